Context: an optimization exercise on an open-source flow, tuned for small area. The choices shown serve that exercise and are no tape-out recipe. At most, simulation tests tie the RTL to the original design; equivalence was not proved. Runs are listed by start time; runs that overlapped did not see each other's results, and the first one shown may already differ from the original design. Some runs may be left out. An edit can pass the tests and still lose a function that they never use. No functional check of the RTL was part of runs 1, 2 and 6 to 8. The clock cells of runs 9 to 13 come from the design's own scripts or RTL, not from TritonCTS. The clock port is modelled as an ideal driver, which makes a skipped or thinned clock tree look cheaper than it is; a real chip needs a root buffer or a tree. No activity file was given, so power comes from the tool's default toggle rates.

==> flow/design.v <==
`timescale 1ns / 1ps
module debounce
    (
        input logic clk,
        input logic rst,
        input logic button,
        output logic pulse
    );
    localparam logic [9:0] START = 10'd751;   
    logic [9:0] s;
    logic p;
    logic det;
    logic [9:0] nxt;
    assign det = ~s[9] & s[8] & s[7] & s[5] & s[4] & s[3] & s[1] & s[0];
    assign nxt = {s[8], s[7], s[6] | det, s[5:0], ~(s[9] ^ s[6])};
    always_ff @(posedge clk) begin
        if (rst || !button)
            s <= START;
        else
            s <= nxt;
        p <= det & ~rst;
    end
    assign pulse = p;
endmodule
`timescale 1ns / 1ps
module single_pulse_detector 
    #(
        parameter detect_type = 2'b0
    )
    (
        input logic clk,
        input logic rst,
        input logic input_signal,
        output logic output_pulse
    );
    logic ff0;
    logic ff1;
    always_ff@(posedge clk, posedge rst) begin
        if (rst) begin
            ff0 <= 1'b0;
            ff1 <= 1'b0;
        end
        else begin
            ff0 <= input_signal;
            ff1 <= ff0;
        end
    end
    always_comb begin
        if (detect_type == 2'b00)
            output_pulse = ~ff1 & ff0;
        else if (detect_type == 2'b01)
            output_pulse = ~ff0 & ff1;
        else if (detect_type == 2'b10)
            output_pulse = ff0 ^ ff1;
        else
            output_pulse = 1'b0;
    end
endmodule
`timescale 1ns/1ps
module lock_fsm
(
    input logic clk,
    input logic rst,
    input logic [3:0] nwse,
    output logic [3:0] led,
    output logic [2:0] rgb
);
    localparam logic [3:0] LOCK   = 4'd0;
    localparam logic [3:0] S1     = 4'd1;
    localparam logic [3:0] S2     = 4'd2;
    localparam logic [3:0] S3     = 4'd3;
    localparam logic [3:0] UNLOCK = 4'd4;
    localparam logic [3:0] W1     = 4'd5;
    localparam logic [3:0] W2     = 4'd6;
    localparam logic [3:0] W3     = 4'd7;
    localparam logic [3:0] ALARM  = 4'd8;
    localparam logic [3:0] A1     = 4'd9;
    localparam logic [3:0] R1     = 4'd10;
    localparam logic [3:0] R2     = 4'd11;
    localparam logic [3:0] R3     = 4'd12;
    localparam logic [3:0] RESET  = 4'd13;
    logic [3:0] st, nst;
    logic any, is_e, is_s, is_w, is_n;
    assign any  = |nwse;
    assign is_e = nwse == 4'h1;
    assign is_s = nwse == 4'h2;
    assign is_w = nwse == 4'h4;
    assign is_n = nwse == 4'h8;
    always_comb begin
        nst = st;
        case (st)
            LOCK:   if (nwse[1]) nst = S1;
                    else if (is_w || is_n) nst = W1;
                    else if (nwse[0]) nst = R1;
            R1:     if (nwse[0]) nst = RESET;
                    else if (any) nst = W2;
            R2:     if (nwse[0]) nst = RESET;
                    else if (any) nst = W3;
            R3:     if (nwse[0]) nst = RESET;
                    else if (any) nst = ALARM;
                    else nst = R2;
            RESET:  nst = LOCK;
            S1:     if (nwse[2]) nst = S2;
                    else if (is_s || is_n) nst = W2;
                    else if (nwse[0]) nst = R2;
            S2:     if (nwse[0]) nst = S3;
                    else if (any) nst = W3;
            S3:     if (nwse[2]) nst = UNLOCK;
                    else if (is_s || is_e || is_n) nst = ALARM;
                    else if (nwse[0]) nst = RESET;
            UNLOCK: if (any) nst = LOCK;
            W1:     if (nwse[0]) nst = R2;
                    else if (any) nst = W2;
            W2:     if (nwse[0]) nst = R3;
                    else if (any) nst = W3;
            W3:     if (any) nst = ALARM;
            ALARM:  if (is_w) nst = A1;
            A1:     if (is_e) nst = RESET;
                    else if (is_s || is_w || is_n) nst = ALARM;
            default: nst = LOCK;
        endcase
    end
    always_ff @(posedge clk, posedge rst) begin
        if (rst)
            st <= LOCK;
        else
            st <= nst;
    end
    logic [12:0] y1;
    logic [13:0] y2;
    logic f;
    logic en1, en2;
    logic [13:0] c1;
    logic [14:0] c2;
    assign en1 = (st == UNLOCK) || (st == ALARM);
    assign en2 = (st == A1);
    assign c1[0] = en1;
    assign c2[0] = en2;
    genvar i;
    generate
        for (i = 0; i < 13; i++) begin : g_c1
            assign c1[i+1] = c1[i] & y1[i];
        end
        for (i = 0; i < 14; i++) begin : g_c2
            assign c2[i+1] = c2[i] & y2[i];
        end
    endgenerate
    always_ff @(posedge clk) begin
        if (!(en1 || en2)) begin
            y1 <= '1;
            y2 <= '1;
            f <= 1'b0;
        end
        else begin
            y1 <= y1 ^ c1[12:0];
            y2 <= y2 ^ c2[13:0];
            f <= f ^ (c1[13] | c2[14]);
        end
    end
    always_comb begin
        rgb = 3'h0;
        led = 4'h0;
        case (st)
            LOCK:            rgb = 3'h1;
            S1, W1, R1:      led = 4'h1;
            S2, W2, R2:      led = 4'h3;
            S3, W3, R3:      led = 4'h7;
            UNLOCK:          led = {4{f}};
            ALARM, A1:       rgb = {f, 2'b00};
            default: ;
        endcase
    end
endmodule
`timescale 1ns / 1ps
module top_fsm
(
    input logic clk,
    input logic rst,
    input logic [3:0] btn,
    output logic [3:0] led,
    output logic [2:0] rgb
);
    logic [3:0] btn_pulse;
genvar k;
generate
    for (k = 0; k < 4; k++) begin : g_btn
        debounce db_btn_i
        (
            .clk(clk),
            .rst(rst),
            .button(btn[k]),
            .pulse(btn_pulse[k])
        );
    end
endgenerate
lock_fsm lock_fsm_i
(
    .clk(clk),
    .rst(rst),
    .nwse(btn_pulse),
    .led(led),
    .rgb(rgb)
);
endmodule
==> flow/constraint.sdc <==
create_clock -name core_clock -period 8.0 [get_ports {clk}]
set_input_delay 1.6000 -clock core_clock [delete_from_list [all_inputs] [get_ports {clk}]]
set_output_delay 1.6000 -clock core_clock [all_outputs]
set_load 0.01 [all_outputs]
==> flow/config.mk <==
export PLATFORM = sky130hd
export DESIGN_NAME = top_fsm
export DESIGN_NICKNAME = top_fsm
export VERILOG_FILES = /design/flow/design.v
export SDC_FILE = /design/flow/constraint.sdc
export NUM_CORES = 4
export LEC_CHECK = 0
export ABC_AREA = 1
export CAP_MARGIN = 20
export CORE_MARGIN = 2
export CORE_UTILIZATION = 40
export SLEW_MARGIN = 20
==> flow/run.sh <==
#!/bin/bash
# synth_recipe.tcl (not shown) runs the flow's synth.tcl, then flattens the netlist and writes it again
# the make line also repeats each setting of config.mk as NAME=value (left out here)
make -C /OpenROAD-flow-scripts/flow DESIGN_CONFIG=/design/flow/config.mk WORK_HOME=/design/flow/orfs CLKGATE_MAP_FILE= SYNTH_SCRIPT=/design/flow/synth_recipe.tcl finish
==> summary.txt, run 1 <==
* Final layout net count at 459
* Max frequency at 255 MHz
* DRT antenna net count at 0
* WL met2 at 2.41 mm
* Layout cell share with drive strength beyond 1 at 11.4%
* Met3 wire len at 229 µm
* Std-Cell Rows at 32
* Cell area power density at 306 nW/µm²
* # DRC at 0
* Number of detailed-route iterations in the first pass at 4
* Final Wtd Congestion at 0.960
* Synthesized area per cell at 7.99 µm²
* Max clock buf depth at 2
* Worst setup path class: register to register
* Largest net degree at the start of global routing at 29
* Flops & latches, synth at 76
* Status: no timing/DRC/antenna violations
* First-pass GRT wire length at 9.89 mm
* Area share of the largest cell type after synthesis at 44.1%
* Ant diodes at 0
* CP Capture Type: register
* Most frequent cells in the layout: nand2_1 (104), dfxtp_1 (72), inv_1 (70), nor2_1 (39), ha_1 (27)
* RSZ-0062 raised after global routing: no
* Vias in the first global route at 2247
* Initial DRC Count at 145
* Grt ovf at 0
* Initial antenna violation count at 0
* Buffers on Ports at 11
* Cell area after placement at 3460 µm²
* Finished layout cell area at 3700 µm²
* Peak VDD IR at 0.0950 mV
* Core area at 7810 µm²
* Synth warn at 2
* Setup_tns at 0 ns
* Yosys cell types at 28
* Max Cap Viol at 0
* Post-Synthesis Cells at 409
* DR top layer: met4
* Min Clock Period, post-route at 3.92 ns
* Count of pins over their slew limit at 0
* Top cells by area, synth: dfxtp_1 (44%), nand2_1 (12%), ha_1 (10%), inv_1 (8.0%), nor2_1 (4.5%)
* Most common cell after layout, fill and taps aside: nand2_1
* Sequential area share after synthesis at 47.2%
* Vias at 2402
* TritonCTS Sinks at 76
* Initial Util at 41.8%
* Post-DR vias/cell at 4.51
* Max Clock Skew at 0.0138 ns
* Leak at 1.97 nW
* Leading area contributor after synthesis: dfxtp_1
* Critical Path AT at 4.20 ns
* GRT Total Usage at 14.2%
* Worst Path Required at 8.28 ns
* Cells on Worst Hold Path at 1
* M1 WL at 2.71 mm
* Min-delay worst type: register to register
* Post-CTS Resized at 0
* Final HPWL DP at 4.00 mm
* Die area at 8910 µm²
* Final Cycle Share at 49.0%
* H-Tree Depth at 3
* Layout area overhead at 13.2%
* CTS tree: yes
* Post-CTS Hold Fix Bufs at 0
* Setup Buffers After CTS at 0
* IO Pins at 13
* Root Driver: clkbuf_8
* Fin. Hold Viols at 0
* Crit-path max FO at 5
* Worst skew pair latency at 0.34 ns
* Routed length per instance at 10.3 µm
* Die height at 94.4 µm
* FF-to-FF path depth at 21
* Cell area after synthesis at 3270 µm²
* Total Wirelength at 5.48 mm
* Clk slew on worst S/H paths at 0.07 ns
* CP Launch Type: register
* Cts bufs inserted at 9
* Syn nets at 442
* Setup Viol. Count Final at 0
* Die Width at 94.4 µm
-- cell type report --
class / count / area, µm²
Fill cell: 802 / 4110
Sequential cell: 76 / 1540
Multi-Input combinational cell: 250 / 1390
Inverter: 78 / 293
Clock buffer: 10 / 128
Tap cell: 102 / 128
Clock inverter: 6 / 111
Timing Repair Buffer: 11 / 110
-- critical path, cell delays in order (launching register included) --
cell	delay, ns
dfrtp_1	0.52
inv_2	0.08
nand2_1	0.07
nor2_1	0.06
ha_1	0.20
ha_1	0.20
ha_1	0.20
ha_1	0.20
ha_1	0.20
ha_1	0.20
ha_1	0.19
ha_1	0.19
ha_1	0.19
ha_1	0.19
ha_1	0.20
ha_1	0.21
ha_1	0.20
ha_1	0.20
nor2_1	0.11
xor2_1	0.15
nand2_1	0.06
inv_1	0.05
-- cell usage after synthesis --
cell,instances
a211oi_2,1
a21oi_1,8
a21oi_4,3
buf_4,3
buf_6,2
conb_1,1
dfrtp_1,4
dfxtp_1,72
ha_1,27
inv_1,70
inv_2,8
nand2_1,104
nand2_2,6
nand2_4,1
nand3_1,22
nand4_1,1
nand4_2,1
nor2_1,39
nor2_2,3
nor2_4,3
nor3_1,6
nor4_1,4
o211ai_1,2
o21ai_0,7
o21ai_1,1
o311ai_0,1
or2_2,8
xor2_1,1
-- power breakdown --
group / switching (mW) / internal (mW) / leakage, nW / total [mW]
sequential: 0.0264 / 0.432 / 0.642 / 0.458
clock: 0.135 / 0.208 / 0.117 / 0.343
combinational: 0.198 / 0.131 / 1.22 / 0.329
-- per-stage QoR --
stage | utilization [%] | worst slack (ns) | power (mW) | cells | hold WS, ns
after floorplan | - | 4.37 | 0.731 | 409 | 0.393
after global placement | 44.3 | 4.14 | 0.792 | 517 | 0.394
after detailed placement | 44.3 | 4.08 | 0.797 | 517 | 0.400
after CTS | 47.4 | 4.04 | 1.14 | 533 | 0.420
after global routing | 47.4 | 3.79 | 1.23 | 533 | 0.431
final | 47.4 | 4.08 | 1.13 | 533 | 0.417
-- registers in the layout (all words and copies together), names as in the netlist --
name,flops
g_btn.db_btn_i.s,40
lock_fsm_i.y1,13
lock_fsm_i.f,1
lock_fsm_i.st,4
lock_fsm_i.y2,14
g_btn.db_btn_i.p,4
-- final timing paths --
kind	from	endpoint	slack [ns]
max	lock_fsm_i.st[2]	lock_fsm_i.f	4.08
min	g_btn[1].db_btn_i.s[2]	g_btn[1].db_btn_i.s[3]	0.42
max reg2reg	lock_fsm_i.st[2]	lock_fsm_i.f	4.08
min reg2reg	g_btn[1].db_btn_i.s[2]	g_btn[1].db_btn_i.s[3]	0.42
max in group asynchronous	rst	lock_fsm_i.st[1]	6.07
min in group asynchronous	rst	lock_fsm_i.st[2]	1.67
-- kinds of logic (layout without fill, tap and decap cells) --
group,count (synthesis),count (layout),share of synthesized area [%]
compound gates,23,23,5.06
other cells,1,1,0.115
simple gates,198,198,26.7
xor+xnor,1,1,0.268
buf+inv,83,105,10.3
flops,76,76,47.2
fa+ha+maj,27,27,10.3
-- layer usage --
layer / GRT usage, % / up-vias
met5: 0 / -
met4: 7.73 / 0
met3: 3.35 / 8
met2: 22.4 / 52
met1: 18.1 / 1058
li1: - / 1284
==> inputs of run 2 (changes only) <==
--- a/flow/config.mk
+++ b/flow/config.mk
@@ -6,5 +6,4 @@
 export NUM_CORES = 4
 export LEC_CHECK = 0
-export ABC_AREA = 1
 export CAP_MARGIN = 20
 export CORE_MARGIN = 2
==> run 2 against run 1 <==
Compared with the run above:
- setup slack worse by 0.63 ns
- hold slack worse by 0.0041 ns
- sequential power up 4%
==> summary.txt, run 2 <==
* Layout cell share with drive strength beyond 1 at 6.73% (-4.6 points)
* Finished layout cell area at 3570 µm² (-3.4%)
* Count of pins over their slew limit at 0 (unchanged)
* Worst skew pair latency at 0.34 ns (about the same)
* Post-DR vias/cell at 4.91 (+8.9%)
* Final Cycle Share at 56.9% (+7.9 points)
* Cts bufs inserted at 9 (unchanged)
* Final HPWL DP at 3.52 mm (-12%)
* RSZ-0062 raised after global routing: no
* Final core utilization at 46.2% (-1.1 points)
* Top cells by area, synth: dfxtp_1 (45%), nand2b_1 (11%), ha_1 (11%), dfrtp_1 (3.1%), nand2_1 (2.2%)
* Crit path top cell by count: ha_1
* Status: no timing/DRC/antenna violations
* Fin. Hold Viols at 0 (unchanged)
* Min-delay worst type: register to register
* GRT Total Usage at 13.3% (-0.91 points)
* CP Capture Type: register
* Buffers on Ports at 11 (unchanged)
* Largest net degree at the start of global routing at 29 (unchanged)
* Worst Path Required at 8.24 ns (-0.04 ns)
* Simple-Gate Fraction of Synth Area at 24.1% (-2.6 points)
* Post-synthesis compound-gate area fraction at 10.5% (+5.4 points)
* Die area at 8700 µm² (-2.3%)
* Overall Power at 1.14 mW (+0.45%)
* Post-CTS Resized at 0 (unchanged)
* Post-synth EDFFs at 0 (unchanged)
* Synthesized area per cell at 9.99 µm² (+25%)
* Std-Cell Rows at 32 (unchanged)
* Post-CTS Hold Fix Bufs at 0 (unchanged)
* Initial Util at 41.3% (-0.59 points)
* Grt ovf at 0 (unchanged)
* Worst-Margin Slew at 0.748 ns
* Most frequent cells in the layout: dfxtp_1 (72), nand2b_1 (58), ha_1 (27), nand2_1 (19), nor2_1 (13)
* Hold WS at 0.413 ns (-0.00414 ns)
* Initial DRC Count at 92 (-37%)
* Largest regs: g_btn.db_btn_i.s x40, lock_fsm_i.y2 x14, lock_fsm_i.y1 x13
* Post-Synthesis Cells at 319 (-22%)
* Syn nets at 352 (-20%)
* Post-Synth XOR/XNOR Area at 1.92% (+1.7 points)
* Pre-CTS setup slack at 3.43 ns (-0.655 ns)
* Critical path, cell by cell: inv_1, nand2_1, nor3_1, ha_1, ha_1, ha_1, ha_1, ha_1, ha_1, ha_1, ha_1, ha_1, ha_1, ha_1, ha_1, ha_1, ha_1, or3_1, and3_1
* Yosys cell types at 48 (+71%)
* Largest reg by FF count: g_btn.db_btn_i.s
* Main combinational cell family by area after synthesis: simple AND/OR/NAND/NOR gates
* Peak VDD IR at 0.126 mV (+33%)
* Flops & latches, synth at 76 (unchanged)
* Clk slew on worst S/H paths at 0.08 ns (about the same)
* Vias in the first global route at 2001 (-11%)
* Post-placement cell count at 413 (-20%)
* Crit-path max FO at 17 (+12)
* Max Clock Skew at 0.00704 ns (-0.00679 ns)
* Sequential area share after synthesis at 48.4% (+1.2 points)
* Worst setup margin at 3.45 ns (-0.629 ns)
* Final layout net count at 355 (-23%)
* Most common cell after layout, fill and taps aside: dfxtp_1
* Mux contribution to synthesized area at 0.667% (+0.67 points)
* Die height at 93.3 µm (-1.2%)
* Worst setup path class: register to register
* DRT antenna net count at 0 (unchanged)
* Routed length per instance at 12.0 µm (+17%)
* TritonCTS Sinks at 76 (unchanged)
* Final Wtd Congestion at 0.845 (-12%)
* Max Cap Viol at 0 (unchanged)
* Max frequency at 220 MHz (-14%)
* Root Driver: clkbuf_8
* Die Width at 93.3 µm (-1.2%)
* Cells on Worst Hold Path at 1 (unchanged)
* CTS tree: yes
* Initial antenna violation count at 0 (unchanged)
* Post-synth top cells: dfxtp_1 (72), nand2b_1 (58), ha_1 (27), nand2_1 (19), nor2_1 (13)
* Total Wirelength at 5.14 mm (-6.1%)
* CP Launch Type: register
* Vias at 2106 (-12%)
* Cell family with most CP delay: adder cells
* Setup_tns at 0 ns (unchanged)
* Setup Viol. Count Final at 0 (unchanged)
* Layout area overhead at 12.0%
* Cell area after synthesis at 3190 µm² (-2.4%)
* # DRC at 0 (unchanged)
* Main synth FF type: dfxtp_1
* Core area at 7730 µm² (-1.0%)
* Critical Path AT at 4.78 ns (+0.58 ns)
* Crit path depth at 19 (-9.5%)
* Relative slew slack at 50.1%
* FF-to-FF path depth at 19 (-9.5%)
* H-Tree Depth at 3 (unchanged)
* Leading area contributor after synthesis: dfxtp_1
* Post-Layout Cell Count at 429 (-20%)
* CP Buf/Inv Count at 1 (-1)
* Max clock buf depth at 2 (unchanged)
* Setup Buffers After CTS at 0 (unchanged)
* Top-count cell post-synth: dfxtp_1
* Slowest cell on crit path: dfrtp_1
* Leak at 1.35 nW (-32%)
* Synth warn at 2 (unchanged)
* Ant diodes at 0 (unchanged)
* Number of flip-flops in the largest register at 40 (unchanged)
* Number of detailed-route iterations in the first pass at 4 (unchanged)
* First-pass GRT wire length at 9.25 mm (-6.5%)
* Area share of the largest cell type after synthesis at 45.2% (+1.1 points)
* Adder-cell share of the synthesized area at 10.6% (+0.26 points)
* FFs w/ async S/R, synth at 5.26% (unchanged)
* Min Clock Period, post-route at 4.55 ns (+0.629 ns)
* Cell area after placement at 3340 µm² (-3.4%)
* Cell area power density at 318 nW/µm² (+4.0%)
* IO Pins at 13 (unchanged)
* Slowest cell delay on critical path at 0.67 ns (+0.15 ns)
[run 2: cell count changes after synthesis, moves of 9 or more]
| cell | change |
|---|---|
| clkbuf_1 | +11 |
| and2_1 | +9 |
| nand2b_1 | +58 |
| inv_1 | -62 |
| nand2_1 | -85 |
| nand3_1 | -22 |
| nor2_1 | -26 |
[run 2: area by class of cell]
type	instances	area, µm²
fillers	732	4160
flip-flops and latches	76	1540
multi-input cells	215	1530
well taps	102	128
clock buffers	9	124
repair buffers	12	118
clock inverters	7	106
inverters	8	30.0
[run 2: kinds of logic (layout without fill, tap and decap cells)]
kind of cell / after synthesis / after routing
other cells: 1 / 1
mux: 2 / 2
compound gates: 47 / 47
buf+inv: 28 / 36
fa+ha+maj: 27 / 27
flops: 76 / 76
xor+xnor: 7 / 7
simple gates: 131 / 131
[run 2: worst reg2reg max path, cell delays in order (launching register included)]
cell and delay [ns]:
dfrtp_1 0.67, inv_1 0.20, nand2_1 0.23, nor3_1 0.09
ha_1 0.23, ha_1 0.19, ha_1 0.20, ha_1 0.20
ha_1 0.20, ha_1 0.21, ha_1 0.20, ha_1 0.19
ha_1 0.20, ha_1 0.20, ha_1 0.19, ha_1 0.19
ha_1 0.20, ha_1 0.20, or3_1 0.30, and3_1 0.16
[run 2: metal layers]
layer | track usage (%) | part of all wire (%) | vias to the layer above
met5 | 0 | 0 | -
met4 | 5.51 | 1.8 | 0
met3 | 3.63 | 4.5 | 7
met2 | 18.6 | 41 | 35
met1 | 19.2 | 52 | 965
li1 | - | - | 1099
[run 2: worst paths after layout]
check | endpoint | slack, ns | start
max reg2reg | lock_fsm_i.f | 3.45 | lock_fsm_i.st[2]
min in group asynchronous | lock_fsm_i.st[3] | 1.76 | rst
max in group asynchronous | lock_fsm_i.st[2] | 6.08 | rst
max | lock_fsm_i.f | 3.45 | lock_fsm_i.st[2]
min | g_btn[2].db_btn_i.s[3] | 0.41 | g_btn[2].db_btn_i.s[2]
min reg2reg | g_btn[2].db_btn_i.s[3] | 0.41 | g_btn[2].db_btn_i.s[2]
[run 2: report_power, final]
part / total, mW / internal, mW / switching (mW)
clock network: 0.330 / 0.182 / 0.148
registers: 0.476 / 0.417 / 0.0587
logic: 0.330 / 0.165 / 0.165
total: 1.14 / 0.764 / 0.372
==> inputs of run 3 (changes only) <==
--- a/flow/design.v
+++ b/flow/design.v
@@ -7,16 +7,16 @@
         output logic pulse
     );
-    localparam logic [9:0] START = 10'd751;   
-    logic [9:0] s;
-    logic p;
-    logic det;
-    logic [9:0] nxt;
-    assign det = ~s[9] & s[8] & s[7] & s[5] & s[4] & s[3] & s[1] & s[0];
-    assign nxt = {s[8], s[7], s[6] | det, s[5:0], ~(s[9] ^ s[6])};
+    localparam logic [9:0] START = 10'd751;           
+    localparam logic [9:0] POL   = 10'b10_1010_1010;
+    logic [9:0] q, l, nl;
+    logic p, det;
+    assign l = q ^ POL;
+    assign det = ~l[9] & l[8] & l[7] & l[5] & l[4] & l[3] & l[1] & l[0];
+    assign nl = {l[8], l[7], l[6] | det, l[5:0], ~(l[9] ^ l[6])};
     always_ff @(posedge clk) begin
         if (rst || !button)
-            s <= START;
+            q <= START ^ POL;
         else
-            s <= nxt;
+            q <= nl ^ POL;
         p <= det & ~rst;
     end
@@ -94,9 +94,9 @@
                     else if (nwse[0]) nst = R1;
             R1:     if (nwse[0]) nst = RESET;
-                    else if (any) nst = W2;
+                    else if (is_s || is_w || is_n) nst = W2;
             R2:     if (nwse[0]) nst = RESET;
-                    else if (any) nst = W3;
+                    else if (is_s || is_w || is_n) nst = W3;
             R3:     if (nwse[0]) nst = RESET;
-                    else if (any) nst = ALARM;
+                    else if (is_s || is_w || is_n) nst = ALARM;
                     else nst = R2;
             RESET:  nst = LOCK;
@@ -105,5 +105,5 @@
                     else if (nwse[0]) nst = R2;
             S2:     if (nwse[0]) nst = S3;
-                    else if (any) nst = W3;
+                    else if (is_s || is_w || is_n) nst = W3;
             S3:     if (nwse[2]) nst = UNLOCK;
                     else if (is_s || is_e || is_n) nst = ALARM;
@@ -127,7 +127,11 @@
             st <= nst;
     end
-    logic [12:0] y1;
-    logic [13:0] y2;
+    logic [12:0] y1, z1;
+    localparam logic [12:0] P1 = 13'b1010101010101;
+    logic [13:0] y2, z2;
+    localparam logic [13:0] P2 = 14'b01010101010101;
     logic f;
+    assign y1 = z1 ^ P1;
+    assign y2 = z2 ^ P2;
     logic en1, en2;
     logic [13:0] c1;
@@ -148,11 +152,11 @@
     always_ff @(posedge clk) begin
         if (!(en1 || en2)) begin
-            y1 <= '1;
-            y2 <= '1;
+            z1 <= ~P1;
+            z2 <= ~P2;
             f <= 1'b0;
         end
         else begin
-            y1 <= y1 ^ c1[12:0];
-            y2 <= y2 ^ c2[13:0];
+            z1 <= y1 ^ c1[12:0] ^ P1;
+            z2 <= y2 ^ c2[13:0] ^ P2;
             f <= f ^ (c1[13] | c2[14]);
         end
==> run 3 against run 2 <==
Compared with the run above:
- still clean
- sequential share of layout area is 0.34 points lower
- final cell count increased by 7.7%
- combinational power grew 27%
- first-iteration DRC count fell by 1.1%
- cell area is 0.81% higher
==> summary.txt, run 3 <==
* Post-synth EDFFs at 0 (unchanged)
* Number of flip-flops in the largest register at 40 (unchanged)
* Sequential area share after synthesis at 47.0% (-1.3 points)
* Crit-path max FO at 23 (+6)
* Cells on Worst Hold Path at 1 (unchanged)
* Psw at 452 µW (+22%)
* Crit path depth at 17 (-2)
* Worst setup path class: register to register
* Initial antenna violation count at 0 (unchanged)
* Critical Path AT at 4.59 ns (-0.19 ns)
* Synthesized area per cell at 9.44 µm² (-5.5%)
* Sequential Power Share at 42.5% (+0.6 points)
* Die area at 8930 µm² (+2.7%)
* Worst skew pair latency at 0.35 ns (about the same)
* TritonCTS Sinks at 76 (unchanged)
* RSZ-0062 raised after global routing: no
* Count of pins over their slew limit at 0 (unchanged)
* Hold path startpoint: g_btn[0].db_btn_i.q[2]
* Ant diodes at 0 (unchanged)
* Critical path, cell by cell: nand2b_1, nor3_1, ha_1, ha_1, ha_1, ha_1, ha_1, ha_1, ha_1, ha_1, ha_1, ha_1, ha_1, ha_1, ha_1, ha_1, or2_2
* Max Cap Viol at 0 (unchanged)
* Routed length per instance at 12.1 µm (+1.0%)
* Clk pwr share at 22.8% (-6.2 points)
* Relative slew slack at 48.4% (-1.7 points)
* Post-CTS Hold Fix Bufs at 0 (unchanged)
* Layout cell share with drive strength beyond 1 at 9.80% (+3.1 points)
* FF-to-FF path depth at 17 (-2)
* Worst setup margin at 3.65 ns (+0.200 ns)
* Yosys cell types at 64 (+33%)
* Final layout net count at 385 (+8.5%)
* Max frequency at 230 MHz (+4.6%)
* Min-delay worst type: register to register
* Final HPWL DP at 3.78 mm (+7.4%)
* R2R Setup Slk at 3.65 ns (+0.20 ns)
* Initial DRC Count at 91 (-1.1%)
* Flops & latches, synth at 76 (unchanged)
* Post-Synthesis Cells at 347 (+8.8%)
* Fin. Hold Viols at 0 (unchanged)
* Min Clock Period, post-route at 4.35 ns (-0.200 ns)
* Root Driver: clkbuf_8
* Post-synth top cells: dfxtp_1 (72), nor2_1 (49), ha_1 (27), nand2_1 (27), inv_1 (20)
* Post-CTS Resized at 0 (unchanged)
* Finished layout cell area at 3600 µm² (+0.81%)
* Sw frac at 37.3% (+4.6 points)
* Most frequent cells in the layout: dfxtp_1 (72), nor2_1 (49), nand2_1 (27), ha_1 (27), inv_1 (20)
* Setup_tns at 0 ns (unchanged)
* Vias in the first global route at 2181 (+9.0%)
* Initial Util at 40.5% (-0.76 points)
* Leak at 1.38 nW (+2.3%)
* CP Buf/Inv Count at 0 (-1)
* Max clock buf depth at 2 (unchanged)
* WHS Endpoint: g_btn[0].db_btn_i.q[3]
* H-Tree Depth at 3 (unchanged)
* Setup Viol. Count Final at 0 (unchanged)
* Die height at 94.5 µm (+1.3%)
* Cts bufs inserted at 9 (unchanged)
* Largest reg by FF count: g_btn.db_btn_i.q
* # DRC at 0 (unchanged)
* GRT Total Usage at 14.0% (+0.65 points)
* Die Width at 94.5 µm (+1.3%)
* Std-Cell Rows at 33 (+3.1%)
* Setup Buffers After CTS at 0 (unchanged)
* Worst-Margin Slew at 0.772 ns (+0.0235 ns)
* Top-count cell post-synth: dfxtp_1
* Pre-CTS setup slack at 3.63 ns (+0.202 ns)
* CP Launch Type: register
* Buffers on Ports at 11 (unchanged)
* Layout area overhead at 9.89%
* DRT antenna net count at 0 (unchanged)
* Final core utilization at 44.5% (-1.7 points)
* Cell area after synthesis at 3280 µm² (+2.8%)
* Crit path top cell by count: ha_1
* Status: no timing/DRC/antenna violations
* Final Wtd Congestion at 0.872 (+3.2%)
* RR Startpoint: lock_fsm_i.st[1]
* Area share of the largest cell type after synthesis at 44.0% (-1.2 points)
* Cell area after placement at 3410 µm² (+2.1%)
* Most common cell after layout, fill and taps aside: dfxtp_1
* Grt ovf at 0 (unchanged)
* CP Capture Type: register
* Peak VDD IR at 0.115 mV (-9.1%)
* Clk slew on worst S/H paths at 0.09 ns (about the same)
* IO Pins at 13 (unchanged)
* Largest regs: g_btn.db_btn_i.q x40, lock_fsm_i.z2 x14, lock_fsm_i.z1 x13
* Cell family with most CP delay: adder cells
* Largest net degree at the start of global routing at 29 (unchanged)
* Main synth FF type: dfxtp_1
* Power share of the combinational group at 34.7% (+5.6 points)
* R2r endpoint: lock_fsm_i.z2[13]
* First-pass GRT wire length at 9.90 mm (+7.1%)
* FFs w/ async S/R, synth at 5.26% (unchanged)
* Slowest cell delay on critical path at 0.79 ns (+0.12 ns)
* Total Wirelength at 5.60 mm (+8.8%)
* CTS tree: yes
* Final Cycle Share at 54.4% (-2.5 points)
* Max Clock Skew at 0.0101 ns (+0.00306 ns)
* Worst Path Required at 8.24 ns (about the same)
* Slowest cell on crit path: dfrtp_1
* Post-DR vias/cell at 5.08 (+3.6%)
* Core area at 8090 µm² (+4.7%)
* Top cells by area, synth: dfxtp_1 (44%), ha_1 (10%), nor2_1 (5.6%), nand2_1 (3.1%), dfrtp_1 (3.1%)
* Leading area contributor after synthesis: dfxtp_1
* Internal Pwr Total at 758 µW (-0.78%)
* Synth warn at 2 (unchanged)
* Vias at 2349 (+12%)
* Cell area power density at 336 nW/µm² (+5.7%)
* Number of detailed-route iterations in the first pass at 4 (unchanged)
* Syn nets at 380 (+8.0%)
-- run 3: per-layer routing --
layer / wire (µm) / GRT usage [%] / vias to the layer above
met2: 2440 / 20.5 / 55
met3: 258 / 3.67 / 9
met1: 2780 / 19.0 / 1073
met4: 111 / 6.64 / 0
met5: 0 / 0 / -
li1: - / - / 1212
-- run 3: logic make-up (layout without fill, tap and decap cells) --
| logic type | count (synthesis) | count (layout) | share of synthesized area, % |
|---|---|---|---|
| adder cells (fa/ha/maj) | 27 | 27 | 10.3 |
| XOR/XNOR | 8 | 8 | 2.14 |
| other | 1 | 1 | 0.114 |
| AND/OR/NAND/NOR | 141 | 141 | 22.6 |
| AO/OA/AOI/OAI | 56 | 56 | 12.0 |
| multiplexers | 1 | 1 | 0.305 |
| buffers and inverters | 37 | 47 | 5.50 |
| flip-flops | 76 | 76 | 47.0 |
-- run 3: layout make-up --
| class | count | area, µm² |
|---|---|---|
| multi-input combinational | 234 | 1560 |
| sequential | 76 | 1540 |
| tap | 105 | 131 |
| inverter | 20 | 75.1 |
| clock buffer | 9 | 124 |
| fill | 820 | 4490 |
| timing repair buffer | 11 | 110 |
| clock inverter | 7 | 63.8 |
-- run 3: worst register-to-register path, cell delays in order, from the launching register on --
cell and delay, ns:
dfrtp_1 0.79, nand2b_1 0.26, nor3_1 0.07, ha_1 0.23, ha_1 0.20, ha_1 0.19
ha_1 0.19, ha_1 0.19, ha_1 0.19, ha_1 0.20, ha_1 0.19, ha_1 0.19
ha_1 0.19, ha_1 0.19, ha_1 0.19, ha_1 0.19, ha_1 0.28, or2_2 0.29
-- run 3: stage by stage --
stage          power [mW]  std cells  hold slack [ns]
3_5_place_dp        0.944        446            0.365
4_1_cts              1.23        462            0.378
2_1_floorplan       0.843        347            0.352
3_3_place_gp        0.941        446            0.363
5_1_grt              1.32        462            0.398
6_report             1.21        462            0.381
-- run 3: power by group through the flow --
| stage | Combinational, mW | Sequential, mW | Clock, mW |
|---|---|---|---|
| 3_3_place_gp | 0.421 | 0.520 | 0 |
| 3_5_place_dp | 0.423 | 0.521 | 0 |
| 5_1_grt | 0.492 | 0.525 | 0.303 |
| 4_1_cts | 0.428 | 0.513 | 0.287 |
| 6_report | 0.420 | 0.514 | 0.276 |
| 2_1_floorplan | 0.376 | 0.467 | 0 |
-- run 3: how the worst max path moves through the flow --
| stage | startpoint | endpoint | slack (ns) |
|---|---|---|---|
| 5_1_grt | lock_fsm_i.st[1] | lock_fsm_i.f | 3.30 |
| 3_3_place_gp | lock_fsm_i.st[1] | lock_fsm_i.z2[13] | 3.70 |
| 6_report | lock_fsm_i.st[1] | lock_fsm_i.z2[13] | 3.65 |
| 4_1_cts | lock_fsm_i.st[1] | lock_fsm_i.z2[13] | 3.63 |
| 3_5_place_dp | lock_fsm_i.st[1] | lock_fsm_i.z2[13] | 3.63 |
| 2_1_floorplan | lock_fsm_i.st[2] | lock_fsm_i.z2[13] | 4.03 |
==> inputs of run 4 (changes only) <==
--- a/flow/config.mk
+++ b/flow/config.mk
@@ -9,3 +9,5 @@
 export CORE_MARGIN = 2
 export CORE_UTILIZATION = 40
+export CTS_CLUSTER_DIAMETER = 500
+export CTS_CLUSTER_SIZE = 100
 export SLEW_MARGIN = 20
==> run 4 against run 3 <==
Compared with the run above:
- flip-flop and latch count stayed put
- first-iteration DRC count unchanged
- clock skew is the same
- largest cell class unchanged
- die area stayed put
- combinational power is essentially flat
- critical endpoint unchanged
- setup slack did not move
- non-clock buffer count unchanged
- sequential share of layout area is the same
- core utilization stayed put
==> summary.txt, run 4 <==
* Leading area contributor after synthesis: dfxtp_1
* Initial Util at 40.5% (unchanged)
* Peak VDD IR at 0.115 mV (unchanged)
* Worst setup path class: register to register
* CP Capture Type: register
* RSZ-0062 raised after global routing: no
* Main synth FF type: dfxtp_1
* WL met2 at 2.44 mm (unchanged)
* Clk slew on worst S/H paths at 0.09 ns (about the same)
* Max frequency at 230 MHz (unchanged)
* Synth warn at 2 (unchanged)
* M1 WL at 2.78 mm (unchanged)
* Initial DRC Count at 91 (unchanged)
* DR top layer: met4
* Worst-Margin Slew at 0.772 ns (unchanged)
* Filler cells at 820 (unchanged)
* Layout cell share with drive strength beyond 1 at 9.80% (unchanged)
* DRT antenna net count at 0 (unchanged)
* Largest reg by FF count: g_btn.db_btn_i.q
* Cell area after synthesis at 3280 µm² (unchanged)
* Setup Viol. Count Final at 0 (unchanged)
* GRT Total Usage at 14.0% (unchanged)
* Most frequent cells in the layout: dfxtp_1 (72), nor2_1 (49), nand2_1 (27), ha_1 (27), inv_1 (20)
* Grt ovf at 0 (unchanged)
* CP Launch Type: register
* Total Wirelength at 5.60 mm (unchanged)
* Count of pins over their slew limit at 0 (unchanged)
* Post-synth top cells: dfxtp_1 (72), nor2_1 (49), ha_1 (27), nand2_1 (27), inv_1 (20)
* Die height at 94.5 µm (unchanged)
* Most common cell after layout, fill and taps aside: dfxtp_1
* Synthesized area per cell at 9.44 µm² (unchanged)
* Routed length per instance at 12.1 µm (unchanged)
* Fin. Hold Viols at 0 (unchanged)
* Setup Buffers After CTS at 0 (unchanged)
* Area share of the largest cell type after synthesis at 44.0% (unchanged)
* Vias in the first global route at 2181 (unchanged)
* Yosys cell types at 64 (unchanged)
* Worst Path Required at 8.24 ns (about the same)
* # DRC at 0 (unchanged)
* Cell area power density at 336 nW/µm² (unchanged)
* Vias at 2349 (unchanged)
* Top cells by area, synth: dfxtp_1 (44%), ha_1 (10%), nor2_1 (5.6%), nand2_1 (3.1%), dfrtp_1 (3.1%)
* IO Pins at 13 (unchanged)
* Syn nets at 380 (unchanged)
* Critical Path AT at 4.59 ns (about the same)
* Final layout net count at 385 (unchanged)
* Sequential area share after synthesis at 47.0% (unchanged)
* Worst skew pair latency at 0.35 ns (about the same)
* Min-delay worst type: register to register
* Post-DR vias/cell at 5.08 (unchanged)
* Finished layout cell area at 3600 µm² (unchanged)
* H-Tree Depth at 3 (unchanged)
* Post-CTS Hold Fix Bufs at 0 (unchanged)
* Setup_tns at 0 ns (unchanged)
* Buffers on Ports at 11 (unchanged)
* Ant diodes at 0 (unchanged)
* Top-count cell post-synth: dfxtp_1
* Cts bufs inserted at 9 (unchanged)
* Post-synth EDFFs at 0 (unchanged)
* Final Wtd Congestion at 0.872 (unchanged)
* Crit-path max FO at 23 (unchanged)
* Final Cycle Share at 54.4% (unchanged)
* Status: no timing/DRC/antenna violations
* Layout area overhead at 9.89% (unchanged)
* Cell area after placement at 3410 µm² (unchanged)
* Die Width at 94.5 µm (unchanged)
* First-pass GRT wire length at 9.90 mm (unchanged)
* Met3 wire len at 258 µm (unchanged)
* Post-CTS Resized at 0 (unchanged)
* Core area at 8090 µm² (unchanged)
* Max Clock Skew at 0.0101 ns (unchanged)
* Std-Cell Rows at 33 (unchanged)
* Relative slew slack at 48.4% (unchanged)
* Leak at 1.38 nW (unchanged)
* Min Clock Period, post-route at 4.35 ns (unchanged)
* Flops & latches, synth at 76 (unchanged)
* Max Cap Viol at 0 (unchanged)
* Number of detailed-route iterations in the first pass at 4 (unchanged)
* Die area at 8930 µm² (unchanged)
* CTS tree: yes
* Final HPWL DP at 3.78 mm (unchanged)
* Largest regs: g_btn.db_btn_i.q x40, lock_fsm_i.z2 x14, lock_fsm_i.z1 x13
* Max clock buf depth at 2 (unchanged)
* Initial antenna violation count at 0 (unchanged)
* Largest net degree at the start of global routing at 29 (unchanged)
* TritonCTS Sinks at 76 (unchanged)
* Root Driver: clkbuf_8
* Post-Synthesis Cells at 347 (unchanged)
* FFs w/ async S/R, synth at 5.26% (unchanged)
* Final core utilization at 44.5% (unchanged)
* Number of flip-flops in the largest register at 40 (unchanged)
[run 4: cell counts after synthesis]
No cell type changed its count.
[run 4: where the power goes]
group | internal [mW] | total [mW] | switching, mW
Combinational | 0.200 | 0.420 | 0.220
Clock | 0.121 | 0.276 | 0.155
Sequential | 0.438 | 0.514 | 0.0762
Total | 0.758 | 1.21 | 0.452
[run 4: critical path: stages, from the launching register on]
cell and delay, ns:
dfrtp_1 0.79, nand2b_1 0.25, nor3_1 0.07, ha_1 0.23
ha_1 0.20, ha_1 0.19, ha_1 0.19, ha_1 0.19
ha_1 0.19, ha_1 0.20, ha_1 0.19, ha_1 0.19
ha_1 0.19, ha_1 0.19, ha_1 0.19, ha_1 0.19
ha_1 0.28, or2_2 0.29
[run 4: metrics by stage]
step                      std cells  setup WS (ns)  hold WS (ns)  total power [mW]
after global placement          446           3.70         0.363             0.941
after floorplan                 347           4.03         0.352             0.843
final                           462           3.65         0.381              1.21
after CTS                       462           3.63         0.378              1.23
after global routing            462           3.30         0.398              1.32
after detailed placement        446           3.63         0.365             0.944
[run 4: cell type report]
class	instances	area (µm²)	share of cell area [%]
clock buffers	9	124	3.44
clock inverters	7	63.8	1.77
inverters	20	75.1	2.08
multi-input cells	234	1560	43.2
flip-flops and latches	76	1540	42.8
well taps	105	131	3.65
repair buffers	11	110	3.06
[run 4: path summary, 6_finish.rpt]
kind	startpoint	end	slack, ns	depth (start not counted)
hold / removal	g_btn[0].db_btn_i.q[2]	g_btn[0].db_btn_i.q[3]	0.38	1
max in group asynchronous	rst	lock_fsm_i.st[3]	5.94	2
min in group asynchronous	rst	lock_fsm_i.st[0]	1.82	2
setup / recovery	lock_fsm_i.st[1]	lock_fsm_i.z2[13]	3.65	17
setup reg to reg	lock_fsm_i.st[1]	lock_fsm_i.z2[13]	3.65	17
hold reg to reg	g_btn[0].db_btn_i.q[2]	g_btn[0].db_btn_i.q[3]	0.38	1
[run 4: metal layers]
metal	up-vias	track usage [%]
met4	0	6.64
met1	1073	19.0
met3	9	3.67
met5	-	0
met2	55	20.5
li1	1212	-
[run 4: logic make-up after synthesis]
group / Yosys count / share of synthesized area [%]
and+or+nand+nor: 141 / 22.6
DFF: 76 / 47.0
AOI/OAI and AO/OA: 56 / 12.0
buffers and inverters: 37 / 5.50
adders and majority gates: 27 / 10.3
xor gates and xnor gates: 8 / 2.14
other: 1 / 0.114
muxes: 1 / 0.305
==> inputs of run 5 (changes only) <==
==> flow/design.v (replaced) <==
`timescale 1ns / 1ps
module debounce
    (
        input logic clk,
        input logic rst,
        input logic button,
        output logic pulse
    );
    localparam logic [9:0] START = 10'd751;           
    localparam logic [9:0] POL   = 10'b10_1010_1010;
    logic [9:0] q, l, nl;
    logic p, det;
    assign l = q ^ POL;
    assign det = ~l[9] & l[8] & l[7] & l[5] & l[4] & l[3] & l[1] & l[0];
    assign nl = {l[8], l[7], l[6] | det, l[5:0], ~(l[9] ^ l[6])};
    always_ff @(posedge clk) begin
        if (rst || !button)
            q <= START ^ POL;
        else
            q <= nl ^ POL;
        p <= det & ~rst;
    end
    assign pulse = p;
endmodule
`timescale 1ns / 1ps
module single_pulse_detector 
    #(
        parameter detect_type = 2'b0
    )
    (
        input logic clk,
        input logic rst,
        input logic input_signal,
        output logic output_pulse
    );
    logic ff0;
    logic ff1;
    always_ff@(posedge clk, posedge rst) begin
        if (rst) begin
            ff0 <= 1'b0;
            ff1 <= 1'b0;
        end
        else begin
            ff0 <= input_signal;
            ff1 <= ff0;
        end
    end
    always_comb begin
        if (detect_type == 2'b00)
            output_pulse = ~ff1 & ff0;
        else if (detect_type == 2'b01)
            output_pulse = ~ff0 & ff1;
        else if (detect_type == 2'b10)
            output_pulse = ff0 ^ ff1;
        else
            output_pulse = 1'b0;
    end
endmodule
`timescale 1ns/1ps
module lock_fsm
(
    input logic clk,
    input logic rst,
    input logic [3:0] nwse,
    output logic [3:0] led,
    output logic [2:0] rgb
);
    logic [3:0] st, nst;
    logic fl, en1, is_unl, is_alm, is_lock, ge1, ge2, ge3;
    assign nst[0] = (~st[1] & ~st[2]) | (nwse[0] & ~st[3]) | (~nwse[1] & ~nwse[2] & ~nwse[3] & st[0]) | (nwse[1] & nwse[2] & st[0] & ~st[2]) | (nwse[1] & nwse[3] & st[0] & ~st[2]) | (st[0] & ~st[1]) | (nwse[0] & ~st[0] & st[1] & st[2]) | (~nwse[1] & nwse[2] & nwse[3] & st[0]) | (nwse[1] & st[2] & ~st[3]) | (nwse[0] & ~nwse[2] & ~st[2]) | (nwse[2] & st[2] & ~st[3]) | (nwse[0] & ~nwse[1] & st[0]) | (nwse[3] & st[2] & ~st[3]);
    assign nst[1] = (~nwse[0] & ~nwse[1] & ~nwse[2] & ~nwse[3] & ~st[0] & ~st[2]) | (~nwse[0] & nwse[1] & nwse[2] & ~st[2]) | (~nwse[0] & nwse[1] & nwse[3] & ~st[0] & ~st[2]) | (~nwse[0] & nwse[2] & nwse[3] & ~st[2]) | (~st[1] & ~st[2] & st[3]) | (nwse[2] & st[0] & ~st[1] & ~st[2]) | (~nwse[0] & ~nwse[1] & ~nwse[2] & ~nwse[3] & st[1]) | (st[0] & st[1] & st[2]) | (nwse[0] & ~st[0] & st[1] & st[3]) | (~nwse[0] & nwse[1] & nwse[3] & st[0] & st[1]) | (nwse[2] & ~st[0] & ~st[2] & st[3]);
    assign nst[2] = (~nwse[0] & ~nwse[1] & ~nwse[2] & nwse[3]) | (nwse[2] & st[0] & ~st[1]) | (~nwse[0] & ~nwse[1] & nwse[2] & ~nwse[3] & ~st[3]) | (~nwse[0] & nwse[1] & ~nwse[2] & ~nwse[3] & ~st[2]) | (~nwse[0] & ~nwse[1] & nwse[2] & ~nwse[3] & st[0]) | (st[2] & ~st[3]) | (~nwse[0] & ~st[0] & st[2]) | (~nwse[0] & ~nwse[1] & st[2]) | (nwse[1] & st[0] & ~st[1] & st[3]) | (~st[1] & ~st[2] & st[3]) | (nwse[3] & st[0] & ~st[1] & st[2]) | (nwse[0] & ~nwse[1] & ~nwse[3] & st[0] & ~st[1] & ~st[3]);
    assign nst[3] = (nwse[0] & ~st[0] & ~st[1] & ~st[2]) | (nwse[0] & st[0] & st[1]) | (~nwse[0] & ~nwse[1] & ~nwse[2] & ~nwse[3] & st[3]) | (nwse[0] & st[0] & st[3]) | (~nwse[0] & ~nwse[1] & nwse[2] & ~nwse[3] & st[0] & st[2] & ~st[3]) | (nwse[1] & nwse[2] & st[0] & st[3]) | (nwse[1] & nwse[3] & st[0] & st[3]) | (nwse[2] & nwse[3] & st[0] & st[3]) | (~nwse[0] & ~nwse[2] & st[1] & st[3]) | (~nwse[0] & nwse[2] & st[1] & st[2]) | (st[0] & ~st[2] & st[3]) | (nwse[3] & st[1] & st[2] & ~st[3]) | (nwse[0] & nwse[1] & ~nwse[2] & st[0] & ~st[2]) | (~nwse[0] & nwse[1] & st[1] & st[2]) | (nwse[0] & ~nwse[2] & nwse[3] & st[0] & ~st[2]);
    assign fl = (st[0] & ~st[1] & st[2]) | (st[1] & st[2] & ~st[3]);
    assign en1 = (~st[3]);
    assign is_unl = (st[1] & ~st[3]);
    assign is_alm = (~st[1] & st[2]);
    assign is_lock = (st[0] & st[1] & st[2] & st[3]);
    assign ge1 = (~st[2] & ~st[3]) | (~st[0]) | (st[1] & ~st[2]);
    assign ge2 = (~st[2] & ~st[3]) | (~st[0] & ~st[1]);
    assign ge3 = (~st[1] & ~st[2] & ~st[3]) | (~st[0] & ~st[1] & ~st[3]);
    always_ff @(posedge clk, posedge rst) begin
        if (rst)
            st <= 4'd15;
        else
            st <= nst;
    end
    logic [12:0] y1;
    logic [13:0] y2;
    logic f;
    logic [13:0] c1;
    logic [14:0] c2;
    assign c1[0] = en1;
    assign c2[0] = ~en1;
    genvar i;
    generate
        for (i = 0; i < 13; i++) begin : g_c1
            assign c1[i+1] = c1[i] & y1[i];
        end
        for (i = 0; i < 14; i++) begin : g_c2
            assign c2[i+1] = c2[i] & y2[i];
        end
    endgenerate
    always_ff @(posedge clk) begin
        if (!fl) begin
            y1 <= '1;
            y2 <= '1;
        end
        else begin
            y1 <= y1 ^ c1[12:0];
            y2 <= y2 ^ c2[13:0];
        end
    end
    always_ff @(posedge clk, posedge rst) begin
        if (rst)
            f <= 1'b0;
        else if (!fl)
            f <= 1'b0;
        else
            f <= f ^ (c1[13] | c2[14]);
    end
    assign led = {is_unl & f, {3{is_unl & f}} | {ge3, ge2, ge1}};
    assign rgb = {is_alm & f, 1'b0, is_lock};
endmodule
`timescale 1ns / 1ps
module top_fsm
(
    input logic clk,
    input logic rst,
    input logic [3:0] btn,
    output logic [3:0] led,
    output logic [2:0] rgb
);
    logic [3:0] btn_pulse;
genvar k;
generate
    for (k = 0; k < 4; k++) begin : g_btn
        debounce db_btn_i
        (
            .clk(clk),
            .rst(rst),
            .button(btn[k]),
            .pulse(btn_pulse[k])
        );
    end
endgenerate
lock_fsm lock_fsm_i
(
    .clk(clk),
    .rst(rst),
    .nwse(btn_pulse),
    .led(led),
    .rgb(rgb)
);
endmodule
--- a/flow/config.mk
+++ b/flow/config.mk
@@ -9,5 +9,3 @@
 export CORE_MARGIN = 2
 export CORE_UTILIZATION = 40
-export CTS_CLUSTER_DIAMETER = 500
-export CTS_CLUSTER_SIZE = 100
 export SLEW_MARGIN = 20
==> run 5 against run 4 <==
Compared with the run above:
- first-iteration DRC count increased by 1.1%
- synthesized cell count shrank 16%
- sequential power decreased by 9.3%
- register-to-register slack gained 0.55 ns
- sequential share of layout area increased by 4.5 points
- clock power rose by 13%
- global-route usage fell by 0.60 points
- critical path type unchanged
- highest routed layer unchanged
==> summary.txt, run 5 <==
* Min-delay worst type: register to register
* Post-Synthesis Cells at 291 (-16%)
* IO Pins at 13 (unchanged)
* Largest reg by FF count: g_btn.db_btn_i.q
* Layout area overhead at 12.1%
* Core area at 7180 µm² (-11%)
* Cell area after synthesis at 2930 µm² (-11%)
* Finished layout cell area at 3280 µm² (-9.0%)
* Top cells by area, synth: dfxtp_1 (49%), ha_1 (12%), or3_1 (6.0%), nor2_1 (4.6%), dfstp_2 (3.6%)
* Top-count cell post-synth: dfxtp_1
* Cell area after placement at 3060 µm² (-10%)
* Vias at 1978 (-16%)
* Worst setup path class: register to register
* Overall Power at 1.05 mW (-13%)
* Critical Path AT at 4.03 ns (-0.56 ns)
* Die Width at 89.5 µm (-5.3%)
* CP Launch Type: register
* Post-DR vias/cell at 4.95 (-2.7%)
* Layout cell share with drive strength beyond 1 at 7.64% (-2.2 points)
* Initial Util at 40.8% (+0.28 points)
* Area of the multi-input gates at 1260 µm² (-19%)
* Area share of the largest cell type after synthesis at 48.6% (+4.6 points)
* Leading area contributor after synthesis: dfxtp_1
* Count of pins over their slew limit at 0 (unchanged)
* TritonCTS Sinks at 76 (unchanged)
* Routed length per instance at 11.6 µm (-4.6%)
* CTS tree: yes
* H-Tree Depth at 3 (unchanged)
* Post-Layout Cell Count at 400 (-13%)
* First-pass GRT wire length at 8.20 mm (-17%)
* Root Driver: clkbuf_8
* Die area at 8010 µm² (-10%)
* Final Wtd Congestion at 0.760 (-13%)
* Status: no timing/DRC/antenna violations
* Fin. Hold Viols at 0 (unchanged)
* Std-Cell Rows at 31 (-6.1%)
* Final HPWL DP at 3.11 mm (-18%)
* Max frequency at 263 MHz (+14%)
* Synth warn at 2 (unchanged)
* GRT Total Usage at 13.4% (-0.60 points)
* Crit-path max FO at 9 (-61%)
* Synthesized area per cell at 10.1 µm² (+6.4%)
* Setup_tns at 0 ns (unchanged)
* Final core utilization at 45.7% (+1.2 points)
* Die height at 89.5 µm (-5.3%)
* Max Cap Viol at 0 (unchanged)
* Setup Buffers After CTS at 0 (unchanged)
* Total Wirelength at 4.62 mm (-17%)
* Filler cells at 687 (-16%)
* Post-placement cell count at 384 (-14%)
* Buffers on Ports at 11 (unchanged)
* Largest net degree at the start of global routing at 33 (+14%)
* Sequential area share after synthesis at 53.0% (+6.0 points)
* Yosys cell types at 43 (-33%)
* Max clock buf depth at 2 (unchanged)
* Grt ovf at 0 (unchanged)
* Post-synth EDFFs at 0 (unchanged)
* Initial antenna violation count at 0 (unchanged)
* Flops & latches, synth at 76 (unchanged)
* Largest regs: g_btn.db_btn_i.q x40, lock_fsm_i.y2 x14, lock_fsm_i.y1 x13
* RSZ-0062 raised after global routing: no
* Peak VDD IR at 0.100 mV (-12%)
* Cts bufs inserted at 9 (unchanged)
* Pre-CTS setup slack at 4.19 ns (+0.555 ns)
* Main synth FF type: dfxtp_1
* Hold WS at 0.380 ns (-0.000617 ns)
* Number of detailed-route iterations in the first pass at 4 (unchanged)
* Worst skew pair latency at 0.34 ns (about the same)
* FFs w/ async S/R, synth at 6.58% (+1.3 points)
* Cell area power density at 321 nW/µm² (-4.6%)
* # DRC at 0 (unchanged)
* Final layout net count at 329 (-15%)
* Post-synth top cells: dfxtp_1 (71), nor2_1 (36), or3_1 (28), ha_1 (27), nand2_1 (23)
* Initial DRC Count at 92 (+1.1%)
* FF/Latch Area at 1550 µm² (+0.65%)
* Most common cell after layout, fill and taps aside: dfxtp_1
* Syn nets at 324 (-15%)
* Post-CTS Hold Fix Bufs at 0 (unchanged)
* Relative slew slack at 49.2% (+0.75 points)
* Min Clock Period, post-route at 3.80 ns (-0.546 ns)
* Clk slew on worst S/H paths at 0.08 ns (about the same)
* CP Capture Type: register
* Vias in the first global route at 1862 (-15%)
* Final Cycle Share at 47.5% (-6.8 points)
* Worst Path Required at 8.23 ns (about the same)
* Post-CTS Resized at 0 (unchanged)
* Worst-Margin Slew at 0.762 ns (-0.0102 ns)
* Leak at 1.28 nW (-6.7%)
* Max Clock Skew at 0.0104 ns (+0.000289 ns)
* Ant diodes at 0 (unchanged)
* DRT antenna net count at 0 (unchanged)
* Setup Viol. Count Final at 0 (unchanged)
* Most frequent cells in the layout: dfxtp_1 (71), nor2_1 (36), or3_1 (28), ha_1 (27), nand2_1 (23)
* Worst setup margin at 4.20 ns (+0.546 ns)
* Number of flip-flops in the largest register at 40 (unchanged)
## run 5: cell types whose count changed after synthesis, moves of 5 or more
| cell | before | now |
|---|---|---|
| buf_2 | 3 | 9 |
| or3_1 | 2 | 28 |
| or2_2 | 9 | 1 |
| nor2_1 | 49 | 36 |
| inv_1 | 20 | 3 |
| or2_1 | 5 | 0 |
## run 5: layout make-up
type / instances / area share, %
Timing Repair Buffer: 11 / 3.36
Inverter: 5 / 0.611
Sequential cell: 76 / 47.3
Clock buffer: 10 / 3.89
Clock inverter: 6 / 2.71
Tap cell: 99 / 3.78
Multi-Input combinational cell: 193 / 38.3
## run 5: kinds of logic after synthesis
group                      after synthesis  synth area share (%)
other                                    1                 0.128
AOI/OAI and AO/OA                       29                  6.07
muxes                                    1                 0.770
DFF                                     76                  53.0
buffers and inverters                   22                  4.02
and+or+nand+nor                        129                  22.6
xor gates and xnor gates                 6                  1.80
adders and majority gates               27                  11.5
## run 5: final timing paths
kind | start | slack [ns] | end | depth (start not counted)
max | lock_fsm_i.st[3] | 4.20 | lock_fsm_i.y1[12] | 15
min | g_btn[1].db_btn_i.q[5] | 0.38 | g_btn[1].db_btn_i.q[6] | 1
max in group asynchronous | rst | 5.78 | lock_fsm_i.st[3] | 2
min in group asynchronous | rst | 1.89 | lock_fsm_i.f | 2
max reg2reg | lock_fsm_i.st[3] | 4.20 | lock_fsm_i.y1[12] | 15
min reg2reg | g_btn[1].db_btn_i.q[5] | 0.38 | g_btn[1].db_btn_i.q[6] | 1
## run 5: layer usage
layer	vias up	routed length [µm]	GRT usage, %
li1	1026	-	-
met1	902	2390	17.5
met2	45	1980	20.2
met3	5	214	4.43
met4	0	40	5.70
met5	-	0	0
## run 5: power breakdown
part / leakage [nW] / internal, mW / total (mW) / switching (mW)
Combinational: 0.546 / 0.131 / 0.272 / 0.141
Sequential: 0.635 / 0.430 / 0.466 / 0.0367
Clock: 0.102 / 0.176 / 0.312 / 0.136
Total: 1.28 / 0.736 / 1.05 / 0.315
## run 5: critical path, cell delays in order (launching register included)
cell and delay, ns:
dfstp_2 0.63, inv_2 0.11, ha_1 0.22, ha_1 0.20
ha_1 0.19, ha_1 0.19, ha_1 0.19, ha_1 0.19
ha_1 0.19, ha_1 0.20, ha_1 0.20, ha_1 0.19
ha_1 0.20, ha_1 0.20, ha_1 0.26, or3_1 0.33
==> inputs of run 6 (changes only) <==
--- a/flow/design.v
+++ b/flow/design.v
@@ -7,16 +7,21 @@
         output logic pulse
     );
-    localparam logic [9:0] START = 10'd751;           
-    localparam logic [9:0] POL   = 10'b10_1010_1010;
-    logic [9:0] q, l, nl;
-    logic p, det;
-    assign l = q ^ POL;
-    assign det = ~l[9] & l[8] & l[7] & l[5] & l[4] & l[3] & l[1] & l[0];
-    assign nl = {l[8], l[7], l[6] | det, l[5:0], ~(l[9] ^ l[6])};
+    logic [9:0] q, nq;
+    logic en, clr, det, p;
+    assign en  = button & ~rst;
+    assign clr = ~en;
+    assign det = (q[0] & q[4] & q[8] & q[9]) & ~(q[1] | q[3] | q[5] | q[7]);
+    assign nq[9] = ~(clr | q[8]);
+    assign nq[8] = ~(clr | q[7]);
+    assign nq[7] = ~(clr | q[6] | det);    
+    assign nq[6] = ~(en & q[5]);
+    assign nq[5] = ~(clr | q[4]);
+    assign nq[4] = ~(clr | q[3]);
+    assign nq[3] = ~(clr | q[2]);
+    assign nq[2] = ~(en & q[1]);
+    assign nq[1] = ~(clr | q[0]);
+    assign nq[0] = ~(en & ~(q[9] ^ q[6]));
     always_ff @(posedge clk) begin
-        if (rst || !button)
-            q <= START ^ POL;
-        else
-            q <= nl ^ POL;
+        q <= nq;
         p <= det & ~rst;
     end
==> run 6 against run 5 <==
Compared with the run above:
- hold slack worse by 0.0026 ns
- clock power up 14%
- register-to-register slack about the same
- critical path type unchanged
- critical endpoint unchanged
- highest routed layer unchanged
==> summary.txt, run 6 <==
* Initial antenna violation count at 0 (unchanged)
* Post-CTS Resized at 0 (unchanged)
* Top cells by area, synth: dfxtp_1 (49%), ha_1 (12%), or2_2 (6.0%), nor2_1 (4.8%), dfstp_2 (3.6%)
* DRT antenna net count at 0 (unchanged)
* Largest regs: g_btn.db_btn_i.q x40, lock_fsm_i.y2 x14, lock_fsm_i.y1 x13
* Min-delay worst type: register to register
* Syn nets at 322 (-0.62%)
* Area share of the largest cell type after synthesis at 48.7% (+0.13 points)
* Sequential area share after synthesis at 53.2% (+0.14 points)
* Largest net degree at the start of global routing at 29 (-12%)
* Most common cell after layout, fill and taps aside: dfxtp_1
* Worst-Margin Slew at 0.826 ns (+0.0638 ns)
* Worst setup path class: register to register
* Cell area power density at 306 nW/µm² (-4.6%)
* Core area at 7180 µm² (unchanged)
* Cts bufs inserted at 9 (unchanged)
* Initial DRC Count at 85 (-7.6%)
* Die area at 7990 µm² (-0.25%)
* Max Clock Skew at 0.0105 ns (+0.000121 ns)
* Final Wtd Congestion at 0.798 (+5.0%)
* Leak at 1.33 nW (+3.5%)
* Setup Viol. Count Final at 0 (unchanged)
* Main synth FF type: dfxtp_1
* Synthesized area per cell at 10.1 µm² (+0.43%)
* Layout cell share with drive strength beyond 1 at 17.2% (+9.6 points)
* Worst Path Required at 8.23 ns (about the same)
* Post-CTS Hold Fix Bufs at 0 (unchanged)
* CP Launch Type: register
* Worst skew pair latency at 0.34 ns (about the same)
* Synth warn at 2 (unchanged)
* Peak VDD IR at 0.121 mV (+20%)
* RSZ-0062 raised after global routing: no
* Top-count cell post-synth: dfxtp_1
* IO Pins at 13 (unchanged)
* Post-Synthesis Cells at 289 (-0.69%)
* Post-DR vias/cell at 4.77 (-3.6%)
* Crit-path max FO at 10 (+1)
* First-pass GRT wire length at 8.07 mm (-1.7%)
* Final Cycle Share at 47.6% (about the same)
* Root Driver: clkbuf_8
* Die Width at 89.4 µm (-0.12%)
* Clk slew on worst S/H paths at 0.07 ns (about the same)
* TritonCTS Sinks at 76 (unchanged)
* Final core utilization at 46.2% (+0.54 points)
* H-Tree Depth at 3 (unchanged)
* Yosys cell types at 45 (+4.7%)
* Max Cap Viol at 0 (unchanged)
* Cell area after placement at 3060 µm² (-0.12%)
* Max frequency at 263 MHz (about the same)
* Routed length per instance at 11.3 µm (-2.4%)
* CP Capture Type: register
* Largest reg by FF count: g_btn.db_btn_i.q
* Fin. Hold Viols at 0 (unchanged)
* Vias at 1911 (-3.4%)
* Number of flip-flops in the largest register at 40 (unchanged)
* Min Clock Period, post-route at 3.81 ns (+0.00365 ns)
* Worst setup margin at 4.19 ns (-0.00365 ns)
* Flops & latches, synth at 76 (unchanged)
* FFs w/ async S/R, synth at 6.58% (unchanged)
* # DRC at 0 (unchanged)
* Post-synth top cells: dfxtp_1 (71), nor2_1 (37), or2_2 (28), ha_1 (27), nand2_1 (25)
* Std-Cell Rows at 31 (unchanged)
* GRT Total Usage at 13.3% (-0.036 points)
* Setup_tns at 0 ns (unchanged)
* Critical Path AT at 4.03 ns (about the same)
* Vias in the first global route at 1850 (-0.64%)
* Buffers on Ports at 11 (unchanged)
* Relative slew slack at 45.0% (-4.2 points)
* Number of detailed-route iterations in the first pass at 4 (unchanged)
* Most frequent cells in the layout: dfxtp_1 (71), nor2_1 (37), or2_2 (28), ha_1 (27), nand2_1 (25)
* CTS tree: yes
* Pre-CTS setup slack at 4.19 ns (+0.00109 ns)
* Leading area contributor after synthesis: dfxtp_1
* Setup Buffers After CTS at 0 (unchanged)
* Count of pins over their slew limit at 0 (unchanged)
* Layout area overhead at 13.7%
* Final HPWL DP at 3.10 mm (-0.27%)
* Finished layout cell area at 3320 µm² (+1.2%)
* Filler cells at 695 (+1.2%)
* Die height at 89.4 µm (-0.12%)
* Initial Util at 40.7% (-0.10 points)
* Grt ovf at 0 (unchanged)
* Final layout net count at 330 (+0.30%)
* Max clock buf depth at 2 (unchanged)
* Cell area after synthesis at 2920 µm² (-0.26%)
* Status: no timing/DRC/antenna violations
* Ant diodes at 0 (unchanged)
* Total Wirelength at 4.52 mm (-2.2%)
* Post-synth EDFFs at 0 (unchanged)
==> run 6: changes by cell type in the layout (fill, tap and decap cells not counted), sizes merged, moves of 3 or more <==
cell and delta:
inv +3, nand3b -3, or3 -28, o21ai -7, or2 +29
==> run 6: cell type report <==
class,count,area [µm²],share of cell area (%)
timing repair buffer,11,110,3.32
sequential,76,1550,46.8
inverter,7,26.3,0.792
clock inverter,5,108,3.24
multi-input combinational,192,1250,37.6
clock buffer,11,151,4.56
tap,99,124,3.73
==> run 6: stage by stage <==
| step | hold WS [ns] | total power, mW | instances |
|---|---|---|---|
| 2_1_floorplan | 0.353 | 0.616 | 289 |
| 3_3_place_gp | 0.369 | 0.664 | 385 |
| 3_5_place_dp | 0.369 | 0.671 | 385 |
| 4_1_cts | 0.377 | 1.03 | 401 |
| 5_1_grt | 0.395 | 1.09 | 401 |
| 6_report | 0.377 | 1.01 | 401 |
==> run 6: layer usage <==
layer	GRT usage [%]	wire length (µm)	vias to the layer above	part of all wire, %
met3	4.80	149	4	3.3
met1	17.1	2300	885	51
met2	19.3	2020	29	45
met4	7.73	59	0	1.3
li1	-	-	993	-
met5	0	0	-	0
==> run 6: report_power, final <==
part	switching, mW	internal [mW]
clock network	0.132	0.225
logic	0.102	0.108
registers	0.0288	0.418
total	0.263	0.751
==> run 6: worst max-delay path, stage by stage, from the launching register on <==
cell and delay (ns):
dfstp_2 0.62, inv_1 0.16, ha_1 0.23, ha_1 0.19, ha_1 0.19, ha_1 0.19
ha_1 0.19, ha_1 0.19, ha_1 0.19, ha_1 0.20, ha_1 0.20, ha_1 0.20
ha_1 0.20, ha_1 0.19, ha_1 0.26, or2_2 0.28
==> run 6: cell families after synthesis <==
kind of cell	share of synthesized area, %
simple gates	21.7
flops	53.2
compound gates	7.16
fa+ha+maj	11.6
buf+inv	4.12
xor+xnor	1.80
other cells	0.129
mux	0.343
==> run 6: path summary, 6_finish.rpt <==
check                                    endpoint  slack (ns)  depth (start not counted)              startpoint
min in group asynchronous            lock_fsm_i.f        1.88                          2                     rst
min reg2reg                g_btn[2].db_btn_i.q[2]        0.38                          1  g_btn[2].db_btn_i.q[1]
max in group asynchronous        lock_fsm_i.st[2]        5.79                          2                     rst
min                        g_btn[2].db_btn_i.q[2]        0.38                          1  g_btn[2].db_btn_i.q[1]
max reg2reg                     lock_fsm_i.y1[12]        4.19                         15        lock_fsm_i.st[3]
max                             lock_fsm_i.y1[12]        4.19                         15        lock_fsm_i.st[3]
==> inputs of run 7 (changes only) <==
==> flow/flow/run.sh (new file) <==
#!/bin/bash
# Standard layout with custom clock tree synthesis and port buffer arguments.
set -e
export CTS_ARGS="-sink_clustering_enable -repair_clock_nets -dont_use_dummy_load -sink_clustering_size 40 -sink_clustering_max_diameter 500 -buf_list {sky130_fd_sc_hd__clkbuf_8 sky130_fd_sc_hd__clkbuf_16}"
export BUFFER_PORTS_ARGS="-buffer_cell sky130_fd_sc_hd__buf_1"
bash standard.sh > standard.log 2>&1
==> flow/standard.sh (new file) <==
#!/bin/bash
# synth_recipe.tcl (not shown) runs the flow's synth.tcl, then flattens the netlist and writes it again
# the make line also repeats each setting of config.mk as NAME=value (left out here)
make -C /OpenROAD-flow-scripts/flow DESIGN_CONFIG=/design/flow/config.mk WORK_HOME=/design/flow/orfs CLKGATE_MAP_FILE= SYNTH_SCRIPT=/design/flow/synth_recipe.tcl "${@:-finish}"
removed: flow/run.sh
==> run 7 against run 6 <==
Compared with the run above:
- still clean
- sequential power hardly changed
- combinational power decreased by 6%
- fmax decreased by 0.64%
- die area stayed put
- register-to-register slack got worse by 0.02 ns
- clock skew increased by 0.0094 ns
- first-iteration DRC count fell by 48%
- synthesized cell count stayed put
- critical endpoint unchanged
==> summary.txt, run 7 <==
* Post-Synth XOR/XNOR Area at 1.80% (unchanged)
* Slowest cell delay on critical path at 0.62 ns (about the same)
* Max frequency at 261 MHz (-0.64%)
* Syn nets at 322 (unchanged)
* Finished layout cell area at 3110 µm² (-6.1%)
* Worst-Margin Slew at 0.768 ns (-0.0575 ns)
* Final Cycle Share at 47.9% (+0.30 points)
* Layout cell share with drive strength beyond 1 at 15.3% (-2.0 points)
* Post-CTS Resized at 0 (unchanged)
* Largest regs: g_btn.db_btn_i.q x40, lock_fsm_i.y2 x14, lock_fsm_i.y1 x13
* Setup Buffers After CTS at 0 (unchanged)
* Grt ovf at 0 (unchanged)
* Synth warn at 2 (unchanged)
* Setup_tns at 0 ns (unchanged)
* Slowest cell on crit path: dfstp_2
* Flops & latches, synth at 76 (unchanged)
* Peak VDD IR at 0.149 mV (+24%)
* Post-Synthesis Cells at 289 (unchanged)
* Root Driver: clkbuf_8
* Die Width at 89.4 µm (unchanged)
* Final layout net count at 330 (unchanged)
* Worst Path Required at 8.22 ns (about the same)
* Synthesized area per cell at 10.1 µm² (unchanged)
* First-pass GRT wire length at 8.09 mm (+0.33%)
* Setup Viol. Count Final at 0 (unchanged)
* Ant diodes at 0 (unchanged)
* Hold WS at 0.379 ns (+0.00190 ns)
* IO Pins at 13 (unchanged)
* Leak at 1.24 nW (-7.0%)
* Mux contribution to synthesized area at 0.343% (unchanged)
* Main combinational cell family by area after synthesis: simple AND/OR/NAND/NOR gates
* GRT Total Usage at 13.4% (+0.088 points)
* Final HPWL DP at 3.12 mm (+0.67%)
* Main synth FF type: dfxtp_1
* TritonCTS Sinks at 76 (unchanged)
* Cell area after placement at 2990 µm² (-2.3%)
* Cell area after synthesis at 2920 µm² (unchanged)
* Clk slew on worst S/H paths at 0.08 ns (about the same)
* Post-synth EDFFs at 0 (unchanged)
* Post-synth top cells: dfxtp_1 (71), nor2_1 (37), or2_2 (28), ha_1 (27), nand2_1 (25)
* Area share of the largest cell type after synthesis at 48.7% (unchanged)
* Critical path, cell by cell: inv_1, ha_1, ha_1, ha_1, ha_1, ha_1, ha_1, ha_1, ha_1, ha_1, ha_1, ha_1, ha_1, ha_1, or2_2
* Initial DRC Count at 44 (-48%)
* Most frequent cells in the layout: dfxtp_1 (71), nor2_1 (37), or2_2 (28), ha_1 (27), nand2_1 (25)
* Top-count cell post-synth: dfxtp_1
* Crit path top cell by count: ha_1
* Count of pins over their slew limit at 0 (unchanged)
* Layout area overhead at 6.69%
* Max clock buf depth at 2 (unchanged)
* Leading area contributor after synthesis: dfxtp_1
* Vias in the first global route at 1830 (-1.1%)
* DRT antenna net count at 0 (unchanged)
* Number of detailed-route iterations in the first pass at 4 (unchanged)
* Yosys cell types at 45 (unchanged)
* Largest reg by FF count: g_btn.db_btn_i.q
* Top cells by area, synth: dfxtp_1 (49%), ha_1 (12%), or2_2 (6.0%), nor2_1 (4.8%), dfstp_2 (3.6%)
* Vias at 1911 (unchanged)
* Sequential area share after synthesis at 53.2% (unchanged)
* Relative slew slack at 48.8% (+3.8 points)
* Max Clock Skew at 0.0199 ns (+0.00940 ns)
* Simple-Gate Fraction of Synth Area at 21.7% (unchanged)
* Initial Util at 40.7% (unchanged)
* Total Wirelength at 4.53 mm (about the same)
* Post-synthesis compound-gate area fraction at 7.16% (unchanged)
* Final Wtd Congestion at 0.815 (+2.1%)
* Initial antenna violation count at 0 (unchanged)
* H-Tree Depth at 3 (unchanged)
* Die height at 89.4 µm (unchanged)
* Min-delay worst type: register to register
* CP Capture Type: register
* Cell area power density at 276 nW/µm² (-9.7%)
* Std-Cell Rows at 31 (unchanged)
* Cts bufs inserted at 9 (unchanged)
* Post-CTS Hold Fix Bufs at 0 (unchanged)
* Min Clock Period, post-route at 3.83 ns (+0.0244 ns)
* CTS tree: yes
* CP Launch Type: register
* RSZ-0062 raised after global routing: no
* Worst skew pair latency at 0.34 ns (about the same)
* Max Cap Viol at 0 (unchanged)
* Pre-CTS setup slack at 4.15 ns (-0.0372 ns)
* Fin. Hold Viols at 0 (unchanged)
* Post-DR vias/cell at 4.85 (+1.8%)
* Core area at 7180 µm² (unchanged)
* Status: no timing/DRC/antenna violations
* Buffers on Ports at 11 (unchanged)
* Number of flip-flops in the largest register at 40 (unchanged)
* Die area at 7990 µm² (unchanged)
* Adder-cell share of the synthesized area at 11.6% (unchanged)
* Most common cell after layout, fill and taps aside: dfxtp_1
* Crit-path max FO at 10 (unchanged)
* Routed length per instance at 11.5 µm (+1.8%)
* Largest net degree at the start of global routing at 29 (unchanged)
* Worst setup margin at 4.17 ns (-0.0244 ns)
* Critical Path AT at 4.05 ns (+0.02 ns)
* # DRC at 0 (unchanged)
* Worst setup path class: register to register
* FFs w/ async S/R, synth at 6.58% (unchanged)
==> run 7: final timing paths <==
check	from	to	slack, ns	cells past startpoint
worst max-delay path	lock_fsm_i.st[3]	lock_fsm_i.y1[12]	4.17	15
worst min-delay path	g_btn[0].db_btn_i.q[5]	g_btn[0].db_btn_i.q[6]	0.38	1
worst max register to register	lock_fsm_i.st[3]	lock_fsm_i.y1[12]	4.17	15
worst min register to register	g_btn[0].db_btn_i.q[5]	g_btn[0].db_btn_i.q[6]	0.38	1
max in group asynchronous	rst	lock_fsm_i.st[3]	6.20	2
min in group asynchronous	rst	lock_fsm_i.f	1.46	2
==> run 7: through the flow <==
| stage | cells | util (%) | total power, mW |
|---|---|---|---|
| final | 394 | 43.4 | 0.859 |
| after global routing | 394 | 43.4 | 0.946 |
| after detailed placement | 385 | 41.7 | 0.659 |
| after global placement | 385 | 41.7 | 0.654 |
| after CTS | 394 | 43.4 | 0.878 |
| after floorplan | 289 | - | 0.616 |
==> run 7: logic make-up (layout without fill, tap and decap cells) <==
logic type / count (synthesis) / in the layout
other: 1 / 1
AO/OA/AOI/OAI: 30 / 30
multiplexers: 1 / 1
flip-flops: 76 / 76
AND/OR/NAND/NOR: 127 / 127
buffers and inverters: 21 / 27
adder cells (fa/ha/maj): 27 / 27
XOR/XNOR: 6 / 6
==> run 7: worst max-delay path: cells and delay by family (launching register included) <==
kind / cells / cell delay (ns)
adder cells (fa/ha/maj): 13 / 2.67
flip-flops: 1 / 0.62
AND/OR/NAND/NOR: 1 / 0.28
buffers and inverters: 1 / 0.16
==> run 7: layout make-up <==
cell class	count	area (µm²)
fill	722	4060
sequential	76	1550
multi-input combinational	192	1250
clock buffer	9	124
tap	99	124
timing repair buffer	11	41.3
inverter	7	26.3
==> run 7: where the power goes <==
| part | internal [mW] | switching, mW |
|---|---|---|
| combinational | 0.0967 | 0.100 |
| clock | 0.100 | 0.114 |
| sequential | 0.418 | 0.0297 |
| total | 0.615 | 0.244 |
==> run 7: per-layer routing <==
metal / up-vias / global-route usage (%) / part of all wire [%]
li1: 979 / - / -
met1: 874 / 17.0 / 49
met2: 49 / 19.7 / 44
met3: 9 / 5.26 / 5.1
met4: 0 / 7.06 / 2.0
met5: - / 0 / 0
==> inputs of run 8 (changes only) <==
==> flow/flow/run.sh (replaced) <==
#!/bin/bash
# Standard layout with custom clock tree synthesis and port buffer arguments.
set -e
export CTS_ARGS="-repair_clock_nets -dont_use_dummy_load -buf_list sky130_fd_sc_hd__clkbuf_16"
export BUFFER_PORTS_ARGS=""
bash standard.sh > standard.log 2>&1
==> run 8 against run 7 <==
Compared with the run above:
- clock-buffer cell count stayed put
- cell area is 5.5% higher
- first-iteration DRC count up 48%
- clock skew is 0.0036 ns lower
- critical endpoint unchanged
- largest power group unchanged
==> summary.txt, run 8 <==
* Finished layout cell area at 3280 µm² (+5.5%)
* CP Launch Type: register
* Cell area power density at 297 nW/µm² (+7.7%)
* Status: no timing/DRC/antenna violations
* Main synth FF type: dfxtp_1
* Most common cell after layout, fill and taps aside: dfxtp_1
* IO Pins at 13 (unchanged)
* Setup_tns at 0 ns (unchanged)
* Post-CTS Hold Fix Bufs at 0 (unchanged)
* Worst-Margin Slew at 0.793 ns (+0.0251 ns)
* Core area at 7180 µm² (unchanged)
* Std-Cell Rows at 31 (unchanged)
* # DRC at 0 (unchanged)
* Post-CTS Resized at 0 (unchanged)
* Post-Synthesis Cells at 289 (unchanged)
* H-Tree Depth at 3 (unchanged)
* GRT Total Usage at 13.2% (-0.18 points)
* Die Width at 89.4 µm (unchanged)
* Setup Viol. Count Final at 0 (unchanged)
* Largest regs: g_btn.db_btn_i.q x40, lock_fsm_i.y2 x14, lock_fsm_i.y1 x13
* Max Clock Skew at 0.0163 ns (-0.00364 ns)
* Initial antenna violation count at 0 (unchanged)
* Count of pins over their slew limit at 0 (unchanged)
* Min Clock Period, post-route at 3.80 ns (-0.0338 ns)
* Leak at 1.31 nW (+6.0%)
* Post-synth top cells: dfxtp_1 (71), nor2_1 (37), or2_2 (28), ha_1 (27), nand2_1 (25)
* Top-count cell post-synth: dfxtp_1
* Buffers on Ports at 11 (unchanged)
* Initial DRC Count at 65 (+48%)
* Synth warn at 2 (unchanged)
* Min-delay worst type: register to register
* Ant diodes at 0 (unchanged)
* Internal Pwr Total at 723 µW (+17%)
* Fin. Hold Viols at 0 (unchanged)
* Cts bufs inserted at 9 (unchanged)
* Leading area contributor after synthesis: dfxtp_1
* R2R Setup Slk at 4.20 ns (+0.03 ns)
* Initial Util at 40.7% (unchanged)
* Flops & latches, synth at 76 (unchanged)
* Largest reg by FF count: g_btn.db_btn_i.q
* Most frequent cells in the layout: dfxtp_1 (71), nor2_1 (37), or2_2 (28), ha_1 (27), nand2_1 (25)
* Cell area after placement at 3060 µm² (+2.3%)
* Relative slew slack at 47.1% (-1.7 points)
* CP Capture Type: register
* Final layout net count at 330 (unchanged)
* Layout cell share with drive strength beyond 1 at 15.3% (unchanged)
* Grt ovf at 0 (unchanged)
* Max clock buf depth at 2 (unchanged)
* Layout area overhead at 12.5%
* Die height at 89.4 µm (unchanged)
* Number of detailed-route iterations in the first pass at 4 (unchanged)
* Sequential Power Share at 45.9% (-6.2 points)
* Top cells by area, synth: dfxtp_1 (49%), ha_1 (12%), or2_2 (6.0%), nor2_1 (4.8%), dfstp_2 (3.6%)
* Number of flip-flops in the largest register at 40 (unchanged)
* Worst skew pair latency at 0.32 ns (-0.02 ns)
* Final HPWL DP at 3.10 mm (-0.67%)
* Crit-path max FO at 10 (unchanged)
* Clk pwr share at 32.7% (+7.7 points)
* TritonCTS Sinks at 76 (unchanged)
* Worst setup path class: register to register
* Setup Buffers After CTS at 0 (unchanged)
* Post-DR vias/cell at 4.82 (-0.63%)
* RSZ-0062 raised after global routing: no
* Sequential area share after synthesis at 53.2% (unchanged)
* Area share of the largest cell type after synthesis at 48.7% (unchanged)
* Overall Power at 976 µW (+14%)
* Final Wtd Congestion at 0.798 (-2.1%)
* FFs w/ async S/R, synth at 6.58% (unchanged)
* Largest net degree at the start of global routing at 29 (unchanged)
* DRT antenna net count at 0 (unchanged)
* First-pass GRT wire length at 8.07 mm (-0.25%)
* Routed length per instance at 11.5 µm (-0.13%)
* Die area at 7990 µm² (unchanged)
* Peak VDD IR at 0.145 mV (-2.8%)
* Synthesized area per cell at 10.1 µm² (unchanged)
* Clk slew on worst S/H paths at 0.05 ns (-0.03 ns)
* Yosys cell types at 45 (unchanged)
* Syn nets at 322 (unchanged)
* Max Cap Viol at 0 (unchanged)
* Psw at 253 µW (+3.7%)
* Final Cycle Share at 47.5% (-0.42 points)
* Max frequency at 263 MHz (+0.89%)
* Vias in the first global route at 1870 (+2.2%)
* Root Driver: clkbuf_16
* CTS tree: yes
* Vias at 1899 (-0.63%)
* Worst Path Required at 8.20 ns (-0.02 ns)
* Cell area after synthesis at 2920 µm² (unchanged)
* Total Wirelength at 4.52 mm (-0.13%)
* Sw frac at 25.9% (-2.5 points)
* Post-synth EDFFs at 0 (unchanged)
* Critical Path AT at 4.00 ns (-0.05 ns)
* Power share of the combinational group at 21.4% (-1.5 points)
[run 8: cell type report]
class	instances	area, µm²
Sequential cell	76	1550
Multi-Input combinational cell	192	1250
Tap cell	99	124
Inverter	7	26.3
Timing Repair Buffer	11	110
Clock buffer	9	225
Fill cell	690	3890
[run 8: final timing paths]
kind,startpoint,to,cells after the start
max in group asynchronous,rst,lock_fsm_i.st[2],2
max reg2reg,lock_fsm_i.st[3],lock_fsm_i.y1[12],15
max,lock_fsm_i.st[3],lock_fsm_i.y1[12],15
min in group asynchronous,rst,lock_fsm_i.f,2
min reg2reg,g_btn[2].db_btn_i.q[1],g_btn[2].db_btn_i.q[2],1
min,g_btn[2].db_btn_i.q[1],g_btn[2].db_btn_i.q[2],1
[run 8: critical path, cell delays in order (launching register included)]
cell and delay [ns]:
dfstp_2 0.62, inv_1 0.16, ha_1 0.23, ha_1 0.19, ha_1 0.19, ha_1 0.19, ha_1 0.19, ha_1 0.19
ha_1 0.19, ha_1 0.20, ha_1 0.20, ha_1 0.20, ha_1 0.20, ha_1 0.19, ha_1 0.26, or2_2 0.28
[run 8: cell families (layout without fill, tap and decap cells)]
group / after synthesis / in the layout / share of synthesized area (%)
compound gates: 30 / 30 / 7.16
xor+xnor: 6 / 6 / 1.80
fa+ha+maj: 27 / 27 / 11.6
buf+inv: 21 / 27 / 4.12
flops: 76 / 76 / 53.2
mux: 1 / 1 / 0.343
other cells: 1 / 1 / 0.129
simple gates: 127 / 127 / 21.7
[run 8: routing by layer]
layer	wire length [µm]	global-route usage [%]	up-vias
li1	-	-	989
met3	200	4.80	9
met5	0	0	-
met1	2190	16.6	861
met2	2020	20.1	40
met4	108	6.51	0
[run 8: power groups by stage]
stage          clock, mW  combinational (mW)  sequential [mW]
6_report           0.319               0.208            0.448
5_1_grt            0.349               0.251            0.454
4_1_cts            0.333               0.217            0.448
3_5_place_dp           0               0.215            0.456
3_3_place_gp           0               0.208            0.456
2_1_floorplan          0               0.179            0.437
[run 8: through the flow]
| step | cells | hold WS [ns] | worst slack, ns | util [%] |
|---|---|---|---|---|
| finish | 394 | 0.371 | 4.20 | 45.8 |
| global route | 394 | 0.390 | 4.01 | 45.8 |
| CTS | 394 | 0.372 | 4.18 | 45.8 |
| detailed placement | 385 | 0.369 | 4.19 | 42.6 |
| global placement | 385 | 0.369 | 4.23 | 42.6 |
| floorplan | 289 | 0.353 | 4.34 | - |
==> inputs of run 9 (changes only) <==
--- a/flow/design.v
+++ b/flow/design.v
@@ -73,19 +73,19 @@
     logic [3:0] st, nst;
     logic fl, en1, is_unl, is_alm, is_lock, ge1, ge2, ge3;
-    assign nst[0] = (~st[1] & ~st[2]) | (nwse[0] & ~st[3]) | (~nwse[1] & ~nwse[2] & ~nwse[3] & st[0]) | (nwse[1] & nwse[2] & st[0] & ~st[2]) | (nwse[1] & nwse[3] & st[0] & ~st[2]) | (st[0] & ~st[1]) | (nwse[0] & ~st[0] & st[1] & st[2]) | (~nwse[1] & nwse[2] & nwse[3] & st[0]) | (nwse[1] & st[2] & ~st[3]) | (nwse[0] & ~nwse[2] & ~st[2]) | (nwse[2] & st[2] & ~st[3]) | (nwse[0] & ~nwse[1] & st[0]) | (nwse[3] & st[2] & ~st[3]);
-    assign nst[1] = (~nwse[0] & ~nwse[1] & ~nwse[2] & ~nwse[3] & ~st[0] & ~st[2]) | (~nwse[0] & nwse[1] & nwse[2] & ~st[2]) | (~nwse[0] & nwse[1] & nwse[3] & ~st[0] & ~st[2]) | (~nwse[0] & nwse[2] & nwse[3] & ~st[2]) | (~st[1] & ~st[2] & st[3]) | (nwse[2] & st[0] & ~st[1] & ~st[2]) | (~nwse[0] & ~nwse[1] & ~nwse[2] & ~nwse[3] & st[1]) | (st[0] & st[1] & st[2]) | (nwse[0] & ~st[0] & st[1] & st[3]) | (~nwse[0] & nwse[1] & nwse[3] & st[0] & st[1]) | (nwse[2] & ~st[0] & ~st[2] & st[3]);
-    assign nst[2] = (~nwse[0] & ~nwse[1] & ~nwse[2] & nwse[3]) | (nwse[2] & st[0] & ~st[1]) | (~nwse[0] & ~nwse[1] & nwse[2] & ~nwse[3] & ~st[3]) | (~nwse[0] & nwse[1] & ~nwse[2] & ~nwse[3] & ~st[2]) | (~nwse[0] & ~nwse[1] & nwse[2] & ~nwse[3] & st[0]) | (st[2] & ~st[3]) | (~nwse[0] & ~st[0] & st[2]) | (~nwse[0] & ~nwse[1] & st[2]) | (nwse[1] & st[0] & ~st[1] & st[3]) | (~st[1] & ~st[2] & st[3]) | (nwse[3] & st[0] & ~st[1] & st[2]) | (nwse[0] & ~nwse[1] & ~nwse[3] & st[0] & ~st[1] & ~st[3]);
-    assign nst[3] = (nwse[0] & ~st[0] & ~st[1] & ~st[2]) | (nwse[0] & st[0] & st[1]) | (~nwse[0] & ~nwse[1] & ~nwse[2] & ~nwse[3] & st[3]) | (nwse[0] & st[0] & st[3]) | (~nwse[0] & ~nwse[1] & nwse[2] & ~nwse[3] & st[0] & st[2] & ~st[3]) | (nwse[1] & nwse[2] & st[0] & st[3]) | (nwse[1] & nwse[3] & st[0] & st[3]) | (nwse[2] & nwse[3] & st[0] & st[3]) | (~nwse[0] & ~nwse[2] & st[1] & st[3]) | (~nwse[0] & nwse[2] & st[1] & st[2]) | (st[0] & ~st[2] & st[3]) | (nwse[3] & st[1] & st[2] & ~st[3]) | (nwse[0] & nwse[1] & ~nwse[2] & st[0] & ~st[2]) | (~nwse[0] & nwse[1] & st[1] & st[2]) | (nwse[0] & ~nwse[2] & nwse[3] & st[0] & ~st[2]);
-    assign fl = (st[0] & ~st[1] & st[2]) | (st[1] & st[2] & ~st[3]);
-    assign en1 = (~st[3]);
-    assign is_unl = (st[1] & ~st[3]);
-    assign is_alm = (~st[1] & st[2]);
-    assign is_lock = (st[0] & st[1] & st[2] & st[3]);
-    assign ge1 = (~st[2] & ~st[3]) | (~st[0]) | (st[1] & ~st[2]);
-    assign ge2 = (~st[2] & ~st[3]) | (~st[0] & ~st[1]);
-    assign ge3 = (~st[1] & ~st[2] & ~st[3]) | (~st[0] & ~st[1] & ~st[3]);
+    assign nst[0] = (st[0] & ~st[1] & ~st[2] & ~st[3]) | (~nwse[0] & st[0] & ~st[2]) | (nwse[1] & st[1] & st[3]) | (~nwse[0] & nwse[1] & ~nwse[2] & ~nwse[3] & ~st[0] & st[3]) | (~nwse[0] & ~nwse[1] & nwse[2] & ~nwse[3] & ~st[0] & st[3]) | (~nwse[0] & ~nwse[1] & ~nwse[2] & nwse[3] & ~st[0] & st[3]) | (~nwse[0] & ~nwse[1] & ~nwse[2] & ~nwse[3] & st[0] & ~st[3]) | (~nwse[0] & nwse[1] & ~nwse[2] & nwse[3] & st[0] & ~st[1] & ~st[3]) | (st[1] & st[2] & st[3]) | (nwse[2] & st[0] & ~st[2] & st[3]);
+    assign nst[1] = (~st[0] & ~st[2] & ~st[3]) | (~nwse[0] & ~nwse[1] & ~nwse[2] & ~nwse[3] & st[1]) | (nwse[2] & st[0] & ~st[2] & st[3]) | (~nwse[0] & nwse[1] & ~nwse[2] & ~nwse[3] & st[2]) | (~nwse[0] & ~nwse[1] & ~nwse[2] & nwse[3] & st[2]) | (nwse[0] & ~nwse[1] & ~nwse[3] & st[0] & st[2] & ~st[3]) | (nwse[2] & st[0] & st[2] & ~st[3]) | (nwse[0] & st[1] & st[2] & ~st[3]) | (~nwse[0] & nwse[1] & st[1] & st[2]) | (~nwse[0] & ~nwse[1] & st[1] & st[3]) | (~nwse[0] & nwse[2] & st[0] & ~st[1] & ~st[3]) | (~nwse[0] & ~nwse[1] & nwse[2] & ~nwse[3] & ~st[1] & st[2]) | (~nwse[0] & nwse[1] & ~st[1] & ~st[2] & ~st[3]) | (nwse[3] & st[1] & st[2] & ~st[3]) | (~nwse[0] & nwse[3] & ~st[1] & ~st[2] & ~st[3]);
+    assign nst[2] = (nwse[2] & st[0] & ~st[1] & ~st[2]) | (nwse[1] & ~st[0] & st[2] & ~st[3]) | (nwse[2] & ~st[0] & st[2] & ~st[3]) | (nwse[3] & ~st[0] & st[2] & ~st[3]) | (nwse[0] & st[0] & ~st[2]) | (st[1] & st[2]) | (~nwse[0] & st[2] & st[3]) | (~nwse[0] & ~nwse[2] & st[2]) | (nwse[3] & st[0] & ~st[1] & ~st[2] & ~st[3]) | (nwse[1] & st[0] & ~st[1] & ~st[2] & ~st[3]) | (~nwse[1] & ~nwse[2] & ~nwse[3] & st[0] & st[2] & ~st[3]);
+    assign nst[3] = (nwse[2] & ~st[0] & ~st[2] & ~st[3]) | (nwse[3] & ~st[0] & ~st[2] & ~st[3]) | (nwse[0] & st[0] & ~st[2]) | (~nwse[0] & ~nwse[1] & ~nwse[2] & ~nwse[3] & st[3]) | (~nwse[0] & nwse[1] & nwse[2] & st[3]) | (~nwse[0] & nwse[1] & nwse[3] & st[3]) | (~nwse[0] & nwse[2] & nwse[3] & st[3]) | (nwse[0] & st[1] & ~st[2]) | (~st[0] & ~st[1] & ~st[2] & ~st[3]) | (nwse[1] & ~st[0] & st[1] & ~st[2]) | (nwse[2] & st[0] & ~st[2] & st[3]);
+    assign fl = (~st[0] & st[1] & ~st[3]) | (~st[0] & st[2] & ~st[3]);
+    assign en1 = (st[1]);
+    assign is_unl = (st[1] & ~st[2] & ~st[3]);
+    assign is_alm = (st[2]);
+    assign is_lock = (~st[0] & st[1] & st[3]);
+    assign ge1 = (st[0]) | (~st[1] & st[3]);
+    assign ge2 = (st[0] & ~st[1] & ~st[3]) | (st[2] & st[3]) | (st[0] & st[2]);
+    assign ge3 = (st[0] & ~st[1] & st[2]) | (st[0] & st[2] & ~st[3]);
     always_ff @(posedge clk, posedge rst) begin
         if (rst)
-            st <= 4'd15;
+            st <= 4'd10;
         else
             st <= nst;
@@ -117,8 +117,6 @@
         end
     end
-    always_ff @(posedge clk, posedge rst) begin
-        if (rst)
-            f <= 1'b0;
-        else if (!fl)
+    always_ff @(posedge clk) begin
+        if (!fl)
             f <= 1'b0;
         else
==> flow/flow/run.sh (replaced) <==
#!/bin/bash
# The standard layout (standard.sh) with two changes:
# - port buffers are buf_1 cells (every input and output still gets one);
# - the clock tree is a root clkbuf_4 driving 5 clkbuf_8 leaves, each at the
#   centre of a fifth of the flip-flops (flow/manual_cts.tcl), instead of
#   TritonCTS's H-tree with dummy loads.
set -e
export BUFFER_PORTS_ARGS="-buffer_cell sky130_fd_sc_hd__buf_1"
export PRE_CTS_TCL="$PWD/flow/pre_cts.tcl"
bash standard.sh > standard.log 2>&1
==> flow/flow/manual_cts.tcl (new file) <==
# Manual clock tree: the flip-flops are split into NLEAF groups by position
# (recursive bisection along the longer side), each group is driven by a
# LEAFBUF at the group's centre, and the leaves by a ROOTBUF driven by the
# clock port. Every flip-flop sees the same two buffer stages.
# Split the sinks into k groups of near-equal size: cut along the longer
# side of their bounding box, in proportion to the groups on each side.
proc clock_tree_partition {g k} {
  if {$k <= 1} { return [list $g] }
  set xs [lmap s $g {lindex $s 1}]; set ys [lmap s $g {lindex $s 2}]
  set dx [expr {[tcl::mathfunc::max {*}$xs] - [tcl::mathfunc::min {*}$xs]}]
  set dy [expr {[tcl::mathfunc::max {*}$ys] - [tcl::mathfunc::min {*}$ys]}]
  set g [lsort -integer -index [expr {$dx >= $dy ? 1 : 2}] $g]
  set k1 [expr {$k / 2}]
  set h [expr {([llength $g] * $k1 + $k / 2) / $k}]
  return [concat [clock_tree_partition [lrange $g 0 [expr {$h-1}]] $k1] \
                 [clock_tree_partition [lrange $g $h end] [expr {$k - $k1}]]]
}

proc manual_clock_tree {nleaf leafbuf rootbuf} {
  set db [ord::get_db]
  set block [ord::get_db_block]
  set clknet [$block findNet clk]
  set sinks {}
  foreach it [$clknet getITerms] {
    set b [[$it getInst] getBBox]
    lappend sinks [list $it [expr {([$b xMin]+[$b xMax])/2}] [expr {([$b yMin]+[$b yMax])/2}]]
  }
  set groups [clock_tree_partition $sinks $nleaf]
  set rootm [$db findMaster $rootbuf]
  set leafm [$db findMaster $leafbuf]
  set root [odb::dbInst_create $block $rootm clkbuf_root]
  set rootnet [odb::dbNet_create $block clknet_root]
  $rootnet setSigType CLOCK
  [$root findITerm A] connect $clknet
  [$root findITerm X] connect $rootnet
  set rx 0; set ry 0; set n 0
  foreach g $groups {
    set leaf [odb::dbInst_create $block $leafm clkbuf_leaf_$n]
    set lnet [odb::dbNet_create $block clknet_leaf_$n]
    $lnet setSigType CLOCK
    set sx 0; set sy 0
    foreach s $g {
      set it [lindex $s 0]
      $it disconnect
      $it connect $lnet
      set sx [expr {$sx + [lindex $s 1]}]; set sy [expr {$sy + [lindex $s 2]}]
    }
    set cx [expr {$sx / [llength $g]}]; set cy [expr {$sy / [llength $g]}]
    [$leaf findITerm A] connect $rootnet
    [$leaf findITerm X] connect $lnet
    $leaf setLocation $cx $cy
    $leaf setPlacementStatus PLACED
    set rx [expr {$rx + $cx}]; set ry [expr {$ry + $cy}]
    incr n
  }
  $root setLocation [expr {$rx / $n}] [expr {$ry / $n}]
  $root setPlacementStatus PLACED
  set_propagated_clock [all_clocks]
  puts "manual clock tree: $n leaves of $leafbuf, root $rootbuf"
}
==> flow/flow/pre_cts.tcl (new file) <==
# Hook run by ORFS before clock tree synthesis (PRE_CTS_TCL): replace
# TritonCTS's H-tree with the small two-level tree of manual_cts.tcl.
source [file join [file dirname [info script]] manual_cts.tcl]
rename clock_tree_synthesis tritoncts_clock_tree_synthesis
proc clock_tree_synthesis {args} {
  manual_clock_tree 5 sky130_fd_sc_hd__clkbuf_8 sky130_fd_sc_hd__clkbuf_4
}
==> run 9 against run 8 <==
Compared with the run above:
- still clean on timing, DRC and antenna
- setup slack worse by 0.27 ns
- combinational power is 46% higher
- global-route usage is 1.7 points lower
- cell area is 7.2% lower
==> summary.txt, run 9 <==
* Cell area power density at 317 nW/µm² (+6.6%)
* Worst setup margin at 3.94 ns (-0.265 ns)
* CP Capture Type: register
* Post-CTS Hold Fix Bufs at 0 (unchanged)
* Sequential area share after synthesis at 53.0% (-0.19 points)
* Vias in the first global route at 1807 (-3.4%)
* Post-synth top cells: dfxtp_1 (72), nor2_1 (34), ha_1 (27), nand2b_1 (22), nand2_1 (21)
* Die area at 7980 µm² (-0.12%)
* Post-Synthesis Cells at 278 (-3.8%)
* Layout area overhead at 4.55%
* Setup Viol. Count Final at 0 (unchanged)
* Cell area after synthesis at 2910 µm² (-0.13%)
* Setup_tns at 0 ns (unchanged)
* Most common cell after layout, fill and taps aside: dfxtp_1
* Post-Layout Cell Count at 380 (-3.6%)
* Status: no timing/DRC/antenna violations
* Main synth FF type: dfxtp_1
* Finished layout cell area at 3050 µm² (-7.2%)
* Final Cycle Share at 50.8% (+3.3 points)
* FFs w/ async S/R, synth at 5.26% (-1.3 points)
* Final HPWL DP at 2.96 mm (-4.5%)
* Yosys cell types at 50 (+11%)
* Initial antenna violation count at 0 (unchanged)
* Pre-CTS setup slack at 3.93 ns (-0.258 ns)
* Worst-Margin Slew at 0.907 ns (+0.113 ns)
* Largest net degree at the start of global routing at 29 (unchanged)
* CP Launch Type: register
* Max Clock Skew at 0.0116 ns (-0.00471 ns)
* Min Clock Period, post-route at 4.06 ns (+0.265 ns)
* Final layout net count at 316 (-4.2%)
* Cell area after placement at 2970 µm² (-2.9%)
* RR Startpoint: lock_fsm_i.st[1]
* Final core utilization at 42.7% (-3.1 points)
* # DRC at 0 (unchanged)
* Peak VDD IR at 0.131 mV (-9.8%)
* GRT Total Usage at 11.6% (-1.7 points)
* IO Pins at 13 (unchanged)
* Buffers on Ports at 11 (unchanged)
* Top cells by area, synth: dfxtp_1 (49%), ha_1 (12%), nand2b_1 (4.7%), nor2_1 (4.4%), nand2_1 (2.7%)
* Layout cell share with drive strength beyond 1 at 5.34% (-9.9 points)
* DRT antenna net count at 0 (unchanged)
* Final Wtd Congestion at 0.803 (+0.63%)
* Relative slew slack at 39.4% (-7.8 points)
* Die height at 89.4 µm (about the same)
* Worst skew pair latency at 0.39 ns (+0.07 ns)
* Std-Cell Rows at 31 (unchanged)
* Max frequency at 246 MHz (-6.5%)
* Worst Path Required at 8.29 ns (+0.09 ns)
* Count of pins over their slew limit at 0 (unchanged)
* Setup Buffers After CTS at 0 (unchanged)
* Synth warn at 2 (unchanged)
* Clk slew on worst S/H paths at 0.10 ns (+0.05 ns)
* RSZ-0062 raised after global routing: no
* Post-placement cell count at 374 (-2.9%)
* Flops & latches, synth at 76 (unchanged)
* Vias at 1820 (-4.2%)
* R2R Setup Slk at 3.94 ns (-0.27 ns)
* Die Width at 89.4 µm (about the same)
* Initial DRC Count at 51 (-22%)
* Max Cap Viol at 0 (unchanged)
* Number of detailed-route iterations in the first pass at 4 (unchanged)
* Synthesized area per cell at 10.5 µm² (+3.8%)
* Fin. Hold Viols at 0 (unchanged)
* Critical Path AT at 4.35 ns (+0.35 ns)
* Top-count cell post-synth: dfxtp_1
* Syn nets at 311 (-3.4%)
* Leak at 1.20 nW (-8.8%)
* Worst setup path class: register to register
* Total Wirelength at 4.25 mm (-5.9%)
* Hold WS at 0.382 ns (+0.0104 ns)
* Core area at 7140 µm² (-0.54%)
* Routed length per instance at 11.2 µm (-2.4%)
* Leading area contributor after synthesis: dfxtp_1
* Min-delay worst type: register to register
* Post-CTS Resized at 0 (unchanged)
* Grt ovf at 0 (unchanged)
* Overall Power at 965 µW (-1.1%)
* Hold path startpoint: g_btn[0].db_btn_i.q[1]
* First-pass GRT wire length at 7.75 mm (-4.0%)
* Area share of the largest cell type after synthesis at 49.5% (+0.75 points)
* Most frequent cells in the layout: dfxtp_1 (72), nor2_1 (34), ha_1 (27), nand2b_1 (22), nand2_1 (21)
* Post-DR vias/cell at 4.79 (-0.63%)
* Largest reg by FF count: g_btn.db_btn_i.q
* Crit-path max FO at 13 (+3)
* Post-synth EDFFs at 0 (unchanged)
* Initial Util at 40.8% (+0.17 points)
* Number of flip-flops in the largest register at 40 (unchanged)
* Filler cells at 721 (+4.5%)
* Ant diodes at 0 (unchanged)
* Largest regs: g_btn.db_btn_i.q x40, lock_fsm_i.y2 x14, lock_fsm_i.y1 x13
* Crit path launch: lock_fsm_i.st[1]
[run 9: cell types whose count changed in the layout (fill, tap and decap cells not counted), sizes merged, moves of 3 or more]
cell / delta
or2: -28
nand2b: +20
buf: +11
clkdlybuf4s50: -11
or2b: +7
nand2: -4
a31oi: -3
clkbuf: -3
nor2: -3
[run 9: cells by family after synthesis]
| family | count (synthesis) | share of synthesized area [%] |
|---|---|---|
| AO/OA/AOI/OAI | 32 | 8.24 |
| XOR/XNOR | 5 | 1.50 |
| adder cells (fa/ha/maj) | 27 | 11.6 |
| buffers and inverters | 20 | 4.51 |
| flip-flops | 76 | 53.0 |
| multiplexers | 1 | 0.386 |
| other | 1 | 0.129 |
| AND/OR/NAND/NOR | 116 | 20.7 |
[run 9: critical path, cell delays in order (launching register included)]
cell and delay, ns:
dfstp_2 0.67, inv_1 0.12, ha_1 0.19, ha_1 0.19, ha_1 0.19, ha_1 0.20
ha_1 0.19, ha_1 0.19, ha_1 0.19, ha_1 0.20, ha_1 0.20, ha_1 0.20
ha_1 0.19, ha_1 0.20, ha_1 0.19, ha_1 0.18, or3_1 0.30, and3_1 0.16
[run 9: final timing paths]
kind                                     endpoint  cells after the start
setup / recovery                     lock_fsm_i.f                     17
hold / removal             g_btn[0].db_btn_i.q[2]                      1
setup reg to reg                     lock_fsm_i.f                     17
hold reg to reg            g_btn[0].db_btn_i.q[2]                      1
max in group asynchronous        lock_fsm_i.st[3]                      2
min in group asynchronous        lock_fsm_i.st[0]                      2
[run 9: metal layers]
layer	wire, µm	GRT usage, %
met4	106	2.58
met3	196	1.66
met1	2030	14.8
met5	0	0
met2	1920	20.6
[run 9: layout make-up]
type	count	area (µm²)	area share [%]
buffer	6	76.3	2.51
inverter	6	22.5	0.739
multi-input combinational	182	1240	40.7
sequential	76	1540	50.7
tap	99	124	4.07
timing repair buffer	11	41.3	1.36
[run 9: where the power goes]
| group | leakage [nW] | internal [mW] | total (mW) | switching, mW |
|---|---|---|---|---|
| clock network | 0.0406 | 0.0621 | 0.169 | 0.107 |
| registers | 0.631 | 0.437 | 0.492 | 0.0550 |
| logic | 0.524 | 0.166 | 0.304 | 0.138 |
==> inputs of run 10 (changes only) <==
--- a/flow/design.v
+++ b/flow/design.v
@@ -73,19 +73,19 @@
     logic [3:0] st, nst;
     logic fl, en1, is_unl, is_alm, is_lock, ge1, ge2, ge3;
-    assign nst[0] = (st[0] & ~st[1] & ~st[2] & ~st[3]) | (~nwse[0] & st[0] & ~st[2]) | (nwse[1] & st[1] & st[3]) | (~nwse[0] & nwse[1] & ~nwse[2] & ~nwse[3] & ~st[0] & st[3]) | (~nwse[0] & ~nwse[1] & nwse[2] & ~nwse[3] & ~st[0] & st[3]) | (~nwse[0] & ~nwse[1] & ~nwse[2] & nwse[3] & ~st[0] & st[3]) | (~nwse[0] & ~nwse[1] & ~nwse[2] & ~nwse[3] & st[0] & ~st[3]) | (~nwse[0] & nwse[1] & ~nwse[2] & nwse[3] & st[0] & ~st[1] & ~st[3]) | (st[1] & st[2] & st[3]) | (nwse[2] & st[0] & ~st[2] & st[3]);
-    assign nst[1] = (~st[0] & ~st[2] & ~st[3]) | (~nwse[0] & ~nwse[1] & ~nwse[2] & ~nwse[3] & st[1]) | (nwse[2] & st[0] & ~st[2] & st[3]) | (~nwse[0] & nwse[1] & ~nwse[2] & ~nwse[3] & st[2]) | (~nwse[0] & ~nwse[1] & ~nwse[2] & nwse[3] & st[2]) | (nwse[0] & ~nwse[1] & ~nwse[3] & st[0] & st[2] & ~st[3]) | (nwse[2] & st[0] & st[2] & ~st[3]) | (nwse[0] & st[1] & st[2] & ~st[3]) | (~nwse[0] & nwse[1] & st[1] & st[2]) | (~nwse[0] & ~nwse[1] & st[1] & st[3]) | (~nwse[0] & nwse[2] & st[0] & ~st[1] & ~st[3]) | (~nwse[0] & ~nwse[1] & nwse[2] & ~nwse[3] & ~st[1] & st[2]) | (~nwse[0] & nwse[1] & ~st[1] & ~st[2] & ~st[3]) | (nwse[3] & st[1] & st[2] & ~st[3]) | (~nwse[0] & nwse[3] & ~st[1] & ~st[2] & ~st[3]);
-    assign nst[2] = (nwse[2] & st[0] & ~st[1] & ~st[2]) | (nwse[1] & ~st[0] & st[2] & ~st[3]) | (nwse[2] & ~st[0] & st[2] & ~st[3]) | (nwse[3] & ~st[0] & st[2] & ~st[3]) | (nwse[0] & st[0] & ~st[2]) | (st[1] & st[2]) | (~nwse[0] & st[2] & st[3]) | (~nwse[0] & ~nwse[2] & st[2]) | (nwse[3] & st[0] & ~st[1] & ~st[2] & ~st[3]) | (nwse[1] & st[0] & ~st[1] & ~st[2] & ~st[3]) | (~nwse[1] & ~nwse[2] & ~nwse[3] & st[0] & st[2] & ~st[3]);
-    assign nst[3] = (nwse[2] & ~st[0] & ~st[2] & ~st[3]) | (nwse[3] & ~st[0] & ~st[2] & ~st[3]) | (nwse[0] & st[0] & ~st[2]) | (~nwse[0] & ~nwse[1] & ~nwse[2] & ~nwse[3] & st[3]) | (~nwse[0] & nwse[1] & nwse[2] & st[3]) | (~nwse[0] & nwse[1] & nwse[3] & st[3]) | (~nwse[0] & nwse[2] & nwse[3] & st[3]) | (nwse[0] & st[1] & ~st[2]) | (~st[0] & ~st[1] & ~st[2] & ~st[3]) | (nwse[1] & ~st[0] & st[1] & ~st[2]) | (nwse[2] & st[0] & ~st[2] & st[3]);
-    assign fl = (~st[0] & st[1] & ~st[3]) | (~st[0] & st[2] & ~st[3]);
-    assign en1 = (st[1]);
-    assign is_unl = (st[1] & ~st[2] & ~st[3]);
-    assign is_alm = (st[2]);
-    assign is_lock = (~st[0] & st[1] & st[3]);
-    assign ge1 = (st[0]) | (~st[1] & st[3]);
-    assign ge2 = (st[0] & ~st[1] & ~st[3]) | (st[2] & st[3]) | (st[0] & st[2]);
-    assign ge3 = (st[0] & ~st[1] & st[2]) | (st[0] & st[2] & ~st[3]);
+    assign nst[0] = (st[0] & ~st[1] & ~st[2] & ~st[3]) | (~nwse[0] & nwse[1] & ~nwse[2] & ~nwse[3] & ~st[0] & st[3]) | (~nwse[0] & ~nwse[1] & nwse[2] & ~nwse[3] & ~st[0] & st[3]) | (~nwse[0] & ~nwse[1] & ~nwse[2] & nwse[3] & ~st[0] & st[3]) | (~nwse[0] & ~nwse[1] & ~nwse[2] & ~nwse[3] & st[0] & ~st[3]) | (nwse[0] & ~st[0] & ~st[1] & st[3]) | (~nwse[0] & nwse[1] & ~nwse[2] & ~nwse[3] & ~st[1] & st[2]) | (~nwse[0] & ~nwse[1] & nwse[2] & ~nwse[3] & ~st[1] & st[2]) | (~nwse[0] & ~nwse[1] & ~nwse[2] & nwse[3] & ~st[1] & st[2]) | (nwse[1] & ~st[1] & st[2] & st[3]) | (~nwse[0] & st[0] & st[2]) | (~nwse[0] & ~nwse[2] & ~st[1] & ~st[2] & st[3]) | (nwse[2] & ~st[0] & ~st[1] & st[3]);
+    assign nst[1] = (nwse[0] & ~nwse[1] & ~nwse[2] & ~nwse[3] & ~st[2] & ~st[3]) | (~nwse[0] & nwse[1] & ~nwse[2] & ~nwse[3] & ~st[2] & ~st[3]) | (~nwse[0] & ~nwse[1] & ~nwse[2] & nwse[3] & ~st[2] & ~st[3]) | (nwse[0] & st[0] & ~st[3]) | (~nwse[0] & st[1]) | (nwse[0] & st[0] & ~st[1] & ~st[2]) | (nwse[1] & st[1] & ~st[3]) | (nwse[2] & st[1] & ~st[3]) | (nwse[3] & st[1] & ~st[3]) | (nwse[2] & st[0] & ~st[1] & ~st[2]) | (nwse[1] & st[0] & ~st[2] & ~st[3]);
+    assign nst[2] = (nwse[2] & ~st[0] & ~st[1] & ~st[2]) | (~st[0] & ~st[1] & st[3]) | (nwse[2] & ~st[1] & ~st[2] & st[3]) | (~nwse[0] & ~nwse[1] & nwse[2] & ~nwse[3] & ~st[0] & ~st[2] & ~st[3]) | (~nwse[0] & ~nwse[1] & ~nwse[2] & ~nwse[3] & st[2]) | (~nwse[0] & nwse[1] & nwse[3] & ~st[0] & st[2]) | (nwse[0] & nwse[1] & st[1] & st[2] & ~st[3]) | (nwse[0] & nwse[2] & st[1] & st[2] & ~st[3]) | (nwse[0] & nwse[3] & st[1] & st[2] & ~st[3]) | (~nwse[1] & st[0] & st[2] & st[3]) | (~nwse[0] & nwse[2] & nwse[3] & ~st[0] & st[2]) | (~nwse[0] & nwse[1] & nwse[2] & ~st[0] & st[2]);
+    assign nst[3] = (nwse[0] & nwse[1] & ~st[1]) | (nwse[2] & ~st[0] & ~st[1] & ~st[2]) | (nwse[0] & ~nwse[1] & ~nwse[2] & ~nwse[3] & st[2] & ~st[3]) | (~st[0] & ~st[1] & st[3]) | (nwse[0] & ~st[2] & st[3]) | (~nwse[0] & nwse[2] & nwse[3] & st[3]) | (~nwse[0] & ~nwse[1] & ~nwse[2] & ~nwse[3] & st[3]) | (~nwse[0] & nwse[1] & nwse[2] & st[3]) | (~nwse[0] & nwse[1] & nwse[3] & st[3]) | (nwse[0] & st[0] & ~st[1] & ~st[3]) | (nwse[0] & ~st[1] & st[2] & ~st[3]) | (nwse[1] & ~st[1] & st[2] & st[3]) | (nwse[0] & nwse[3] & ~st[1] & ~st[3]) | (nwse[2] & ~st[1] & ~st[2] & st[3]);
+    assign fl = (~st[0] & st[1] & ~st[3]) | (~st[0] & ~st[1] & st[2] & st[3]);
+    assign en1 = (~st[2]) | (st[3]);
+    assign is_unl = (~st[0] & st[2] & st[3]);
+    assign is_alm = (~st[3]);
+    assign is_lock = (st[0] & st[2] & st[3]);
+    assign ge1 = (~st[1] & ~st[3]) | (st[0] & ~st[2]) | (st[1] & st[3]);
+    assign ge2 = (~st[1] & ~st[2] & ~st[3]) | (st[1] & st[3]) | (st[0] & st[1]);
+    assign ge3 = (~st[0] & ~st[1] & ~st[2] & ~st[3]) | (st[0] & st[1]);
     always_ff @(posedge clk, posedge rst) begin
         if (rst)
-            st <= 4'd10;
+            st <= 4'd13;
         else
             st <= nst;
==> run 10 against run 9 <==
Compared with the run above:
- fmax fell by 4.2%
- largest power group unchanged
- die area down 2.2%
- critical path depth up 2
- highest routed layer unchanged
- final cell count down 0.26%
- clock skew about the same
==> summary.txt, run 10 <==
* Post-CTS Hold Fix Bufs at 0 (unchanged)
* Syn nets at 310 (-0.32%)
* # DRC at 0 (unchanged)
* RR Startpoint: lock_fsm_i.st[3]
* Setup_tns at 0 ns (unchanged)
* Min Clock Period, post-route at 4.24 ns (+0.177 ns)
* Routed length per instance at 11.4 µm (+1.9%)
* Top-count cell post-synth: dfxtp_1
* Post-Synthesis Cells at 277 (-0.36%)
* Worst Path Required at 8.28 ns (about the same)
* Sequential Power Share at 54.2% (+3.2 points)
* FF/Latch Area at 1550 µm² (about the same)
* Clk pwr share at 19.2% (+1.7 points)
* IO Pins at 13 (unchanged)
* Cell area power density at 290 nW/µm² (-8.4%)
* Final layout net count at 318 (+0.63%)
* Crit path launch: lock_fsm_i.st[3]
* Min-delay worst type: register to register
* Count of pins over their slew limit at 0 (unchanged)
* Largest reg by FF count: g_btn.db_btn_i.q
* Std-Cell Rows at 30 (-3.2%)
* Max Cap Viol at 0 (unchanged)
* Hold path startpoint: g_btn[3].db_btn_i.q[1]
* Number of detailed-route iterations in the first pass at 4 (unchanged)
* Sequential area share after synthesis at 54.3% (+1.3 points)
* Initial Util at 41.7% (+0.84 points)
* Buffers on Ports at 11 (unchanged)
* Overall Power at 880 µW (-8.8%)
* Initial antenna violation count at 0 (unchanged)
* Post-CTS Resized at 0 (unchanged)
* Largest net degree at the start of global routing at 29 (unchanged)
* Total Wirelength at 4.32 mm (+1.6%)
* Most common cell after layout, fill and taps aside: dfxtp_1
* Post-synth EDFFs at 0 (unchanged)
* Filler cells at 683 (-5.3%)
* Area of the multi-input gates at 1220 µm² (-1.2%)
* Cell area after synthesis at 2850 µm² (-2.3%)
* Die area at 7810 µm² (-2.2%)
* Slowest cell on crit path: dfstp_2
* Grt ovf at 0 (unchanged)
* RSZ-0062 raised after global routing: no
* Largest regs: g_btn.db_btn_i.q x40, lock_fsm_i.y2 x14, lock_fsm_i.y1 x13
* CP Launch Type: register
* Slowest cell delay on critical path at 0.65 ns (-0.02 ns)
* Ant diodes at 0 (unchanged)
* Area share of the largest cell type after synthesis at 50.6% (+1.2 points)
* Clk slew on worst S/H paths at 0.10 ns (about the same)
* Worst-Margin Slew at 0.678 ns (-0.228 ns)
* Final Wtd Congestion at 0.790 (-1.6%)
* GRT Total Usage at 11.4% (-0.16 points)
* Crit-path max FO at 11 (-2)
* Number of flip-flops in the largest register at 40 (unchanged)
* Fin. Hold Viols at 0 (unchanged)
* Hold WS at 0.385 ns (+0.00327 ns)
* Setup Viol. Count Final at 0 (unchanged)
* Leak at 1.22 nW (+1.7%)
* Final Cycle Share at 53.0% (+2.2 points)
* Max Clock Skew at 0.0118 ns (+0.000285 ns)
* CP Capture Type: register
* Internal Pwr Total at 619 µW (-7.1%)
* Setup Buffers After CTS at 0 (unchanged)
* Worst setup margin at 3.76 ns (-0.177 ns)
* Worst setup path class: register to register
* Leading area contributor after synthesis: dfxtp_1
* Die height at 88.4 µm (-1.1%)
* Status: no timing/DRC/antenna violations
* DRT antenna net count at 0 (unchanged)
* Power share of the combinational group at 26.6% (-4.9 points)
* Final core utilization at 44.4% (+1.7 points)
* Sw frac at 29.7% (-1.3 points)
* Die Width at 88.4 µm (-1.1%)
* Most frequent cells in the layout: dfxtp_1 (72), nor2_1 (31), nand2_1 (27), ha_1 (27), nand2b_1 (23)
* FFs w/ async S/R, synth at 5.26% (unchanged)
* Layout area overhead at 6.55%
* Psw at 261 µW (-13%)
* Top cells by area, synth: dfxtp_1 (51%), ha_1 (12%), nand2b_1 (5.1%), nor2_1 (4.1%), nand2_1 (3.6%)
* Relative slew slack at 54.7% (+15 points)
* First-pass GRT wire length at 7.50 mm (-3.2%)
* Max frequency at 236 MHz (-4.2%)
* CP Buf/Inv Count at 2 (+1)
* Layout cell share with drive strength beyond 1 at 4.95% (-0.39 points)
* Cell family with most CP delay: adder cells
* Synth warn at 2 (unchanged)
* Initial DRC Count at 79 (+55%)
* Crit path top cell by count: ha_1
* Core area at 6830 µm² (-4.3%)
* Synthesized area per cell at 10.3 µm² (-2.0%)
* Post-DR vias/cell at 4.81 (+0.43%)
* Vias at 1823 (+0.16%)
* Yosys cell types at 41 (-18%)
* Vias in the first global route at 1704 (-5.7%)
* Final HPWL DP at 2.89 mm (-2.3%)
* Flops & latches, synth at 76 (unchanged)
* Worst skew pair latency at 0.39 ns (about the same)
* Critical path, cell by cell: inv_2, nand2_1, inv_1, ha_1, ha_1, ha_1, ha_1, ha_1, ha_1, ha_1, ha_1, ha_1, ha_1, ha_1, ha_1, ha_1, ha_1, or3_1, and3_1
* Critical Path AT at 4.52 ns (+0.17 ns)
* Post-synth top cells: dfxtp_1 (72), nor2_1 (31), ha_1 (27), nand2_1 (27), nand2b_1 (23)
* Peak VDD IR at 0.0721 mV (-45%)
* Main synth FF type: dfxtp_1
* Pre-CTS setup slack at 3.79 ns (-0.137 ns)
-- run 10: cells by family (layout without fill, tap and decap cells) --
| logic type | count (synthesis) | after routing | synth area share (%) |
|---|---|---|---|
| flops | 76 | 76 | 54.3 |
| simple gates | 122 | 122 | 21.6 |
| xor+xnor | 5 | 5 | 1.54 |
| fa+ha+maj | 29 | 29 | 12.6 |
| buf+inv | 18 | 24 | 2.99 |
| mux | 2 | 2 | 0.747 |
| other cells | 1 | 1 | 0.132 |
| compound gates | 24 | 24 | 6.11 |
-- run 10: layer usage --
layer  up-vias  track usage [%]  routed length [µm]
li1        949                -                   -
met1       842             16.3                2210
met2        23             18.8                1870
met3         9             1.40                 137
met4         0             2.07                 101
met5         -                0                   0
-- run 10: layout make-up --
cell class,instances,share of cell area (%)
Buffer,6,2.52
Inverter,7,0.866
Tap cell,96,3.96
Sequential cell,76,50.9
Multi-Input combinational cell,183,40.3
Timing Repair Buffer,11,1.36
-- run 10: power groups by stage --
stage	sequential, mW	clock (mW)	combinational, mW
after global routing	0.485	0.193	0.280
after CTS	0.476	0.180	0.241
after floorplan	0.465	0	0.207
after global placement	0.484	0	0.230
after detailed placement	0.485	0	0.234
final	0.477	0.169	0.234
-- run 10: path summary, 6_finish.rpt --
kind,cells past startpoint,to,slack [ns]
setup / recovery,19,lock_fsm_i.f,3.76
hold / removal,1,g_btn[3].db_btn_i.q[2],0.39
setup reg to reg,19,lock_fsm_i.f,3.76
hold reg to reg,1,g_btn[3].db_btn_i.q[2],0.39
max in group asynchronous,2,lock_fsm_i.st[2],6.34
min in group asynchronous,2,lock_fsm_i.st[1],1.36
-- run 10: metrics by stage --
stage	cells	cell area (µm²)
final	379	3030
after global routing	379	3030
after CTS	379	3030
after detailed placement	373	2950
after global placement	373	2950
after floorplan	277	2850
==> inputs of run 11 (changes only) <==
--- a/flow/design.v
+++ b/flow/design.v
@@ -73,14 +73,14 @@
     logic [3:0] st, nst;
     logic fl, en1, is_unl, is_alm, is_lock, ge1, ge2, ge3;
-    assign nst[0] = (st[0] & ~st[1] & ~st[2] & ~st[3]) | (~nwse[0] & nwse[1] & ~nwse[2] & ~nwse[3] & ~st[0] & st[3]) | (~nwse[0] & ~nwse[1] & nwse[2] & ~nwse[3] & ~st[0] & st[3]) | (~nwse[0] & ~nwse[1] & ~nwse[2] & nwse[3] & ~st[0] & st[3]) | (~nwse[0] & ~nwse[1] & ~nwse[2] & ~nwse[3] & st[0] & ~st[3]) | (nwse[0] & ~st[0] & ~st[1] & st[3]) | (~nwse[0] & nwse[1] & ~nwse[2] & ~nwse[3] & ~st[1] & st[2]) | (~nwse[0] & ~nwse[1] & nwse[2] & ~nwse[3] & ~st[1] & st[2]) | (~nwse[0] & ~nwse[1] & ~nwse[2] & nwse[3] & ~st[1] & st[2]) | (nwse[1] & ~st[1] & st[2] & st[3]) | (~nwse[0] & st[0] & st[2]) | (~nwse[0] & ~nwse[2] & ~st[1] & ~st[2] & st[3]) | (nwse[2] & ~st[0] & ~st[1] & st[3]);
-    assign nst[1] = (nwse[0] & ~nwse[1] & ~nwse[2] & ~nwse[3] & ~st[2] & ~st[3]) | (~nwse[0] & nwse[1] & ~nwse[2] & ~nwse[3] & ~st[2] & ~st[3]) | (~nwse[0] & ~nwse[1] & ~nwse[2] & nwse[3] & ~st[2] & ~st[3]) | (nwse[0] & st[0] & ~st[3]) | (~nwse[0] & st[1]) | (nwse[0] & st[0] & ~st[1] & ~st[2]) | (nwse[1] & st[1] & ~st[3]) | (nwse[2] & st[1] & ~st[3]) | (nwse[3] & st[1] & ~st[3]) | (nwse[2] & st[0] & ~st[1] & ~st[2]) | (nwse[1] & st[0] & ~st[2] & ~st[3]);
-    assign nst[2] = (nwse[2] & ~st[0] & ~st[1] & ~st[2]) | (~st[0] & ~st[1] & st[3]) | (nwse[2] & ~st[1] & ~st[2] & st[3]) | (~nwse[0] & ~nwse[1] & nwse[2] & ~nwse[3] & ~st[0] & ~st[2] & ~st[3]) | (~nwse[0] & ~nwse[1] & ~nwse[2] & ~nwse[3] & st[2]) | (~nwse[0] & nwse[1] & nwse[3] & ~st[0] & st[2]) | (nwse[0] & nwse[1] & st[1] & st[2] & ~st[3]) | (nwse[0] & nwse[2] & st[1] & st[2] & ~st[3]) | (nwse[0] & nwse[3] & st[1] & st[2] & ~st[3]) | (~nwse[1] & st[0] & st[2] & st[3]) | (~nwse[0] & nwse[2] & nwse[3] & ~st[0] & st[2]) | (~nwse[0] & nwse[1] & nwse[2] & ~st[0] & st[2]);
-    assign nst[3] = (nwse[0] & nwse[1] & ~st[1]) | (nwse[2] & ~st[0] & ~st[1] & ~st[2]) | (nwse[0] & ~nwse[1] & ~nwse[2] & ~nwse[3] & st[2] & ~st[3]) | (~st[0] & ~st[1] & st[3]) | (nwse[0] & ~st[2] & st[3]) | (~nwse[0] & nwse[2] & nwse[3] & st[3]) | (~nwse[0] & ~nwse[1] & ~nwse[2] & ~nwse[3] & st[3]) | (~nwse[0] & nwse[1] & nwse[2] & st[3]) | (~nwse[0] & nwse[1] & nwse[3] & st[3]) | (nwse[0] & st[0] & ~st[1] & ~st[3]) | (nwse[0] & ~st[1] & st[2] & ~st[3]) | (nwse[1] & ~st[1] & st[2] & st[3]) | (nwse[0] & nwse[3] & ~st[1] & ~st[3]) | (nwse[2] & ~st[1] & ~st[2] & st[3]);
+    assign nst[0] = (st[0] & ~st[1] & ~st[2] & ~st[3]) | (~nwse[0] & ~nwse[1] & nwse[2] & ~nwse[3] & ~st[0] & st[3]) | (nwse[1] & ~st[1] & st[2] & st[3]) | (~nwse[0] & nwse[1] & ~nwse[2] & ~nwse[3] & ~st[0] & st[3]) | (~nwse[0] & ~nwse[1] & ~nwse[2] & nwse[3] & ~st[0] & st[3]) | (nwse[0] & ~st[0] & ~st[1] & st[2]) | (~nwse[0] & ~st[1] & st[2] & ~st[3]) | (~nwse[0] & ~nwse[2] & st[0] & ~st[1]) | (~nwse[0] & nwse[2] & ~st[1] & st[2]) | (~nwse[0] & ~nwse[1] & ~nwse[2] & ~nwse[3] & st[0] & ~st[3]);
+    assign nst[1] = (nwse[0] & ~nwse[1] & ~nwse[2] & ~nwse[3] & ~st[2] & ~st[3]) | (~nwse[0] & nwse[1] & ~nwse[2] & ~nwse[3] & ~st[2] & ~st[3]) | (~nwse[0] & ~nwse[1] & ~nwse[2] & nwse[3] & ~st[2] & ~st[3]) | (nwse[2] & st[0] & ~st[2]) | (~nwse[0] & st[1]) | (nwse[0] & st[0] & ~st[2]) | (nwse[0] & st[0] & ~st[3]) | (nwse[1] & st[1] & ~st[3]) | (nwse[2] & st[1] & ~st[3]) | (nwse[3] & st[1] & ~st[3]) | (nwse[1] & st[0] & ~st[2] & ~st[3]);
+    assign nst[2] = (nwse[2] & ~st[0] & ~st[1] & ~st[3]) | (~nwse[0] & ~nwse[1] & nwse[2] & ~nwse[3] & ~st[0] & ~st[2] & ~st[3]) | (~st[0] & ~st[1] & st[2]) | (~nwse[0] & ~nwse[1] & ~st[1] & st[2] & st[3]) | (nwse[0] & st[1] & st[2]) | (nwse[0] & st[0] & ~st[1] & ~st[3]) | (nwse[0] & ~st[0] & ~st[1] & st[3]) | (nwse[1] & nwse[2] & st[1] & st[2]) | (nwse[0] & ~nwse[2] & st[0] & ~st[2] & st[3]) | (~nwse[0] & ~nwse[1] & ~nwse[2] & ~nwse[3] & st[2]) | (nwse[2] & nwse[3] & st[1] & st[2]) | (nwse[1] & nwse[3] & st[1] & st[2]) | (nwse[0] & nwse[1] & ~st[1] & ~st[3]) | (nwse[0] & nwse[3] & ~st[1] & ~st[3]);
+    assign nst[3] = (nwse[2] & ~st[0] & ~st[1] & ~st[3]) | (nwse[0] & st[0] & ~st[1]) | (~nwse[0] & ~nwse[1] & ~nwse[2] & ~nwse[3] & st[3]) | (~nwse[0] & nwse[1] & nwse[3] & st[3]) | (~nwse[0] & nwse[1] & nwse[2] & st[3]) | (~nwse[0] & nwse[2] & nwse[3] & st[3]) | (~st[0] & ~st[1] & st[2]) | (nwse[1] & ~st[1] & st[2] & st[3]) | (nwse[2] & st[0] & ~st[2] & st[3]);
     assign fl = (~st[0] & st[1] & ~st[3]) | (~st[0] & ~st[1] & st[2] & st[3]);
     assign en1 = (~st[2]) | (st[3]);
-    assign is_unl = (~st[0] & st[2] & st[3]);
-    assign is_alm = (~st[3]);
-    assign is_lock = (st[0] & st[2] & st[3]);
-    assign ge1 = (~st[1] & ~st[3]) | (st[0] & ~st[2]) | (st[1] & st[3]);
+    assign is_unl = (~st[0] & st[3]);
+    assign is_alm = (st[1]);
+    assign is_lock = (st[0] & ~st[1] & st[2] & st[3]);
+    assign ge1 = (~st[1] & ~st[2]) | (st[0] & ~st[3]) | (st[1] & st[3]);
     assign ge2 = (~st[1] & ~st[2] & ~st[3]) | (st[1] & st[3]) | (st[0] & st[1]);
     assign ge3 = (~st[0] & ~st[1] & ~st[2] & ~st[3]) | (st[0] & st[1]);
==> flow/flow/run.sh (replaced) <==
#!/bin/bash
# The standard layout (standard.sh) with two changes:
# - port buffers are buf_1 cells (every input and output still gets one);
# - the clock tree is a root inv_4 driving 4 inv_8 leaves, each at the
#   centre of a quarter of the flip-flops (flow/manual_cts.tcl), instead of
#   TritonCTS's H-tree with dummy loads. Two inversions keep the polarity.
set -e
export BUFFER_PORTS_ARGS="-buffer_cell sky130_fd_sc_hd__buf_1"
export PRE_CTS_TCL="$PWD/flow/pre_cts.tcl"
bash standard.sh > standard.log 2>&1
--- a/flow/flow/manual_cts.tcl
+++ b/flow/flow/manual_cts.tcl
@@ -5,4 +5,10 @@
 # Split the sinks into k groups of near-equal size: cut along the longer
 # side of their bounding box, in proportion to the groups on each side.
+proc cell_output_pin {master} {
+  foreach mt [$master getMTerms] {
+    if {[$mt getIoType] == "OUTPUT"} { return [$mt getName] }
+  }
+}
+
 proc clock_tree_partition {g k} {
   if {$k <= 1} { return [list $g] }
@@ -33,5 +39,5 @@
   $rootnet setSigType CLOCK
   [$root findITerm A] connect $clknet
-  [$root findITerm X] connect $rootnet
+  [$root findITerm [cell_output_pin $rootm]] connect $rootnet
   set rx 0; set ry 0; set n 0
   foreach g $groups {
@@ -48,5 +54,5 @@
     set cx [expr {$sx / [llength $g]}]; set cy [expr {$sy / [llength $g]}]
     [$leaf findITerm A] connect $rootnet
-    [$leaf findITerm X] connect $lnet
+    [$leaf findITerm [cell_output_pin $leafm]] connect $lnet
     $leaf setLocation $cx $cy
     $leaf setPlacementStatus PLACED
--- a/flow/flow/pre_cts.tcl
+++ b/flow/flow/pre_cts.tcl
@@ -4,4 +4,4 @@
 rename clock_tree_synthesis tritoncts_clock_tree_synthesis
 proc clock_tree_synthesis {args} {
-  manual_clock_tree 5 sky130_fd_sc_hd__clkbuf_8 sky130_fd_sc_hd__clkbuf_4
+  manual_clock_tree 4 sky130_fd_sc_hd__inv_8 sky130_fd_sc_hd__inv_4
 }
==> run 11 against run 10 <==
Compared with the run above:
- via count rose by 3.2%
- setup slack improved by 0.020 ns
- flip-flop and latch count did not move
- hold slack got worse by 0.00071 ns
- clock skew fell by 0.0029 ns
- combinational power fell by about 50%
- highest routed layer unchanged
==> summary.txt, run 11 <==
* Setup_tns at 0 ns (unchanged)
* Area share of the largest cell type after synthesis at 49.8% (-0.87 points)
* Initial Util at 40.6% (-1.1 points)
* Worst setup path class: register to register
* Worst Path Required at 8.11 ns (-0.17 ns)
* Grt ovf at 0 (unchanged)
* Min-delay worst type: register to register
* Filler cells at 724 (+6.0%)
* Max Clock Skew at 0.00894 ns (-0.00289 ns)
* WHS Endpoint: g_btn[1].db_btn_i.q[6]
* Std-Cell Rows at 31 (+3.3%)
* Count of pins over their slew limit at 0 (unchanged)
* Finished layout cell area at 3000 µm² (-1.1%)
* Core area at 7140 µm² (+4.5%)
* Final layout net count at 321 (+0.94%)
* Largest regs: g_btn.db_btn_i.q x40, lock_fsm_i.y2 x14, lock_fsm_i.y1 x13
* RR Startpoint: lock_fsm_i.st[3]
* Initial DRC Count at 74 (-6.3%)
* Crit-path max FO at 18 (+7)
* Top-count cell post-synth: dfxtp_1
* RSZ-0062 raised after global routing: no
* Final Wtd Congestion at 0.754 (-4.6%)
* Post-CTS Hold Fix Bufs at 0 (unchanged)
* Ant diodes at 0 (unchanged)
* Critical Path AT at 4.33 ns (-0.19 ns)
* First-pass GRT wire length at 7.28 mm (-2.9%)
* Buffers on Ports at 11 (unchanged)
* Hold path startpoint: g_btn[1].db_btn_i.q[5]
* Number of flip-flops in the largest register at 40 (unchanged)
* Hold WS at 0.384 ns (-0.000713 ns)
* Sw frac at 28.4% (-1.3 points)
* Peak VDD IR at 0.0688 mV (-4.6%)
* Internal Pwr Total at 499 µW (-19%)
* Syn nets at 317 (+2.3%)
* Post-synth top cells: dfxtp_1 (72), nor2_1 (34), nand2b_1 (28), ha_1 (27), nand2_1 (23)
* Min Clock Period, post-route at 4.22 ns (-0.0196 ns)
* Number of detailed-route iterations in the first pass at 4 (unchanged)
* CP Capture Type: register
* Sequential area share after synthesis at 53.3% (-0.94 points)
* Synthesized area per cell at 10.2 µm² (-0.75%)
* Setup Viol. Count Final at 0 (unchanged)
* Most common cell after layout, fill and taps aside: dfxtp_1
* Clk pwr share at 20.8% (+1.6 points)
* Psw at 199 µW (-24%)
* Max Cap Viol at 0 (unchanged)
* CP Launch Type: register
* Overall Power at 698 µW (-21%)
* Max frequency at 237 MHz (+0.46%)
* FFs w/ async S/R, synth at 5.26% (unchanged)
* R2r endpoint: lock_fsm_i.f
* Post-DR vias/cell at 4.89 (+1.6%)
* Leading area contributor after synthesis: dfxtp_1
* Vias in the first global route at 1720 (+0.94%)
* FF-to-FF path depth at 19 (unchanged)
* Cell area after placement at 2950 µm² (about the same)
* Largest net degree at the start of global routing at 29 (unchanged)
* Most frequent cells in the layout: dfxtp_1 (72), nor2_1 (34), nand2b_1 (28), ha_1 (27), nand2_1 (23)
* Die area at 7940 µm² (+1.7%)
* Power share of the combinational group at 16.7% (-9.9 points)
* Leak at 1.21 nW (-0.63%)
* Die Width at 89.1 µm (+0.84%)
* Flops & latches, synth at 76 (unchanged)
* Final HPWL DP at 2.98 mm (+3.2%)
* Yosys cell types at 42 (+2.4%)
* Layout cell share with drive strength beyond 1 at 3.50% (-1.5 points)
* Main synth FF type: dfxtp_1
* IO Pins at 13 (unchanged)
* Cells on Worst Hold Path at 1 (unchanged)
* Setup Buffers After CTS at 0 (unchanged)
* DRT antenna net count at 0 (unchanged)
* Fin. Hold Viols at 0 (unchanged)
* Sequential Power Share at 62.5% (+8.3 points)
* Synth warn at 2 (unchanged)
* Post-synth EDFFs at 0 (unchanged)
* Total Wirelength at 4.19 mm (-3.0%)
* R2R Setup Slk at 3.78 ns (+0.02 ns)
* Largest reg by FF count: g_btn.db_btn_i.q
* Top cells by area, synth: dfxtp_1 (50%), ha_1 (12%), nand2b_1 (6.0%), nor2_1 (4.4%), nand2_1 (3.0%)
* # DRC at 0 (unchanged)
* Routed length per instance at 10.9 µm (-4.5%)
* Cell area power density at 233 nW/µm² (-20%)
* Worst skew pair latency at 0.21 ns (-0.18 ns)
* Initial antenna violation count at 0 (unchanged)
* Cell area after synthesis at 2900 µm² (+1.8%)
* Layout area overhead at 3.54%
* Final Cycle Share at 52.7% (-0.25 points)
* Vias at 1881 (+3.2%)
* Status: no timing/DRC/antenna violations
* Clk slew on worst S/H paths at 0.10 ns (about the same)
* Final core utilization at 42.0% (-2.4 points)
* Post-Synthesis Cells at 284 (+2.5%)
* Post-CTS Resized at 0 (unchanged)
* Die height at 89.1 µm (+0.84%)
* GRT Total Usage at 10.7% (-0.72 points)
==> run 11: cell types whose count changed in the layout (fill, tap and decap cells not counted), sizes merged, moves of 3 or more <==
cell    before  now
clkbuf       6    0
a21oi        3    8
nand2b      23   28
or2b         5    0
inv          7   11
nand2       27   23
o21ai        5    9
nand4        7    4
nor2        31   34
nor3         9   12
or3          4    1
==> run 11: how the worst max path moves through the flow <==
stage	endpoint	startpoint	cells past startpoint
final	lock_fsm_i.f	lock_fsm_i.st[3]	19
after global routing	lock_fsm_i.f	lock_fsm_i.st[3]	19
after CTS	lock_fsm_i.f	lock_fsm_i.st[3]	19
after detailed placement	lock_fsm_i.f	lock_fsm_i.st[3]	19
after global placement	lock_fsm_i.f	lock_fsm_i.st[3]	19
after floorplan	lock_fsm_i.f	lock_fsm_i.st[3]	20
==> run 11: power by group through the flow <==
| stage | registers, mW | logic, mW | clock network, mW |
|---|---|---|---|
| after floorplan | 0.437 | 0.105 | 0 |
| after global placement | 0.445 | 0.117 | 0 |
| after detailed placement | 0.445 | 0.119 | 0 |
| after CTS | 0.437 | 0.121 | 0.154 |
| after global routing | 0.441 | 0.148 | 0.167 |
| final | 0.436 | 0.117 | 0.145 |
==> run 11: final cells by class <==
class	instances	area, µm²	area share, %
sequential	76	1550	51.5
multi-input combinational	188	1210	40.5
tap	99	124	4.13
timing repair buffer	11	41.3	1.38
inverter	11	73.8	2.46
==> run 11: cell families (layout without fill, tap and decap cells) <==
logic type	after synthesis	count (layout)	synth area share (%)
DFF	76	76	53.3
and+or+nand+nor	125	125	22.1
other	1	1	0.129
xor gates and xnor gates	5	5	1.51
buffers and inverters	20	22	4.71
AOI/OAI and AO/OA	30	30	6.52
adders and majority gates	27	27	11.7
==> run 11: worst max-delay path, cell delays in order (launching register included) <==
cell and delay [ns]:
dfstp_2 0.71, inv_1 0.11, nand2_1 0.10, inv_1 0.05, ha_1 0.19, ha_1 0.19
ha_1 0.19, ha_1 0.19, ha_1 0.20, ha_1 0.20, ha_1 0.20, ha_1 0.20
ha_1 0.19, ha_1 0.19, ha_1 0.19, ha_1 0.19, ha_1 0.19, ha_1 0.18
or3_1 0.29, and3_1 0.16
==> run 11: stage by stage <==
step	instances	setup WS (ns)
after global routing	385	3.51
after detailed placement	380	3.78
final	385	3.78
after CTS	385	3.75
after global placement	380	3.82
after floorplan	284	4.06
==> run 11: metal layers <==
metal | up-vias | wire (µm) | track usage (%)
met1 | 881 | 2030 | 14.9
met2 | 32 | 1890 | 18.0
met5 | - | 0 | 0
met4 | 0 | 129 | 2.85
li1 | 959 | - | -
met3 | 9 | 139 | 0.831
==> inputs of run 12 (changes only) <==
--- a/flow/design.v
+++ b/flow/design.v
@@ -73,13 +73,13 @@
     logic [3:0] st, nst;
     logic fl, en1, is_unl, is_alm, is_lock, ge1, ge2, ge3;
-    assign nst[0] = (st[0] & ~st[1] & ~st[2] & ~st[3]) | (~nwse[0] & ~nwse[1] & nwse[2] & ~nwse[3] & ~st[0] & st[3]) | (nwse[1] & ~st[1] & st[2] & st[3]) | (~nwse[0] & nwse[1] & ~nwse[2] & ~nwse[3] & ~st[0] & st[3]) | (~nwse[0] & ~nwse[1] & ~nwse[2] & nwse[3] & ~st[0] & st[3]) | (nwse[0] & ~st[0] & ~st[1] & st[2]) | (~nwse[0] & ~st[1] & st[2] & ~st[3]) | (~nwse[0] & ~nwse[2] & st[0] & ~st[1]) | (~nwse[0] & nwse[2] & ~st[1] & st[2]) | (~nwse[0] & ~nwse[1] & ~nwse[2] & ~nwse[3] & st[0] & ~st[3]);
-    assign nst[1] = (nwse[0] & ~nwse[1] & ~nwse[2] & ~nwse[3] & ~st[2] & ~st[3]) | (~nwse[0] & nwse[1] & ~nwse[2] & ~nwse[3] & ~st[2] & ~st[3]) | (~nwse[0] & ~nwse[1] & ~nwse[2] & nwse[3] & ~st[2] & ~st[3]) | (nwse[2] & st[0] & ~st[2]) | (~nwse[0] & st[1]) | (nwse[0] & st[0] & ~st[2]) | (nwse[0] & st[0] & ~st[3]) | (nwse[1] & st[1] & ~st[3]) | (nwse[2] & st[1] & ~st[3]) | (nwse[3] & st[1] & ~st[3]) | (nwse[1] & st[0] & ~st[2] & ~st[3]);
-    assign nst[2] = (nwse[2] & ~st[0] & ~st[1] & ~st[3]) | (~nwse[0] & ~nwse[1] & nwse[2] & ~nwse[3] & ~st[0] & ~st[2] & ~st[3]) | (~st[0] & ~st[1] & st[2]) | (~nwse[0] & ~nwse[1] & ~st[1] & st[2] & st[3]) | (nwse[0] & st[1] & st[2]) | (nwse[0] & st[0] & ~st[1] & ~st[3]) | (nwse[0] & ~st[0] & ~st[1] & st[3]) | (nwse[1] & nwse[2] & st[1] & st[2]) | (nwse[0] & ~nwse[2] & st[0] & ~st[2] & st[3]) | (~nwse[0] & ~nwse[1] & ~nwse[2] & ~nwse[3] & st[2]) | (nwse[2] & nwse[3] & st[1] & st[2]) | (nwse[1] & nwse[3] & st[1] & st[2]) | (nwse[0] & nwse[1] & ~st[1] & ~st[3]) | (nwse[0] & nwse[3] & ~st[1] & ~st[3]);
-    assign nst[3] = (nwse[2] & ~st[0] & ~st[1] & ~st[3]) | (nwse[0] & st[0] & ~st[1]) | (~nwse[0] & ~nwse[1] & ~nwse[2] & ~nwse[3] & st[3]) | (~nwse[0] & nwse[1] & nwse[3] & st[3]) | (~nwse[0] & nwse[1] & nwse[2] & st[3]) | (~nwse[0] & nwse[2] & nwse[3] & st[3]) | (~st[0] & ~st[1] & st[2]) | (nwse[1] & ~st[1] & st[2] & st[3]) | (nwse[2] & st[0] & ~st[2] & st[3]);
+    assign nst[0] = (st[0] & ~st[1] & ~st[2] & ~st[3]) | (~nwse[0] & ~nwse[1] & nwse[2] & ~nwse[3] & ~st[0] & st[3]) | (~nwse[0] & ~nwse[2] & st[0] & ~st[1]) | (~nwse[0] & nwse[1] & ~nwse[2] & ~nwse[3] & ~st[0] & st[3]) | (~nwse[0] & ~nwse[1] & ~nwse[2] & nwse[3] & ~st[0] & st[3]) | (~nwse[0] & ~nwse[1] & ~nwse[2] & ~nwse[3] & st[0] & ~st[3]) | (nwse[0] & ~st[0] & ~st[1] & st[2]) | (~nwse[0] & nwse[2] & ~st[1] & st[2]) | (nwse[1] & ~st[1] & st[2] & st[3]) | (~st[0] & ~st[1] & st[2] & ~st[3]);
+    assign nst[1] = (nwse[0] & ~nwse[1] & ~nwse[2] & ~nwse[3] & ~st[2] & ~st[3]) | (~nwse[0] & nwse[1] & ~nwse[2] & ~nwse[3] & ~st[2] & ~st[3]) | (~nwse[0] & ~nwse[1] & ~nwse[2] & nwse[3] & ~st[2] & ~st[3]) | (nwse[0] & st[0] & ~st[3]) | (~nwse[0] & st[1]) | (nwse[0] & st[0] & ~st[1] & ~st[2]) | (nwse[1] & st[1] & ~st[3]) | (nwse[2] & st[1] & ~st[3]) | (nwse[3] & st[1] & ~st[3]) | (nwse[2] & st[0] & ~st[1] & ~st[2]) | (nwse[1] & st[0] & ~st[2] & ~st[3]);
+    assign nst[2] = (nwse[0] & nwse[1] & ~st[0] & ~st[1]) | (nwse[2] & ~st[0] & ~st[1] & ~st[3]) | (nwse[0] & nwse[3] & ~st[0] & ~st[1]) | (nwse[2] & st[0] & ~st[1] & ~st[2] & st[3]) | (~nwse[0] & ~nwse[1] & nwse[2] & ~nwse[3] & ~st[0] & ~st[2] & ~st[3]) | (~st[0] & ~st[1] & st[2]) | (~nwse[0] & ~nwse[1] & ~nwse[2] & ~nwse[3] & st[2]) | (nwse[0] & st[1] & ~st[2] & st[3]) | (nwse[0] & ~st[0] & st[2] & ~st[3]) | (~nwse[0] & nwse[2] & nwse[3] & ~st[0] & st[2]) | (~nwse[0] & ~nwse[1] & st[0] & st[2] & st[3]) | (nwse[0] & ~st[0] & ~st[2] & st[3]) | (~nwse[0] & nwse[1] & nwse[3] & st[1] & st[2]) | (~nwse[0] & nwse[1] & nwse[2] & st[1] & st[2]);
+    assign nst[3] = (nwse[2] & ~st[0] & ~st[1] & ~st[3]) | (nwse[0] & st[0] & ~st[1]) | (~nwse[0] & ~nwse[1] & ~nwse[2] & ~nwse[3] & st[3]) | (~nwse[0] & nwse[1] & nwse[3] & st[3]) | (~nwse[0] & nwse[1] & nwse[2] & st[3]) | (~nwse[0] & nwse[2] & nwse[3] & st[3]) | (~st[0] & ~st[1] & st[2]) | (nwse[1] & st[0] & st[2] & st[3]) | (nwse[2] & st[0] & ~st[1] & ~st[2] & st[3]);
     assign fl = (~st[0] & st[1] & ~st[3]) | (~st[0] & ~st[1] & st[2] & st[3]);
     assign en1 = (~st[2]) | (st[3]);
     assign is_unl = (~st[0] & st[3]);
     assign is_alm = (st[1]);
-    assign is_lock = (st[0] & ~st[1] & st[2] & st[3]);
+    assign is_lock = (st[0] & st[2] & st[3]);
     assign ge1 = (~st[1] & ~st[2]) | (st[0] & ~st[3]) | (st[1] & st[3]);
     assign ge2 = (~st[1] & ~st[2] & ~st[3]) | (st[1] & st[3]) | (st[0] & st[1]);
==> run 12 against run 11 <==
Compared with the run above:
- sequential power is 3% higher
- combinational power grew 4%
- synthesized cell count down 0.70%
- flip-flop and latch count is the same
- fmax increased by 0.14%
- critical endpoint is now lock_fsm_i.y2[13]
- largest power group unchanged
- highest routed layer unchanged
==> summary.txt, run 12 <==
* Std-Cell Rows at 30 (-3.2%)
* Min Clock Period, post-route at 4.21 ns (-0.00594 ns)
* Post-synthesis compound-gate area fraction at 6.12% (-0.41 points)
* Cell area power density at 240 nW/µm² (+3.2%)
* Post-CTS Hold Fix Bufs at 0 (unchanged)
* Cell area after synthesis at 2860 µm² (-1.1%)
* Setup Viol. Count Final at 0 (unchanged)
* # DRC at 0 (unchanged)
* RSZ-0062 raised after global routing: no
* Initial Util at 41.7% (+1.1 points)
* Post-CTS Resized at 0 (unchanged)
* Max frequency at 237 MHz (+0.14%)
* CP Launch Type: register
* Sw frac at 29.4% (+0.99 points)
* IO Pins at 13 (unchanged)
* Die height at 88.6 µm (-0.54%)
* Psw at 211 µW (+6.2%)
* Area share of the largest cell type after synthesis at 50.3% (+0.57 points)
* DR top layer: met4
* Largest regs: g_btn.db_btn_i.q x40, lock_fsm_i.y2 x14, lock_fsm_i.y1 x13
* Final HPWL DP at 2.90 mm (-2.7%)
* Buffers on Ports at 11 (unchanged)
* Die Width at 88.6 µm (-0.54%)
* Clk slew on worst S/H paths at 0.09 ns (about the same)
* Hold WS at 0.386 ns (+0.00181 ns)
* Min-delay worst type: register to register
* Clk pwr share at 20.3% (-0.5 points)
* Mux contribution to synthesized area at 0.874% (+0.87 points)
* Grt ovf at 0 (unchanged)
* Synth warn at 2 (unchanged)
* Initial antenna violation count at 0 (unchanged)
* Most common cell after layout, fill and taps aside: dfxtp_1
* Worst Path Required at 8.09 ns (-0.02 ns)
* Count of pins over their slew limit at 0 (unchanged)
* Ant diodes at 0 (unchanged)
* Status: no timing/DRC/antenna violations
* M1 WL at 2.19 mm (+7.8%)
* Layout cell share with drive strength beyond 1 at 4.63% (+1.1 points)
* GRT Total Usage at 11.7% (+0.96 points)
* Internal Pwr Total at 505 µW (+1.2%)
* Max Clock Skew at 0.00289 ns (-0.00605 ns)
* Met3 wire len at 170 µm (+22%)
* Worst setup path class: register to register
* Filler cells at 674 (-6.9%)
* Largest reg by FF count: g_btn.db_btn_i.q
* Crit-path max FO at 18 (unchanged)
* Relative slew slack at 64.3%
* Post-synth EDFFs at 0 (unchanged)
* Post-DR vias/cell at 5.06 (+3.5%)
* Area of the multi-input gates at 1210 µm² (-0.62%)
* Main synth FF type: dfxtp_1
* Most frequent cells in the layout: dfxtp_1 (72), nor2_1 (35), or3_1 (27), ha_1 (27), nand2_1 (21)
* Number of flip-flops in the largest register at 40 (unchanged)
* Power share of the combinational group at 17.1% (+0.4 points)
* Simple-Gate Fraction of Synth Area at 21.4% (-0.71 points)
* Sequential area share after synthesis at 54.0% (+0.61 points)
* Sequential Power Share at 62.7% (+0.2 points)
* Routed length per instance at 11.4 µm (+5.1%)
* Vias at 1907 (+1.4%)
* Largest net degree at the start of global routing at 39 (+34%)
* Top-count cell post-synth: dfxtp_1
* Worst skew pair latency at 0.20 ns (about the same)
* Max Cap Viol at 0 (unchanged)
* Number of detailed-route iterations in the first pass at 4 (unchanged)
* Total Wirelength at 4.32 mm (+3.0%)
* Fin. Hold Viols at 0 (unchanged)
* Setup_tns at 0 ns (unchanged)
* WL met2 at 1.88 mm (-0.79%)
* Final Wtd Congestion at 0.737 (-2.3%)
* Post-Synthesis Cells at 282 (-0.70%)
* Flops & latches, synth at 76 (unchanged)
* Leak at 1.20 nW (-0.32%)
* FF/Latch Area at 1550 µm² (unchanged)
* DRT antenna net count at 0 (unchanged)
* Top cells by area, synth: dfxtp_1 (50%), ha_1 (12%), or3_1 (5.9%), nor2_1 (4.6%), dfstp_2 (2.8%)
* Setup Buffers After CTS at 0 (unchanged)
* Syn nets at 315 (-0.63%)
* CP Capture Type: register
* Final layout net count at 316 (-1.6%)
* Yosys cell types at 41 (-2.4%)
* Die area at 7850 µm² (-1.1%)
* Leading area contributor after synthesis: dfxtp_1
* Synthesized area per cell at 10.2 µm² (-0.42%)
* Initial DRC Count at 85 (+15%)
* Vias in the first global route at 1813 (+5.4%)
* Main combinational cell family by area after synthesis: simple AND/OR/NAND/NOR gates
* Post-Synth XOR/XNOR Area at 1.83% (+0.32 points)
* Layout area overhead at 4.19%
* Worst-Margin Slew at 0.536 ns
* First-pass GRT wire length at 7.78 mm (+6.8%)
* Core area at 6870 µm² (-3.8%)
* Final Cycle Share at 52.7% (-0.074 points)
* FFs w/ async S/R, synth at 5.26% (unchanged)
* Peak VDD IR at 0.0898 mV (+31%)
* Post-synth top cells: dfxtp_1 (72), nor2_1 (35), ha_1 (27), or3_1 (27), nand2_1 (21)
* Critical Path AT at 4.31 ns (-0.02 ns)
* Adder-cell share of the synthesized area at 11.8% (+0.13 points)
-- run 12: power by group through the flow --
stage / logic [mW] / clock network (mW) / registers, mW
final: 0.122 / 0.145 / 0.449
after global routing: 0.148 / 0.167 / 0.455
after CTS: 0.127 / 0.155 / 0.450
after detailed placement: 0.125 / 0 / 0.459
after global placement: 0.122 / 0 / 0.458
after floorplan: 0.112 / 0 / 0.442
-- run 12: cells by family (layout without fill, tap and decap cells) --
family / count (synthesis) / count (layout)
xor gates and xnor gates: 6 / 6
DFF: 76 / 76
buffers and inverters: 22 / 21
AOI/OAI and AO/OA: 26 / 26
and+or+nand+nor: 122 / 122
other: 1 / 1
adders and majority gates: 27 / 27
muxes: 2 / 2
-- run 12: metal layers --
metal	vias to the layer above	track usage, %
met5	-	0
met4	0	2.34
met2	36	19.8
li1	967	-
met1	896	16.1
met3	8	1.31
-- run 12: worst max-delay path: stages, from the launching register on --
cell and delay [ns]:
dfstp_2 0.73, nand2b_1 0.19, inv_1 0.05, ha_1 0.19
ha_1 0.20, ha_1 0.20, ha_1 0.19, ha_1 0.19
ha_1 0.19, ha_1 0.19, ha_1 0.19, ha_1 0.19
ha_1 0.19, ha_1 0.20, ha_1 0.20, ha_1 0.19
ha_1 0.26, or3_1 0.34
-- run 12: area by class of cell --
type / instances / area share (%)
Sequential cell: 76 / 51.8
Multi-Input combinational cell: 184 / 40.5
Tap cell: 96 / 4.03
Inverter: 10 / 2.35
Timing Repair Buffer: 11 / 1.38
-- run 12: through the flow --
stage | utilization [%] | cell area (µm²) | setup WS [ns] | instances | total power, mW
3_3_place_gp | 42.7 | 2930 | 3.84 | 372 | 0.580
2_1_floorplan | - | 2860 | 4.05 | 282 | 0.554
3_5_place_dp | 42.7 | 2930 | 3.79 | 372 | 0.584
4_1_cts | 43.4 | 2980 | 3.77 | 377 | 0.731
6_report | 43.4 | 2980 | 3.79 | 377 | 0.716
5_1_grt | 43.4 | 2980 | 3.54 | 377 | 0.771
-- run 12: path summary, 6_finish.rpt --
kind | start | to | slack, ns | depth (start not counted)
worst max-delay path | lock_fsm_i.st[3] | lock_fsm_i.y2[13] | 3.79 | 17
worst min-delay path | g_btn[3].db_btn_i.q[2] | g_btn[3].db_btn_i.q[3] | 0.39 | 1
worst max register to register | lock_fsm_i.st[3] | lock_fsm_i.y2[13] | 3.79 | 17
worst min register to register | g_btn[3].db_btn_i.q[2] | g_btn[3].db_btn_i.q[3] | 0.39 | 1
max in group asynchronous | rst | lock_fsm_i.st[2] | 6.25 | 2
min in group asynchronous | rst | lock_fsm_i.st[1] | 1.51 | 2
==> inputs of run 13 (changes only) <==
--- a/flow/design.v
+++ b/flow/design.v
@@ -73,19 +73,19 @@
     logic [3:0] st, nst;
     logic fl, en1, is_unl, is_alm, is_lock, ge1, ge2, ge3;
-    assign nst[0] = (st[0] & ~st[1] & ~st[2] & ~st[3]) | (~nwse[0] & ~nwse[1] & nwse[2] & ~nwse[3] & ~st[0] & st[3]) | (~nwse[0] & ~nwse[2] & st[0] & ~st[1]) | (~nwse[0] & nwse[1] & ~nwse[2] & ~nwse[3] & ~st[0] & st[3]) | (~nwse[0] & ~nwse[1] & ~nwse[2] & nwse[3] & ~st[0] & st[3]) | (~nwse[0] & ~nwse[1] & ~nwse[2] & ~nwse[3] & st[0] & ~st[3]) | (nwse[0] & ~st[0] & ~st[1] & st[2]) | (~nwse[0] & nwse[2] & ~st[1] & st[2]) | (nwse[1] & ~st[1] & st[2] & st[3]) | (~st[0] & ~st[1] & st[2] & ~st[3]);
-    assign nst[1] = (nwse[0] & ~nwse[1] & ~nwse[2] & ~nwse[3] & ~st[2] & ~st[3]) | (~nwse[0] & nwse[1] & ~nwse[2] & ~nwse[3] & ~st[2] & ~st[3]) | (~nwse[0] & ~nwse[1] & ~nwse[2] & nwse[3] & ~st[2] & ~st[3]) | (nwse[0] & st[0] & ~st[3]) | (~nwse[0] & st[1]) | (nwse[0] & st[0] & ~st[1] & ~st[2]) | (nwse[1] & st[1] & ~st[3]) | (nwse[2] & st[1] & ~st[3]) | (nwse[3] & st[1] & ~st[3]) | (nwse[2] & st[0] & ~st[1] & ~st[2]) | (nwse[1] & st[0] & ~st[2] & ~st[3]);
-    assign nst[2] = (nwse[0] & nwse[1] & ~st[0] & ~st[1]) | (nwse[2] & ~st[0] & ~st[1] & ~st[3]) | (nwse[0] & nwse[3] & ~st[0] & ~st[1]) | (nwse[2] & st[0] & ~st[1] & ~st[2] & st[3]) | (~nwse[0] & ~nwse[1] & nwse[2] & ~nwse[3] & ~st[0] & ~st[2] & ~st[3]) | (~st[0] & ~st[1] & st[2]) | (~nwse[0] & ~nwse[1] & ~nwse[2] & ~nwse[3] & st[2]) | (nwse[0] & st[1] & ~st[2] & st[3]) | (nwse[0] & ~st[0] & st[2] & ~st[3]) | (~nwse[0] & nwse[2] & nwse[3] & ~st[0] & st[2]) | (~nwse[0] & ~nwse[1] & st[0] & st[2] & st[3]) | (nwse[0] & ~st[0] & ~st[2] & st[3]) | (~nwse[0] & nwse[1] & nwse[3] & st[1] & st[2]) | (~nwse[0] & nwse[1] & nwse[2] & st[1] & st[2]);
-    assign nst[3] = (nwse[2] & ~st[0] & ~st[1] & ~st[3]) | (nwse[0] & st[0] & ~st[1]) | (~nwse[0] & ~nwse[1] & ~nwse[2] & ~nwse[3] & st[3]) | (~nwse[0] & nwse[1] & nwse[3] & st[3]) | (~nwse[0] & nwse[1] & nwse[2] & st[3]) | (~nwse[0] & nwse[2] & nwse[3] & st[3]) | (~st[0] & ~st[1] & st[2]) | (nwse[1] & st[0] & st[2] & st[3]) | (nwse[2] & st[0] & ~st[1] & ~st[2] & st[3]);
-    assign fl = (~st[0] & st[1] & ~st[3]) | (~st[0] & ~st[1] & st[2] & st[3]);
-    assign en1 = (~st[2]) | (st[3]);
-    assign is_unl = (~st[0] & st[3]);
-    assign is_alm = (st[1]);
-    assign is_lock = (st[0] & st[2] & st[3]);
-    assign ge1 = (~st[1] & ~st[2]) | (st[0] & ~st[3]) | (st[1] & st[3]);
-    assign ge2 = (~st[1] & ~st[2] & ~st[3]) | (st[1] & st[3]) | (st[0] & st[1]);
-    assign ge3 = (~st[0] & ~st[1] & ~st[2] & ~st[3]) | (st[0] & st[1]);
+    assign nst[0] = (st[0] & ~st[1] & ~st[2]) | (st[0] & st[1] & st[2]) | (nwse[1] & ~st[1] & ~st[2] & st[3]) | (nwse[3] & ~st[1] & ~st[2] & st[3]) | (nwse[0] & ~st[0] & st[3]) | (~nwse[0] & ~nwse[2] & st[0]) | (~nwse[0] & nwse[2] & ~st[2] & st[3]) | (~nwse[0] & st[0] & ~st[3]) | (nwse[3] & st[0] & st[2] & ~st[3]) | (nwse[2] & st[0] & st[2] & ~st[3]) | (nwse[1] & st[0] & st[2] & ~st[3]) | (~nwse[1] & ~nwse[2] & ~nwse[3] & st[0] & st[2] & st[3]);
+    assign nst[1] = (~nwse[0] & ~nwse[1] & ~nwse[2] & ~nwse[3] & st[1]) | (~nwse[0] & nwse[1] & nwse[2] & st[1]) | (~nwse[0] & nwse[1] & nwse[3] & st[1]) | (nwse[0] & ~st[0] & st[3]) | (~nwse[0] & nwse[2] & nwse[3] & st[1]) | (nwse[2] & ~st[0] & ~st[1] & ~st[3]) | (nwse[3] & ~st[0] & ~st[1] & ~st[3]) | (nwse[0] & ~st[0] & st[2]) | (~st[0] & ~st[1] & ~st[2] & ~st[3]) | (nwse[1] & ~st[0] & st[2] & ~st[3]) | (nwse[2] & ~st[0] & st[1] & st[3]);
+    assign nst[2] = (~st[0] & ~st[1] & ~st[3]) | (~nwse[0] & ~nwse[1] & nwse[2] & ~nwse[3] & ~st[1] & ~st[2] & ~st[3]) | (nwse[2] & ~st[0] & st[1] & st[3]) | (~nwse[0] & ~nwse[1] & ~nwse[2] & ~nwse[3] & st[2]) | (~nwse[0] & nwse[1] & nwse[3] & st[0] & st[2]) | (nwse[1] & nwse[2] & st[0] & st[2]) | (nwse[2] & nwse[3] & st[0] & st[2]) | (nwse[0] & st[0] & st[1] & st[2]) | (~nwse[0] & ~nwse[1] & ~st[0] & st[2] & ~st[3]) | (nwse[2] & st[0] & st[2] & st[3]) | (nwse[0] & nwse[1] & st[0] & st[2] & ~st[3]) | (nwse[0] & nwse[2] & st[0] & st[2]) | (nwse[0] & nwse[3] & st[0] & st[2] & ~st[3]);
+    assign nst[3] = (~st[0] & ~st[1] & ~st[2] & st[3]) | (~nwse[0] & ~nwse[1] & ~nwse[2] & ~nwse[3] & ~st[1] & st[3]) | (~nwse[0] & ~nwse[2] & ~st[0] & st[3]) | (~nwse[0] & ~nwse[1] & nwse[2] & ~nwse[3] & st[1] & ~st[3]) | (~nwse[0] & nwse[1] & ~nwse[2] & ~nwse[3] & st[1] & ~st[3]) | (~nwse[0] & ~nwse[1] & ~nwse[2] & nwse[3] & st[1] & ~st[3]) | (~nwse[0] & nwse[1] & ~nwse[2] & nwse[3] & st[2] & st[3]) | (nwse[1] & ~st[0] & st[1] & st[2]) | (nwse[0] & st[0] & st[1] & st[2]) | (~nwse[0] & ~st[0] & ~st[1] & st[3]);
+    assign fl = (st[0] & ~st[1] & ~st[3]) | (~st[1] & st[2] & ~st[3]);
+    assign en1 = (~st[2]) | (~st[0]);
+    assign is_unl = (~st[0] & ~st[1] & st[2]);
+    assign is_alm = (st[0]);
+    assign is_lock = (~st[0] & st[1] & st[2]);
+    assign ge1 = (st[1] & ~st[2]) | (st[0] & st[1]) | (st[3]);
+    assign ge2 = (st[0] & st[1]) | (~st[1] & ~st[2] & st[3]) | (st[0] & st[3]);
+    assign ge3 = (st[0] & st[3]);
     always_ff @(posedge clk, posedge rst) begin
         if (rst)
-            st <= 4'd13;
+            st <= 4'd6;
         else
             st <= nst;
==> run 13 against run 12 <==
Compared with the run above:
- still clean
- cell area down 0.50%
- synthesized area fell by 1.1%
- first-iteration DRC count shrank 8.2%
- hold slack better by 0.0015 ns
- die area down 1.0%
- synthesized cell count fell by 2.5%
- register-to-register slack improved by 0.08 ns
- flip-flop and latch count did not move
- core utilization hardly changed
- sequential power grew 6.2%
- clock skew is 0.0023 ns higher
- largest cell class unchanged
- highest routed layer unchanged
==> summary.txt, run 13 <==
* Status: no timing/DRC/antenna violations
* Final layout net count at 313 (-0.95%)
* Setup Buffers After CTS at 0 (unchanged)
* Number of flip-flops in the largest register at 40 (unchanged)
* Post-Layout Cell Count at 374 (-0.80%)
* Routed length per instance at 11.1 µm (-3.2%)
* Area share of the largest cell type after synthesis at 50.9% (+0.56 points)
* Layout cell share with drive strength beyond 1 at 3.24% (-1.4 points)
* Simple-Gate Fraction of Synth Area at 21.2% (-0.21 points)
* Setup_tns at 0 ns (unchanged)
* Met1 global-route usage at 15.6% (-0.52 points)
* CP Launch Type: register
* Area of the multi-input gates at 1190 µm² (-1.1%)
* Number of detailed-route iterations in the first pass at 5 (+1)
* Final Wtd Congestion at 0.854 (+16%)
* Worst skew pair latency at 0.21 ns (about the same)
* Synth warn at 2 (unchanged)
* Critical path, cell by cell: nand2_1, inv_1, ha_1, ha_1, ha_1, ha_1, ha_1, ha_1, ha_1, ha_1, ha_1, ha_1, ha_1, ha_1, ha_1, ha_1, or3_1, and3_1
* Post-synth top cells: dfxtp_1 (72), nor2_1 (33), nand2b_1 (31), ha_1 (27), nand2_1 (19)
* Main synth FF type: dfxtp_1
* Worst setup margin at 3.87 ns (+0.0824 ns)
* Largest regs: g_btn.db_btn_i.q x40, lock_fsm_i.y2 x14, lock_fsm_i.y1 x13
* Grt met2 use at 18.6% (-1.2 points)
* Overall Power at 939 µW (+31%)
* Die area at 7770 µm² (-1.0%)
* Adder-cell share of the synthesized area at 11.9% (+0.13 points)
* Top cells by area, synth: dfxtp_1 (51%), ha_1 (12%), nand2b_1 (6.8%), nor2_1 (4.4%), nand2_1 (2.5%)
* Post-synthesis compound-gate area fraction at 7.33% (+1.2 points)
* Cell area after synthesis at 2830 µm² (-1.1%)
* Slowest cell delay on critical path at 0.53 ns (-0.20 ns)
* Vias at 1789 (-6.2%)
* Initial Util at 41.5% (-0.23 points)
* Min Clock Period, post-route at 4.13 ns (-0.0824 ns)
* Cell area power density at 316 nW/µm² (+32%)
* Most frequent cells in the layout: dfxtp_1 (72), nor2_1 (33), nand2b_1 (31), ha_1 (27), nand2_1 (19)
* Initial DRC Count at 78 (-8.2%)
* Fin. Hold Viols at 0 (unchanged)
* Hold WS at 0.388 ns (+0.00150 ns)
* Top-count cell post-synth: dfxtp_1
* Count of pins over their slew limit at 0 (unchanged)
* Leak at 1.17 nW (-3.0%)
* Worst Path Required at 8.11 ns (+0.02 ns)
* Flops & latches, synth at 76 (unchanged)
* Post-CTS Resized at 0 (unchanged)
* Worst-Margin Slew at 0.945 ns (+0.409 ns)
* Post-CTS Hold Fix Bufs at 0 (unchanged)
* Post-placement cell count at 369 (-0.81%)
* Yosys cell types at 38 (-7.3%)
* Total Wirelength at 4.14 mm (-4.0%)
* Setup Viol. Count Final at 0 (unchanged)
* Global-route layer with the greatest usage: met2
* Filler cells at 693 (+2.8%)
* Grt ovf at 0 (unchanged)
* Post-DR vias/cell at 4.78 (-5.4%)
* Post-Synth XOR/XNOR Area at 1.55% (-0.29 points)
* Initial antenna violation count at 0 (unchanged)
* Max Cap Viol at 0 (unchanged)
* Leading area contributor after synthesis: dfxtp_1
* Worst setup path class: register to register
* First-pass GRT wire length at 7.40 mm (-4.9%)
* Cell area after placement at 2920 µm² (-0.51%)
* Std-Cell Rows at 30 (unchanged)
* GRT Total Usage at 11.2% (-0.42 points)
* Buffers on Ports at 11 (unchanged)
* Min-delay worst type: register to register
* Max Clock Skew at 0.00517 ns (+0.00228 ns)
* Die Width at 88.2 µm (-0.52%)
* Die height at 88.2 µm (-0.52%)
* Most common cell after layout, fill and taps aside: dfxtp_1
* Pre-CTS setup slack at 3.84 ns (+0.0527 ns)
* Largest net degree at the start of global routing at 29 (-26%)
* Finished layout cell area at 2970 µm² (-0.50%)
* Crit path top cell by count: ha_1
* Relative slew slack at 37.0% (-27 points)
* Max frequency at 242 MHz (+2.0%)
* Vias in the first global route at 1689 (-6.8%)
* Sequential area share after synthesis at 54.5% (+0.55 points)
* RSZ-0062 raised after global routing: no
* DRT antenna net count at 0 (unchanged)
* Slowest cell on crit path: dfrtp_1
* # DRC at 0 (unchanged)
* Mux contribution to synthesized area at 0% (-0.87 points)
* Clk slew on worst S/H paths at 0.09 ns (about the same)
* Largest reg by FF count: g_btn.db_btn_i.q
* Cell family with most CP delay: adder cells
* Crit-path max FO at 14 (-4)
* Syn nets at 308 (-2.2%)
* Layout area overhead at 4.81%
* CP Buf/Inv Count at 1 (unchanged)
* FFs w/ async S/R, synth at 5.26% (unchanged)
* Peak VDD IR at 0.105 mV (+17%)
* Main combinational cell family by area after synthesis: simple AND/OR/NAND/NOR gates
* Ant diodes at 0 (unchanged)
* CP Capture Type: register
* Core area at 6830 µm² (-0.55%)
* Final Cycle Share at 51.6% (-1.0 points)
* Post-synth EDFFs at 0 (unchanged)
* Synthesized area per cell at 10.3 µm² (+1.4%)
* Final core utilization at 43.5% (about the same)
* Post-Synthesis Cells at 275 (-2.5%)
* FF/Latch Area at 1540 µm² (about the same)
* Global Route met3 Usage at 1.32% (+0.014 points)
* Final HPWL DP at 2.87 mm (-1.2%)
* IO Pins at 13 (unchanged)
* Critical Path AT at 4.24 ns (-0.07 ns)
-- run 13: changes by cell type after synthesis, sizes merged, moves of 3 or more --
cell    previous run  this run
or3               27         5
nor3              13         9
nor2b              9         4
a21oi              4         8
a31oi              3         0
nand3              0         3
buf                7        11
nand2b             3        31
clkbuf            10         2
nand2             22        19
-- run 13: where the power goes --
part / switching, mW / internal (mW)
Sequential: 0.0425 / 0.435
Clock: 0.126 / 0.0199
Combinational: 0.139 / 0.177
-- run 13: cell type report --
class | instances | area share (%)
flip-flops and latches | 76 | 52.0
multi-input cells | 181 | 40.2
well taps | 96 | 4.05
inverters | 10 | 2.36
repair buffers | 11 | 1.39
-- run 13: final timing paths --
| kind | start | endpoint | slack, ns | cells after the start |
|---|---|---|---|---|
| worst max-delay path | lock_fsm_i.st[0] | lock_fsm_i.f | 3.87 | 18 |
| worst min-delay path | g_btn[1].db_btn_i.q[2] | g_btn[1].db_btn_i.q[3] | 0.39 | 1 |
| worst max register to register | lock_fsm_i.st[0] | lock_fsm_i.f | 3.87 | 18 |
| worst min register to register | g_btn[1].db_btn_i.q[2] | g_btn[1].db_btn_i.q[3] | 0.39 | 1 |
| max in group asynchronous | rst | lock_fsm_i.st[1] | 6.13 | 2 |
| min in group asynchronous | rst | lock_fsm_i.st[0] | 1.56 | 2 |
-- run 13: logic make-up (layout without fill, tap and decap cells) --
logic type,count (synthesis),count (layout)
AND/OR/NAND/NOR,118,118
flip-flops,76,76
AO/OA/AOI/OAI,30,30
adder cells (fa/ha/maj),27,27
buffers and inverters,18,21
XOR/XNOR,5,5
other,1,1
-- run 13: per-layer routing --
layer | wire length [µm] | share of wire (%)
met1 | 2090 | 50
met2 | 1730 | 42
met3 | 186 | 4.5
met4 | 131 | 3.2
met5 | 0 | 0

separate check: timing with driven ports:
The flow's constraints put no driver on any port. The routed layouts listed below were extracted and timed again, unchanged, in two steps. Step 1 assumes that a clkbuf_16 drives the clock port and a buf_2 every other input. Step 2 times the ports against the registers' clock, not the clock port: input delays grow and output delays shrink by t, the midpoint of the rising clock arrivals with the driver on. a / b / c = no drivers / after step 1 / after step 2; a / b = the first two.
| run | t (ns) | setup WS [ns] | hold slack, ns | worst setup path after step 2 | worst register clock-pin slew, ns |
|---|---|---|---|---|---|
| run 1 | 0.364 | 4.080 / 4.069 / 4.080 | 0.417 / 0.417 / 0.417 | register to register | 0.08 / 0.08 |
| run 2 | 0.366 | 3.452 / 3.452 / 3.452 | 0.413 / 0.413 / 0.413 | register to register | 0.09 / 0.09 |
| run 3 | 0.373 | 3.651 / 3.651 / 3.651 | 0.381 / 0.381 / 0.381 | register to register | 0.09 / 0.09 |
| run 4 | 0.373 | 3.651 / 3.651 / 3.651 | 0.381 / 0.381 / 0.381 | register to register | 0.09 / 0.09 |
| run 5 | 0.362 | 4.198 / 4.198 / 4.198 | 0.380 / 0.380 / 0.380 | register to register | 0.08 / 0.08 |
| run 6 | 0.358 | 4.194 / 4.194 / 4.194 | 0.377 / 0.377 / 0.377 | register to register | 0.08 / 0.08 |
| run 7 | 0.355 | 4.170 / 4.170 / 4.170 | 0.379 / 0.379 / 0.379 | register to register | 0.08 / 0.08 |
| run 8 | 0.345 | 4.203 / 4.203 / 4.203 | 0.371 / 0.371 / 0.371 | register to register | 0.06 / 0.06 |
| run 9 | 0.407 | 3.938 / 3.938 / 3.938 | 0.382 / 0.382 / 0.382 | register to register | 0.10 / 0.10 |
| run 10 | 0.406 | 3.761 / 3.761 / 3.761 | 0.385 / 0.385 / 0.385 | register to register | 0.10 / 0.10 |
| run 11 | 0.236 | 3.781 / 3.781 / 3.781 | 0.384 / 0.384 / 0.384 | register to register | 0.10 / 0.10 |
| run 12 | 0.234 | 3.787 / 3.787 / 3.787 | 0.386 / 0.386 / 0.386 | register to register | 0.09 / 0.09 |
| run 13 | 0.237 | 3.869 / 3.869 / 3.869 | 0.388 / 0.388 / 0.388 | register to register | 0.09 / 0.09 |
After both steps every run listed still meets setup and hold.
